Source: an optimization exercise on an open RTL-to-GDS flow (aim: small area). Production flows keep margins and buffers that such runs may drop. Where RTL was checked, it was by simulation tests only, not by an equivalence proof against the original. The runs stand in the order in which they began. Some may have run side by side, so a run need not build on the results above it, and the first need not be the original design. Not every run is shown, and edits may drop behaviour that the tests do not exercise. Only the layout flow was run in runs 4 and 5; the RTL was not checked for function there.

==> design.v <==
`timescale 1ns / 1ps
`timescale 1ns / 1ps
`timescale 1ns / 1ps
module create_frequency(input clock, input rst, input [18:0] limit, output tick);
reg [18:0] count;
reg phase;
wire wrap = (count >= limit);
assign tick = wrap && !phase;
always @(posedge clock) begin
    if (rst) begin
        count <= 0;
        phase <= 0;
    end
    else if (wrap) begin
        count <= 0;
        phase <= ~phase;
    end
    else
        count <= count + 1'b1;
end
endmodule
`timescale 1ns / 1ps
module set_frequency(input clk, input rst, input en_4hz, input [8:0] pre,
input [3:0] placeValue,
output reg [3:0] one, output reg [3:0] ten, output reg [3:0] hundred,
output reg [3:0] thousand, output reg [18:0] limit);
localparam [18:0] N = 19'd500000;
reg [13:0] f;             
reg [18:0] cand0, cand1, cand2, cand3;
reg [13:0] r;
wire onehot = (placeValue == 4'b0001) || (placeValue == 4'b0010) ||
              (placeValue == 4'b0100) || (placeValue == 4'b1000);
wire [1:0] pv = {placeValue[3] | placeValue[2], placeValue[3] | placeValue[1]};
wire [1:0] k = en_4hz ? pv : pre[6:5];
reg [3:0] digit;
reg wrap;
reg [13:0] delta;
always @(*) begin
    case (k)
        2'd0: begin digit = one;      wrap = (one == 4'd9);      delta = wrap ? -14'd9   : 14'd1;    end
        2'd1: begin digit = ten;      wrap = (ten == 4'd9);      delta = wrap ? -14'd90  : 14'd10;   end
        2'd2: begin digit = hundred;  wrap = (hundred == 4'd9);  delta = wrap ? -14'd900 : 14'd100;  end
        default: begin digit = thousand; wrap = (thousand == 4'd8); delta = wrap ? -14'd8000 : 14'd1000; end
    endcase
end
wire [13:0] fnext = f + delta;
wire [3:0] dnext = wrap ? 4'd0 : digit + 1'b1;
wire [13:0] d = {fnext[13:1], fnext[0] | (fnext == 14'd0)};
wire [4:0] s = pre[4:0];
wire active = (pre[8:7] == 2'b01);
wire stepping = active && (s != 5'd0) && (s <= 5'd19);
wire nbit = N[5'd19 - s];
wire [14:0] a = {r, nbit};
wire [15:0] diff = {1'b0, a} - {2'b00, d};
wire ge = !diff[15];
always @(posedge clk) begin
    if (active && s == 5'd0)
        r <= 14'd0;
    else if (stepping)
        r <= ge ? diff[13:0] : a[13:0];
end
always @(posedge clk) begin
    if (stepping) begin
        case (pre[6:5])
            2'd0: cand0 <= {cand0[17:0], ge};
            2'd1: cand1 <= {cand1[17:0], ge};
            2'd2: cand2 <= {cand2[17:0], ge};
            default: cand3 <= {cand3[17:0], ge};
        endcase
    end
end
always @(posedge clk) begin
    if (rst) begin
        one <= 4'd0;
        ten <= 4'd0;
        hundred <= 4'd0;
        thousand <= 4'd1;
        f <= 14'd1000;
        limit <= 19'd500;
    end
    else if (en_4hz && onehot) begin
        f <= fnext;
        case (pv)
            2'd0: begin one <= dnext;      limit <= cand0; end
            2'd1: begin ten <= dnext;      limit <= cand1; end
            2'd2: begin hundred <= dnext;  limit <= cand2; end
            default: begin thousand <= dnext; limit <= cand3; end
        endcase
    end
end
endmodule
`timescale 1ns / 1ps
`timescale 1ns / 1ps
`timescale 1ns / 1ps
module create_pulse(input valid, input [6:0] step, input [1:0] sel,
input [5:0] maxi, input [5:0] mini, input [3:0] duty_ten, input [3:0] duty_one,
output [11:0] value);
wire [5:0] amp = maxi - mini;
wire [6:0] sine_v;
wire [5:0] saw_h;
wire [6:0] tri_h;
sine_tab t0(step, sine_v);
saw_step t1(amp, saw_h);
tri_step t2(amp, tri_h);
wire is_sine = (sel == 2'd0);
wire is_pulse = (sel == 2'd1);
wire is_tri = (sel == 2'd2);
wire down = (step >= 7'd50);
wire [6:0] step50 = down ? step - 7'd50 : step;
wire [6:0] duty = {duty_ten, 3'b000} + {duty_ten, 1'b0} + duty_one;
wire high = (step < duty);
wire [6:0] x = is_sine ? sine_v : (is_tri ? tri_h : {1'b0, saw_h});
wire [6:0] y = is_sine ? {1'b0, amp} : (is_tri ? step50 : step);
wire [11:0] p = is_pulse ? 12'd0 : x * y;
wire neg = is_pulse ? high : (is_tri & down);
wire [5:0] base = neg ? maxi : mini;
wire [11:0] b124 = {base, 7'd0} - {base, 2'd0};
wire [11:0] v = neg ? b124 - p : b124 + p;
assign value = valid ? v : 12'd0;
endmodule
`timescale 1ns / 1ps
module sine_tab(input [6:0] a, output reg [6:0] y);
always @(*) begin
    case (a)
        7'd0: y = 7'd62;
        7'd1: y = 7'd66;
        7'd2: y = 7'd70;
        7'd3: y = 7'd74;
        7'd4: y = 7'd77;
        7'd5: y = 7'd81;
        7'd6: y = 7'd85;
        7'd7: y = 7'd88;
        7'd8: y = 7'd92;
        7'd9: y = 7'd95;
        7'd10: y = 7'd98;
        7'd11: y = 7'd102;
        7'd12: y = 7'd104;
        7'd13: y = 7'd107;
        7'd14: y = 7'd110;
        7'd15: y = 7'd112;
        7'd16: y = 7'd114;
        7'd17: y = 7'd116;
        7'd18: y = 7'd118;
        7'd19: y = 7'd120;
        7'd20: y = 7'd121;
        7'd21: y = 7'd122;
        7'd22: y = 7'd123;
        7'd23: y = 7'd124;
        7'd24: y = 7'd124;
        7'd25: y = 7'd124;
        7'd26: y = 7'd124;
        7'd27: y = 7'd124;
        7'd28: y = 7'd123;
        7'd29: y = 7'd122;
        7'd30: y = 7'd121;
        7'd31: y = 7'd120;
        7'd32: y = 7'd118;
        7'd33: y = 7'd116;
        7'd34: y = 7'd114;
        7'd35: y = 7'd112;
        7'd36: y = 7'd110;
        7'd37: y = 7'd107;
        7'd38: y = 7'd104;
        7'd39: y = 7'd102;
        7'd40: y = 7'd98;
        7'd41: y = 7'd95;
        7'd42: y = 7'd92;
        7'd43: y = 7'd88;
        7'd44: y = 7'd85;
        7'd45: y = 7'd81;
        7'd46: y = 7'd77;
        7'd47: y = 7'd74;
        7'd48: y = 7'd70;
        7'd49: y = 7'd66;
        7'd50: y = 7'd62;
        7'd51: y = 7'd58;
        7'd52: y = 7'd54;
        7'd53: y = 7'd50;
        7'd54: y = 7'd47;
        7'd55: y = 7'd43;
        7'd56: y = 7'd39;
        7'd57: y = 7'd36;
        7'd58: y = 7'd32;
        7'd59: y = 7'd29;
        7'd60: y = 7'd26;
        7'd61: y = 7'd22;
        7'd62: y = 7'd20;
        7'd63: y = 7'd17;
        7'd64: y = 7'd14;
        7'd65: y = 7'd12;
        7'd66: y = 7'd10;
        7'd67: y = 7'd8;
        7'd68: y = 7'd6;
        7'd69: y = 7'd4;
        7'd70: y = 7'd3;
        7'd71: y = 7'd2;
        7'd72: y = 7'd1;
        7'd73: y = 7'd0;
        7'd74: y = 7'd0;
        7'd75: y = 7'd0;
        7'd76: y = 7'd0;
        7'd77: y = 7'd0;
        7'd78: y = 7'd1;
        7'd79: y = 7'd2;
        7'd80: y = 7'd3;
        7'd81: y = 7'd4;
        7'd82: y = 7'd6;
        7'd83: y = 7'd8;
        7'd84: y = 7'd10;
        7'd85: y = 7'd12;
        7'd86: y = 7'd14;
        7'd87: y = 7'd17;
        7'd88: y = 7'd20;
        7'd89: y = 7'd22;
        7'd90: y = 7'd26;
        7'd91: y = 7'd29;
        7'd92: y = 7'd32;
        7'd93: y = 7'd36;
        7'd94: y = 7'd39;
        7'd95: y = 7'd43;
        7'd96: y = 7'd47;
        7'd97: y = 7'd50;
        7'd98: y = 7'd54;
        7'd99: y = 7'd58;
        default: y = 7'd0;
    endcase
end
endmodule
`timescale 1ns / 1ps
module saw_step(input [5:0] a, output reg [5:0] y);
always @(*) begin
    case (a)
        6'd0: y = 6'd0;
        6'd1: y = 6'd1;
        6'd2: y = 6'd2;
        6'd3: y = 6'd3;
        6'd4: y = 6'd5;
        6'd5: y = 6'd6;
        6'd6: y = 6'd7;
        6'd7: y = 6'd8;
        6'd8: y = 6'd10;
        6'd9: y = 6'd11;
        6'd10: y = 6'd12;
        6'd11: y = 6'd13;
        6'd12: y = 6'd15;
        6'd13: y = 6'd16;
        6'd14: y = 6'd17;
        6'd15: y = 6'd18;
        6'd16: y = 6'd20;
        6'd17: y = 6'd21;
        6'd18: y = 6'd22;
        6'd19: y = 6'd23;
        6'd20: y = 6'd25;
        6'd21: y = 6'd26;
        6'd22: y = 6'd27;
        6'd23: y = 6'd28;
        6'd24: y = 6'd30;
        6'd25: y = 6'd31;
        6'd26: y = 6'd32;
        6'd27: y = 6'd33;
        6'd28: y = 6'd35;
        6'd29: y = 6'd36;
        6'd30: y = 6'd37;
        6'd31: y = 6'd38;
        6'd32: y = 6'd40;
        6'd33: y = 6'd41;
        default: y = 6'd0;
    endcase
end
endmodule
`timescale 1ns / 1ps
module tri_step(input [5:0] a, output reg [6:0] y);
always @(*) begin
    case (a)
        6'd0: y = 7'd0;
        6'd1: y = 7'd2;
        6'd2: y = 7'd5;
        6'd3: y = 7'd7;
        6'd4: y = 7'd10;
        6'd5: y = 7'd12;
        6'd6: y = 7'd15;
        6'd7: y = 7'd17;
        6'd8: y = 7'd20;
        6'd9: y = 7'd22;
        6'd10: y = 7'd25;
        6'd11: y = 7'd27;
        6'd12: y = 7'd30;
        6'd13: y = 7'd32;
        6'd14: y = 7'd35;
        6'd15: y = 7'd37;
        6'd16: y = 7'd40;
        6'd17: y = 7'd43;
        6'd18: y = 7'd45;
        6'd19: y = 7'd48;
        6'd20: y = 7'd50;
        6'd21: y = 7'd53;
        6'd22: y = 7'd55;
        6'd23: y = 7'd58;
        6'd24: y = 7'd60;
        6'd25: y = 7'd63;
        6'd26: y = 7'd65;
        6'd27: y = 7'd68;
        6'd28: y = 7'd70;
        6'd29: y = 7'd73;
        6'd30: y = 7'd75;
        6'd31: y = 7'd78;
        6'd32: y = 7'd80;
        6'd33: y = 7'd83;
        default: y = 7'd0;
    endcase
end
endmodule
`timescale 1ns / 1ps
`timescale 1ns / 1ps
module display_7segment(input [1:0] count, input [2:0] mode, input is_pulse,
input [5:0] maxi, input [5:0] mini, input [3:0] duty_ten, input [3:0] duty_one,
input [3:0] f_one, input [3:0] f_ten, input [3:0] f_hundred, input [3:0] f_thousand,
output [11:0] segSeven);
    localparam [4:0] S_U = 5'd16, S_A = 5'd17, S_H = 5'd18, S_L = 5'd19,
                     S_O = 5'd20, S_D = 5'd21, S_C = 5'd22, S_BAR = 5'd23;
    reg [5:0] v;
    reg [1:0] tens;
    reg [3:0] ones;
    always @(*) begin
        case (mode[1:0])
            2'b00: v = maxi - mini;
            2'b10: v = maxi;
            default: v = mini;
        endcase
        if (v >= 6'd30) tens = 2'd3;
        else if (v >= 6'd20) tens = 2'd2;
        else if (v >= 6'd10) tens = 2'd1;
        else tens = 2'd0;
        ones = v - tens * 4'd10;
    end
    reg [4:0] sym;
    reg dpo;
    reg [1:0] pos;
    always @(*) begin
        sym = S_BAR;
        dpo = 1'b1;
        pos = count;
        case (mode)
            3'b000, 3'b001, 3'b010, 3'b111:
                case (count)
                    2'd0: sym = S_U;
                    2'd1: sym = {1'b0, ones};
                    2'd2: begin sym = {3'b000, tens}; dpo = 1'b0; end
                    default: case (mode)
                        3'b000: sym = S_A;
                        3'b001: sym = S_L;
                        3'b010: sym = S_H;
                        default: sym = S_O;
                    endcase
                endcase
            3'b011:
                case (count)
                    2'd0: sym = {1'b0, f_one};
                    2'd1: sym = {1'b0, f_ten};
                    2'd2: sym = {1'b0, f_hundred};
                    default: sym = {1'b0, f_thousand};
                endcase
            3'b110:
                if (is_pulse)
                    case (count)
                        2'd0: sym = {1'b0, duty_one};
                        2'd1: sym = {1'b0, duty_ten};
                        2'd2: begin sym = S_D; pos = 2'd3; end
                        default: begin sym = S_C; pos = 2'd2; end
                    endcase
            default: ;
        endcase
    end
    reg [6:0] segs;
    always @(*) begin
        case (sym)
            5'd0: segs = 7'h40;
            5'd1: segs = 7'h79;
            5'd2: segs = 7'h24;
            5'd3: segs = 7'h30;
            5'd4: segs = 7'h19;
            5'd5: segs = 7'h12;
            5'd6: segs = 7'h02;
            5'd7: segs = 7'h78;
            5'd8: segs = 7'h00;
            5'd9: segs = 7'h18;
            S_U: segs = 7'h41;
            S_A: segs = 7'h08;
            S_H: segs = 7'h09;
            S_L: segs = 7'h47;
            S_O: segs = 7'h1C;
            S_D: segs = 7'h21;
            S_C: segs = 7'h27;
            default: segs = 7'h77;
        endcase
    end
    assign segSeven = {~(4'b0001 << pos), dpo, segs};
endmodule
`timescale 1ns / 1ps
`timescale 1ns / 1ps
module DA2RefComp(input clk,input rst,input en_clk,input dac_rst,
output D1,output D2,output CLK_OUT,output nSYNC,
input [11:0] DATA1,input [11:0] DATA2,input START,output DONE);
localparam [1:0] Idle = 2'd0, ShiftOut = 2'd1, SyncData = 2'd2;
reg [1:0] current_state;
reg [1:0] next_state;
reg [11:0] data1;
reg [11:0] data2;
reg clk_div;
reg [3:0] shiftCounter;
wire clk_div_rise = en_clk && !dac_rst && !clk_div;
always @(posedge clk) begin
    if (rst || dac_rst)
        clk_div <= 1'b0;
    else if (en_clk)
        clk_div <= ~clk_div;
end
assign CLK_OUT = clk_div;
always @(posedge clk) begin
    if (rst) begin
        shiftCounter <= 4'd0;
        data1 <= 12'd0;
        data2 <= 12'd0;
    end
    else if (clk_div_rise) begin
        if (current_state == Idle) begin
            shiftCounter <= 4'd0;
            data1 <= DATA1;
            data2 <= DATA2;
        end
        else if (current_state == ShiftOut)
            shiftCounter <= shiftCounter + 1'b1;
    end
end
wire [15:0] word1 = {4'b0000, data1};
wire [15:0] word2 = {4'b0000, data2};
assign D1 = word1[~shiftCounter];
assign D2 = word2[~shiftCounter];
always @(posedge clk) begin
    if (rst || dac_rst)
        current_state <= Idle;
    else if (clk_div_rise)
        current_state <= next_state;
end
assign DONE = (current_state == Idle);
assign nSYNC = (current_state != ShiftOut);
always @(*) begin
    next_state = current_state;
    case (current_state)
        Idle: if (START) next_state = ShiftOut;
        ShiftOut: if (shiftCounter == 4'hF) next_state = SyncData;
        SyncData: if (!START) next_state = Idle;
        default: next_state = Idle;
    endcase
end
endmodule
`timescale 1ns / 1ps
module myDAC(input CLOCK,input rst,input [3:0] frequencyPlaceValue,
input [3:0] dutycycle,
input minOrMax,input [2:0] mode,input [1:0] waveform,
input btnC,input btnD,input btnL,
input btnR,input btnU,
input load_B,
output [3:0] an, output dp, output [6:0] seg,
output [3:0] JA,output LED,output warning);
reg [8:0] pre;
always @(posedge CLOCK) begin
    if (rst) pre <= 9'd8;
    else pre <= pre + 1'b1;
end
wire HALF_TICK = (pre[1:0] == 2'b01);
wire TICK_4HZ = (pre == 9'd263);
wire [1:0] scan = pre[5:4];
reg [5:0] start_cnt;
reg START;
wire start_wrap = start_cnt[5] & start_cnt[4] & start_cnt[1];    
always @(posedge CLOCK) begin
    if (rst) begin
        start_cnt <= 6'd0;
        START <= 1'b0;
    end
    else if (start_wrap) begin
        start_cnt <= 6'd0;
        START <= ~START;
    end
    else
        start_cnt <= start_cnt + 1'b1;
end
reg [4:0] q1, q2;
always @(posedge CLOCK) begin
    if (rst) begin
        q1 <= 5'd0;
        q2 <= 5'd0;
    end
    else if (TICK_4HZ) begin
        q1 <= {btnC, btnD, btnL, btnR, btnU};
        q2 <= q1;
    end
end
wire [4:0] pulse = q1 & ~q2;
wire RESET = pulse[4];
wire PULSE_D = pulse[3];
wire PULSE_L = pulse[2];
wire PULSE_R = pulse[1];
wire PULSE_U = pulse[0];
wire [3:0] f_one, f_ten, f_hundred, f_thousand;
wire [18:0] limit_A;
set_frequency f1(CLOCK, rst, TICK_4HZ, pre, frequencyPlaceValue,
    f_one, f_ten, f_hundred, f_thousand, limit_A);
reg [3:0] duty_ten, duty_one;
wire [3:0] dsel = (dutycycle > 4'd9) ? 4'd0 : dutycycle;
always @(posedge CLOCK) begin
    if (rst) begin
        duty_ten <= 4'd5;
        duty_one <= 4'd0;
    end
    else if (TICK_4HZ && PULSE_R) begin
        if (duty_ten == dsel && duty_one != 4'd9)
            duty_one <= duty_one + 1'b1;
        else begin
            duty_ten <= dsel;
            duty_one <= 4'd0;
        end
    end
end
reg [5:0] maxi, mini;
wire [5:0] span = maxi - mini;
wire wide = (span >= 6'd2);
always @(posedge CLOCK) begin
    if (rst) begin
        maxi <= 6'd33;
        mini <= 6'd0;
    end
    else if (TICK_4HZ) begin
        if (!minOrMax) begin
            if (PULSE_U && !PULSE_D) begin
                if (wide) mini <= mini + 1'b1;
            end
            else if (!PULSE_U && PULSE_D) begin
                if (mini != 6'd0) mini <= mini - 1'b1;
            end
        end
        else begin
            if (PULSE_U && !PULSE_D) begin
                if (maxi != 6'd33) maxi <= maxi + 1'b1;
            end
            else if (!PULSE_U && PULSE_D) begin
                if (wide) maxi <= maxi - 1'b1;
            end
        end
    end
end
reg [5:0] maxi_B, mini_B;
reg [3:0] dutyB_ten, dutyB_one;
reg [3:0] fB_one, fB_ten, fB_hundred, fB_thousand;
reg [18:0] limit_B;
reg [1:0] wave_B;
always @(posedge CLOCK) begin
    if (rst) begin
        maxi_B <= 6'd33;
        mini_B <= 6'd0;
        dutyB_ten <= 4'd5;
        dutyB_one <= 4'd0;
        fB_one <= 4'd0;
        fB_ten <= 4'd0;
        fB_hundred <= 4'd0;
        fB_thousand <= 4'd1;
        limit_B <= 19'd500;
        wave_B <= 2'd0;
    end
    else if (TICK_4HZ && load_B && PULSE_L) begin
        maxi_B <= maxi;
        mini_B <= mini;
        dutyB_ten <= duty_ten;
        dutyB_one <= duty_one;
        fB_one <= f_one;
        fB_ten <= f_ten;
        fB_hundred <= f_hundred;
        fB_thousand <= f_thousand;
        limit_B <= limit_A;
        wave_B <= waveform;
    end
end
wire tick_A, tick_B;
create_frequency cA(CLOCK, rst, limit_A, tick_A);
create_frequency cB(CLOCK, rst, limit_B, tick_B);
reg valid_A, valid_B;
reg [6:0] step_A, step_B;
reg [5:0] smax_A, smin_A, smax_B, smin_B;
reg [3:0] sdt_A, sdo_A, sdt_B, sdo_B;
always @(posedge CLOCK) begin
    if (rst) begin
        valid_A <= 1'b0;
        step_A <= 7'd0;
        smax_A <= 6'd0;
        smin_A <= 6'd0;
        sdt_A <= 4'd0;
        sdo_A <= 4'd0;
    end
    else if (tick_A) begin
        valid_A <= 1'b1;
        step_A <= (!valid_A || step_A == 7'd99) ? 7'd0 : step_A + 1'b1;
        smax_A <= maxi;
        smin_A <= mini;
        sdt_A <= duty_ten;
        sdo_A <= duty_one;
    end
end
wire nvalid_B = valid_B | tick_B;
wire [6:0] nstep_B = !tick_B ? step_B : ((!valid_B || step_B == 7'd99) ? 7'd0 : step_B + 1'b1);
wire [5:0] nsmax_B = tick_B ? maxi_B : smax_B;
wire [5:0] nsmin_B = tick_B ? mini_B : smin_B;
wire [3:0] nsdt_B = tick_B ? dutyB_ten : sdt_B;
wire [3:0] nsdo_B = tick_B ? dutyB_one : sdo_B;
always @(posedge CLOCK) begin
    if (rst) begin
        valid_B <= 1'b0;
        step_B <= 7'd0;
        smax_B <= 6'd0;
        smin_B <= 6'd0;
        sdt_B <= 4'd0;
        sdo_B <= 4'd0;
    end
    else begin
        valid_B <= nvalid_B;
        step_B <= nstep_B;
        smax_B <= nsmax_B;
        smin_B <= nsmin_B;
        sdt_B <= nsdt_B;
        sdo_B <= nsdo_B;
    end
end
wire use_A = HALF_TICK;
wire [11:0] wave_value;
create_pulse w(use_A ? valid_A : nvalid_B, use_A ? step_A : nstep_B,
    use_A ? waveform : wave_B, use_A ? smax_A : nsmax_B, use_A ? smin_A : nsmin_B,
    use_A ? sdt_A : nsdt_B, use_A ? sdo_A : nsdo_B, wave_value);
reg [11:0] data_B;
always @(posedge CLOCK) begin
    if (pre[1:0] == 2'b00)
        data_B <= wave_value;
end
wire [11:0] DATA_A = wave_value;
wire [11:0] DATA_B = data_B;
wire [11:0] segSeven;
display_7segment s4(scan, mode, load_B ? (wave_B == 2'd1) : (waveform == 2'd1),
    load_B ? maxi_B : maxi, load_B ? mini_B : mini,
    load_B ? dutyB_ten : duty_ten, load_B ? dutyB_one : duty_one,
    load_B ? fB_one : f_one, load_B ? fB_ten : f_ten,
    load_B ? fB_hundred : f_hundred, load_B ? fB_thousand : f_thousand,
    segSeven);
assign an = segSeven[11:8];
assign dp = segSeven[7];
assign seg = segSeven[6:0];
assign warning = load_B;
DA2RefComp MY_BASIC_DAC (
 .clk(CLOCK),
 .rst(rst),
 .en_clk(HALF_TICK),
 .START(START),
 .dac_rst(RESET),
 .D1(JA[1]),
 .D2(JA[2]),
 .CLK_OUT(JA[3]),
 .nSYNC(JA[0]),
 .DATA1(DATA_A),
 .DATA2(DATA_B),
 .DONE(LED)
);
endmodule
==> run.sh <==
#!/bin/bash
# synth_recipe.tcl (not shown) runs the flow's synth.tcl, then flattens the netlist and writes it again
# the make line also repeats each setting of config.mk as NAME=value (left out here)
make -C /OpenROAD-flow-scripts/flow DESIGN_CONFIG=/design/flow/config.mk WORK_HOME=/design/flow/orfs CLKGATE_MAP_FILE= SYNTH_SCRIPT=/design/flow/synth_recipe.tcl finish
==> config.mk <==
export PLATFORM = sky130hd
export DESIGN_NAME = myDAC
export DESIGN_NICKNAME = myDAC
export VERILOG_FILES = /design/flow/design.v
export SDC_FILE = /design/flow/constraint.sdc
export NUM_CORES = 4
export LEC_CHECK = 0
export ABC_AREA = 1
export CAP_MARGIN = 20
export CORE_MARGIN = 2
export CORE_UTILIZATION = 55
export SLEW_MARGIN = 20
==> constraint.sdc <==
create_clock -name core_clock -period 110.0 [get_ports {CLOCK}]
set_input_delay 22.0000 -clock core_clock [delete_from_list [all_inputs] [get_ports {CLOCK}]]
set_output_delay 22.0000 -clock core_clock [all_outputs]
set_load 0.01 [all_outputs]
==> flow_summary.ini, run 1 <==
[worst_setup_path]
timing.critical_path.fanout_max = 45
setup.reg_to_reg.worst_slack_ns = 98.74
worstSetupStartpointType = input port
required_ns = 88.00
worst_setup_path_end_kind = primary output
path_class = input port to primary output
reg2reg_depth = 49
worst-endpoint-arrival_ns = 27.59
r2r_start = cB.count[16]
worst_r2r_endpoint = data_B[11]

[routing]
postRouteAntennaNets = 0
detail_route.wirelength_um = 60690
drt_drc_violations_left = 0
wl_per_cell_um = 15.77
viasPerCell = 5.515
detailroute.via_count = 21221
dr_iter_0_viols = 1467
drt_pre_antenna_iters = 5

[sta]
period_utilization_post_route = 0.4508
finalMaxSlewViolations = 0
rsz_0062_raised_after_global_routing = false
maxClockFrequency_ghz = 0.02017
finalClockSkew_ns = 0.02130
max_slew.worst_pin.slew_ns = 1.094
fin_crit_ns = 49.59
maxSlewHeadroom = 0.2652
final.setup.tns_ns = 0
hold_viol_final = 0
finalSetupViolations = 0

[layout]
fillerInstances = 4020
layout-area-overhead-vs-synth_pct = 9.165
layout-drive-gt1-share = 0.05242
layout.nets = 3480

[outcome]
status = timing/DRC/antenna clean

[synth]
async_flop_share = 0
syn_avg_cell_area_um2 = 7.440
synth_top_flop_cell = sky130_fd_sc_hd__dfxtp_1
synth-edff-count = 88
syn-cell-area_mm2 = 0.02407
netlist-cell-type-count = 68
number_of_cells_produced_by_synthesis = 3235
ys.warnings.count = 8
synth-seq-cells = 381
synth-seq-area-share = 0.3535

[cts]
clockRootBuffer = sky130_fd_sc_hd__clkbuf_16
clock_latency_ns = 0.57
clk_path_buf_depth = 3
cts.sink_count = 381
h-tree-depth = 2
cts_hold_repair_buffers = 0
post-cts-setup-buffer-count = 0
clock_tree_from_tritoncts = built
worst_setup_hold_path_clk_slew_ns = 0.06
cts_buffers = 41
ctsResizeCount = 0

[hold_path]
holdPathStages = 0
worst_hold_path.endpoint = f1.cand1[3]
hold_path_class = register to register
timing.hold.worst.start = f1.cand1[2]

[floorplanning]
die_height_um = 213.2
rows = 76
die-width_um = 213.2
coreArea_mm2 = 0.04317
pin_count = 40
dieArea_mm2 = 0.04545
initial_utilization = 0.5575

[global_routing]
grt_start_max_net_pins = 95
number_of_global_route_vias_before_repair = 19884
total_routing_usage_gr = 0.2679
global_route.overflow_total = 0
wire_length_of_the_first_global_routing_pass_um = 99190
antenna_found_initial = 1

[placement]
globalplace.congestion = 0.9408
buffer_ports.inserted = 39
place.detailed.hpwl_um = 44840

[flow_run]
maxCapViolations = 0
==> layout make-up <==
type / count / area (um^2) / share of cell area
clock inverters: 15 / 200.2 / 0.007619
diodes: 1 / 2.502 / 0.00009524
flip-flops and latches: 381 / 8508 / 0.3238
well taps: 585 / 732.0 / 0.02786
multi-input cells: 2301 / 13440 / 0.5116
repair buffers: 57 / 520.5 / 0.01981
inverters: 448 / 1690 / 0.06433
clock buffers: 60 / 1179 / 0.04486
==> cells in the mapped netlist, types with 6 or more instances <==
cell type | number | area, um^2
sky130_fd_sc_hd__nor3b_1 | 17 | 127.6
sky130_fd_sc_hd__a221oi_1 | 6 | 52.55
sky130_fd_sc_hd__nand2_2 | 15 | 93.84
sky130_fd_sc_hd__buf_4 | 6 | 45.04
sky130_fd_sc_hd__nor2_2 | 6 | 37.54
sky130_fd_sc_hd__nor3_1 | 47 | 235.2
sky130_fd_sc_hd__nand3_2 | 12 | 120.1
sky130_fd_sc_hd__edfxtp_1 | 88 | 2643
sky130_fd_sc_hd__nor2_1 | 293 | 1100
sky130_fd_sc_hd__nand3_1 | 124 | 620.6
sky130_fd_sc_hd__clkbuf_1 | 81 | 304.0
sky130_fd_sc_hd__inv_2 | 14 | 52.55
sky130_fd_sc_hd__a21oi_1 | 317 | 1587
sky130_fd_sc_hd__o31ai_1 | 6 | 45.04
sky130_fd_sc_hd__xor2_1 | 56 | 490.5
sky130_fd_sc_hd__nor4_1 | 8 | 50.05
sky130_fd_sc_hd__o21bai_1 | 12 | 90.09
sky130_fd_sc_hd__ha_1 | 194 | 2427
sky130_fd_sc_hd__buf_2 | 11 | 55.05
sky130_fd_sc_hd__dfxtp_1 | 293 | 5866
sky130_fd_sc_hd__inv_1 | 428 | 1607
sky130_fd_sc_hd__a211oi_1 | 9 | 67.56
sky130_fd_sc_hd__fa_1 | 34 | 680.7
sky130_fd_sc_hd__o21ai_1 | 15 | 75.07
sky130_fd_sc_hd__o211ai_1 | 27 | 202.7
sky130_fd_sc_hd__a22o_1 | 17 | 148.9
sky130_fd_sc_hd__xnor2_1 | 25 | 219.0
sky130_fd_sc_hd__o21ai_0 | 339 | 1697
sky130_fd_sc_hd__a31oi_1 | 24 | 150.1
sky130_fd_sc_hd__or2_2 | 14 | 87.58
sky130_fd_sc_hd__o22ai_1 | 8 | 50.05
sky130_fd_sc_hd__nand2_4 | 14 | 157.7
sky130_fd_sc_hd__nand4_1 | 15 | 93.84
sky130_fd_sc_hd__nand2_1 | 591 | 2218
==> layer usage <==
metal,GRT usage,share of wire,wire [um],up-vias
met3,0.03559,0.045,2720,106
met2,0.4549,0.47,28600,495
met4,0.08740,0.027,1663,0
met1,0.3530,0.46,27710,9884
li1,-,-,-,10736
met5,0,0,0,-
==> sequential cells by signal, indices dropped and copies added (netlist names), 12 cells and up <==
register	count
cB.count	19
f1.cand1	19
limit_B	19
f1.limit	19
f1.cand3	19
MY_BASIC_DAC.data1	12
MY_BASIC_DAC.data2	12
cA.count	19
data_B	12
f1.r	14
f1.cand0	19
f1.cand2	19
f1.f	14
==> layout by cell type, fill, tap and decap left out, drive strengths merged, types with 24 or more instances in the layout <==
cell type | Yosys | routed
xor2 | 56 | 56
a31oi | 24 | 24
o21ai | 356 | 356
nor3 | 47 | 47
nand2 | 620 | 620
inv | 445 | 445
nor2 | 301 | 301
nand3 | 137 | 137
a21oi | 317 | 317
edfxtp | 88 | 88
fa | 34 | 34
clkdlybuf4s50 | 0 | 38
ha | 194 | 194
o211ai | 27 | 27
clkbuf | 81 | 60
dfxtp | 293 | 293
xnor2 | 25 | 25
==> logic make-up after synthesis <==
family / after synthesis / share of synthesized area
simple gates: 1171 / 0.2108
fa+ha+maj: 228 / 0.1291
compound gates: 817 / 0.1863
xor+xnor: 81 / 0.02947
buf+inv: 553 / 0.08915
flops: 381 / 0.3535
mux: 4 / 0.001664
==> how the worst max path moves through the flow <==
stage          endpoint  depth (start not counted)    from
6_report         seg[1]                         27  load_B
5_1_grt          seg[1]                         28  load_B
4_1_cts          seg[1]                         27  load_B
3_5_place_dp     seg[1]                         27  load_B
3_3_place_gp     seg[0]                         26  load_B
2_1_floorplan    seg[0]                         26  load_B
==> critical path, stage by stage <==
cell                              delay, ns
sky130_fd_sc_hd__clkdlybuf4s50_1       0.45
sky130_fd_sc_hd__buf_4                 0.35
sky130_fd_sc_hd__o21ai_0               0.22
sky130_fd_sc_hd__ha_1                  0.25
sky130_fd_sc_hd__fa_1                  0.42
sky130_fd_sc_hd__o21ai_0               0.19
sky130_fd_sc_hd__a21oi_1               0.10
sky130_fd_sc_hd__or2_2                 0.28
sky130_fd_sc_hd__a31oi_1               0.19
sky130_fd_sc_hd__inv_1                 0.08
sky130_fd_sc_hd__a21oi_1               0.14
sky130_fd_sc_hd__nor2_1                0.11
sky130_fd_sc_hd__nand2_1               0.07
sky130_fd_sc_hd__nand2_1               0.10
sky130_fd_sc_hd__ha_1                  0.21
sky130_fd_sc_hd__inv_1                 0.06
sky130_fd_sc_hd__fa_1                  0.40
sky130_fd_sc_hd__nand2_1               0.08
sky130_fd_sc_hd__o21ai_0               0.08
sky130_fd_sc_hd__a21oi_1               0.19
sky130_fd_sc_hd__nand3_1               0.30
sky130_fd_sc_hd__inv_2                 0.24
sky130_fd_sc_hd__nand2_1               0.07
sky130_fd_sc_hd__nand2_1               0.09
sky130_fd_sc_hd__a21oi_1               0.06
sky130_fd_sc_hd__a22oi_1               0.27
sky130_fd_sc_hd__clkdlybuf4s50_1       0.59
==> per-stage QoR <==
step	std cells	worst slack [ns]	util	hold WS [ns]	instance area, um^2
2_1_floorplan	3235	61.76	-	0.4175	24070
3_3_place_gp	3772	60.64	0.5766	0.4256	24890
3_5_place_dp	3772	60.53	0.5766	0.4284	24890
4_1_cts	3847	60.50	0.6085	0.4442	26270
5_1_grt	3848	59.91	0.6086	0.4485	26280
6_report	3848	60.41	0.6086	0.4449	26280
Power of run 1 is not shown: the default activity estimate is doubtful for this run.
==> run 2: changes to the inputs <==
--- a/config.mk
+++ b/config.mk
@@ -9,4 +9,6 @@
 export CAP_MARGIN = 20
 export CORE_MARGIN = 2
 export CORE_UTILIZATION = 55
+export CTS_BUF_LIST = sky130_fd_sc_hd__clkbuf_4
+export CTS_CLUSTER_SIZE = 30
 export SLEW_MARGIN = 20
==> run 2 against run 1 <==
Net effect:
- still clean
- clock skew grew 0.077 ns
- sequential share of layout area grew 0.088 points
- non-clock buffer count is the same
- die area is the same
- first-iteration DRC count shrank 5.2%
- via count grew 2.0%
- routed wire length grew 0.84%
- hold slack lost 0.026 ns
- critical path depth is the same
- highest routed layer unchanged
==> flow_summary.ini, run 2 <==
[worst_setup_path]
reg2reg_depth = 50
worst-endpoint-arrival_ns = 27.59
path_delay_family = buffers and inverters
critical_path.max_stage_delay_ns = 0.60
worst_setup_path_end_kind = primary output
slowest_stage = sky130_fd_sc_hd__clkdlybuf4s50_1
worst_r2r_endpoint = data_B[11]
worstSetupStartpointType = input port
path_class = input port to primary output
cpMostUsedCell = sky130_fd_sc_hd__nand2_1
setup.reg_to_reg.worst_slack_ns = 98.74
r2r_start = limit_B[16]
required_ns = 88.00
timing.critical_path.buf_inv = 6
critical_path_cell_count = 27
timing.critical_path.fanout_max = 45

[sta]
final.setup.tns_ns = 0
finalSetupViolations = 0
maxClockFrequency_ghz = 0.02017
fin_crit_ns = 49.59
finalClockSkew_ns = 0.09847
period_utilization_post_route = 0.4508
finalMaxSlewViolations = 0
maxSlewHeadroom = 0.2774
max_slew.worst_pin.slew_ns = 1.076
rsz_0062_raised_after_global_routing = false
hold_viol_final = 0
setup_slack_ns = 60.41

[routing]
drt_pre_antenna_iters = 6
detail_route.wirelength_um = 61200
viasPerCell = 5.479
detailroute.via_count = 21654
drt_drc_violations_left = 0
postRouteAntennaNets = 0
dr_iter_0_viols = 1390
wl_per_cell_um = 15.48

[cts]
clock_latency_ns = 0.87
clock_tree_from_tritoncts = built
h-tree-depth = 3
cts_hold_repair_buffers = 0
cts.sink_count = 381
post-cts-setup-buffer-count = 0
cts_buffers = 102
ctsResizeCount = 0
clk_path_buf_depth = 3
worst_setup_hold_path_clk_slew_ns = 0.07
clockRootBuffer = sky130_fd_sc_hd__clkbuf_4

[floorplanning]
die_height_um = 213.2
dieArea_mm2 = 0.04545
rows = 76
pin_count = 40
die-width_um = 213.2
initial_utilization = 0.5575
coreArea_mm2 = 0.04317

[layout]
layout-area-overhead-vs-synth_pct = 8.868
layout-drive-gt1-share = 0.07969
layout.nets = 3541
most_frequent_cells_in_the_layout = sky130_fd_sc_hd__nand2_1, sky130_fd_sc_hd__inv_1, sky130_fd_sc_hd__o21ai_0
layout_commonest_cell = sky130_fd_sc_hd__nand2_1
fillerInstances = 4061

[global_routing]
gr_util_met3 = 0.04251
global_route.overflow_total = 0
grt_util_met1 = 0.3494
global_route.usage.met2 = 0.4540
grt_start_max_net_pins = 95
grt_busiest_layer = met2
wire_length_of_the_first_global_routing_pass_um = 99940
number_of_global_route_vias_before_repair = 20413
total_routing_usage_gr = 0.2704
antenna_found_initial = 2

[synth]
async_flop_share = 0
ys_top_cells_by_area = sky130_fd_sc_hd__dfxtp_1, sky130_fd_sc_hd__edfxtp_1, sky130_fd_sc_hd__ha_1
number_of_cells_produced_by_synthesis = 3235
synth_top_flop_cell = sky130_fd_sc_hd__dfxtp_1
synth-seq-area-share = 0.3535
netlist-cell-type-count = 68
ys.warnings.count = 8
synth.cells.most_frequent = sky130_fd_sc_hd__nand2_1, sky130_fd_sc_hd__inv_1, sky130_fd_sc_hd__o21ai_0, sky130_fd_sc_hd__a21oi_1
synth-seq-cells = 381
syn-cell-area_mm2 = 0.02407
yosys.cell_count.top_type = sky130_fd_sc_hd__nand2_1
synth_top_cell_area_share = 0.2437
synth-edff-count = 88
synth_top_area_cell = sky130_fd_sc_hd__dfxtp_1
syn_avg_cell_area_um2 = 7.440

[placement]
globalplace.congestion = 0.9408
pre_cts_ws_ns = 60.53
buffer_ports.inserted = 39
place.detailed.hpwl_um = 44840

[hold_path]
hold_path_class = register to register
worst_hold_path.endpoint = f1.cand3[11]
holdPathStages = 0
timing.hold.worst.start = f1.cand3[10]

[outcome]
status = timing/DRC/antenna clean

[flow_run]
maxCapViolations = 0
[run 2: cell counts after synthesis]
Identical to the previous run, type by type.
[run 2: worst max path at each step]
stage	from	end	slack, ns
2_1_floorplan	load_B	seg[0]	61.76
3_3_place_gp	load_B	seg[0]	60.64
3_5_place_dp	load_B	seg[1]	60.53
4_1_cts	load_B	seg[1]	60.51
5_1_grt	load_B	seg[1]	59.92
6_report	load_B	seg[1]	60.41
[run 2: worst reg2reg max path: cells and delay by family (launching register included)]
family | cells | cell delay, ns
DFF | 1 | 0.32
and+or+nand+nor | 21 | 3.06
buffers and inverters | 10 | 1.04
xor gates and xnor gates | 1 | 0.58
adders and majority gates | 9 | 3.68
AOI/OAI and AO/OA | 9 | 2.28
[run 2: cells by family after synthesis]
kind of cell               synth area share
DFF                                  0.3535
muxes                              0.001664
and+or+nand+nor                      0.2108
adders and majority gates            0.1291
xor gates and xnor gates            0.02947
AOI/OAI and AO/OA                    0.1863
buffers and inverters               0.08915
[run 2: metal layers]
layer  share of wire  vias up  wire length, um
met5               0        -                0
met4           0.031        0             1904
met3           0.047      127             2889
met2            0.47      555            28750
met1            0.45    10039            27650
li1                -    10933                -
[run 2: layout make-up]
type | count | area, um^2 | area share
flip-flops and latches | 381 | 8508 | 0.3247
clock inverters | 31 | 211.5 | 0.008070
clock buffers | 145 | 1089 | 0.04154
well taps | 585 | 732.0 | 0.02793
multi-input cells | 2301 | 13440 | 0.5130
diodes | 4 | 10.01 | 0.0003820
inverters | 448 | 1690 | 0.06451
repair buffers | 57 | 520.5 | 0.01986
[run 2: stage by stage]
| stage | area (um^2) | hold WS [ns] | cells | utilization |
|---|---|---|---|---|
| finish | 26200 | 0.4189 | 3952 | 0.6070 |
| global placement | 24890 | 0.4256 | 3772 | 0.5766 |
| floorplan | 24070 | 0.4175 | 3235 | - |
| detailed placement | 24890 | 0.4284 | 3772 | 0.5766 |
| CTS | 26190 | 0.4220 | 3948 | 0.6067 |
| global route | 26200 | 0.4480 | 3950 | 0.6069 |
Power of run 2 is not shown: the default activity estimate is doubtful for this run.
==> run 3: changes to the inputs <==
--- a/config.mk
+++ b/config.mk
@@ -9,6 +9,5 @@
 export CAP_MARGIN = 20
 export CORE_MARGIN = 2
 export CORE_UTILIZATION = 55
-export CTS_BUF_LIST = sky130_fd_sc_hd__clkbuf_4
-export CTS_CLUSTER_SIZE = 30
+export CTS_BUF_LIST = sky130_fd_sc_hd__clkbuf_2 sky130_fd_sc_hd__clkbuf_4 sky130_fd_sc_hd__clkbuf_8
 export SLEW_MARGIN = 20
==> run 3 against run 2 <==
Net effect:
- still clean
- first-iteration DRC count up 3.1%
- critical path depth unchanged
- utilization up 0.48 points
- die area unchanged
- non-clock buffer count unchanged
- clock skew down 0.047 ns
- global-route usage about the same
- synthesized cell count unchanged
- sequential cell count unchanged
- hold slack better by 0.023 ns
- design area up 0.79%
- highest routed layer unchanged
==> flow_summary.ini, run 3 <==
[layout]
layout-area-overhead-vs-synth_pct = 9.726
most_frequent_cells_in_the_layout = sky130_fd_sc_hd__nand2_1, sky130_fd_sc_hd__inv_1, sky130_fd_sc_hd__o21ai_0
layout_commonest_cell = sky130_fd_sc_hd__nand2_1
layout-drive-gt1-share = 0.06860
fin_area_mm2 = 0.02641
layout.nets = 3507

[sta]
fin_crit_ns = 49.63
max_slew.worst_pin.slew_ns = 1.042
finalSetupViolations = 0
finalClockSkew_ns = 0.05127
period_utilization_post_route = 0.4512
holdWs_ns = 0.4422
maxClockFrequency_ghz = 0.02015
rsz_0062_raised_after_global_routing = false
hold_viol_final = 0
maxSlewHeadroom = 0.2999
setup_slack_ns = 60.37
finalMaxSlewViolations = 0
final.setup.tns_ns = 0

[floorplanning]
rows = 76
pin_count = 40
die-width_um = 213.2
dieArea_mm2 = 0.04545
coreArea_mm2 = 0.04317
die_height_um = 213.2
initial_utilization = 0.5575

[global_routing]
number_of_global_route_vias_before_repair = 20135
wire_length_of_the_first_global_routing_pass_um = 99870
global_route.overflow_total = 0
total_routing_usage_gr = 0.2709
antenna_found_initial = 1
grt_start_max_net_pins = 95

[routing]
detailroute.via_count = 21361
drt_drc_violations_left = 0
dr_iter_0_viols = 1433
viasPerCell = 5.484
postRouteAntennaNets = 0
drt_pre_antenna_iters = 7
detail_route.wirelength_um = 61130
wl_per_cell_um = 15.69

[cts]
clock_latency_ns = 0.69
ctsResizeCount = 0
h-tree-depth = 3
clk_path_buf_depth = 3
clock_tree_from_tritoncts = built
worst_setup_hold_path_clk_slew_ns = 0.05
cts_buffers = 68
cts_hold_repair_buffers = 0
cts.sink_count = 381
post-cts-setup-buffer-count = 0
clockRootBuffer = sky130_fd_sc_hd__clkbuf_8

[synth]
syn-cell-area_mm2 = 0.02407
synth_top_area_cell = sky130_fd_sc_hd__dfxtp_1
netlist-cell-type-count = 68
ys.warnings.count = 8
synth.cells.most_frequent = sky130_fd_sc_hd__nand2_1, sky130_fd_sc_hd__inv_1, sky130_fd_sc_hd__o21ai_0, sky130_fd_sc_hd__a21oi_1
synth_top_flop_cell = sky130_fd_sc_hd__dfxtp_1
async_flop_share = 0
ys_top_cells_by_area = sky130_fd_sc_hd__dfxtp_1, sky130_fd_sc_hd__edfxtp_1, sky130_fd_sc_hd__ha_1
synth-edff-count = 88
synth-seq-area-share = 0.3535
syn_avg_cell_area_um2 = 7.440
synth_top_cell_area_share = 0.2437
yosys.cell_count.top_type = sky130_fd_sc_hd__nand2_1
number_of_cells_produced_by_synthesis = 3235
synth-seq-cells = 381

[outcome]
status = timing/DRC/antenna clean

[worst_setup_path]
worst_setup_path_startpoint = load_B
worst_setup_path_end_kind = primary output
path_class = input port to primary output
worst-endpoint-arrival_ns = 27.63
timing.critical_path.fanout_max = 45
r2r_start = cB.count[16]
worstSetupStartpointType = input port
required_ns = 88.00

[placement]
place.detailed.hpwl_um = 44840
pre_cts_ws_ns = 60.53
buffer_ports.inserted = 39
globalplace.congestion = 0.9408
placed_cell_area_mm2 = 0.02489

[hold_path]
timing.hold.worst.start = start_cnt[0]
hold_path_class = register to register

[flow_run]
maxCapViolations = 0
## run 3: path summary, 6_finish.rpt
kind	end	slack [ns]	cells past startpoint
worst min-delay path	start_cnt[0]	0.44	1
worst min register to register	start_cnt[0]	0.44	1
worst max register to register	data_B[11]	98.78	49
worst max-delay path	seg[1]	60.37	27
## run 3: stage by stage
stage,util,std cells
finish,0.6118,3895
global route,0.6118,3895
CTS,0.6116,3894
detailed placement,0.5766,3772
global placement,0.5766,3772
floorplan,-,3235
## run 3: cell type report
cell class,instances,area (um^2)
Fill cell,4010,16760
Multi-Input combinational cell,2301,13440
Sequential cell,381,8508
Inverter,448,1690
Clock buffer,97,1197
Tap cell,585,732.0
Timing Repair Buffer,57,520.5
Clock inverter,25,316.6
Antenna cell,1,2.502
## run 3: cell families after synthesis
family | share of synthesized area
compound gates | 0.1863
mux | 0.001664
fa+ha+maj | 0.1291
simple gates | 0.2108
flops | 0.3535
xor+xnor | 0.02947
buf+inv | 0.08915
## run 3: routing by layer
layer  share of wire  global-route usage  vias to the layer above
li1                -                   -                    10816
met1            0.46              0.3535                     9912
met2            0.47              0.4528                      507
met3           0.044             0.04383                      126
met4           0.030             0.09938                        0
met5               0                   0                        -
## run 3: worst max-delay path, cell delays in order
cell and delay, ns:
sky130_fd_sc_hd__clkdlybuf4s50_1 0.45, sky130_fd_sc_hd__buf_4 0.35, sky130_fd_sc_hd__o21ai_0 0.22, sky130_fd_sc_hd__ha_1 0.25, sky130_fd_sc_hd__fa_1 0.42, sky130_fd_sc_hd__o21ai_0 0.19
sky130_fd_sc_hd__a21oi_1 0.10, sky130_fd_sc_hd__or2_2 0.28, sky130_fd_sc_hd__a31oi_1 0.20, sky130_fd_sc_hd__inv_1 0.08, sky130_fd_sc_hd__a21oi_1 0.14, sky130_fd_sc_hd__nor2_1 0.11
sky130_fd_sc_hd__nand2_1 0.07, sky130_fd_sc_hd__nand2_1 0.10, sky130_fd_sc_hd__ha_1 0.21, sky130_fd_sc_hd__inv_1 0.06, sky130_fd_sc_hd__fa_1 0.40, sky130_fd_sc_hd__nand2_1 0.08
sky130_fd_sc_hd__o21ai_0 0.08, sky130_fd_sc_hd__a21oi_1 0.20, sky130_fd_sc_hd__nand3_1 0.30, sky130_fd_sc_hd__inv_2 0.23, sky130_fd_sc_hd__nand2_1 0.07, sky130_fd_sc_hd__nand2_1 0.09
sky130_fd_sc_hd__a21oi_1 0.06, sky130_fd_sc_hd__a22oi_1 0.29, sky130_fd_sc_hd__clkdlybuf4s50_1 0.60
Power of run 3 is not shown: the default activity estimate is doubtful for this run.
==> run 4: changes to the inputs <==
--- a/design.v
+++ b/design.v
@@ -47,28 +47,24 @@
 wire [3:0] dnext = wrap ? 4'd0 : digit + 1'b1;
 wire [13:0] d = {fnext[13:1], fnext[0] | (fnext == 14'd0)};
 wire [4:0] s = pre[4:0];
-wire active = (pre[8:7] == 2'b01);
-wire stepping = active && (s != 5'd0) && (s <= 5'd19);
-wire nbit = N[5'd19 - s];
-wire [14:0] a = {r, nbit};
+wire active = (pre[8:7] == 2'b01) && (s <= 5'd18);
+wire nbit = N[5'd18 - s];
+wire [14:0] a = {(s == 5'd0) ? 14'd0 : r, nbit};
 wire [15:0] diff = {1'b0, a} - {2'b00, d};
 wire ge = !diff[15];
+always @(posedge clk)
+    r <= ge ? diff[13:0] : a[13:0];
+wire [1:0] j = pre[6:5];
 always @(posedge clk) begin
-    if (active && s == 5'd0)
-        r <= 14'd0;
-    else if (stepping)
-        r <= ge ? diff[13:0] : a[13:0];
-end
-always @(posedge clk) begin
-    if (stepping) begin
-        case (pre[6:5])
-            2'd0: cand0 <= {cand0[17:0], ge};
-            2'd1: cand1 <= {cand1[17:0], ge};
-            2'd2: cand2 <= {cand2[17:0], ge};
-            default: cand3 <= {cand3[17:0], ge};
-        endcase
-    end
-end
+    cand0 <= {cand0[17:0], (active && j == 2'd0) ? ge : cand0[18]};
+    cand1 <= {cand1[17:0], (active && j == 2'd1) ? ge : cand1[18]};
+    cand2 <= {cand2[17:0], (active && j == 2'd2) ? ge : cand2[18]};
+    cand3 <= {cand3[17:0], (active && j == 2'd3) ? ge : cand3[18]};
+end
+wire [18:0] q0 = {cand0[1:0], cand0[18:2]};
+wire [18:0] q1 = {cand1[7:0], cand1[18:8]};
+wire [18:0] q2 = {cand2[13:0], cand2[18:14]};
+wire [18:0] q3 = {cand3[0], cand3[18:1]};
 always @(posedge clk) begin
     if (rst) begin
         one <= 4'd0;
@@ -81,10 +77,10 @@
     else if (en_4hz && onehot) begin
         f <= fnext;
         case (pv)
-            2'd0: begin one <= dnext;      limit <= cand0; end
-            2'd1: begin ten <= dnext;      limit <= cand1; end
-            2'd2: begin hundred <= dnext;  limit <= cand2; end
-            default: begin thousand <= dnext; limit <= cand3; end
+            2'd0: begin one <= dnext;      limit <= q0; end
+            2'd1: begin ten <= dnext;      limit <= q1; end
+            2'd2: begin hundred <= dnext;  limit <= q2; end
+            default: begin thousand <= dnext; limit <= q3; end
         endcase
     end
 end
@@ -93,7 +89,7 @@
 `timescale 1ns / 1ps
 `timescale 1ns / 1ps
 module create_pulse(input valid, input [6:0] step, input [1:0] sel,
-input [5:0] maxi, input [5:0] mini, input [3:0] duty_ten, input [3:0] duty_one,
+input [5:0] maxi, input [5:0] mini, input high,
 output [11:0] value);
 wire [5:0] amp = maxi - mini;
 wire [6:0] sine_v;
@@ -107,8 +103,6 @@
 wire is_tri = (sel == 2'd2);
 wire down = (step >= 7'd50);
 wire [6:0] step50 = down ? step - 7'd50 : step;
-wire [6:0] duty = {duty_ten, 3'b000} + {duty_ten, 1'b0} + duty_one;
-wire high = (step < duty);
 wire [6:0] x = is_sine ? sine_v : (is_tri ? tri_h : {1'b0, saw_h});
 wire [6:0] y = is_sine ? {1'b0, amp} : (is_tri ? step50 : step);
 wire [11:0] p = is_pulse ? 12'd0 : x * y;
@@ -587,54 +581,50 @@
 reg valid_A, valid_B;
 reg [6:0] step_A, step_B;
 reg [5:0] smax_A, smin_A, smax_B, smin_B;
-reg [3:0] sdt_A, sdo_A, sdt_B, sdo_B;
+reg high_A, high_B;
+wire [6:0] nstep_A = (!valid_A || step_A == 7'd99) ? 7'd0 : step_A + 1'b1;
 always @(posedge CLOCK) begin
     if (rst) begin
         valid_A <= 1'b0;
         step_A <= 7'd0;
         smax_A <= 6'd0;
         smin_A <= 6'd0;
-        sdt_A <= 4'd0;
-        sdo_A <= 4'd0;
+        high_A <= 1'b0;
     end
     else if (tick_A) begin
         valid_A <= 1'b1;
-        step_A <= (!valid_A || step_A == 7'd99) ? 7'd0 : step_A + 1'b1;
+        step_A <= nstep_A;
         smax_A <= maxi;
         smin_A <= mini;
-        sdt_A <= duty_ten;
-        sdo_A <= duty_one;
+        high_A <= (nstep_A < {duty_ten, 3'b000} + {duty_ten, 1'b0} + duty_one);
     end
 end
 wire nvalid_B = valid_B | tick_B;
 wire [6:0] nstep_B = !tick_B ? step_B : ((!valid_B || step_B == 7'd99) ? 7'd0 : step_B + 1'b1);
 wire [5:0] nsmax_B = tick_B ? maxi_B : smax_B;
 wire [5:0] nsmin_B = tick_B ? mini_B : smin_B;
-wire [3:0] nsdt_B = tick_B ? dutyB_ten : sdt_B;
-wire [3:0] nsdo_B = tick_B ? dutyB_one : sdo_B;
+wire nhigh_B = tick_B ? (nstep_B < {dutyB_ten, 3'b000} + {dutyB_ten, 1'b0} + dutyB_one) : high_B;
 always @(posedge CLOCK) begin
     if (rst) begin
         valid_B <= 1'b0;
         step_B <= 7'd0;
         smax_B <= 6'd0;
         smin_B <= 6'd0;
-        sdt_B <= 4'd0;
-        sdo_B <= 4'd0;
+        high_B <= 1'b0;
     end
     else begin
         valid_B <= nvalid_B;
         step_B <= nstep_B;
         smax_B <= nsmax_B;
         smin_B <= nsmin_B;
-        sdt_B <= nsdt_B;
-        sdo_B <= nsdo_B;
+        high_B <= nhigh_B;
     end
 end
 wire use_A = HALF_TICK;
 wire [11:0] wave_value;
 create_pulse w(use_A ? valid_A : nvalid_B, use_A ? step_A : nstep_B,
     use_A ? waveform : wave_B, use_A ? smax_A : nsmax_B, use_A ? smin_A : nsmin_B,
-    use_A ? sdt_A : nsdt_B, use_A ? sdo_A : nsdo_B, wave_value);
+    use_A ? high_A : nhigh_B, wave_value);
 reg [11:0] data_B;
 always @(posedge CLOCK) begin
     if (pre[1:0] == 2'b00)
==> flow/run.sh (new file) <==
#!/bin/bash
# Standard synthesis, then the combinational logic is re-mapped for area
# with a stronger ABC script (flip-flops untouched), then the standard
# layout from that netlist.
set -euo pipefail
W=$PWD
R=$W/orfs/results/$FLOW_PLATFORM/myDAC/base
bash standard.sh synth > $W/synth_standard.log 2>&1
cp $R/1_2_yosys.v $W/standard_1_2_yosys.v
LIB=$FLOW_HOME/platforms/sky130hd/lib/sky130_fd_sc_hd__tt_025C_1v80.lib \
DONTUSE=$W/flow/dontuse.txt IN_V=$W/standard_1_2_yosys.v TOP=$FLOW_TOP OUTDIR=$W \
OUT_V=$W/reopt_1_2_yosys.v ABC_SCRIPT=$W/flow/area.abc \
  yosys -c $W/flow/reopt.tcl > $W/reopt.log 2>&1
cp $W/reopt_1_2_yosys.v $R/1_2_yosys.v
rm -f $R/1_synth.odb
bash standard.sh > $W/layout_standard.log 2>&1
==> flow/area.abc (new file) <==
strash
&get -n
&fraig -x
&put
scorr
dc2
dretime
strash
&get -n
&dch -f
&nf -R 1000
&put
==> flow/dontuse.txt (new file) <==
-dont_use sky130_fd_sc_hd__lpflow_bleeder_1 -dont_use sky130_fd_sc_hd__lpflow_clkbufkapwr_1 -dont_use sky130_fd_sc_hd__lpflow_clkbufkapwr_16 -dont_use sky130_fd_sc_hd__lpflow_clkbufkapwr_2 -dont_use sky130_fd_sc_hd__lpflow_clkbufkapwr_4 -dont_use sky130_fd_sc_hd__lpflow_clkbufkapwr_8 -dont_use sky130_fd_sc_hd__lpflow_clkinvkapwr_1 -dont_use sky130_fd_sc_hd__lpflow_clkinvkapwr_16 -dont_use sky130_fd_sc_hd__lpflow_clkinvkapwr_2 -dont_use sky130_fd_sc_hd__lpflow_clkinvkapwr_4 -dont_use sky130_fd_sc_hd__lpflow_clkinvkapwr_8 -dont_use sky130_fd_sc_hd__lpflow_decapkapwr_12 -dont_use sky130_fd_sc_hd__lpflow_decapkapwr_3 -dont_use sky130_fd_sc_hd__lpflow_decapkapwr_4 -dont_use sky130_fd_sc_hd__lpflow_decapkapwr_6 -dont_use sky130_fd_sc_hd__lpflow_decapkapwr_8 -dont_use sky130_fd_sc_hd__lpflow_inputiso0n_1 -dont_use sky130_fd_sc_hd__lpflow_inputiso0p_1 -dont_use sky130_fd_sc_hd__lpflow_inputiso1n_1 -dont_use sky130_fd_sc_hd__lpflow_inputiso1p_1 -dont_use sky130_fd_sc_hd__lpflow_inputisolatch_1 -dont_use sky130_fd_sc_hd__lpflow_isobufsrc_1 -dont_use sky130_fd_sc_hd__lpflow_isobufsrc_16 -dont_use sky130_fd_sc_hd__lpflow_isobufsrc_2 -dont_use sky130_fd_sc_hd__lpflow_isobufsrc_4 -dont_use sky130_fd_sc_hd__lpflow_isobufsrc_8 -dont_use sky130_fd_sc_hd__lpflow_isobufsrckapwr_16 -dont_use sky130_fd_sc_hd__lpflow_lsbuf_lh_hl_isowell_tap_1 -dont_use sky130_fd_sc_hd__lpflow_lsbuf_lh_hl_isowell_tap_2 -dont_use sky130_fd_sc_hd__lpflow_lsbuf_lh_hl_isowell_tap_4 -dont_use sky130_fd_sc_hd__lpflow_lsbuf_lh_isowell_4 -dont_use sky130_fd_sc_hd__lpflow_lsbuf_lh_isowell_tap_1 -dont_use sky130_fd_sc_hd__lpflow_lsbuf_lh_isowell_tap_2 -dont_use sky130_fd_sc_hd__lpflow_lsbuf_lh_isowell_tap_4 -dont_use sky130_fd_sc_hd__probe_p_8 -dont_use sky130_fd_sc_hd__probec_p_8 
==> flow/reopt.tcl (new file) <==
# Re-map the combinational logic of the standard synthesis netlist for area.
# Flip-flops stay as they are (same instances, names and cell types).
yosys -import
set lib $::env(LIB)
set dont [exec cat $::env(DONTUSE)]
read_liberty -wb -ignore_miss_func $lib
blackbox =sky130_fd_sc_hd__df* =sky130_fd_sc_hd__edf* =sky130_fd_sc_hd__sdf* =sky130_fd_sc_hd__sedf* =sky130_fd_sc_hd__dl*
read_verilog $::env(IN_V)
hierarchy -top $::env(TOP)
flatten -wb
opt -purge
eval abc -liberty $lib $dont -script $::env(ABC_SCRIPT)
opt_clean -purge
hilomap -singleton -hicell sky130_fd_sc_hd__conb_1 HI -locell sky130_fd_sc_hd__conb_1 LO
insbuf -buf sky130_fd_sc_hd__buf_4 A X
splitnets
opt_clean -purge
tee -o $::env(OUTDIR)/reopt_stat.txt stat -liberty $lib
write_verilog -noattr -nohex -nodec $::env(OUT_V)
==> standard.sh (new file) <==
#!/bin/bash
# synth_recipe.tcl (not shown) runs the flow's synth.tcl, then flattens the netlist and writes it again
# the make line also repeats each setting of config.mk as NAME=value (left out here)
make -C /OpenROAD-flow-scripts/flow DESIGN_CONFIG=/design/flow/config.mk WORK_HOME=/design/flow/orfs CLKGATE_MAP_FILE= SYNTH_SCRIPT=/design/flow/synth_recipe.tcl "${@:-finish}"
--- a/config.mk
+++ b/config.mk
@@ -9,5 +9,4 @@
 export CAP_MARGIN = 20
 export CORE_MARGIN = 2
 export CORE_UTILIZATION = 55
-export CTS_BUF_LIST = sky130_fd_sc_hd__clkbuf_2 sky130_fd_sc_hd__clkbuf_4 sky130_fd_sc_hd__clkbuf_8
 export SLEW_MARGIN = 20
removed: run.sh
==> run 4 against run 3 <==
Net effect:
- still clean on timing, DRC and antenna
- non-clock buffer count rose by 7
- routed wire length shrank 18%
- clock skew shrank 0.031 ns
- utilization is 2.0 points higher
- sequential cell count is 14 lower
- critical path depth is 5 lower
- register-to-register slack worse by 1.3 ns
- largest cell class unchanged
==> flow_summary.ini, run 4 <==
[layout]
layout.nets = 2545
layout_commonest_cell = sky130_fd_sc_hd__dfxtp_1
layout-area-overhead-vs-synth_pct = 12.84
finish.cell_count_without_fillers = 3007
fillerInstances = 3057
layout-drive-gt1-share = 0.03723
antenna_cells_inserted = 0
most_frequent_cells_in_the_layout = sky130_fd_sc_hd__dfxtp_1, sky130_fd_sc_hd__nor2_1, sky130_fd_sc_hd__nand2_1
layout.core_utilization = 0.6313

[floorplanning]
rows = 68
initial_utilization = 0.5595
die-width_um = 191.7
pin_count = 40
coreArea_mm2 = 0.03463
die_height_um = 191.7
dieArea_mm2 = 0.03675

[global_routing]
grt_start_max_net_pins = 72
wire_length_of_the_first_global_routing_pass_um = 82330
antenna_found_initial = 0
number_of_global_route_vias_before_repair = 16713
total_routing_usage_gr = 0.2704
global_route.overflow_total = 0

[worst_setup_path]
slowest_stage = sky130_fd_sc_hd__o21ai_0
path_class = input port to primary output
worstSetupStartpointType = input port
worst_setup_path_end_kind = primary output
timing.critical_path.fanout_max = 32
required_ns = 88.00
worst-endpoint-arrival_ns = 28.27
critical_path.max_stage_delay_ns = 0.73
critical_path.cell_chain = clkdlybuf4s50_1, buf_4, mux2i_1, clkinv_1, maj3_1, maj3_1, a21oi_1, xnor2_1, o21ai_0, nor3_1, a221oi_1, o31a_1, o21ai_0, xnor2_1, xnor2_1, o21ai_0, clkinv_1, nand2_1, a21oi_1, o31a_1, nor3_1, clkdlybuf4s50_1

[synth]
syn_avg_cell_area_um2 = 8.006
syn-cell-area_mm2 = 0.01937
ys.warnings.count = 8
number_of_cells_produced_by_synthesis = 2420

[routing]
drt_drc_violations_left = 0
detailroute.via_count = 17781
detail_route.wirelength_um = 49870
drt_pre_antenna_iters = 8
wl_per_cell_um = 16.59
postRouteAntennaNets = 0
dr_iter_0_viols = 1051
viasPerCell = 5.913

[flow_run]
maxCapViolations = 0

[hold_path]
hold_path_class = register to register

[cts]
clock_latency_ns = 0.55
ctsResizeCount = 0
worst_setup_hold_path_clk_slew_ns = 0.06
cts_buffers = 39
cts_hold_repair_buffers = 0
h-tree-depth = 2
clock_tree_from_tritoncts = built
clk_path_buf_depth = 3
cts.sink_count = 367
post-cts-setup-buffer-count = 0
clockRootBuffer = sky130_fd_sc_hd__clkbuf_16

[placement]
place.detailed.hpwl_um = 35870
globalplace.congestion = 0.8914
buffer_ports.inserted = 39
place_inst = 2936

[sta]
period_utilization_post_route = 0.4570
maxSlewHeadroom = 0.2916
final.setup.tns_ns = 0
finalMaxSlewViolations = 0
rsz_0062_raised_after_global_routing = false
hold_viol_final = 0
fin_crit_ns = 50.27
max_slew.worst_pin.slew_ns = 1.060
maxClockFrequency_ghz = 0.01989
finalSetupViolations = 0
finalClockSkew_ns = 0.02067

[outcome]
status = timing/DRC/antenna clean
-- run 4: cell count changes in the layout (fill, tap and decap cells not counted), sizes merged, moves of 76 or more --
cell | previous run | this run
edfxtp | 88 | 12
inv | 447 | 1
o21ai | 356 | 142
nand2 | 620 | 302
nand3 | 137 | 40
ha | 194 | 0
xnor2 | 25 | 124
a21oi | 317 | 237
-- run 4: layer usage --
layer  track usage  wire length, um
met4       0.07426             1131
met5             0                0
met3       0.03654             2158
met1        0.3440            22420
met2        0.4783            24160
-- run 4: per-stage QoR --
stage | hold slack [ns] | worst slack, ns | instance area [um^2]
5_1_grt | 0.3520 | 59.14 | 21860
6_report | 0.3376 | 59.73 | 21860
3_5_place_dp | 0.3312 | 59.77 | 20530
3_3_place_gp | 0.3307 | 59.82 | 20530
2_1_floorplan | 0.3259 | 61.88 | 19370
4_1_cts | 0.3468 | 59.77 | 21850
-- run 4: cell type report --
type,count,area (um^2),share of cell area
multi-input cells,1971,11630,0.5318
flip-flops and latches,367,7467,0.3416
clock buffers,54,1092,0.04996
repair buffers,64,575.6,0.02633
well taps,455,569.3,0.02604
inverters,80,300.3,0.01374
clock inverters,16,231.5,0.01059
-- run 4: path summary, 6_finish.rpt --
| path | startpoint | endpoint | slack [ns] | cells past startpoint |
|---|---|---|---|---|
| worst min-delay path | f1.cand3[6] | f1.cand3[7] | 0.34 | 0 |
| worst max-delay path | load_B | seg[2] | 59.73 | 22 |
| worst max register to register | limit_B[10] | MY_BASIC_DAC.data1[11] | 97.53 | 55 |
| worst min register to register | f1.cand3[6] | f1.cand3[7] | 0.34 | 0 |
-- run 4: critical path, delay by kind of cell --
family                     cells  cell delay, ns
AOI/OAI and AO/OA              8            2.39
xor gates and xnor gates       3            0.45
adders and majority gates      2            0.79
buffers and inverters          5            1.76
muxes                          1            0.38
and+or+nand+nor                3            0.46
Power of run 4 is not shown: the default activity estimate is doubtful for this run.
==> run 5: changes to the inputs <==
==> run.sh (new file) <==
#!/bin/bash
# synth_recipe.tcl (not shown) runs the flow's synth.tcl, then flattens the netlist and writes it again
# the make line also repeats each setting of config.mk as NAME=value (left out here)
make -C /OpenROAD-flow-scripts/flow DESIGN_CONFIG=/design/flow/config.mk WORK_HOME=/design/flow/orfs CLKGATE_MAP_FILE= SYNTH_SCRIPT=/design/flow/synth_recipe.tcl finish
removed: flow/run.sh
removed: flow/area.abc
removed: flow/dontuse.txt
removed: flow/reopt.tcl
removed: standard.sh
==> run 5 against run 4 <==
Net effect:
- sequential cell count is the same
- clock skew grew 0.011 ns
- register-to-register slack gained 1.8 ns
- non-clock buffer count shrank 13
- first-iteration DRC count grew 30%
- critical path type unchanged
- die area grew 20%
- worst setup slack gained 0.53 ns
==> flow_summary.ini, run 5 <==
[synth]
synth-seq-area-share = 0.3199
synth-seq-cells = 367
number_of_cells_produced_by_synthesis = 3243
synth.cells.most_frequent = sky130_fd_sc_hd__nand2_1, sky130_fd_sc_hd__inv_1, sky130_fd_sc_hd__dfxtp_1, sky130_fd_sc_hd__o21ai_0, sky130_fd_sc_hd__nor2_1
synth_top_cell_area_share = 0.3044
netlist-cell-type-count = 69
synth-edff-count = 12
syn_avg_cell_area_um2 = 7.199
synth_top_area_cell = sky130_fd_sc_hd__dfxtp_1
yosys.cell_count.top_type = sky130_fd_sc_hd__nand2_1
synth_top_flop_cell = sky130_fd_sc_hd__dfxtp_1
ys.warnings.count = 8
syn-cell-area_mm2 = 0.02334
async_flop_share = 0
ys_top_cells_by_area = sky130_fd_sc_hd__dfxtp_1, sky130_fd_sc_hd__ha_1, sky130_fd_sc_hd__nand2_1

[worst_setup_path]
required_ns = 88.00
setup.reg_to_reg.worst_slack_ns = 99.29
timing.critical_path.fanout_max = 51
reg2reg_depth = 57
worst_r2r_endpoint = data_B[11]
path_class = input port to primary output
r2r_start = limit_B[14]
worstSetupStartpointType = input port
worst_setup_path_end_kind = primary output
worst-endpoint-arrival_ns = 27.74
timing.critical_path.buf_inv = 7
path_delay_family = buffers and inverters
cpMostUsedCell = sky130_fd_sc_hd__nand2_1
critical_path.max_stage_delay_ns = 0.60
slowest_stage = sky130_fd_sc_hd__clkdlybuf4s50_1

[routing]
wl_per_cell_um = 16.21
drt_pre_antenna_iters = 5
viasPerCell = 5.536
detailroute.via_count = 21052
dr_iter_0_viols = 1368
detail_route.wirelength_um = 61630
postRouteAntennaNets = 0
drt_drc_violations_left = 0

[layout]
layout.core_utilization = 0.6046
regArea_mm2 = 0.007467
antenna_cells_inserted = 0
fillerInstances = 4000
layout-drive-gt1-share = 0.05576
layout.nets = 3495
most_frequent_cells_in_the_layout = sky130_fd_sc_hd__nand2_1, sky130_fd_sc_hd__inv_1, sky130_fd_sc_hd__dfxtp_1
layout_commonest_cell = sky130_fd_sc_hd__nand2_1
finish.cell_count_without_fillers = 3803
layout-area-overhead-vs-synth_pct = 8.629
multi_input_comb_area_mm2 = 0.01356

[flow_run]
maxCapViolations = 0

[cts]
clockRootBuffer = sky130_fd_sc_hd__clkbuf_16
cts_buffers = 40
cts_hold_repair_buffers = 0
clock_latency_ns = 0.57
clock_tree_from_tritoncts = built
clk_path_buf_depth = 3
post-cts-setup-buffer-count = 0
cts.sink_count = 367
h-tree-depth = 2
worst_setup_hold_path_clk_slew_ns = 0.06
ctsResizeCount = 0

[sta]
rsz_0062_raised_after_global_routing = false
period_utilization_post_route = 0.4522
finalMaxSlewViolations = 0
final.setup.tns_ns = 0
fin_crit_ns = 49.74
max_slew.worst_pin.slew_ns = 1.039
hold_viol_final = 0
maxClockFrequency_ghz = 0.02010
maxSlewHeadroom = 0.3017
finalClockSkew_ns = 0.03207
finalSetupViolations = 0

[global_routing]
grt_start_max_net_pins = 101
global_route.overflow_total = 0
total_routing_usage_gr = 0.2793
antenna_found_initial = 0
number_of_global_route_vias_before_repair = 19797
wire_length_of_the_first_global_routing_pass_um = 100900

[floorplanning]
initial_utilization = 0.5565
dieArea_mm2 = 0.04411
die_height_um = 210.0
die-width_um = 210.0
rows = 75
pin_count = 40
coreArea_mm2 = 0.04195

[hold_path]
timing.hold.worst.start = f1.cand1[10]
worst_hold_path.endpoint = f1.cand1[11]
hold_path_class = register to register
holdPathStages = 0

[outcome]
status = timing/DRC/antenna clean

[placement]
place.detailed.hpwl_um = 46300
buffer_ports.inserted = 39
place_inst = 3729
globalplace.congestion = 0.9327
-- run 5: changes by cell type in the layout (fill, tap and decap cells not counted), moves of 39 or more --
cell                       before  now
sky130_fd_sc_hd__clkinv_1      80   10
sky130_fd_sc_hd__nand2_1      302  574
sky130_fd_sc_hd__ha_1           0  205
sky130_fd_sc_hd__nand3_1       40  139
sky130_fd_sc_hd__inv_1          0  475
sky130_fd_sc_hd__a22o_1        65   19
sky130_fd_sc_hd__o21ai_0      141  302
sky130_fd_sc_hd__and2_0        39    0
sky130_fd_sc_hd__nand2b_1      39    0
sky130_fd_sc_hd__mux2i_1       44    1
sky130_fd_sc_hd__nor2b_1       40    0
sky130_fd_sc_hd__xnor2_1      124   25
sky130_fd_sc_hd__a21oi_1      236  289
-- run 5: cells by family after synthesis --
group / count (synthesis) / synth area share
AOI/OAI and AO/OA: 770 / 0.1859
muxes: 1 / 0.0004288
adders and majority gates: 241 / 0.1407
buffers and inverters: 595 / 0.09974
DFF: 367 / 0.3199
xor gates and xnor gates: 84 / 0.03151
and+or+nand+nor: 1185 / 0.2218
-- run 5: worst max-delay path by stage --
stage            from      to  depth (start not counted)
2_1_floorplan  load_B  seg[1]                         25
3_3_place_gp   load_B  seg[1]                         25
3_5_place_dp   load_B  seg[1]                         25
4_1_cts        load_B  seg[1]                         25
5_1_grt        load_B  seg[4]                         26
6_report       load_B  seg[4]                         26
-- run 5: worst reg2reg max path, delay by kind of cell (launching register included) --
kind	cells	cell delay (ns)
AND/OR/NAND/NOR	29	4.02
adder cells (fa/ha/maj)	8	3.42
AO/OA/AOI/OAI	9	1.83
buffers and inverters	11	0.89
flip-flops	1	0.33
-- run 5: per-stage QoR --
step | setup WS (ns) | area [um^2] | hold slack [ns]
after floorplan | 61.61 | 23340 | 0.3259
after global placement | 60.55 | 24020 | 0.3296
after detailed placement | 60.45 | 24020 | 0.3315
after CTS | 60.43 | 25350 | 0.3478
after global routing | 59.72 | 25360 | 0.3510
final | 60.26 | 25360 | 0.3471
-- run 5: area by class of cell --
| class | instances | share of cell area |
|---|---|---|
| Multi-Input combinational cell | 2281 | 0.5347 |
| Sequential cell | 367 | 0.2945 |
| Inverter | 491 | 0.07273 |
| Clock buffer | 55 | 0.04564 |
| Tap cell | 539 | 0.02659 |
| Timing Repair Buffer | 51 | 0.01875 |
| Clock inverter | 19 | 0.007154 |
-- run 5: routing by layer --
| layer | wire (um) | GRT usage | vias up | share of wire |
|---|---|---|---|---|
| li1 | - | - | 10640 | - |
| met2 | 28110 | 0.4626 | 507 | 0.46 |
| met5 | 0 | 0 | - | 0 |
| met3 | 2918 | 0.03620 | 113 | 0.047 |
| met1 | 28770 | 0.3779 | 9792 | 0.47 |
| met4 | 1834 | 0.09293 | 0 | 0.030 |
Power of run 5 is not shown: the default activity estimate is doubtful for this run.
==> run 6: changes to the inputs <==
--- a/design.v
+++ b/design.v
@@ -88,7 +88,7 @@
 `timescale 1ns / 1ps
 `timescale 1ns / 1ps
 `timescale 1ns / 1ps
-module create_pulse(input valid, input [6:0] step, input [1:0] sel,
+module create_pulse(input [6:0] step, input [1:0] sel,
 input [5:0] maxi, input [5:0] mini, input high,
 output [11:0] value);
 wire [5:0] amp = maxi - mini;
@@ -103,14 +103,13 @@
 wire is_tri = (sel == 2'd2);
 wire down = (step >= 7'd50);
 wire [6:0] step50 = down ? step - 7'd50 : step;
-wire [6:0] x = is_sine ? sine_v : (is_tri ? tri_h : {1'b0, saw_h});
-wire [6:0] y = is_sine ? {1'b0, amp} : (is_tri ? step50 : step);
+wire [6:0] x = is_sine ? sine_v : (is_tri ? tri_h : step);
+wire [5:0] y = is_sine ? amp : (is_tri ? step50[5:0] : saw_h);
 wire [11:0] p = is_pulse ? 12'd0 : x * y;
 wire neg = is_pulse ? high : (is_tri & down);
 wire [5:0] base = neg ? maxi : mini;
 wire [11:0] b124 = {base, 7'd0} - {base, 2'd0};
-wire [11:0] v = neg ? b124 - p : b124 + p;
-assign value = valid ? v : 12'd0;
+assign value = neg ? b124 - p : b124 + p;
 endmodule
 `timescale 1ns / 1ps
 module sine_tab(input [6:0] a, output reg [6:0] y);
@@ -392,7 +391,7 @@
 endmodule
 `timescale 1ns / 1ps
 `timescale 1ns / 1ps
-module DA2RefComp(input clk,input rst,input en_clk,input dac_rst,
+module DA2RefComp(input clk,input rst,input en_clk,input en_pre,input dac_rst,
 output D1,output D2,output CLK_OUT,output nSYNC,
 input [11:0] DATA1,input [11:0] DATA2,input START,output DONE);
 localparam [1:0] Idle = 2'd0, ShiftOut = 2'd1, SyncData = 2'd2;
@@ -403,6 +402,9 @@
 reg clk_div;
 reg [3:0] shiftCounter;
 wire clk_div_rise = en_clk && !dac_rst && !clk_div;
+wire load = clk_div_rise && (current_state == Idle);
+wire preload = en_pre && !dac_rst && !clk_div && (current_state == Idle);
+reg d2_last;
 always @(posedge clk) begin
     if (rst || dac_rst)
         clk_div <= 1'b0;
@@ -416,20 +418,25 @@
         data1 <= 12'd0;
         data2 <= 12'd0;
     end
-    else if (clk_div_rise) begin
-        if (current_state == Idle) begin
-            shiftCounter <= 4'd0;
-            data1 <= DATA1;
+    else begin
+        if (preload)
             data2 <= DATA2;
+        if (clk_div_rise) begin
+            if (current_state == Idle) begin
+                shiftCounter <= 4'd0;
+                data1 <= DATA1;
+            end
+            else if (current_state == ShiftOut)
+                shiftCounter <= shiftCounter + 1'b1;
         end
-        else if (current_state == ShiftOut)
-            shiftCounter <= shiftCounter + 1'b1;
     end
 end
 wire [15:0] word1 = {4'b0000, data1};
 wire [15:0] word2 = {4'b0000, data2};
 assign D1 = word1[~shiftCounter];
-assign D2 = word2[~shiftCounter];
+assign D2 = load ? d2_last : word2[~shiftCounter];
+always @(posedge clk)
+    d2_last <= D2;
 always @(posedge clk) begin
     if (rst || dac_rst)
         current_state <= Idle;
@@ -578,42 +585,36 @@
 wire tick_A, tick_B;
 create_frequency cA(CLOCK, rst, limit_A, tick_A);
 create_frequency cB(CLOCK, rst, limit_B, tick_B);
-reg valid_A, valid_B;
 reg [6:0] step_A, step_B;
 reg [5:0] smax_A, smin_A, smax_B, smin_B;
 reg high_A, high_B;
-wire [6:0] nstep_A = (!valid_A || step_A == 7'd99) ? 7'd0 : step_A + 1'b1;
+wire [6:0] nstep_A = (step_A == 7'd99) ? 7'd0 : step_A + 1'b1;
 always @(posedge CLOCK) begin
     if (rst) begin
-        valid_A <= 1'b0;
-        step_A <= 7'd0;
+        step_A <= 7'd99;
         smax_A <= 6'd0;
         smin_A <= 6'd0;
         high_A <= 1'b0;
     end
     else if (tick_A) begin
-        valid_A <= 1'b1;
         step_A <= nstep_A;
         smax_A <= maxi;
         smin_A <= mini;
         high_A <= (nstep_A < {duty_ten, 3'b000} + {duty_ten, 1'b0} + duty_one);
     end
 end
-wire nvalid_B = valid_B | tick_B;
-wire [6:0] nstep_B = !tick_B ? step_B : ((!valid_B || step_B == 7'd99) ? 7'd0 : step_B + 1'b1);
+wire [6:0] nstep_B = !tick_B ? step_B : ((step_B == 7'd99) ? 7'd0 : step_B + 1'b1);
 wire [5:0] nsmax_B = tick_B ? maxi_B : smax_B;
 wire [5:0] nsmin_B = tick_B ? mini_B : smin_B;
 wire nhigh_B = tick_B ? (nstep_B < {dutyB_ten, 3'b000} + {dutyB_ten, 1'b0} + dutyB_one) : high_B;
 always @(posedge CLOCK) begin
     if (rst) begin
-        valid_B <= 1'b0;
-        step_B <= 7'd0;
+        step_B <= 7'd99;
         smax_B <= 6'd0;
         smin_B <= 6'd0;
         high_B <= 1'b0;
     end
     else begin
-        valid_B <= nvalid_B;
         step_B <= nstep_B;
         smax_B <= nsmax_B;
         smin_B <= nsmin_B;
@@ -622,16 +623,9 @@
 end
 wire use_A = HALF_TICK;
 wire [11:0] wave_value;
-create_pulse w(use_A ? valid_A : nvalid_B, use_A ? step_A : nstep_B,
-    use_A ? waveform : wave_B, use_A ? smax_A : nsmax_B, use_A ? smin_A : nsmin_B,
+create_pulse w(use_A ? step_A : nstep_B, use_A ? waveform : wave_B,
+    use_A ? smax_A : nsmax_B, use_A ? smin_A : nsmin_B,
     use_A ? high_A : nhigh_B, wave_value);
-reg [11:0] data_B;
-always @(posedge CLOCK) begin
-    if (pre[1:0] == 2'b00)
-        data_B <= wave_value;
-end
-wire [11:0] DATA_A = wave_value;
-wire [11:0] DATA_B = data_B;
 wire [11:0] segSeven;
 display_7segment s4(scan, mode, load_B ? (wave_B == 2'd1) : (waveform == 2'd1),
     load_B ? maxi_B : maxi, load_B ? mini_B : mini,
@@ -647,14 +641,15 @@
  .clk(CLOCK),
  .rst(rst),
  .en_clk(HALF_TICK),
+ .en_pre(pre[1:0] == 2'b00),
  .START(START),
  .dac_rst(RESET),
  .D1(JA[1]),
  .D2(JA[2]),
  .CLK_OUT(JA[3]),
  .nSYNC(JA[0]),
- .DATA1(DATA_A),
- .DATA2(DATA_B),
+ .DATA1(wave_value),
+ .DATA2(wave_value),
  .DONE(LED)
 );
 endmodule
==> flow/run.sh (new file) <==
#!/bin/bash
# Standard synthesis, then the combinational logic is re-mapped for area
# with a stronger ABC script (flip-flops untouched), then the standard
# layout from that netlist.
set -euo pipefail
W=$PWD
R=$W/orfs/results/$FLOW_PLATFORM/myDAC/base
bash standard.sh synth > $W/synth_standard.log 2>&1
cp $R/1_2_yosys.v $W/standard_1_2_yosys.v
LIB=$FLOW_HOME/platforms/sky130hd/lib/sky130_fd_sc_hd__tt_025C_1v80.lib \
DONTUSE=$W/flow/dontuse.txt IN_V=$W/standard_1_2_yosys.v TOP=$FLOW_TOP OUTDIR=$W \
OUT_V=$W/reopt_1_2_yosys.v ABC_SCRIPT=$W/flow/area.abc \
  yosys -c $W/flow/reopt.tcl > $W/reopt.log 2>&1
cp $W/reopt_1_2_yosys.v $R/1_2_yosys.v
rm -f $R/1_synth.odb
bash standard.sh > $W/layout_standard.log 2>&1
==> flow/area.abc (new file) <==
strash
&get -n
&fraig -x
&put
scorr
dc2
dretime
strash
&get -n
&dch -f
&nf -R 1000
&put
==> flow/dontuse.txt (new file) <==
-dont_use sky130_fd_sc_hd__lpflow_bleeder_1 -dont_use sky130_fd_sc_hd__lpflow_clkbufkapwr_1 -dont_use sky130_fd_sc_hd__lpflow_clkbufkapwr_16 -dont_use sky130_fd_sc_hd__lpflow_clkbufkapwr_2 -dont_use sky130_fd_sc_hd__lpflow_clkbufkapwr_4 -dont_use sky130_fd_sc_hd__lpflow_clkbufkapwr_8 -dont_use sky130_fd_sc_hd__lpflow_clkinvkapwr_1 -dont_use sky130_fd_sc_hd__lpflow_clkinvkapwr_16 -dont_use sky130_fd_sc_hd__lpflow_clkinvkapwr_2 -dont_use sky130_fd_sc_hd__lpflow_clkinvkapwr_4 -dont_use sky130_fd_sc_hd__lpflow_clkinvkapwr_8 -dont_use sky130_fd_sc_hd__lpflow_decapkapwr_12 -dont_use sky130_fd_sc_hd__lpflow_decapkapwr_3 -dont_use sky130_fd_sc_hd__lpflow_decapkapwr_4 -dont_use sky130_fd_sc_hd__lpflow_decapkapwr_6 -dont_use sky130_fd_sc_hd__lpflow_decapkapwr_8 -dont_use sky130_fd_sc_hd__lpflow_inputiso0n_1 -dont_use sky130_fd_sc_hd__lpflow_inputiso0p_1 -dont_use sky130_fd_sc_hd__lpflow_inputiso1n_1 -dont_use sky130_fd_sc_hd__lpflow_inputiso1p_1 -dont_use sky130_fd_sc_hd__lpflow_inputisolatch_1 -dont_use sky130_fd_sc_hd__lpflow_isobufsrc_1 -dont_use sky130_fd_sc_hd__lpflow_isobufsrc_16 -dont_use sky130_fd_sc_hd__lpflow_isobufsrc_2 -dont_use sky130_fd_sc_hd__lpflow_isobufsrc_4 -dont_use sky130_fd_sc_hd__lpflow_isobufsrc_8 -dont_use sky130_fd_sc_hd__lpflow_isobufsrckapwr_16 -dont_use sky130_fd_sc_hd__lpflow_lsbuf_lh_hl_isowell_tap_1 -dont_use sky130_fd_sc_hd__lpflow_lsbuf_lh_hl_isowell_tap_2 -dont_use sky130_fd_sc_hd__lpflow_lsbuf_lh_hl_isowell_tap_4 -dont_use sky130_fd_sc_hd__lpflow_lsbuf_lh_isowell_4 -dont_use sky130_fd_sc_hd__lpflow_lsbuf_lh_isowell_tap_1 -dont_use sky130_fd_sc_hd__lpflow_lsbuf_lh_isowell_tap_2 -dont_use sky130_fd_sc_hd__lpflow_lsbuf_lh_isowell_tap_4 -dont_use sky130_fd_sc_hd__probe_p_8 -dont_use sky130_fd_sc_hd__probec_p_8 
==> flow/reopt.tcl (new file) <==
# Re-map the combinational logic of the standard synthesis netlist for area.
# Flip-flops stay as they are (same instances, names and cell types).
yosys -import
set lib $::env(LIB)
set dont [exec cat $::env(DONTUSE)]
read_liberty -wb -ignore_miss_func $lib
blackbox =sky130_fd_sc_hd__df* =sky130_fd_sc_hd__edf* =sky130_fd_sc_hd__sdf* =sky130_fd_sc_hd__sedf* =sky130_fd_sc_hd__dl*
read_verilog $::env(IN_V)
hierarchy -top $::env(TOP)
flatten -wb
opt -purge
eval abc -liberty $lib $dont -script $::env(ABC_SCRIPT)
opt_clean -purge
hilomap -singleton -hicell sky130_fd_sc_hd__conb_1 HI -locell sky130_fd_sc_hd__conb_1 LO
insbuf -buf sky130_fd_sc_hd__buf_4 A X
splitnets
opt_clean -purge
tee -o $::env(OUTDIR)/reopt_stat.txt stat -liberty $lib
write_verilog -noattr -nohex -nodec $::env(OUT_V)
==> standard.sh (new file) <==
#!/bin/bash
# synth_recipe.tcl (not shown) runs the flow's synth.tcl, then flattens the netlist and writes it again
# the make line also repeats each setting of config.mk as NAME=value (left out here)
make -C /OpenROAD-flow-scripts/flow DESIGN_CONFIG=/design/flow/config.mk WORK_HOME=/design/flow/orfs CLKGATE_MAP_FILE= SYNTH_SCRIPT=/design/flow/synth_recipe.tcl "${@:-finish}"
--- a/config.mk
+++ b/config.mk
@@ -9,4 +9,6 @@
 export CAP_MARGIN = 20
 export CORE_MARGIN = 2
 export CORE_UTILIZATION = 55
+export CTS_CLUSTER_DIAMETER = 500
+export CTS_CLUSTER_SIZE = 30
 export SLEW_MARGIN = 20
removed: run.sh
==> run 6 against run 5 <==
Net effect:
- critical endpoint is now seg[6]
- synthesized area is 20% lower
- critical path type unchanged
- clock skew is 0.0043 ns lower
- still clean on timing, DRC and antenna
- highest routed layer unchanged
- non-clock buffer count is 9 higher
==> flow_summary.ini, run 6 <==
[layout]
most_frequent_cells_in_the_layout = sky130_fd_sc_hd__dfxtp_1, sky130_fd_sc_hd__nor2_1, sky130_fd_sc_hd__nand2_1
layout-drive-gt1-share = 0.02007
layout-area-overhead-vs-synth_pct = 8.198
antenna_cells_inserted = 0
layout.nets = 2463
layout_commonest_cell = sky130_fd_sc_hd__dfxtp_1

[cts]
cts_hold_repair_buffers = 0
clock_latency_ns = 0.53
cts_buffers = 15
cts.sink_count = 354
worst_setup_hold_path_clk_slew_ns = 0.12
h-tree-depth = 1
ctsResizeCount = 0
post-cts-setup-buffer-count = 0
clock_tree_from_tritoncts = built
clk_path_buf_depth = 3
clockRootBuffer = sky130_fd_sc_hd__clkbuf_16

[global_routing]
antenna_found_initial = 0
number_of_global_route_vias_before_repair = 16045
grt_start_max_net_pins = 71
wire_length_of_the_first_global_routing_pass_um = 79610
global_route.overflow_total = 0
total_routing_usage_gr = 0.2661

[floorplanning]
pin_count = 40
rows = 67
die-width_um = 188.7
die_height_um = 188.7
coreArea_mm2 = 0.03353
initial_utilization = 0.5594
dieArea_mm2 = 0.03560

[sta]
final.setup.tns_ns = 0
holdWs_ns = 0.3475
max_slew.worst_pin.slew_ns = 1.049
rsz_0062_raised_after_global_routing = false
maxSlewHeadroom = 0.3008
maxClockFrequency_ghz = 0.02010
hold_viol_final = 0
finalMaxSlewViolations = 0
finalClockSkew_ns = 0.02774
fin_crit_ns = 49.75
period_utilization_post_route = 0.4523
finalSetupViolations = 0

[routing]
drt_pre_antenna_iters = 8
detail_route.wirelength_um = 48030
wl_per_cell_um = 16.63
detailroute.via_count = 17064
drt_drc_violations_left = 0
viasPerCell = 5.907
dr_iter_0_viols = 1146
postRouteAntennaNets = 0

[worst_setup_path]
required_ns = 88.00
path_class = input port to primary output
worst-endpoint-arrival_ns = 27.75
worst_setup_path_end_kind = primary output
r2r_start = cB.count[0]
reg2reg_depth = 52
timing.critical_path.fanout_max = 39
worstSetupStartpointType = input port
worst_setup_path_startpoint = load_B

[outcome]
status = timing/DRC/antenna clean

[placement]
place.detailed.hpwl_um = 35490
buffer_ports.inserted = 39
globalplace.congestion = 0.9602

[synth]
number_of_cells_produced_by_synthesis = 2366
syn_avg_cell_area_um2 = 7.928
ys.warnings.count = 8
syn-cell-area_mm2 = 0.01876

[hold_path]
timing.hold.worst.start = f1.cand1[5]
hold_path_class = register to register
holdPathStages = 0

[flow_run]
maxCapViolations = 0
[run 6: critical path: stages]
cell and delay, ns:
sky130_fd_sc_hd__buf_2 0.63, sky130_fd_sc_hd__mux2i_1 0.45, sky130_fd_sc_hd__nand2_1 0.10, sky130_fd_sc_hd__a21oi_1 0.21
sky130_fd_sc_hd__nor2b_1 0.16, sky130_fd_sc_hd__a21oi_1 0.08, sky130_fd_sc_hd__maj3_1 0.41, sky130_fd_sc_hd__maj3_1 0.39
sky130_fd_sc_hd__xnor2_1 0.17, sky130_fd_sc_hd__nor3_1 0.06, sky130_fd_sc_hd__nor4_1 0.40, sky130_fd_sc_hd__nand2_1 0.18
sky130_fd_sc_hd__and2_0 0.24, sky130_fd_sc_hd__nor2_1 0.14, sky130_fd_sc_hd__o21ai_0 0.08, sky130_fd_sc_hd__o311ai_0 0.14
sky130_fd_sc_hd__nand2_1 0.10, sky130_fd_sc_hd__a21oi_1 0.48, sky130_fd_sc_hd__a21oi_1 0.13, sky130_fd_sc_hd__nor2_1 0.30
sky130_fd_sc_hd__o21ai_0 0.17, sky130_fd_sc_hd__a22oi_1 0.18, sky130_fd_sc_hd__a21oi_1 0.07, sky130_fd_sc_hd__clkdlybuf4s50_1 0.49
[run 6: final cells by class]
cell class              instances  area (um^2)
clock buffers                  15        375.4
clock inverters                 2        17.52
fillers                      3072        13240
inverters                      86        322.8
multi-input cells            1924        11370
flip-flops and latches        354         7087
well taps                     448        560.5
repair buffers                 60        564.3
[run 6: routing by layer]
layer	wire length, um	global-route usage	up-vias
li1	-	-	8579
met1	21150	0.3345	8019
met2	24090	0.4897	392
met3	1638	0.02235	74
met4	1151	0.06731	0
met5	0	0	-
[run 6: path summary, 6_finish.rpt]
kind	endpoint	slack, ns
max	seg[6]	60.25
max reg2reg	MY_BASIC_DAC.data1[11]	98.04
min reg2reg	f1.cand1[6]	0.35
min	f1.cand1[6]	0.35
[run 6: through the flow]
| stage | cell area (um^2) | instances | util | setup slack, ns |
|---|---|---|---|---|
| after CTS | 20260 | 2887 | 0.6041 | 60.34 |
| after global placement | 19860 | 2870 | 0.5924 | 60.67 |
| after detailed placement | 19860 | 2870 | 0.5924 | 60.37 |
| after global routing | 20290 | 2889 | 0.6052 | 59.69 |
| after floorplan | 18760 | 2366 | - | 62.27 |
| final | 20290 | 2889 | 0.6052 | 60.25 |
Power of run 6 is not shown: the default activity estimate is doubtful for this run.
==> run 7: changes to the inputs <==
--- a/config.mk
+++ b/config.mk
@@ -10,5 +10,5 @@
 export CORE_MARGIN = 2
 export CORE_UTILIZATION = 55
 export CTS_CLUSTER_DIAMETER = 500
-export CTS_CLUSTER_SIZE = 30
+export CTS_CLUSTER_SIZE = 25
 export SLEW_MARGIN = 20
==> run 7 against run 6 <==
Net effect:
- maximum frequency barely moved
- synthesized cell count did not move
- non-clock buffer count did not move
- sequential share of layout area fell by 0.20 points
- final cell count rose by 0.10%
- critical path type unchanged
- hold slack improved by 0.00078 ns
- register-to-register slack got worse by 0.05 ns
==> flow_summary.ini, run 7 <==
[outcome]
status = timing/DRC/antenna clean

[layout]
layout.nets = 2466
fillerInstances = 3054
layout-area-overhead-vs-synth_pct = 8.825
layout_commonest_cell = sky130_fd_sc_hd__dfxtp_1
fin_area_mm2 = 0.02041
antenna_cells_inserted = 0
most_frequent_cells_in_the_layout = sky130_fd_sc_hd__dfxtp_1, sky130_fd_sc_hd__nor2_1, sky130_fd_sc_hd__nand2_1
layout-drive-gt1-share = 0.02128

[sta]
final.setup.tns_ns = 0
fin_crit_ns = 49.78
hold_viol_final = 0
maxClockFrequency_ghz = 0.02009
maxSlewHeadroom = 0.2668
finalMaxSlewViolations = 0
max_slew.worst_pin.slew_ns = 1.100
finalSetupViolations = 0
finalClockSkew_ns = 0.03246
period_utilization_post_route = 0.4525
rsz_0062_raised_after_global_routing = false

[worst_setup_path]
timing.critical_path.buf_inv = 2
worstSetupStartpointType = input port
required_ns = 88.00
path_class = input port to primary output
r2r_start = cB.count[0]
worst_setup_path_end_kind = primary output
cpMostUsedCell = sky130_fd_sc_hd__a21oi_1
critical_path.max_stage_delay_ns = 0.62
critical_path.cell_chain = buf_2, mux2i_1, nand2_1, a21oi_1, nor2b_1, a21oi_1, maj3_1, maj3_1, xnor2_1, nor3_1, nor4_1, nand2_1, and2_0, nor2_1, o21ai_0, o311ai_0, nand2_1, a21oi_1, a21oi_1, nor2_1, o21ai_0, a22oi_1, a21oi_1, clkdlybuf4s50_1
slowest_stage = sky130_fd_sc_hd__buf_2
worst_r2r_endpoint = MY_BASIC_DAC.data1[11]
worst-endpoint-arrival_ns = 27.78
timing.critical_path.fanout_max = 39
path_delay_family = simple AND/OR/NAND/NOR gates
setup.reg_to_reg.worst_slack_ns = 97.99
reg2reg_depth = 52

[routing]
drt_pre_antenna_iters = 6
detail_route.wirelength_um = 48180
wl_per_cell_um = 16.66
viasPerCell = 5.902
postRouteAntennaNets = 0
drt_drc_violations_left = 0
dr_iter_0_viols = 1110
detailroute.via_count = 17070

[placement]
globalplace.congestion = 0.9602
place.detailed.hpwl_um = 35490
buffer_ports.inserted = 39
placed_cell_area_mm2 = 0.01986

[cts]
clk_path_buf_depth = 3
cts_hold_repair_buffers = 0
post-cts-setup-buffer-count = 0
clock_tree_from_tritoncts = built
cts.sink_count = 354
cts_buffers = 18
ctsResizeCount = 0
clockRootBuffer = sky130_fd_sc_hd__clkbuf_16
clock_latency_ns = 0.55
worst_setup_hold_path_clk_slew_ns = 0.10
h-tree-depth = 1

[floorplanning]
pin_count = 40
coreArea_mm2 = 0.03353
rows = 67
dieArea_mm2 = 0.03560
die_height_um = 188.7
initial_utilization = 0.5594
die-width_um = 188.7

[hold_path]
hold_path_class = register to register
holdPathStages = 0
worst_hold_path.endpoint = f1.cand1[6]
timing.hold.worst.start = f1.cand1[5]

[synth]
ys.warnings.count = 8
syn_avg_cell_area_um2 = 7.928
number_of_cells_produced_by_synthesis = 2366
syn-cell-area_mm2 = 0.01876

[global_routing]
total_routing_usage_gr = 0.2676
global_route.overflow_total = 0
wire_length_of_the_first_global_routing_pass_um = 79920
grt_start_max_net_pins = 71
number_of_global_route_vias_before_repair = 16114
antenna_found_initial = 0

[flow_run]
maxCapViolations = 0
==> run 7: area by class of cell <==
| type | count | area (um^2) | area share |
|---|---|---|---|
| clock buffers | 18 | 450.4 | 0.02207 |
| clock inverters | 2 | 60.06 | 0.002942 |
| inverters | 86 | 322.8 | 0.01581 |
| multi-input cells | 1924 | 11370 | 0.5569 |
| flip-flops and latches | 354 | 7087 | 0.3472 |
| well taps | 448 | 560.5 | 0.02746 |
| repair buffers | 60 | 564.3 | 0.02764 |
==> run 7: layer usage <==
| metal | track usage | part of all wire |
|---|---|---|
| met5 | 0 | 0 |
| met4 | 0.07181 | 0.025 |
| met3 | 0.02328 | 0.036 |
| met2 | 0.4905 | 0.50 |
| met1 | 0.3358 | 0.44 |
==> run 7: worst max-delay path by stage <==
| stage | from | end | slack (ns) | cells past startpoint |
|---|---|---|---|---|
| after floorplan | load_B | seg[6] | 62.27 | 22 |
| after global placement | load_B | seg[6] | 60.67 | 22 |
| after detailed placement | load_B | seg[6] | 60.37 | 24 |
| after CTS | load_B | seg[6] | 60.34 | 24 |
| after global routing | load_B | seg[6] | 59.69 | 24 |
| final | load_B | seg[6] | 60.22 | 24 |
==> run 7: through the flow <==
| step | hold WS, ns | instances | worst slack (ns) | util |
|---|---|---|---|---|
| finish | 0.3483 | 2892 | 60.22 | 0.6087 |
| global route | 0.3533 | 2892 | 59.69 | 0.6087 |
| CTS | 0.3430 | 2890 | 60.34 | 0.6076 |
| detailed placement | 0.3358 | 2870 | 60.37 | 0.5924 |
| global placement | 0.3292 | 2870 | 60.67 | 0.5924 |
| floorplan | 0.3262 | 2366 | 62.27 | - |
Power of run 7 is not shown: the default activity estimate is doubtful for this run.
==> run 8: changes to the inputs <==
--- a/config.mk
+++ b/config.mk
@@ -9,6 +9,6 @@
 export CAP_MARGIN = 20
 export CORE_MARGIN = 2
 export CORE_UTILIZATION = 55
-export CTS_CLUSTER_DIAMETER = 500
-export CTS_CLUSTER_SIZE = 25
+export CTS_CLUSTER_DIAMETER = 150
+export CTS_CLUSTER_SIZE = 30
 export SLEW_MARGIN = 20
==> run 8 against run 7 <==
Net effect:
- still clean
- via count about the same
- clock skew shrank 0.0031 ns
- synthesized cell count did not move
- maximum frequency hardly changed
- die area did not move
- first-iteration DRC count rose by 2.3%
- utilization shrank 0.38 points
- global-route usage decreased by 0.14 points
- design area is 0.62% lower
- count of clock-buffer cells in the layout fell by 3
- largest cell class unchanged
- highest routed layer unchanged
==> flow_summary.ini, run 8 <==
[outcome]
status = timing/DRC/antenna clean

[global_routing]
total_routing_usage_gr = 0.2663
grt_start_max_net_pins = 71
global_route.overflow_total = 0
number_of_global_route_vias_before_repair = 16044
wire_length_of_the_first_global_routing_pass_um = 79500
antenna_found_initial = 0

[layout]
regArea_mm2 = 0.007087
antenna_cells_inserted = 0
layout.nets = 2463
layout-drive-gt1-share = 0.01967
multi_input_comb_area_mm2 = 0.01137
most_frequent_cells_in_the_layout = sky130_fd_sc_hd__dfxtp_1, sky130_fd_sc_hd__nor2_1, sky130_fd_sc_hd__nand2_1
layout-area-overhead-vs-synth_pct = 8.152
finish.cell_count_without_fillers = 2888
layout_commonest_cell = sky130_fd_sc_hd__dfxtp_1
fillerInstances = 3065

[synth]
ys.warnings.count = 8
syn-cell-area_mm2 = 0.01876
number_of_cells_produced_by_synthesis = 2366
syn_avg_cell_area_um2 = 7.928

[cts]
worst_setup_hold_path_clk_slew_ns = 0.12
clk_path_buf_depth = 3
clock_tree_from_tritoncts = built
cts_buffers = 15
cts.sink_count = 354
ctsResizeCount = 0
clockRootBuffer = sky130_fd_sc_hd__clkbuf_16
clock_latency_ns = 0.52
post-cts-setup-buffer-count = 0
h-tree-depth = 1
cts_hold_repair_buffers = 0

[worst_setup_path]
worst_r2r_endpoint = MY_BASIC_DAC.data1[11]
endpoint = seg[6]
path_class = input port to primary output
worst_setup_path_startpoint = load_B
r2r_start = cB.count[0]
worstSetupStartpointType = input port
critical_path.max_stage_delay_ns = 0.61
critical_path_cell_count = 24
worst_setup_path_end_kind = primary output
reg2reg_depth = 52
required_ns = 88.00
path_delay_family = simple AND/OR/NAND/NOR gates
critical_path.cell_chain = buf_2, mux2i_1, nand2_1, a21oi_1, nor2b_1, a21oi_1, maj3_1, maj3_1, xnor2_1, nor3_1, nor4_1, nand2_1, and2_0, nor2_1, o21ai_0, o311ai_0, nand2_1, a21oi_1, a21oi_1, nor2_1, o21ai_0, a22oi_1, a21oi_1, clkdlybuf4s50_1
slowest_stage = sky130_fd_sc_hd__buf_2
worst-endpoint-arrival_ns = 27.77
timing.critical_path.fanout_max = 39
cpMostUsedCell = sky130_fd_sc_hd__a21oi_1
setup.reg_to_reg.worst_slack_ns = 98.03
timing.critical_path.buf_inv = 2

[placement]
globalplace.congestion = 0.9602
pre_cts_ws_ns = 60.37
place.detailed.hpwl_um = 35490
buffer_ports.inserted = 39
place_inst = 2870

[floorplanning]
dieArea_mm2 = 0.03560
coreArea_mm2 = 0.03353
pin_count = 40
die-width_um = 188.7
initial_utilization = 0.5594
rows = 67
die_height_um = 188.7

[hold_path]
hold_path_class = register to register
timing.hold.worst.start = f1.cand1[5]

[sta]
finalSetupViolations = 0
rsz_0062_raised_after_global_routing = false
maxClockFrequency_ghz = 0.02009
period_utilization_post_route = 0.4524
final.setup.tns_ns = 0
hold_viol_final = 0
finalClockSkew_ns = 0.02939
fin_crit_ns = 49.77
finalMaxSlewViolations = 0
max_slew.worst_pin.slew_ns = 1.064
setup_slack_ns = 60.23
maxSlewHeadroom = 0.2907

[routing]
detailroute.via_count = 17076
postRouteAntennaNets = 0
wl_per_cell_um = 16.64
dr_iter_0_viols = 1135
drt_drc_violations_left = 0
viasPerCell = 5.913
detail_route.wirelength_um = 48070
drt_pre_antenna_iters = 5

[flow_run]
maxCapViolations = 0
[run 8: worst min path at each step]
stage                               to  slack, ns  depth (start not counted)
after floorplan           f1.cand2[11]       0.33                          0
after global placement     f1.cand2[7]       0.33                          0
after detailed placement   f1.cand1[9]       0.34                          0
after CTS                 f1.cand2[15]       0.35                          0
after global routing       f1.cand3[9]       0.35                          0
final                      f1.cand1[6]       0.35                          0
[run 8: routing by layer]
layer  up-vias  global-route usage  part of all wire  routed length (um)
li1       8582                   -                 -                   -
met1      8078              0.3351              0.44               21360
met2       343              0.4885              0.50               24030
met3        73             0.01937             0.032                1535
met4         0             0.07392             0.024                1151
met5         -                   0                 0                   0
[run 8: area by class of cell]
type	count	area share
multi-input cells	1924	0.5604
flip-flops and latches	354	0.3493
repair buffers	60	0.02782
well taps	448	0.02763
clock buffers	15	0.01850
inverters	86	0.01591
clock inverters	1	0.0004318
[run 8: worst reg2reg max path, delay by kind of cell, from the launching register on]
family          cells  cell delay [ns]
simple gates       15             2.57
xor+xnor            7             1.69
compound gates     17             3.38
buf+inv             4             0.87
flops               1             0.41
mux                 1             0.17
fa+ha+maj           8             2.83
[run 8: per-stage QoR]
| step | cell area [um^2] | util | hold slack [ns] |
|---|---|---|---|
| 2_1_floorplan | 18760 | - | 0.3262 |
| 3_3_place_gp | 19860 | 0.5924 | 0.3292 |
| 3_5_place_dp | 19860 | 0.5924 | 0.3358 |
| 4_1_cts | 20250 | 0.6038 | 0.3509 |
| 5_1_grt | 20290 | 0.6050 | 0.3538 |
| 6_report | 20290 | 0.6050 | 0.3487 |
Power of run 8 is not shown: the default activity estimate is doubtful for this run.
==> run 9: changes to the inputs <==
--- a/design.v
+++ b/design.v
@@ -65,6 +65,8 @@
 wire [18:0] q1 = {cand1[7:0], cand1[18:8]};
 wire [18:0] q2 = {cand2[13:0], cand2[18:14]};
 wire [18:0] q3 = {cand3[0], cand3[18:1]};
+wire [3:0] pvh = placeValue & {4{en_4hz & onehot}};
+wire [18:0] qsel = ({19{pvh[0]}} & q0) | ({19{pvh[1]}} & q1) | ({19{pvh[2]}} & q2) | ({19{pvh[3]}} & q3);
 always @(posedge clk) begin
     if (rst) begin
         one <= 4'd0;
@@ -74,14 +76,15 @@
         f <= 14'd1000;
         limit <= 19'd500;
     end
-    else if (en_4hz && onehot) begin
-        f <= fnext;
-        case (pv)
-            2'd0: begin one <= dnext;      limit <= q0; end
-            2'd1: begin ten <= dnext;      limit <= q1; end
-            2'd2: begin hundred <= dnext;  limit <= q2; end
-            default: begin thousand <= dnext; limit <= q3; end
-        endcase
+    else begin
+        if (|pvh) begin
+            f <= fnext;
+            limit <= qsel;
+        end
+        if (pvh[0]) one <= (one == 4'd9) ? 4'd0 : one + 1'b1;
+        if (pvh[1]) ten <= (ten == 4'd9) ? 4'd0 : ten + 1'b1;
+        if (pvh[2]) hundred <= (hundred == 4'd9) ? 4'd0 : hundred + 1'b1;
+        if (pvh[3]) thousand <= (thousand == 4'd8) ? 4'd0 : thousand + 1'b1;
     end
 end
 endmodule
--- a/flow/run.sh
+++ b/flow/run.sh
@@ -13,4 +13,4 @@
   yosys -c $W/flow/reopt.tcl > $W/reopt.log 2>&1
 cp $W/reopt_1_2_yosys.v $R/1_2_yosys.v
 rm -f $R/1_synth.odb
-bash standard.sh > $W/layout_standard.log 2>&1
+bash standard.sh finish "BUFFER_PORTS_ARGS=-buffer_cell sky130_fd_sc_hd__buf_1" > $W/layout_standard.log 2>&1
--- a/config.mk
+++ b/config.mk
@@ -9,6 +9,6 @@
 export CAP_MARGIN = 20
 export CORE_MARGIN = 2
 export CORE_UTILIZATION = 55
-export CTS_CLUSTER_DIAMETER = 150
-export CTS_CLUSTER_SIZE = 30
+export CTS_CLUSTER_DIAMETER = 500
+export CTS_CLUSTER_SIZE = 25
 export SLEW_MARGIN = 20
==> run 9 against run 8 <==
Net effect:
- synthesized cell count down 2.1%
- critical path type unchanged
- routed wire length fell by 0.12%
- synthesized area shrank 0.48%
- non-clock buffer count rose by 5
- critical path depth is 3 lower
- die area decreased by 0.47%
- count of clock-buffer cells in the layout up 4
- utilization shrank 0.38 points
- maximum frequency increased by 0.51%
- highest routed layer unchanged
- still clean
- worst setup slack gained 0.25 ns
==> flow_summary.ini, run 9 <==
[routing]
drt_pre_antenna_iters = 5
postRouteAntennaNets = 0
wl_per_cell_um = 16.86
detailroute.via_count = 16793
dr_iter_0_viols = 1062
detail_route.wirelength_um = 48010
drt_drc_violations_left = 0
viasPerCell = 5.896

[cts]
clock_tree_from_tritoncts = built
cts.sink_count = 354
worst_setup_hold_path_clk_slew_ns = 0.09
clockRootBuffer = sky130_fd_sc_hd__clkbuf_16
cts_buffers = 18
h-tree-depth = 1
ctsResizeCount = 0
clk_path_buf_depth = 3
clock_latency_ns = 0.53
post-cts-setup-buffer-count = 0
cts_hold_repair_buffers = 0

[floorplanning]
initial_utilization = 0.5581
pin_count = 40
die-width_um = 188.2
die_height_um = 188.2
dieArea_mm2 = 0.03543
coreArea_mm2 = 0.03345
rows = 67

[flow_run]
maxCapViolations = 0

[sta]
maxClockFrequency_ghz = 0.02020
hold_viol_final = 0
maxSlewHeadroom = 0.3080
finalMaxSlewViolations = 0
period_utilization_post_route = 0.4501
holdWs_ns = 0.3462
rsz_0062_raised_after_global_routing = false
finalClockSkew_ns = 0.03598
final.setup.tns_ns = 0
fin_crit_ns = 49.51
finalSetupViolations = 0
max_slew.worst_pin.slew_ns = 1.027

[layout]
layout-area-overhead-vs-synth_pct = 7.722
layout.nets = 2421
layout_commonest_cell = sky130_fd_sc_hd__dfxtp_1
most_frequent_cells_in_the_layout = sky130_fd_sc_hd__dfxtp_1, sky130_fd_sc_hd__nor2_1, sky130_fd_sc_hd__nand2_1
fin_area_mm2 = 0.02011
layout-drive-gt1-share = 0.02501

[worst_setup_path]
path_class = input port to primary output
required_ns = 88.00
worst-endpoint-arrival_ns = 27.51
worst_setup_path_end_kind = primary output
timing.critical_path.fanout_max = 36
worstSetupStartpointType = input port

[synth]
ys.warnings.count = 8
number_of_cells_produced_by_synthesis = 2316
syn_avg_cell_area_um2 = 8.060
syn-cell-area_mm2 = 0.01867

[placement]
globalplace.congestion = 0.8873
buffer_ports.inserted = 39
place.detailed.hpwl_um = 34940
placed_cell_area_mm2 = 0.01958

[hold_path]
hold_path_class = register to register

[global_routing]
antenna_found_initial = 1
number_of_global_route_vias_before_repair = 15858
total_routing_usage_gr = 0.2690
grt_start_max_net_pins = 78
global_route.overflow_total = 0
wire_length_of_the_first_global_routing_pass_um = 79740

[outcome]
status = timing/DRC/antenna clean
==> run 9: final cells by class <==
class / count / area (um^2)
antenna: 1 / 2.502
clock buffer: 19 / 475.5
clock inverter: 1 / 30.03
fill: 3163 / 13340
inverter: 93 / 349.1
multi-input combinational: 1867 / 11240
sequential: 354 / 7087
tap: 448 / 560.5
timing repair buffer: 65 / 359.1
==> run 9: worst max-delay path: stages <==
cell and delay, ns:
sky130_fd_sc_hd__clkbuf_2 0.66, sky130_fd_sc_hd__mux2i_1 0.38, sky130_fd_sc_hd__clkinv_1 0.12, sky130_fd_sc_hd__nor2_1 0.19, sky130_fd_sc_hd__a21o_1 0.19, sky130_fd_sc_hd__maj3_1 0.23, sky130_fd_sc_hd__clkinv_1 0.08, sky130_fd_sc_hd__maj3_1 0.39
sky130_fd_sc_hd__nor2_1 0.12, sky130_fd_sc_hd__o221ai_1 0.18, sky130_fd_sc_hd__or4_1 0.54, sky130_fd_sc_hd__nand3_1 0.19, sky130_fd_sc_hd__nand2_1 0.12, sky130_fd_sc_hd__nand2_1 0.12, sky130_fd_sc_hd__nand2_1 0.05, sky130_fd_sc_hd__o21ai_0 0.67
sky130_fd_sc_hd__nor2_1 0.16, sky130_fd_sc_hd__o21ai_0 0.51, sky130_fd_sc_hd__a31oi_1 0.08, sky130_fd_sc_hd__a21oi_1 0.32, sky130_fd_sc_hd__buf_1 0.20
==> run 9: per-stage QoR <==
stage | util | setup slack [ns] | instances
final | 0.6012 | 60.49 | 2848
after CTS | 0.6005 | 60.57 | 2846
after global routing | 0.6012 | 59.97 | 2848
after global placement | 0.5854 | 60.85 | 2826
after detailed placement | 0.5854 | 60.57 | 2826
after floorplan | - | 62.28 | 2316
==> run 9: layer usage <==
layer	global-route usage	up-vias	wire, um
li1	-	8478	-
met1	0.3495	7874	21640
met2	0.4777	362	23250
met3	0.02086	79	1867
met4	0.07935	0	1256
met5	0	-	0
==> run 9: worst paths after layout <==
path                       to  slack (ns)  depth (start not counted)   startpoint
hold / removal    f1.cand1[3]        0.35                          0  f1.cand1[2]
setup reg to reg      f1.r[0]       97.48                         45       pre[5]
setup / recovery       seg[0]       60.49                         21       load_B
hold reg to reg   f1.cand1[3]        0.35                          0  f1.cand1[2]
Power of run 9 is not shown: the default activity estimate is doubtful for this run.
==> run 10: changes to the inputs <==
==> flow/area.abc (replaced) <==
strash
&get -n
&deepsyn -T 240
&put
strash
&get -n
&dch -f
&nf -R 1000
&put
==> run 10 against run 9 <==
Net effect:
- clock skew is 0.012 ns lower
- via count is 2.9% lower
- sequential share of layout area is 1.2 points higher
- hold slack better by 0.00059 ns
- sequential cell count stayed put
- first-iteration DRC count is 23% higher
- count of clock-buffer cells in the layout stayed put
- non-clock buffer count is 2 higher
- maximum frequency is 1.7% higher
==> flow_summary.ini, run 10 <==
[outcome]
status = timing/DRC/antenna clean

[worst_setup_path]
worst_setup_path_end_kind = primary output
path_class = input port to primary output
required_ns = 88.00
reg2reg_depth = 50
worst_r2r_endpoint = f1.r[0]
setup.reg_to_reg.worst_slack_ns = 96.98
r2r_start = pre[5]
timing.critical_path.fanout_max = 35
worst-endpoint-arrival_ns = 26.69
worstSetupStartpointType = input port

[floorplanning]
rows = 66
die_height_um = 184.7
dieArea_mm2 = 0.03410
pin_count = 40
initial_utilization = 0.5545
die-width_um = 184.7
coreArea_mm2 = 0.03237

[global_routing]
number_of_global_route_vias_before_repair = 15030
total_routing_usage_gr = 0.2796
grt_start_max_net_pins = 52
global_route.overflow_total = 0
antenna_found_initial = 0
wire_length_of_the_first_global_routing_pass_um = 77940

[placement]
place.detailed.hpwl_um = 35830
buffer_ports.inserted = 39
pre_cts_ws_ns = 61.34
globalplace.congestion = 0.9083
placed_cell_area_mm2 = 0.01888

[hold_path]
hold_path_class = register to register
holdPathStages = 0
timing.hold.worst.start = f1.cand0[16]
worst_hold_path.endpoint = f1.cand0[17]

[cts]
post-cts-setup-buffer-count = 0
clock_latency_ns = 0.53
cts_buffers = 18
cts.sink_count = 354
clock_tree_from_tritoncts = built
clockRootBuffer = sky130_fd_sc_hd__clkbuf_16
h-tree-depth = 1
worst_setup_hold_path_clk_slew_ns = 0.10
cts_hold_repair_buffers = 0
ctsResizeCount = 0
clk_path_buf_depth = 3

[layout]
layout.nets = 2277
most_frequent_cells_in_the_layout = sky130_fd_sc_hd__dfxtp_1, sky130_fd_sc_hd__nor2_1, sky130_fd_sc_hd__nand2_1
layout_commonest_cell = sky130_fd_sc_hd__dfxtp_1
layout-drive-gt1-share = 0.02882
antenna_cells_inserted = 0
layout-area-overhead-vs-synth_pct = 8.191
fin_area_mm2 = 0.01942

[routing]
detailroute.via_count = 16308
detail_route.wirelength_um = 48530
dr_iter_0_viols = 1304
drt_drc_violations_left = 0
postRouteAntennaNets = 0
viasPerCell = 6.047
wl_per_cell_um = 17.99
drt_pre_antenna_iters = 6

[sta]
finalSetupViolations = 0
fin_crit_ns = 48.69
final.setup.tns_ns = 0
rsz_0062_raised_after_global_routing = false
max_slew.worst_pin.slew_ns = 1.102
setup_slack_ns = 61.31
period_utilization_post_route = 0.4426
maxClockFrequency_ghz = 0.02054
finalClockSkew_ns = 0.02402
hold_viol_final = 0
maxSlewHeadroom = 0.2656
finalMaxSlewViolations = 0

[synth]
syn-cell-area_mm2 = 0.01795
number_of_cells_produced_by_synthesis = 2170
syn_avg_cell_area_um2 = 8.272
ys.warnings.count = 8

[flow_run]
maxCapViolations = 0
-- run 10: changes by cell type in the layout (fill, tap and decap cells not counted), sizes merged, moves of 10 or more --
cell,change
nand2,-65
a21oi,-24
a22o,+27
a211oi,-10
a22oi,+13
nor2,-32
xor2,-13
a221oi,-12
o22ai,+22
xnor2,-31
-- run 10: worst max path at each step --
stage / from / end / slack (ns)
2_1_floorplan: load_B / seg[2] / 62.84
3_3_place_gp: load_B / seg[2] / 61.44
3_5_place_dp: load_B / seg[2] / 61.34
4_1_cts: load_B / seg[2] / 61.30
5_1_grt: load_B / seg[2] / 60.75
6_report: load_B / seg[2] / 61.31
-- run 10: worst max-delay path, stage by stage --
cell	delay [ns]
sky130_fd_sc_hd__clkbuf_2	0.67
sky130_fd_sc_hd__mux2i_1	0.35
sky130_fd_sc_hd__nor2b_1	0.10
sky130_fd_sc_hd__o21ai_0	0.16
sky130_fd_sc_hd__nand2_1	0.12
sky130_fd_sc_hd__o21ai_0	0.29
sky130_fd_sc_hd__nand2_1	0.12
sky130_fd_sc_hd__nand2_1	0.13
sky130_fd_sc_hd__nand2_1	0.08
sky130_fd_sc_hd__nand3_1	0.08
sky130_fd_sc_hd__nand2_1	0.05
sky130_fd_sc_hd__a211oi_1	0.44
sky130_fd_sc_hd__clkinv_1	0.20
sky130_fd_sc_hd__a21oi_1	0.27
sky130_fd_sc_hd__xor2_1	0.10
sky130_fd_sc_hd__nor2_1	0.10
sky130_fd_sc_hd__o21ai_0	0.19
sky130_fd_sc_hd__nor2_1	0.38
sky130_fd_sc_hd__nor2_1	0.14
sky130_fd_sc_hd__o211a_1	0.26
sky130_fd_sc_hd__a211o_1	0.29
sky130_fd_sc_hd__buf_1	0.12
-- run 10: final cells by class --
type,count,area (um^2)
Clock buffer,19,475.5
Clock inverter,1,30.03
Fill cell,2992,12950
Inverter,88,330.3
Multi-Input combinational cell,1726,10570
Sequential cell,354,7087
Tap cell,442,553.0
Timing Repair Buffer,67,379.1
-- run 10: metal layers --
layer / share of wire / GRT usage / routed length [um]
met1: 0.45 / 0.3669 / 21950
met2: 0.49 / 0.4980 / 23720
met3: 0.040 / 0.02371 / 1959
met4: 0.018 / 0.06571 / 889
met5: 0 / 0 / 0
-- run 10: through the flow --
step,hold slack (ns),std cells,util
final,0.3468,2697,0.5999
after global routing,0.3516,2697,0.5999
after CTS,0.3450,2696,0.5989
after detailed placement,0.3355,2676,0.5833
after global placement,0.3326,2676,0.5831
after floorplan,0.3256,2170,-
Power of run 10 is not shown: the default activity estimate is doubtful for this run.
==> run 11: changes to the inputs <==
==> flow/area.abc (replaced) <==
strash
&get -n
&fraig -x
&put
scorr
dc2
dretime
strash
&get -n
&dch -f
&nf -R 1000
&put
--- a/config.mk
+++ b/config.mk
@@ -6,9 +6,9 @@
 export NUM_CORES = 4
 export LEC_CHECK = 0
 export ABC_AREA = 1
-export CAP_MARGIN = 20
+export CAP_MARGIN = 0
 export CORE_MARGIN = 2
 export CORE_UTILIZATION = 55
 export CTS_CLUSTER_DIAMETER = 500
 export CTS_CLUSTER_SIZE = 25
-export SLEW_MARGIN = 20
+export SLEW_MARGIN = 0
==> run 11 against run 10 <==
Net effect:
- register-to-register slack gained 0.50 ns
- count of clock-buffer cells in the layout is the same
- maximum frequency decreased by 1.7%
- critical path type unchanged
- largest cell class unchanged
==> flow_summary.ini, run 11 <==
[floorplanning]
dieArea_mm2 = 0.03543
rows = 67
die_height_um = 188.2
die-width_um = 188.2
coreArea_mm2 = 0.03345
initial_utilization = 0.5581
pin_count = 40

[layout]
layout-drive-gt1-share = 0.02460
layout.nets = 2420
fin_area_mm2 = 0.02009
fillerInstances = 3165
layout-area-overhead-vs-synth_pct = 7.614
layout_commonest_cell = sky130_fd_sc_hd__dfxtp_1
regArea_mm2 = 0.007087
multi_input_comb_area_mm2 = 0.01124
most_frequent_cells_in_the_layout = sky130_fd_sc_hd__dfxtp_1, sky130_fd_sc_hd__nor2_1, sky130_fd_sc_hd__nand2_1

[routing]
dr_iter_0_viols = 1140
detailroute.wirelength.met3_um = 1695
drt_drc_violations_left = 0
postRouteAntennaNets = 0
viasPerCell = 5.882
routed.top_layer = met4
detailroute.via_count = 16747
wl_per_cell_um = 16.84
detail_route.wirelength_um = 47930
wl_met2_um = 23130
drt_pre_antenna_iters = 8
detail_route.wirelength.met1_um = 21820

[cts]
clock_tree_from_tritoncts = built
post-cts-setup-buffer-count = 0
cts_buffers = 18
clk_path_buf_depth = 3
h-tree-depth = 1
ctsResizeCount = 0
cts_hold_repair_buffers = 0
clockRootBuffer = sky130_fd_sc_hd__clkbuf_16
clock_latency_ns = 0.53
worst_setup_hold_path_clk_slew_ns = 0.09
cts.sink_count = 354

[worst_setup_path]
worst_setup_path_startpoint = load_B
critical_path.max_stage_delay_ns = 0.66
worstSetupStartpointType = input port
timing.critical_path.buf_inv = 4
timing.critical_path.fanout_max = 36
critical_path.cell_chain = clkbuf_2, mux2i_1, clkinv_1, nor2_1, a21o_1, maj3_1, clkinv_1, maj3_1, nor2_1, o221ai_1, or4_1, nand3_1, nand2_1, nand2_1, nand2_1, o21ai_0, nor2_1, o21ai_0, a31oi_1, a21oi_1, buf_1
setup.reg_to_reg.worst_slack_ns = 97.48
worst-endpoint-arrival_ns = 27.51
path_delay_family = compound AO/OA/AOI/OAI gates
path_class = input port to primary output
required_ns = 88.00
slowest_stage = sky130_fd_sc_hd__clkbuf_2
worst_setup_path_end_kind = primary output
r2r_start = pre[5]

[sta]
finalSetupViolations = 0
holdWs_ns = 0.3476
maxSlewHeadroom = 0.2312
finalMaxSlewViolations = 0
max_slew.worst_pin.slew_ns = 1.150
finalClockSkew_ns = 0.03660
hold_viol_final = 0
maxClockFrequency_ghz = 0.02020
rsz_0062_raised_after_global_routing = false
fin_crit_ns = 49.51
final.setup.tns_ns = 0
period_utilization_post_route = 0.4501

[global_routing]
total_routing_usage_gr = 0.2690
global_route.overflow_total = 0
number_of_global_route_vias_before_repair = 15858
antenna_found_initial = 1
grt_start_max_net_pins = 78
wire_length_of_the_first_global_routing_pass_um = 79740

[outcome]
status = timing/DRC/antenna clean

[hold_path]
hold_path_class = register to register
timing.hold.worst.start = f1.cand1[2]

[flow_run]
maxCapViolations = 0

[placement]
globalplace.congestion = 0.8873
placed_cell_area_mm2 = 0.01958
buffer_ports.inserted = 39
place.detailed.hpwl_um = 34940

[synth]
ys.warnings.count = 8
syn-cell-area_mm2 = 0.01867
number_of_cells_produced_by_synthesis = 2316
syn_avg_cell_area_um2 = 8.060
==> run 11: cell types whose count changed in the layout (fill, tap and decap cells not counted), moves of 8 or more <==
cell,delta
sky130_fd_sc_hd__a21oi_1,+24
sky130_fd_sc_hd__a221oi_1,+12
sky130_fd_sc_hd__a22oi_1,-13
sky130_fd_sc_hd__xor2_1,+13
sky130_fd_sc_hd__nor2_1,+34
sky130_fd_sc_hd__a211oi_1,+11
sky130_fd_sc_hd__a22o_1,-27
sky130_fd_sc_hd__xnor2_1,+31
sky130_fd_sc_hd__nand3_1,+8
sky130_fd_sc_hd__o22ai_1,-22
sky130_fd_sc_hd__nand2_1,+65
sky130_fd_sc_hd__nand4_1,+8
==> run 11: layout make-up <==
class	instances	area share
antenna	1	0.0001246
clock buffer	19	0.02367
clock inverter	1	0.001495
inverter	93	0.01738
multi-input combinational	1867	0.5598
sequential	354	0.3528
tap	448	0.02790
timing repair buffer	64	0.01688
==> run 11: worst paths after layout <==
path | endpoint | depth (start not counted)
worst max-delay path | seg[0] | 21
worst min-delay path | f1.cand1[3] | 0
worst max register to register | f1.r[0] | 45
worst min register to register | f1.cand1[3] | 0
==> run 11: per-layer routing <==
layer  vias to the layer above  global-route usage
li1                       8482                   -
met1                      7859              0.3495
met5                         -                   0
met2                       328              0.4777
met4                         0             0.07935
met3                        78             0.02086
==> run 11: through the flow <==
step / setup WS, ns / utilization / std cells
after floorplan: 62.28 / - / 2316
after global placement: 60.85 / 0.5854 / 2826
after detailed placement: 60.57 / 0.5854 / 2826
after CTS: 60.57 / 0.6005 / 2846
after global routing: 59.97 / 0.6006 / 2847
final: 60.49 / 0.6006 / 2847
Power of run 11 is not shown: the default activity estimate is doubtful for this run.
==> run 12: changes to the inputs <==
--- a/config.mk
+++ b/config.mk
@@ -9,6 +9,8 @@
 export CAP_MARGIN = 0
 export CORE_MARGIN = 2
 export CORE_UTILIZATION = 55
+export CTS_BUF_LIST = sky130_fd_sc_hd__clkbuf_8
 export CTS_CLUSTER_DIAMETER = 500
-export CTS_CLUSTER_SIZE = 25
+export CTS_CLUSTER_SIZE = 18
+export GPL_TIMING_DRIVEN = 0
 export SLEW_MARGIN = 0
==> run 12 against run 11 <==
Net effect:
- register-to-register slack worse by 0.10 ns
- first-iteration DRC count down 1.8%
- die area unchanged
- design area shrank 0.73%
- count of clock-buffer cells in the layout is 4 higher
- critical path type unchanged
- critical endpoint is now seg[6]
==> flow_summary.ini, run 12 <==
[routing]
dr_iter_0_viols = 1119
drt_pre_antenna_iters = 6
viasPerCell = 5.908
wl_per_cell_um = 16.49
detailroute.via_count = 16785
detail_route.wirelength_um = 46850
drt_drc_violations_left = 0
postRouteAntennaNets = 0

[worst_setup_path]
critical_path.max_stage_delay_ns = 0.71
critical_path.cell_chain = buf_2, mux2i_1, clkinv_1, nor2_1, a21o_1, maj3_1, clkinv_1, maj3_1, nor2_1, o221ai_1, or4_1, nand3_1, nand2_1, nand2_1, nand2_1, o21ai_0, nor2_1, o21ai_0, nor2_1, a21oi_1, buf_1
slowest_stage = sky130_fd_sc_hd__o21ai_0
cpMostUsedCell = sky130_fd_sc_hd__nor2_1
worst_setup_path_end_kind = primary output
path_class = input port to primary output
timing.critical_path.fanout_max = 36
worst-endpoint-arrival_ns = 27.41
worstSetupStartpointType = input port
required_ns = 88.00

[cts]
clk_path_buf_depth = 3
cts_buffers = 23
cts_hold_repair_buffers = 0
clock_latency_ns = 0.62
h-tree-depth = 1
cts.sink_count = 354
ctsResizeCount = 0
clockRootBuffer = sky130_fd_sc_hd__clkbuf_8
post-cts-setup-buffer-count = 0
worst_setup_hold_path_clk_slew_ns = 0.12
clock_tree_from_tritoncts = built

[sta]
rsz_0062_raised_after_global_routing = false
period_utilization_post_route = 0.4492
fin_crit_ns = 49.41
finalSetupViolations = 0
setup_slack_ns = 60.59
final.setup.tns_ns = 0
hold_viol_final = 0
finalMaxSlewViolations = 0
maxSlewHeadroom = 0.2201
max_slew.worst_pin.slew_ns = 1.158
maxClockFrequency_ghz = 0.02024
finalClockSkew_ns = 0.04264

[placement]
place_inst = 2814
pre_cts_ws_ns = 60.60
place.detailed.hpwl_um = 34550
globalplace.congestion = 0.8794
buffer_ports.inserted = 39

[outcome]
status = timing/DRC/antenna clean

[global_routing]
grt_start_max_net_pins = 50
wire_length_of_the_first_global_routing_pass_um = 77760
total_routing_usage_gr = 0.2615
global_route.overflow_total = 0
antenna_found_initial = 1
number_of_global_route_vias_before_repair = 15742

[layout]
layout.nets = 2414
finish.cell_count_without_fillers = 2841
layout.core_utilization = 0.5962
most_frequent_cells_in_the_layout = sky130_fd_sc_hd__dfxtp_1, sky130_fd_sc_hd__nor2_1, sky130_fd_sc_hd__nand2_1
layout_commonest_cell = sky130_fd_sc_hd__dfxtp_1
layout-area-overhead-vs-synth_pct = 6.824
layout-drive-gt1-share = 0.02383

[synth]
syn-cell-area_mm2 = 0.01867
number_of_cells_produced_by_synthesis = 2316
syn_avg_cell_area_um2 = 8.060
ys.warnings.count = 8

[flow_run]
maxCapViolations = 0

[floorplanning]
die-width_um = 188.2
dieArea_mm2 = 0.03543
die_height_um = 188.2
rows = 67
coreArea_mm2 = 0.03345
pin_count = 40
initial_utilization = 0.5581

[hold_path]
hold_path_class = register to register
-- run 12: final cells by class --
class / instances / area [um^2]
antenna: 1 / 2.502
buffer: 2 / 15.01
clock buffer: 23 / 316.6
clock inverter: 2 / 20.02
fill: 3071 / 13510
inverter: 93 / 349.1
multi-input combinational: 1867 / 11260
sequential: 354 / 7087
tap: 448 / 560.5
timing repair buffer: 51 / 326.6
-- run 12: worst paths after layout --
check                           depth (start not counted)            to  slack, ns         start
worst max-delay path                                   21        seg[6]      60.59        load_B
worst min-delay path                                    0  f1.cand2[14]       0.35  f1.cand2[13]
worst min register to register                          0  f1.cand2[14]       0.35  f1.cand2[13]
worst max register to register                         45       f1.r[0]      97.38        pre[5]
-- run 12: worst max-delay path: cells and delay by family --
family | cells | cell delay [ns]
buffers and inverters | 4 | 1.01
multiplexers | 1 | 0.37
AO/OA/AOI/OAI | 5 | 1.85
adder cells (fa/ha/maj) | 2 | 0.60
AND/OR/NAND/NOR | 9 | 1.54
-- run 12: through the flow --
step	cell area, um^2	hold slack (ns)
floorplan	18670	0.3298
global placement	19370	0.3328
detailed placement	19580	0.3378
CTS	19920	0.3522
global route	19940	0.3621
finish	19940	0.3464
-- run 12: metal layers --
layer | up-vias | track usage | part of all wire
met5 | - | 0 | 0
met4 | 0 | 0.08237 | 0.029
met3 | 87 | 0.02067 | 0.037
met2 | 382 | 0.4712 | 0.49
met1 | 7850 | 0.3320 | 0.44
li1 | 8466 | - | -
Power of run 12 is not shown: the default activity estimate is doubtful for this run.
==> run 13: changes to the inputs <==
==> config.mk (replaced) <==
export PLATFORM = sky130hd
export DESIGN_NAME = myDAC
export DESIGN_NICKNAME = myDAC
export VERILOG_FILES = /design/flow/design.v
export SDC_FILE = /design/flow/constraint.sdc
export NUM_CORES = 4
export LEC_CHECK = 0
export ABC_AREA = 1
export CAP_MARGIN = 20
export CORE_MARGIN = 2
export CORE_UTILIZATION = 55
export CTS_CLUSTER_DIAMETER = 500
export CTS_CLUSTER_SIZE = 25
export GPL_TIMING_DRIVEN = 0
export SLEW_MARGIN = 20
==> run 13 against run 12 <==
Net effect:
- clock skew down 0.0036 ns
- routed wire length up 0.13%
- non-clock buffer count up 4
- critical path depth up 1
- hold slack better by 0.0058 ns
- synthesized cell count unchanged
- sequential share of layout area down 0.44 points
- highest routed layer unchanged
==> flow_summary.ini, run 13 <==
[synth]
syn_avg_cell_area_um2 = 8.060
number_of_cells_produced_by_synthesis = 2316
syn-cell-area_mm2 = 0.01867
ys.warnings.count = 8

[cts]
clock_tree_from_tritoncts = built
cts.sink_count = 354
worst_setup_hold_path_clk_slew_ns = 0.09
clock_latency_ns = 0.56
clockRootBuffer = sky130_fd_sc_hd__clkbuf_16
post-cts-setup-buffer-count = 0
cts_buffers = 18
cts_hold_repair_buffers = 0
h-tree-depth = 1
ctsResizeCount = 0
clk_path_buf_depth = 3

[layout]
layout.nets = 2413
layout_commonest_cell = sky130_fd_sc_hd__dfxtp_1
layout-area-overhead-vs-synth_pct = 8.164
most_frequent_cells_in_the_layout = sky130_fd_sc_hd__dfxtp_1, sky130_fd_sc_hd__nor2_1, sky130_fd_sc_hd__nand2_1
layout-drive-gt1-share = 0.02426
antenna_cells_inserted = 0

[global_routing]
wire_length_of_the_first_global_routing_pass_um = 78600
grt_start_max_net_pins = 41
number_of_global_route_vias_before_repair = 15835
total_routing_usage_gr = 0.2646
antenna_found_initial = 0
global_route.overflow_total = 0

[placement]
buffer_ports.inserted = 39
place.detailed.hpwl_um = 34910
globalplace.congestion = 0.8794

[sta]
hold_viol_final = 0
finalMaxSlewViolations = 0
finalSetupViolations = 0
final.setup.tns_ns = 0
maxClockFrequency_ghz = 0.02024
period_utilization_post_route = 0.4491
rsz_0062_raised_after_global_routing = false
fin_crit_ns = 49.40
max_slew.worst_pin.slew_ns = 1.147
finalClockSkew_ns = 0.03902
maxSlewHeadroom = 0.2273

[worst_setup_path]
worst-endpoint-arrival_ns = 27.40
r2r_start = pre[5]
required_ns = 88.00
timing.critical_path.fanout_max = 23
setup.reg_to_reg.worst_slack_ns = 97.37
reg2reg_depth = 45
worst_r2r_endpoint = f1.r[0]
path_class = input port to primary output
worstSetupStartpointType = input port
worst_setup_path_end_kind = primary output

[routing]
wl_per_cell_um = 16.53
viasPerCell = 5.863
drt_drc_violations_left = 0
drt_pre_antenna_iters = 5
detailroute.via_count = 16645
dr_iter_0_viols = 936
postRouteAntennaNets = 0
detail_route.wirelength_um = 46920

[floorplanning]
die_height_um = 188.2
pin_count = 40
dieArea_mm2 = 0.03543
coreArea_mm2 = 0.03345
initial_utilization = 0.5581
die-width_um = 188.2
rows = 67

[outcome]
status = timing/DRC/antenna clean

[hold_path]
worst_hold_path.endpoint = f1.cand3[18]
timing.hold.worst.start = f1.cand3[17]
hold_path_class = register to register
holdPathStages = 0

[flow_run]
maxCapViolations = 0
## run 13: critical path: stages
cell and delay (ns):
sky130_fd_sc_hd__buf_2 0.34, sky130_fd_sc_hd__buf_16 0.22, sky130_fd_sc_hd__mux2i_1 0.31, sky130_fd_sc_hd__clkinv_1 0.10, sky130_fd_sc_hd__nor2_1 0.26, sky130_fd_sc_hd__a21o_1 0.21
sky130_fd_sc_hd__maj3_1 0.23, sky130_fd_sc_hd__clkinv_1 0.08, sky130_fd_sc_hd__maj3_1 0.39, sky130_fd_sc_hd__nor2_1 0.12, sky130_fd_sc_hd__o221ai_1 0.18, sky130_fd_sc_hd__or4_1 0.53
sky130_fd_sc_hd__nand3_1 0.17, sky130_fd_sc_hd__nand2_1 0.12, sky130_fd_sc_hd__nand2_1 0.12, sky130_fd_sc_hd__nand2_1 0.05, sky130_fd_sc_hd__o21ai_0 0.73, sky130_fd_sc_hd__nor2_1 0.16
sky130_fd_sc_hd__o21ai_0 0.49, sky130_fd_sc_hd__nor2_1 0.09, sky130_fd_sc_hd__a21oi_1 0.28, sky130_fd_sc_hd__buf_1 0.21
## run 13: area by class of cell
cell class / instances / area, um^2
Clock buffer: 18 / 450.4
Inverter: 93 / 349.1
Tap cell: 448 / 560.5
Fill cell: 3074 / 13260
Buffer: 2 / 15.01
Clock inverter: 2 / 60.06
Multi-Input combinational cell: 1867 / 11280
Sequential cell: 354 / 7087
Timing Repair Buffer: 55 / 389.1
## run 13: worst max-delay path by stage
| stage | from | end | slack [ns] | depth (start not counted) |
|---|---|---|---|---|
| after detailed placement | load_B | seg[6] | 60.70 | 22 |
| after global placement | load_B | seg[6] | 59.88 | 21 |
| after CTS | load_B | seg[6] | 60.70 | 22 |
| final | load_B | seg[6] | 60.60 | 22 |
| after floorplan | load_B | seg[6] | 62.28 | 21 |
| after global routing | load_B | seg[6] | 60.27 | 22 |
## run 13: metal layers
metal	GRT usage	wire length, um	up-vias
met4	0.08025	1245	0
met2	0.4763	23240	348
li1	-	-	8453
met3	0.01639	1528	65
met1	0.3402	20900	7779
met5	0	0	-
## run 13: metrics by stage
stage	utilization	hold slack [ns]	setup WS, ns	cells	instance area (um^2)
6_report	0.6036	0.3523	60.60	2839	20190
5_1_grt	0.6036	0.3598	60.27	2839	20190
4_1_cts	0.6034	0.3495	60.70	2838	20180
3_5_place_dp	0.5881	0.3378	60.70	2818	19670
3_3_place_gp	0.5792	0.3328	59.88	2803	19370
2_1_floorplan	-	0.3298	62.28	2316	18670
Power of run 13 is not shown: the default activity estimate is doubtful for this run.
==> run 14: changes to the inputs <==
--- a/design.v
+++ b/design.v
@@ -37,10 +37,10 @@
 reg [13:0] delta;
 always @(*) begin
     case (k)
-        2'd0: begin digit = one;      wrap = (one == 4'd9);      delta = wrap ? -14'd9   : 14'd1;    end
-        2'd1: begin digit = ten;      wrap = (ten == 4'd9);      delta = wrap ? -14'd90  : 14'd10;   end
-        2'd2: begin digit = hundred;  wrap = (hundred == 4'd9);  delta = wrap ? -14'd900 : 14'd100;  end
-        default: begin digit = thousand; wrap = (thousand == 4'd8); delta = wrap ? -14'd8000 : 14'd1000; end
+        2'd0: begin digit = one;      wrap = (one[3] & one[0]);      delta = wrap ? -14'd9   : 14'd1;    end
+        2'd1: begin digit = ten;      wrap = (ten[3] & ten[0]);      delta = wrap ? -14'd90  : 14'd10;   end
+        2'd2: begin digit = hundred;  wrap = (hundred[3] & hundred[0]);  delta = wrap ? -14'd900 : 14'd100;  end
+        default: begin digit = thousand; wrap = thousand[3]; delta = wrap ? -14'd8000 : 14'd1000; end
     endcase
 end
 wire [13:0] fnext = f + delta;
@@ -81,10 +81,10 @@
             f <= fnext;
             limit <= qsel;
         end
-        if (pvh[0]) one <= (one == 4'd9) ? 4'd0 : one + 1'b1;
-        if (pvh[1]) ten <= (ten == 4'd9) ? 4'd0 : ten + 1'b1;
-        if (pvh[2]) hundred <= (hundred == 4'd9) ? 4'd0 : hundred + 1'b1;
-        if (pvh[3]) thousand <= (thousand == 4'd8) ? 4'd0 : thousand + 1'b1;
+        if (pvh[0]) one <= (one[3] & one[0]) ? 4'd0 : one + 1'b1;
+        if (pvh[1]) ten <= (ten[3] & ten[0]) ? 4'd0 : ten + 1'b1;
+        if (pvh[2]) hundred <= (hundred[3] & hundred[0]) ? 4'd0 : hundred + 1'b1;
+        if (pvh[3]) thousand <= thousand[3] ? 4'd0 : thousand + 1'b1;
     end
 end
 endmodule
@@ -95,10 +95,9 @@
 input [5:0] maxi, input [5:0] mini, input high,
 output [11:0] value);
 wire [5:0] amp = maxi - mini;
-wire [6:0] sine_v;
+wire [5:0] sine_q;
 wire [5:0] saw_h;
 wire [6:0] tri_h;
-sine_tab t0(step, sine_v);
 saw_step t1(amp, saw_h);
 tri_step t2(amp, tri_h);
 wire is_sine = (sel == 2'd0);
@@ -106,6 +105,8 @@
 wire is_tri = (sel == 2'd2);
 wire down = (step >= 7'd50);
 wire [6:0] step50 = down ? step - 7'd50 : step;
+sine_tab t0(step50[5:0], sine_q);
+wire [6:0] sine_v = down ? 7'd62 - sine_q : 7'd62 + sine_q;
 wire [6:0] x = is_sine ? sine_v : (is_tri ? tri_h : step);
 wire [5:0] y = is_sine ? amp : (is_tri ? step50[5:0] : saw_h);
 wire [11:0] p = is_pulse ? 12'd0 : x * y;
@@ -115,110 +116,60 @@
 assign value = neg ? b124 - p : b124 + p;
 endmodule
 `timescale 1ns / 1ps
-module sine_tab(input [6:0] a, output reg [6:0] y);
+module sine_tab(input [5:0] a, output reg [5:0] y);
 always @(*) begin
     case (a)
-        7'd0: y = 7'd62;
-        7'd1: y = 7'd66;
-        7'd2: y = 7'd70;
-        7'd3: y = 7'd74;
-        7'd4: y = 7'd77;
-        7'd5: y = 7'd81;
-        7'd6: y = 7'd85;
-        7'd7: y = 7'd88;
-        7'd8: y = 7'd92;
-        7'd9: y = 7'd95;
-        7'd10: y = 7'd98;
-        7'd11: y = 7'd102;
-        7'd12: y = 7'd104;
-        7'd13: y = 7'd107;
-        7'd14: y = 7'd110;
-        7'd15: y = 7'd112;
-        7'd16: y = 7'd114;
-        7'd17: y = 7'd116;
-        7'd18: y = 7'd118;
-        7'd19: y = 7'd120;
-        7'd20: y = 7'd121;
-        7'd21: y = 7'd122;
-        7'd22: y = 7'd123;
-        7'd23: y = 7'd124;
-        7'd24: y = 7'd124;
-        7'd25: y = 7'd124;
-        7'd26: y = 7'd124;
-        7'd27: y = 7'd124;
-        7'd28: y = 7'd123;
-        7'd29: y = 7'd122;
-        7'd30: y = 7'd121;
-        7'd31: y = 7'd120;
-        7'd32: y = 7'd118;
-        7'd33: y = 7'd116;
-        7'd34: y = 7'd114;
-        7'd35: y = 7'd112;
-        7'd36: y = 7'd110;
-        7'd37: y = 7'd107;
-        7'd38: y = 7'd104;
-        7'd39: y = 7'd102;
-        7'd40: y = 7'd98;
-        7'd41: y = 7'd95;
-        7'd42: y = 7'd92;
-        7'd43: y = 7'd88;
-        7'd44: y = 7'd85;
-        7'd45: y = 7'd81;
-        7'd46: y = 7'd77;
-        7'd47: y = 7'd74;
-        7'd48: y = 7'd70;
-        7'd49: y = 7'd66;
-        7'd50: y = 7'd62;
-        7'd51: y = 7'd58;
-        7'd52: y = 7'd54;
-        7'd53: y = 7'd50;
-        7'd54: y = 7'd47;
-        7'd55: y = 7'd43;
-        7'd56: y = 7'd39;
-        7'd57: y = 7'd36;
-        7'd58: y = 7'd32;
-        7'd59: y = 7'd29;
-        7'd60: y = 7'd26;
-        7'd61: y = 7'd22;
-        7'd62: y = 7'd20;
-        7'd63: y = 7'd17;
-        7'd64: y = 7'd14;
-        7'd65: y = 7'd12;
-        7'd66: y = 7'd10;
-        7'd67: y = 7'd8;
-        7'd68: y = 7'd6;
-        7'd69: y = 7'd4;
-        7'd70: y = 7'd3;
-        7'd71: y = 7'd2;
-        7'd72: y = 7'd1;
-        7'd73: y = 7'd0;
-        7'd74: y = 7'd0;
-        7'd75: y = 7'd0;
-        7'd76: y = 7'd0;
-        7'd77: y = 7'd0;
-        7'd78: y = 7'd1;
-        7'd79: y = 7'd2;
-        7'd80: y = 7'd3;
-        7'd81: y = 7'd4;
-        7'd82: y = 7'd6;
-        7'd83: y = 7'd8;
-        7'd84: y = 7'd10;
-        7'd85: y = 7'd12;
-        7'd86: y = 7'd14;
-        7'd87: y = 7'd17;
-        7'd88: y = 7'd20;
-        7'd89: y = 7'd22;
-        7'd90: y = 7'd26;
-        7'd91: y = 7'd29;
-        7'd92: y = 7'd32;
-        7'd93: y = 7'd36;
-        7'd94: y = 7'd39;
-        7'd95: y = 7'd43;
-        7'd96: y = 7'd47;
-        7'd97: y = 7'd50;
-        7'd98: y = 7'd54;
-        7'd99: y = 7'd58;
-        default: y = 7'd0;
+        6'd0: y = 6'd0;
+        6'd1: y = 6'd4;
+        6'd2: y = 6'd8;
+        6'd3: y = 6'd12;
+        6'd4: y = 6'd15;
+        6'd5: y = 6'd19;
+        6'd6: y = 6'd23;
+        6'd7: y = 6'd26;
+        6'd8: y = 6'd30;
+        6'd9: y = 6'd33;
+        6'd10: y = 6'd36;
+        6'd11: y = 6'd40;
+        6'd12: y = 6'd42;
+        6'd13: y = 6'd45;
+        6'd14: y = 6'd48;
+        6'd15: y = 6'd50;
+        6'd16: y = 6'd52;
+        6'd17: y = 6'd54;
+        6'd18: y = 6'd56;
+        6'd19: y = 6'd58;
+        6'd20: y = 6'd59;
+        6'd21: y = 6'd60;
+        6'd22: y = 6'd61;
+        6'd23: y = 6'd62;
+        6'd24: y = 6'd62;
+        6'd25: y = 6'd62;
+        6'd26: y = 6'd62;
+        6'd27: y = 6'd62;
+        6'd28: y = 6'd61;
+        6'd29: y = 6'd60;
+        6'd30: y = 6'd59;
+        6'd31: y = 6'd58;
+        6'd32: y = 6'd56;
+        6'd33: y = 6'd54;
+        6'd34: y = 6'd52;
+        6'd35: y = 6'd50;
+        6'd36: y = 6'd48;
+        6'd37: y = 6'd45;
+        6'd38: y = 6'd42;
+        6'd39: y = 6'd40;
+        6'd40: y = 6'd36;
+        6'd41: y = 6'd33;
+        6'd42: y = 6'd30;
+        6'd43: y = 6'd26;
+        6'd44: y = 6'd23;
+        6'd45: y = 6'd19;
+        6'd46: y = 6'd15;
+        6'd47: y = 6'd12;
+        6'd48: y = 6'd8;
+        6'd49: y = 6'd4;
+        default: y = 6'd0;
     endcase
 end
 endmodule
@@ -519,7 +470,7 @@
         duty_one <= 4'd0;
     end
     else if (TICK_4HZ && PULSE_R) begin
-        if (duty_ten == dsel && duty_one != 4'd9)
+        if (duty_ten == dsel && !(duty_one[3] & duty_one[0]))
             duty_one <= duty_one + 1'b1;
         else begin
             duty_ten <= dsel;
@@ -529,7 +480,7 @@
 end
 reg [5:0] maxi, mini;
 wire [5:0] span = maxi - mini;
-wire wide = (span >= 6'd2);
+wire wide = (span[5:1] != 5'd0);
 always @(posedge CLOCK) begin
     if (rst) begin
         maxi <= 6'd33;
@@ -546,7 +497,7 @@
         end
         else begin
             if (PULSE_U && !PULSE_D) begin
-                if (maxi != 6'd33) maxi <= maxi + 1'b1;
+                if (!(maxi[5] & maxi[0])) maxi <= maxi + 1'b1;
             end
             else if (!PULSE_U && PULSE_D) begin
                 if (wide) maxi <= maxi - 1'b1;
@@ -591,7 +542,7 @@
 reg [6:0] step_A, step_B;
 reg [5:0] smax_A, smin_A, smax_B, smin_B;
 reg high_A, high_B;
-wire [6:0] nstep_A = (step_A == 7'd99) ? 7'd0 : step_A + 1'b1;
+wire [6:0] nstep_A = (step_A[6] & step_A[5] & step_A[1] & step_A[0]) ? 7'd0 : step_A + 1'b1;
 always @(posedge CLOCK) begin
     if (rst) begin
         step_A <= 7'd99;
@@ -606,7 +557,7 @@
         high_A <= (nstep_A < {duty_ten, 3'b000} + {duty_ten, 1'b0} + duty_one);
     end
 end
-wire [6:0] nstep_B = !tick_B ? step_B : ((step_B == 7'd99) ? 7'd0 : step_B + 1'b1);
+wire [6:0] nstep_B = !tick_B ? step_B : ((step_B[6] & step_B[5] & step_B[1] & step_B[0]) ? 7'd0 : step_B + 1'b1);
 wire [5:0] nsmax_B = tick_B ? maxi_B : smax_B;
 wire [5:0] nsmin_B = tick_B ? mini_B : smin_B;
 wire nhigh_B = tick_B ? (nstep_B < {dutyB_ten, 3'b000} + {dutyB_ten, 1'b0} + dutyB_one) : high_B;
--- a/config.mk
+++ b/config.mk
@@ -9,7 +9,7 @@
 export CAP_MARGIN = 20
 export CORE_MARGIN = 2
 export CORE_UTILIZATION = 55
-export CTS_CLUSTER_DIAMETER = 500
-export CTS_CLUSTER_SIZE = 25
-export GPL_TIMING_DRIVEN = 0
+export CTS_BUF_LIST = sky130_fd_sc_hd__clkbuf_8
+export CTS_CLUSTER_DIAMETER = 100
+export CTS_CLUSTER_SIZE = 18
 export SLEW_MARGIN = 20
==> run 14 against run 13 <==
Net effect:
- critical path depth up 4
- utilization down 0.84 points
- largest cell class unchanged
- routed wire length down 1.0%
- still clean
- first-iteration DRC count up 12%
- sequential share of layout area up 0.67 points
- non-clock buffer count up 4
- die area down 0.95%
- final cell count down 1.4%
- count of clock-buffer cells in the layout up 6
- synthesized cell count down 2.2%
- maximum frequency down 0.25%
==> flow_summary.ini, run 14 <==
[outcome]
status = timing/DRC/antenna clean

[placement]
buffer_ports.inserted = 39
place_inst = 2769
place.detailed.hpwl_um = 33730
globalplace.congestion = 0.8828
pre_cts_ws_ns = 60.59

[floorplanning]
pin_count = 40
die-width_um = 187.3
die_height_um = 187.3
rows = 67
dieArea_mm2 = 0.03509
coreArea_mm2 = 0.03328
initial_utilization = 0.5554

[sta]
rsz_0062_raised_after_global_routing = false
finalSetupViolations = 0
finalMaxSlewViolations = 0
maxClockFrequency_ghz = 0.02019
maxSlewHeadroom = 0.2984
period_utilization_post_route = 0.4503
fin_crit_ns = 49.53
setup_slack_ns = 60.47
finalClockSkew_ns = 0.06144
final.setup.tns_ns = 0
hold_viol_final = 0
max_slew.worst_pin.slew_ns = 1.045

[layout]
multi_input_comb_area_mm2 = 0.01113
regArea_mm2 = 0.007087
layout-area-overhead-vs-synth_pct = 7.168
layout_commonest_cell = sky130_fd_sc_hd__dfxtp_1
finish.cell_count_without_fillers = 2798
layout-drive-gt1-share = 0.02894
most_frequent_cells_in_the_layout = sky130_fd_sc_hd__dfxtp_1, sky130_fd_sc_hd__nor2_1, sky130_fd_sc_hd__nand2_1
antenna_cells_inserted = 0
fillerInstances = 3188
layout.nets = 2371

[synth]
ys.warnings.count = 8
number_of_cells_produced_by_synthesis = 2264
syn_avg_cell_area_um2 = 8.165
syn-cell-area_mm2 = 0.01849

[routing]
viasPerCell = 5.822
dr_iter_0_viols = 1049
wl_per_cell_um = 16.59
detailroute.via_count = 16289
drt_pre_antenna_iters = 7
postRouteAntennaNets = 0
detail_route.wirelength_um = 46430
drt_drc_violations_left = 0

[hold_path]
hold_path_class = register to register
timing.hold.worst.start = f1.cand3[6]

[global_routing]
wire_length_of_the_first_global_routing_pass_um = 75950
grt_start_max_net_pins = 96
grt_util_met1 = 0.3302
total_routing_usage_gr = 0.2604
global_route.overflow_total = 0
grt_busiest_layer = met2
global_route.usage.met2 = 0.4684
number_of_global_route_vias_before_repair = 15231
gr_util_met3 = 0.02439
antenna_found_initial = 0

[worst_setup_path]
worst_r2r_endpoint = f1.r[12]
timing.critical_path.fanout_max = 37
r2r_start = pre[5]
worst-endpoint-arrival_ns = 27.53
worst_setup_path_end_kind = primary output
setup.reg_to_reg.worst_slack_ns = 97.38
path_class = input port to primary output
endpoint = seg[5]
required_ns = 88.00
worst_setup_path_startpoint = load_B
reg2reg_depth = 42
worstSetupStartpointType = input port

[cts]
clk_path_buf_depth = 3
cts_buffers = 24
cts.sink_count = 354
clock_tree_from_tritoncts = built
ctsResizeCount = 0
worst_setup_hold_path_clk_slew_ns = 0.12
post-cts-setup-buffer-count = 0
clock_latency_ns = 0.63
clockRootBuffer = sky130_fd_sc_hd__clkbuf_8
h-tree-depth = 1
cts_hold_repair_buffers = 0

[flow_run]
maxCapViolations = 0
[run 14: how the worst min path moves through the flow]
| stage | cells past startpoint | to | slack [ns] |
|---|---|---|---|
| finish | 0 | f1.cand3[7] | 0.35 |
| global route | 0 | f1.cand0[2] | 0.36 |
| CTS | 0 | f1.cand1[8] | 0.35 |
| detailed placement | 0 | f1.cand1[5] | 0.34 |
| global placement | 0 | f1.cand0[5] | 0.33 |
| floorplan | 0 | f1.cand0[1] | 0.33 |
[run 14: metal layers]
metal  routed length (um)  share of wire  vias up
li1                     -              -     8246
met1                20930           0.45     7714
met2                22780           0.49      264
met3                 1518          0.033       65
met4                 1197          0.026        0
met5                    0              0        -
[run 14: stage by stage]
stage,util,hold WS [ns],cell area [um^2]
3_5_place_dp,0.5826,0.3379,19390
2_1_floorplan,-,0.3298,18490
5_1_grt,0.5952,0.3556,19810
6_report,0.5952,0.3464,19810
4_1_cts,0.5938,0.3513,19760
3_3_place_gp,0.5826,0.3316,19390
[run 14: worst max-delay path, stage by stage]
cell	delay [ns]
sky130_fd_sc_hd__clkbuf_2	0.69
sky130_fd_sc_hd__mux2i_1	0.31
sky130_fd_sc_hd__clkinv_1	0.09
sky130_fd_sc_hd__nor2_1	0.19
sky130_fd_sc_hd__clkinv_1	0.10
sky130_fd_sc_hd__maj3_1	0.39
sky130_fd_sc_hd__a21oi_1	0.25
sky130_fd_sc_hd__maj3_1	0.27
sky130_fd_sc_hd__xnor2_1	0.13
sky130_fd_sc_hd__nand2b_1	0.08
sky130_fd_sc_hd__o211ai_1	0.15
sky130_fd_sc_hd__nor4_1	0.10
sky130_fd_sc_hd__a211oi_1	0.29
sky130_fd_sc_hd__a21boi_0	0.54
sky130_fd_sc_hd__xor2_1	0.19
sky130_fd_sc_hd__nand2_1	0.07
sky130_fd_sc_hd__nand2_1	0.09
sky130_fd_sc_hd__nand2_1	0.05
sky130_fd_sc_hd__o32ai_1	0.41
sky130_fd_sc_hd__clkinv_1	0.28
sky130_fd_sc_hd__nand2_1	0.18
sky130_fd_sc_hd__nor2_1	0.05
sky130_fd_sc_hd__nor2_1	0.20
sky130_fd_sc_hd__a31oi_1	0.07
sky130_fd_sc_hd__a31oi_1	0.17
sky130_fd_sc_hd__buf_1	0.18
[run 14: cell type report]
cell class / instances / share of cell area
multi-input cells: 1826 / 0.5621
inverters: 82 / 0.01554
clock buffers: 24 / 0.01667
clock inverters: 3 / 0.002211
well taps: 448 / 0.02830
repair buffers: 61 / 0.01750
flip-flops and latches: 354 / 0.3577
Power of run 14 is not shown: the default activity estimate is doubtful for this run.
==> run 15: changes to the inputs <==
--- a/config.mk
+++ b/config.mk
@@ -10,6 +10,6 @@
 export CORE_MARGIN = 2
 export CORE_UTILIZATION = 55
 export CTS_BUF_LIST = sky130_fd_sc_hd__clkbuf_8
-export CTS_CLUSTER_DIAMETER = 100
-export CTS_CLUSTER_SIZE = 18
+export CTS_CLUSTER_DIAMETER = 500
+export CTS_CLUSTER_SIZE = 14
 export SLEW_MARGIN = 20
==> run 15 against run 14 <==
Net effect:
- global-route usage is 0.072 points lower
- routed wire length is 0.23% higher
- critical path depth stayed put
- sequential share of layout area is 0.086 points lower
- count of clock-buffer cells in the layout is 5 higher
- design area is 0.24% higher
- hold slack better by 0.00066 ns
- non-clock buffer count stayed put
- die area stayed put
- synthesized area stayed put
- final cell count is 0.14% higher
- largest cell class unchanged
==> flow_summary.ini, run 15 <==
[sta]
maxSlewHeadroom = 0.2959
maxClockFrequency_ghz = 0.02020
finalClockSkew_ns = 0.02866
hold_viol_final = 0
max_slew.worst_pin.slew_ns = 1.056
rsz_0062_raised_after_global_routing = false
final.setup.tns_ns = 0
period_utilization_post_route = 0.4501
fin_crit_ns = 49.51
finalMaxSlewViolations = 0
finalSetupViolations = 0

[cts]
ctsResizeCount = 0
cts.sink_count = 354
post-cts-setup-buffer-count = 0
cts_hold_repair_buffers = 0
clockRootBuffer = sky130_fd_sc_hd__clkbuf_8
clock_tree_from_tritoncts = built
h-tree-depth = 1
clk_path_buf_depth = 3
clock_latency_ns = 0.63
cts_buffers = 29
worst_setup_hold_path_clk_slew_ns = 0.09

[placement]
place_inst = 2769
globalplace.congestion = 0.8828
place.detailed.hpwl_um = 33730
placed_cell_area_mm2 = 0.01939
buffer_ports.inserted = 39

[worst_setup_path]
worst_setup_path_end_kind = primary output
path_class = input port to primary output
worst-endpoint-arrival_ns = 27.51
setup.reg_to_reg.worst_slack_ns = 97.36
timing.critical_path.fanout_max = 37
worstSetupStartpointType = input port
required_ns = 88.00

[global_routing]
antenna_found_initial = 0
wire_length_of_the_first_global_routing_pass_um = 75960
grt_start_max_net_pins = 96
total_routing_usage_gr = 0.2596
global_route.overflow_total = 0
number_of_global_route_vias_before_repair = 15285

[routing]
detail_route.wirelength_um = 46540
wl_per_cell_um = 16.61
viasPerCell = 5.839
drt_pre_antenna_iters = 8
dr_iter_0_viols = 906
detailroute.via_count = 16360
drt_drc_violations_left = 0
postRouteAntennaNets = 0

[hold_path]
hold_path_class = register to register

[synth]
syn_avg_cell_area_um2 = 8.165
number_of_cells_produced_by_synthesis = 2264
syn-cell-area_mm2 = 0.01849
ys.warnings.count = 8

[floorplanning]
coreArea_mm2 = 0.03328
pin_count = 40
rows = 67
die-width_um = 187.3
initial_utilization = 0.5554
die_height_um = 187.3
dieArea_mm2 = 0.03509

[layout]
antenna_cells_inserted = 0
multi_input_comb_area_mm2 = 0.01113
fillerInstances = 3177
finish.cell_count_without_fillers = 2802
layout_commonest_cell = sky130_fd_sc_hd__dfxtp_1
layout-drive-gt1-share = 0.03059
fin_area_mm2 = 0.01986
most_frequent_cells_in_the_layout = sky130_fd_sc_hd__dfxtp_1, sky130_fd_sc_hd__nor2_1, sky130_fd_sc_hd__nand2_1
layout-area-overhead-vs-synth_pct = 7.425
layout.nets = 2376
regArea_mm2 = 0.007087

[outcome]
status = timing/DRC/antenna clean

[flow_run]
maxCapViolations = 0
run 15: changes by cell type in the layout (fill, tap and decap cells not counted):
cell	before	now
sky130_fd_sc_hd__inv_12	1	0
sky130_fd_sc_hd__clkinv_8	1	0
sky130_fd_sc_hd__clkbuf_8	24	29
sky130_fd_sc_hd__inv_8	1	2
run 15: layer usage:
metal,part of all wire,wire length [um],vias up,global-route usage
met4,0.029,1361,0,0.08059
met3,0.030,1419,77,0.02533
met2,0.49,22820,279,0.4650
li1,-,-,8265,-
met5,0,0,-,0
met1,0.45,20940,7739,0.3293
run 15: cell type report:
class / count / share of cell area
timing repair buffer: 61 / 0.01745
clock inverter: 2 / 0.001134
multi-input combinational: 1826 / 0.5607
tap: 448 / 0.02823
sequential: 354 / 0.3569
inverter: 82 / 0.01550
clock buffer: 29 / 0.02010
run 15: critical path, stage by stage:
cell                       delay, ns
sky130_fd_sc_hd__clkbuf_2       0.68
sky130_fd_sc_hd__mux2i_1        0.31
sky130_fd_sc_hd__clkinv_1       0.09
sky130_fd_sc_hd__nor2_1         0.19
sky130_fd_sc_hd__clkinv_1       0.10
sky130_fd_sc_hd__maj3_1         0.39
sky130_fd_sc_hd__a21oi_1        0.25
sky130_fd_sc_hd__maj3_1         0.27
sky130_fd_sc_hd__xnor2_1        0.13
sky130_fd_sc_hd__nand2b_1       0.08
sky130_fd_sc_hd__o211ai_1       0.14
sky130_fd_sc_hd__nor4_1         0.09
sky130_fd_sc_hd__a211oi_1       0.28
sky130_fd_sc_hd__a21boi_0       0.54
sky130_fd_sc_hd__xor2_1         0.19
sky130_fd_sc_hd__nand2_1        0.07
sky130_fd_sc_hd__nand2_1        0.09
sky130_fd_sc_hd__nand2_1        0.05
sky130_fd_sc_hd__o32ai_1        0.40
sky130_fd_sc_hd__clkinv_1       0.28
sky130_fd_sc_hd__nand2_1        0.18
sky130_fd_sc_hd__nor2_1         0.05
sky130_fd_sc_hd__nor2_1         0.20
sky130_fd_sc_hd__a31oi_1        0.07
sky130_fd_sc_hd__a31oi_1        0.17
sky130_fd_sc_hd__buf_1          0.18
run 15: worst paths after layout:
kind                    start      endpoint  cells after the start
setup / recovery       load_B        seg[5]                     26
hold / removal    f1.cand1[9]  f1.cand1[10]                      0
setup reg to reg       pre[5]       f1.r[0]                     43
hold reg to reg   f1.cand1[9]  f1.cand1[10]                      0
run 15: per-stage QoR:
stage	hold WS [ns]	utilization	setup slack, ns
2_1_floorplan	0.3298	-	62.01
3_3_place_gp	0.3316	0.5826	60.68
3_5_place_dp	0.3379	0.5826	60.59
4_1_cts	0.3500	0.5952	60.54
5_1_grt	0.3514	0.5967	59.85
6_report	0.3470	0.5967	60.49
Power of run 15 is not shown: the default activity estimate is doubtful for this run.
==> run 16: changes to the inputs <==
==> flow/area.abc (replaced) <==
strash
&get -n
&deepsyn -T 240
&put
strash
&get -n
&dch -f
&nf -R 1000
&put
--- a/config.mk
+++ b/config.mk
@@ -9,7 +9,6 @@
 export CAP_MARGIN = 20
 export CORE_MARGIN = 2
 export CORE_UTILIZATION = 55
-export CTS_BUF_LIST = sky130_fd_sc_hd__clkbuf_8
 export CTS_CLUSTER_DIAMETER = 500
-export CTS_CLUSTER_SIZE = 14
+export CTS_CLUSTER_SIZE = 25
 export SLEW_MARGIN = 20
==> run 16 against run 15 <==
Net effect:
- still clean
- worst setup slack improved by 0.28 ns
- routed wire length fell by 1.2%
- clock skew rose by 0.011 ns
- design area fell by 4.2%
- final cell count fell by 7.0%
- count of clock-buffer cells in the layout fell by 11
- maximum frequency rose by 0.57%
- synthesized cell count fell by 6.3%
- utilization rose by 0.47 points
- hold slack got worse by 0.0013 ns
- critical endpoint is now seg[3]
- highest routed layer unchanged
==> flow_summary.ini, run 16 <==
[sta]
rsz_0062_raised_after_global_routing = false
hold_viol_final = 0
fin_crit_ns = 49.23
finalClockSkew_ns = 0.03938
final.setup.tns_ns = 0
period_utilization_post_route = 0.4475
maxClockFrequency_ghz = 0.02031
max_slew.worst_pin.slew_ns = 0.9083
maxSlewHeadroom = 0.3945
finalMaxSlewViolations = 0
finalSetupViolations = 0

[routing]
viasPerCell = 6.081
wl_per_cell_um = 17.64
dr_iter_0_viols = 1031
detailroute.via_count = 15852
drt_drc_violations_left = 0
detail_route.wirelength_um = 45990
drt_pre_antenna_iters = 6
postRouteAntennaNets = 0

[worst_setup_path]
cpMostUsedCell = sky130_fd_sc_hd__nand2_1
path_class = input port to primary output
slowest_stage = sky130_fd_sc_hd__o32ai_1
critical_path.max_stage_delay_ns = 0.73
worst-endpoint-arrival_ns = 27.23
timing.critical_path.fanout_max = 39
worstSetupStartpointType = input port
worst_setup_path_end_kind = primary output
required_ns = 88.00
critical_path.cell_chain = clkbuf_2, mux2i_1, nor2b_1, nor2_1, nor2b_1, a21o_1, nand2_1, nand2_1, nand2_1, nand2_1, nand2_1, o21ai_0, nand2_1, or2_0, a31oi_1, nor3_1, o32ai_1, clkinv_1, nor2_1, nor3_1, o32ai_1, nor3_1, buf_1

[cts]
clock_latency_ns = 0.56
post-cts-setup-buffer-count = 0
ctsResizeCount = 0
clockRootBuffer = sky130_fd_sc_hd__clkbuf_16
cts_buffers = 18
clock_tree_from_tritoncts = built
cts.sink_count = 354
worst_setup_hold_path_clk_slew_ns = 0.10
h-tree-depth = 1
cts_hold_repair_buffers = 0
clk_path_buf_depth = 3

[placement]
buffer_ports.inserted = 39
place.detailed.hpwl_um = 34200
globalplace.congestion = 0.9134

[floorplanning]
pin_count = 40
die-width_um = 183.2
initial_utilization = 0.5586
rows = 65
dieArea_mm2 = 0.03358
coreArea_mm2 = 0.03164
die_height_um = 183.2

[flow_run]
maxCapViolations = 0

[layout]
layout-area-overhead-vs-synth_pct = 7.668
layout.nets = 2225
fillerInstances = 2914
layout-drive-gt1-share = 0.02360
most_frequent_cells_in_the_layout = sky130_fd_sc_hd__dfxtp_1, sky130_fd_sc_hd__nand2_1, sky130_fd_sc_hd__nor2_1
layout_commonest_cell = sky130_fd_sc_hd__dfxtp_1

[global_routing]
antenna_found_initial = 1
number_of_global_route_vias_before_repair = 14822
grt_start_max_net_pins = 55
wire_length_of_the_first_global_routing_pass_um = 75070
total_routing_usage_gr = 0.2710
global_route.overflow_total = 0

[synth]
number_of_cells_produced_by_synthesis = 2122
syn-cell-area_mm2 = 0.01767
syn_avg_cell_area_um2 = 8.327
ys.warnings.count = 8

[outcome]
status = timing/DRC/antenna clean

[hold_path]
hold_path_class = register to register
==> run 16: worst paths after layout <==
path,from,end,slack [ns],cells after the start
setup reg to reg,cB.count[0],MY_BASIC_DAC.data1[11],95.92,59
hold / removal,f1.cand1[3],f1.cand1[4],0.35,0
hold reg to reg,f1.cand1[3],f1.cand1[4],0.35,0
setup / recovery,load_B,seg[3],60.77,23
==> run 16: layout make-up <==
class,instances,area [um^2],area share
multi-input combinational,1678,10260,0.5393
sequential,354,7087,0.3725
tap,402,503.0,0.02644
clock buffer,18,450.4,0.02367
inverter,88,330.3,0.01736
timing repair buffer,63,329.1,0.01730
clock inverter,2,60.06,0.003157
antenna,2,5.005,0.0002631
==> run 16: critical path, delay by kind of cell <==
kind / cells / cell delay (ns)
AO/OA/AOI/OAI: 5 / 1.90
AND/OR/NAND/NOR: 14 / 1.98
buffers and inverters: 3 / 1.01
multiplexers: 1 / 0.30
==> run 16: layer usage <==
layer  share of wire  GRT usage  vias to the layer above  wire length (um)
met5               0          0                        -                 0
met2            0.48     0.4705                      370             21930
met3           0.039    0.02740                       96              1792
li1                -          -                     7850                 -
met1            0.44     0.3450                     7536             20300
met4           0.043     0.1120                        0              1969
==> run 16: stage by stage <==
step           cell area (um^2)  instances  utilization  hold WS (ns)  worst slack, ns
3_5_place_dp              18490       2584       0.5845        0.3337            60.90
4_1_cts                   19000       2604       0.6006        0.3508            60.90
2_1_floorplan             17670       2122            -        0.3256            62.45
3_3_place_gp              18490       2584       0.5845        0.3347            61.06
5_1_grt                   19020       2606       0.6013        0.3565            60.29
6_report                  19030       2607       0.6014        0.3457            60.77
Power of run 16 is not shown: the default activity estimate is doubtful for this run.
==> run 17: changes to the inputs <==
--- a/design.v
+++ b/design.v
@@ -367,24 +367,21 @@
 end
 assign CLK_OUT = clk_div;
 always @(posedge clk) begin
-    if (rst) begin
+    if (rst)
         shiftCounter <= 4'd0;
-        data1 <= 12'd0;
-        data2 <= 12'd0;
-    end
-    else begin
-        if (preload)
-            data2 <= DATA2;
-        if (clk_div_rise) begin
-            if (current_state == Idle) begin
-                shiftCounter <= 4'd0;
-                data1 <= DATA1;
-            end
-            else if (current_state == ShiftOut)
-                shiftCounter <= shiftCounter + 1'b1;
-        end
+    else if (clk_div_rise) begin
+        if (current_state == Idle)
+            shiftCounter <= 4'd0;
+        else if (current_state == ShiftOut)
+            shiftCounter <= shiftCounter + 1'b1;
     end
 end
+always @(posedge clk) begin
+    if (preload)
+        data2 <= DATA2;
+    if (load)
+        data1 <= DATA1;
+end
 wire [15:0] word1 = {4'b0000, data1};
 wire [15:0] word2 = {4'b0000, data2};
 assign D1 = word1[~shiftCounter];
==> flow/area.abc (replaced) <==
strash
&get -n
&deepsyn -T 900
&put
strash
&get -n
&dch -f
&nf -R 1000
&put
==> run 17 against run 16 <==
Net effect:
- die area increased by 0.13%
- critical endpoint is now seg[1]
- first-iteration DRC count increased by 9.0%
- sequential share of layout area increased by 1.1 points
- worst setup slack improved by 0.55 ns
- via count decreased by 2.2%
==> flow_summary.ini, run 17 <==
[outcome]
status = timing/DRC/antenna clean

[floorplanning]
dieArea_mm2 = 0.03362
rows = 65
initial_utilization = 0.5593
die-width_um = 183.4
pin_count = 40
coreArea_mm2 = 0.03164
die_height_um = 183.4

[layout]
most_frequent_cells_in_the_layout = sky130_fd_sc_hd__dfxtp_1, sky130_fd_sc_hd__nor2_1, sky130_fd_sc_hd__nand2_1
layout_commonest_cell = sky130_fd_sc_hd__dfxtp_1
regArea_mm2 = 0.007327
layout-drive-gt1-share = 0.02575
fillerInstances = 2785
layout.nets = 2195
multi_input_comb_area_mm2 = 0.01007
layout-area-overhead-vs-synth_pct = 7.856
antenna_cells_inserted = 0

[sta]
fin_crit_ns = 48.68
rsz_0062_raised_after_global_routing = false
finalSetupViolations = 0
maxClockFrequency_ghz = 0.02054
finalMaxSlewViolations = 0
finalClockSkew_ns = 0.02189
final.setup.tns_ns = 0
hold_viol_final = 0
max_slew.worst_pin.slew_ns = 1.053
maxSlewHeadroom = 0.2981
period_utilization_post_route = 0.4425

[hold_path]
holdPathStages = 0
hold_path_class = register to register
worst_hold_path.endpoint = f1.cand3[15]
timing.hold.worst.start = f1.cand3[14]

[cts]
post-cts-setup-buffer-count = 0
cts_buffers = 18
clock_latency_ns = 0.52
cts.sink_count = 354
cts_hold_repair_buffers = 0
worst_setup_hold_path_clk_slew_ns = 0.09
ctsResizeCount = 0
clock_tree_from_tritoncts = built
clockRootBuffer = sky130_fd_sc_hd__clkbuf_16
clk_path_buf_depth = 3
h-tree-depth = 1

[worst_setup_path]
timing.critical_path.fanout_max = 37
required_ns = 88.00
setup.reg_to_reg.worst_slack_ns = 95.20
worstSetupStartpointType = input port
path_class = input port to primary output
worst-endpoint-arrival_ns = 26.68
r2r_start = cB.count[1]
reg2reg_depth = 68
worst_setup_path_startpoint = load_B
worst_r2r_endpoint = MY_BASIC_DAC.data1[11]
worst_setup_path_end_kind = primary output

[routing]
wl_per_cell_um = 17.07
postRouteAntennaNets = 0
dr_iter_0_viols = 1124
drt_pre_antenna_iters = 6
detailroute.via_count = 15511
detail_route.wirelength_um = 44000
drt_drc_violations_left = 0
viasPerCell = 6.019

[global_routing]
total_routing_usage_gr = 0.2627
antenna_found_initial = 0
grt_start_max_net_pins = 49
global_route.overflow_total = 0
wire_length_of_the_first_global_routing_pass_um = 73130
number_of_global_route_vias_before_repair = 14474

[placement]
place.detailed.hpwl_um = 32070
buffer_ports.inserted = 39
globalplace.congestion = 0.8799

[synth]
ys.warnings.count = 8
syn-cell-area_mm2 = 0.01769
syn_avg_cell_area_um2 = 8.450
number_of_cells_produced_by_synthesis = 2094

[flow_run]
maxCapViolations = 0
-- run 17: cell count changes in the layout (fill, tap and decap cells not counted), moves of 18 or more --
cell	change
sky130_fd_sc_hd__nor2_1	+42
sky130_fd_sc_hd__dfxtp_1	-24
sky130_fd_sc_hd__nand2_1	-37
sky130_fd_sc_hd__edfxtp_1	+24
sky130_fd_sc_hd__a21oi_1	+28
sky130_fd_sc_hd__a22o_1	-18
sky130_fd_sc_hd__nand2b_1	-20
sky130_fd_sc_hd__a22oi_1	-33
sky130_fd_sc_hd__maj3_1	-20
-- run 17: worst max path at each step --
stage | to | slack [ns] | depth (start not counted)
floorplan | seg[1] | 62.89 | 15
global placement | seg[1] | 61.66 | 17
detailed placement | seg[1] | 61.43 | 17
CTS | seg[1] | 61.39 | 17
global route | seg[0] | 60.92 | 18
finish | seg[1] | 61.32 | 17
-- run 17: layout make-up --
| cell class | instances | area share |
|---|---|---|
| multi-input combinational | 1653 | 0.5278 |
| sequential | 354 | 0.3839 |
| tap | 402 | 0.02636 |
| clock buffer | 21 | 0.02531 |
| timing repair buffer | 61 | 0.01836 |
| inverter | 85 | 0.01672 |
| clock inverter | 1 | 0.001573 |
-- run 17: per-layer routing --
metal	vias to the layer above	global-route usage	part of all wire
li1	7758	-	-
met1	7303	0.3801	0.49
met2	398	0.4242	0.44
met3	52	0.03157	0.054
met4	0	0.05184	0.017
met5	-	0	0
-- run 17: critical path, stage by stage --
cell and delay (ns):
sky130_fd_sc_hd__clkbuf_2 0.65, sky130_fd_sc_hd__mux2i_1 0.31, sky130_fd_sc_hd__nand2b_1 0.24, sky130_fd_sc_hd__a21boi_0 0.38, sky130_fd_sc_hd__maj3_1 0.32, sky130_fd_sc_hd__nor4_1 0.07, sky130_fd_sc_hd__a221oi_1 0.24, sky130_fd_sc_hd__o21ai_0 0.31
sky130_fd_sc_hd__a21oi_1 0.30, sky130_fd_sc_hd__nor2b_1 0.08, sky130_fd_sc_hd__o21a_1 0.19, sky130_fd_sc_hd__o311ai_0 0.69, sky130_fd_sc_hd__a21o_1 0.18, sky130_fd_sc_hd__or2_0 0.26, sky130_fd_sc_hd__a21oi_1 0.14, sky130_fd_sc_hd__mux2i_1 0.15
sky130_fd_sc_hd__buf_1 0.16
-- run 17: per-stage QoR --
step           utilization  hold WS (ns)  setup slack (ns)  area, um^2  instances
3_3_place_gp        0.5845        0.3338             61.66       18490       2551
5_1_grt             0.6032        0.3570             60.92       19080       2577
6_report            0.6032        0.3507             61.32       19080       2577
4_1_cts             0.6024        0.3534             61.39       19060       2575
2_1_floorplan            -        0.3256             62.89       17690       2094
3_5_place_dp        0.5862        0.3350             61.43       18550       2553
Power of run 17 is not shown: the default activity estimate is doubtful for this run.
==> run 18: changes to the inputs <==
==> flow/area.abc (replaced) <==
strash
&get -n
&fraig -x
&put
scorr
dc2
dretime
strash
&get -n
&dch -f
&nf -R 1000
&put
==> run 18 against run 17 <==
Net effect:
- still clean on timing, DRC and antenna
- register-to-register slack better by 2.4 ns
- die area increased by 3.5%
- sequential cell count did not move
- final cell count grew 5.4%
- via count up 2.7%
- routed wire length grew 2.4%
- synthesized cell count up 5.0%
- critical endpoint is now seg[6]
==> flow_summary.ini, run 18 <==
[synth]
number_of_cells_produced_by_synthesis = 2198
ys.warnings.count = 8
syn-cell-area_mm2 = 0.01834
syn_avg_cell_area_um2 = 8.342

[cts]
clock_tree_from_tritoncts = built
cts_buffers = 18
cts_hold_repair_buffers = 0
cts.sink_count = 354
worst_setup_hold_path_clk_slew_ns = 0.09
clockRootBuffer = sky130_fd_sc_hd__clkbuf_16
clk_path_buf_depth = 3
ctsResizeCount = 0
h-tree-depth = 1
clock_latency_ns = 0.54
post-cts-setup-buffer-count = 0

[routing]
drt_drc_violations_left = 0
drt_pre_antenna_iters = 7
dr_iter_0_viols = 902
postRouteAntennaNets = 0
detail_route.wirelength_um = 45070
detailroute.via_count = 15928
viasPerCell = 5.862
wl_per_cell_um = 16.59

[floorplanning]
die-width_um = 186.6
coreArea_mm2 = 0.03270
pin_count = 40
dieArea_mm2 = 0.03481
initial_utilization = 0.5607
rows = 66
die_height_um = 186.6

[sta]
hold_viol_final = 0
maxClockFrequency_ghz = 0.01988
maxSlewHeadroom = 0.2662
finalMaxSlewViolations = 0
finalClockSkew_ns = 0.03198
finalSetupViolations = 0
period_utilization_post_route = 0.4573
rsz_0062_raised_after_global_routing = false
max_slew.worst_pin.slew_ns = 1.095
final.setup.tns_ns = 0
fin_crit_ns = 50.30

[placement]
place.detailed.hpwl_um = 33260
placed_cell_area_mm2 = 0.01919
globalplace.congestion = 0.8716
buffer_ports.inserted = 39

[global_routing]
grt_start_max_net_pins = 60
antenna_found_initial = 0
wire_length_of_the_first_global_routing_pass_um = 74430
number_of_global_route_vias_before_repair = 14930
global_route.overflow_total = 0
total_routing_usage_gr = 0.2534

[worst_setup_path]
reg2reg_depth = 51
worstSetupStartpointType = input port
timing.critical_path.fanout_max = 38
path_class = input port to primary output
worst-endpoint-arrival_ns = 28.30
required_ns = 88.00
worst_setup_path_end_kind = primary output

[layout]
layout-area-overhead-vs-synth_pct = 7.411
fin_area_mm2 = 0.01969
layout_commonest_cell = sky130_fd_sc_hd__dfxtp_1
most_frequent_cells_in_the_layout = sky130_fd_sc_hd__dfxtp_1, sky130_fd_sc_hd__nor2_1, sky130_fd_sc_hd__nand2_1
layout.core_utilization = 0.6022
layout.nets = 2295
layout-drive-gt1-share = 0.02330
antenna_cells_inserted = 0

[hold_path]
holdPathStages = 0
hold_path_class = register to register

[outcome]
status = timing/DRC/antenna clean

[flow_run]
maxCapViolations = 0
## run 18: critical path, cell delays in order
cell                        delay, ns
sky130_fd_sc_hd__clkbuf_2        0.69
sky130_fd_sc_hd__mux2i_1         0.42
sky130_fd_sc_hd__clkinv_1        0.12
sky130_fd_sc_hd__maj3_1          0.42
sky130_fd_sc_hd__a21boi_0        0.32
sky130_fd_sc_hd__maj3_1          0.27
sky130_fd_sc_hd__o21ai_0         0.10
sky130_fd_sc_hd__o21ai_0         0.32
sky130_fd_sc_hd__nor4_1          0.10
sky130_fd_sc_hd__a2111oi_0       0.52
sky130_fd_sc_hd__a21boi_0        0.48
sky130_fd_sc_hd__clkinv_1        0.18
sky130_fd_sc_hd__nand2_1         0.10
sky130_fd_sc_hd__a221oi_1        0.09
sky130_fd_sc_hd__nor4_1          0.82
sky130_fd_sc_hd__nor2_1          0.13
sky130_fd_sc_hd__or2_0           0.29
sky130_fd_sc_hd__nand2b_1        0.20
sky130_fd_sc_hd__a22oi_1         0.15
sky130_fd_sc_hd__a21oi_1         0.06
sky130_fd_sc_hd__a21oi_1         0.31
sky130_fd_sc_hd__buf_1           0.20
## run 18: final timing paths
path	startpoint	to	slack [ns]
hold / removal	f1.cand3[14]	f1.cand3[15]	0.34
hold reg to reg	f1.cand3[14]	f1.cand3[15]	0.34
setup / recovery	load_B	seg[6]	59.70
setup reg to reg	cB.count[1]	MY_BASIC_DAC.data2[11]	97.57
## run 18: area by class of cell
type	count	area, um^2
timing repair buffer	57	286.5
multi-input combinational	1753	10690
clock inverter	2	46.29
sequential	354	7327
clock buffer	20	457.9
inverter	89	334.1
tap	442	553.0
fill	3045	13010
## run 18: layer usage
metal / track usage / part of all wire
met5: 0 / 0
met4: 0.07723 / 0.027
met3: 0.01994 / 0.026
met2: 0.4633 / 0.49
met1: 0.3176 / 0.45
## run 18: through the flow
step           std cells  hold WS (ns)  setup WS (ns)
2_1_floorplan       2198        0.3256          61.71
3_5_place_dp        2695        0.3365          59.81
6_report            2717        0.3392          59.70
4_1_cts             2717        0.3395          59.79
5_1_grt             2717        0.3515          59.12
3_3_place_gp        2695        0.3324          60.08
Power of run 18 is not shown: the default activity estimate is doubtful for this run.
==> run 19: changes to the inputs <==
--- a/config.mk
+++ b/config.mk
@@ -8,7 +8,7 @@
 export ABC_AREA = 1
 export CAP_MARGIN = 20
 export CORE_MARGIN = 2
-export CORE_UTILIZATION = 55
+export CORE_UTILIZATION = 70
 export CTS_CLUSTER_DIAMETER = 500
 export CTS_CLUSTER_SIZE = 25
 export SLEW_MARGIN = 20
==> run 19 against run 18 <==
Net effect:
- still clean
- register-to-register slack improved by 0.03 ns
- synthesized area unchanged
- sequential share of layout area increased by 0.25 points
- highest routed layer unchanged
==> flow_summary.ini, run 19 <==
[worst_setup_path]
worst-endpoint-arrival_ns = 28.28
path_delay_family = compound AO/OA/AOI/OAI gates
slowest_stage = sky130_fd_sc_hd__nor4_1
path_class = input port to primary output
r2r_start = cB.count[0]
worst_setup_path_startpoint = load_B
timing.critical_path.fanout_max = 38
setup.reg_to_reg.worst_slack_ns = 97.60
critical_path.max_stage_delay_ns = 0.82
worst_r2r_endpoint = MY_BASIC_DAC.data1[11]
critical_path_cell_count = 22
worst_setup_path_end_kind = primary output
timing.critical_path.buf_inv = 4
worstSetupStartpointType = input port
reg2reg_depth = 51
endpoint = seg[6]
critical_path.cell_chain = clkbuf_2, mux2i_1, clkinv_1, maj3_1, a21boi_0, maj3_1, o21ai_0, o21ai_0, nor4_1, a2111oi_0, a21boi_0, clkinv_1, nand2_1, a221oi_1, nor4_1, nor2_1, or2_0, nand2b_1, a22oi_1, a21oi_1, a21oi_1, buf_1
required_ns = 88.00

[layout]
layout-area-overhead-vs-synth_pct = 6.701
antenna_cells_inserted = 0
layout.nets = 2293
layout-drive-gt1-share = 0.02243
fillerInstances = 1916
layout_commonest_cell = sky130_fd_sc_hd__dfxtp_1
most_frequent_cells_in_the_layout = sky130_fd_sc_hd__dfxtp_1, sky130_fd_sc_hd__nor2_1, sky130_fd_sc_hd__nand2_1

[cts]
cts_buffers = 18
post-cts-setup-buffer-count = 0
clk_path_buf_depth = 3
clock_latency_ns = 0.53
cts_hold_repair_buffers = 0
clockRootBuffer = sky130_fd_sc_hd__clkbuf_16
cts.sink_count = 354
worst_setup_hold_path_clk_slew_ns = 0.09
ctsResizeCount = 0
clock_tree_from_tritoncts = built
h-tree-depth = 1

[sta]
holdWs_ns = 0.3414
maxClockFrequency_ghz = 0.01989
period_utilization_post_route = 0.4571
maxSlewHeadroom = 0.3050
rsz_0062_raised_after_global_routing = false
hold_viol_final = 0
final.setup.tns_ns = 0
max_slew.worst_pin.slew_ns = 1.039
finalMaxSlewViolations = 0
finalClockSkew_ns = 0.04409
finalSetupViolations = 0
fin_crit_ns = 50.28

[floorplanning]
initial_utilization = 0.7076
dieArea_mm2 = 0.02750
die_height_um = 165.8
coreArea_mm2 = 0.02591
pin_count = 40
rows = 59
die-width_um = 165.8

[outcome]
status = timing/DRC/antenna clean

[synth]
syn_avg_cell_area_um2 = 8.342
ys.warnings.count = 8
syn-cell-area_mm2 = 0.01834
number_of_cells_produced_by_synthesis = 2198

[global_routing]
total_routing_usage_gr = 0.3182
number_of_global_route_vias_before_repair = 15600
grt_start_max_net_pins = 72
antenna_found_initial = 0
wire_length_of_the_first_global_routing_pass_um = 74780
global_route.overflow_total = 0

[routing]
detailroute.via_count = 16284
detail_route.wirelength_um = 45010
dr_iter_0_viols = 1250
wl_per_cell_um = 17.25
postRouteAntennaNets = 0
drt_pre_antenna_iters = 7
viasPerCell = 6.241
drt_drc_violations_left = 0

[placement]
buffer_ports.inserted = 39
place.detailed.hpwl_um = 32400
globalplace.congestion = 0.9236

[hold_path]
hold_path_class = register to register

[flow_run]
maxCapViolations = 0
==> run 19: stage by stage <==
step | instances | instance area, um^2 | util | worst slack [ns]
2_1_floorplan | 2198 | 18340 | - | 61.71
3_3_place_gp | 2586 | 19040 | 0.7349 | 60.14
3_5_place_dp | 2586 | 19040 | 0.7349 | 59.90
4_1_cts | 2609 | 19560 | 0.7548 | 59.88
5_1_grt | 2609 | 19560 | 0.7550 | 59.23
6_report | 2609 | 19560 | 0.7550 | 59.72
==> run 19: worst reg2reg max path: cells and delay by family (launching register included) <==
kind                       cells  cell delay (ns)
buffers and inverters          2             0.35
muxes                          1             0.18
AOI/OAI and AO/OA             17             3.07
xor gates and xnor gates       9             2.16
adders and majority gates      4             1.49
and+or+nand+nor               18             4.48
DFF                            1             0.42
==> run 19: cell type report <==
class                   count  area [um^2]  area share
multi-input cells        1753        10700      0.5467
flip-flops and latches    354         7327      0.3745
well taps                 335        419.2     0.02142
clock inverters             1        30.03    0.001535
inverters                  89        334.1     0.01708
clock buffers              22        486.7     0.02488
repair buffers             55        271.5     0.01388
==> run 19: how the worst min path moves through the flow <==
stage | from | end | cells after the start
after floorplan | f1.cand3[8] | f1.cand3[9] | 0
after global placement | f1.cand3[15] | f1.cand3[16] | 0
after detailed placement | f1.cand0[7] | f1.cand0[8] | 0
after CTS | f1.cand2[17] | f1.cand2[18] | 0
after global routing | f1.cand0[3] | f1.cand0[4] | 0
final | f1.cand2[14] | f1.cand2[15] | 0
==> run 19: per-layer routing <==
metal  track usage  part of all wire
met1        0.3897              0.41
met2        0.5851              0.51
met3       0.02741             0.045
met4        0.1138             0.035
met5             0                 0
Power of run 19 is not shown: the default activity estimate is doubtful for this run.
==> run 20: changes to the inputs <==
==> flow/run.sh (replaced) <==
#!/bin/bash
# Standard synthesis, then the combinational logic is re-mapped for area
# with stronger ABC scripts (flip-flops untouched: same instances, names and
# cell types); the smallest of the re-mapped netlists is laid out with the
# standard flow.
set -euo pipefail
W=$PWD
R=$W/orfs/results/$FLOW_PLATFORM/myDAC/base
bash standard.sh synth > $W/synth_standard.log 2>&1
cp $R/1_2_yosys.v $W/standard_1_2_yosys.v
LIB=$FLOW_HOME/platforms/sky130hd/lib/sky130_fd_sc_hd__tt_025C_1v80.lib
best=""
bestarea=""
for s in 0 1 2 3; do
  mkdir -p $W/reopt_$s
  sed "s/SEED/$s/" $W/flow/area.abc.in > $W/reopt_$s/area.abc
  LIB=$LIB DONTUSE=$W/flow/dontuse.txt IN_V=$W/standard_1_2_yosys.v TOP=$FLOW_TOP \
  OUTDIR=$W/reopt_$s OUT_V=$W/reopt_$s/netlist.v ABC_SCRIPT=$W/reopt_$s/area.abc \
    yosys -c $W/flow/reopt.tcl > $W/reopt_$s/reopt.log 2>&1 &
done
wait
for s in 0 1 2 3; do
  a=$(awk '/Chip area/ {print $NF}' $W/reopt_$s/reopt_stat.txt 2>/dev/null || true)
  echo "seed $s: area $a" >> $W/reopt_choice.log
  if [[ -n "$a" && -s $W/reopt_$s/netlist.v ]]; then
    if [[ -z "$best" ]] || awk -v a="$a" -v b="$bestarea" 'BEGIN {exit !(a < b)}'; then
      best=$s; bestarea=$a
    fi
  fi
done
echo "chosen: seed $best, area $bestarea" >> $W/reopt_choice.log
if [[ -n "$best" ]]; then
  cp $W/reopt_$best/netlist.v $R/1_2_yosys.v
  rm -f $R/1_synth.odb
fi
bash standard.sh finish "BUFFER_PORTS_ARGS=-buffer_cell sky130_fd_sc_hd__buf_1" > $W/layout_standard.log 2>&1
==> flow/area.abc.in (new file) <==
strash
&get -n
&deepsyn -T 420 -S SEED
&put
strash
&get -n
&dch -f
&nf -R 1000
&put
--- a/config.mk
+++ b/config.mk
@@ -8,7 +8,7 @@
 export ABC_AREA = 1
 export CAP_MARGIN = 20
 export CORE_MARGIN = 2
-export CORE_UTILIZATION = 70
+export CORE_UTILIZATION = 55
 export CTS_CLUSTER_DIAMETER = 500
 export CTS_CLUSTER_SIZE = 25
 export SLEW_MARGIN = 20
removed: flow/area.abc
==> run 20 against run 19 <==
Net effect:
- still clean
- die area rose by 22%
- sequential share of layout area rose by 1.2 points
- sequential cell count did not move
- synthesized area fell by 3.8%
- count of clock-buffer cells in the layout fell by 2
- hold slack improved by 0.0037 ns
- maximum frequency rose by 3.3%
- clock skew fell by 0.0091 ns
- non-clock buffer count rose by 3
- routed wire length fell by 3.0%
- final cell count fell by 0.92%
- synthesized cell count fell by 4.2%
==> flow_summary.ini, run 20 <==
[sta]
hold_viol_final = 0
max_slew.worst_pin.slew_ns = 1.065
rsz_0062_raised_after_global_routing = false
finalClockSkew_ns = 0.03498
holdWs_ns = 0.3451
setup_slack_ns = 61.32
final.setup.tns_ns = 0
finalMaxSlewViolations = 0
fin_crit_ns = 48.68
maxClockFrequency_ghz = 0.02054
finalSetupViolations = 0
maxSlewHeadroom = 0.2901
period_utilization_post_route = 0.4425

[routing]
dr_iter_0_viols = 989
postRouteAntennaNets = 0
detail_route.wirelength_um = 43650
detailroute.via_count = 15201
drt_pre_antenna_iters = 6
drt_drc_violations_left = 0
viasPerCell = 5.880
wl_per_cell_um = 16.89

[synth]
syn_avg_cell_area_um2 = 8.377
ys.warnings.count = 8
syn-cell-area_mm2 = 0.01763
number_of_cells_produced_by_synthesis = 2105

[outcome]
status = timing/DRC/antenna clean

[cts]
cts_hold_repair_buffers = 0
clock_tree_from_tritoncts = built
clk_path_buf_depth = 3
ctsResizeCount = 0
cts.sink_count = 354
cts_buffers = 18
post-cts-setup-buffer-count = 0
clockRootBuffer = sky130_fd_sc_hd__clkbuf_16
clock_latency_ns = 0.54
worst_setup_hold_path_clk_slew_ns = 0.10
h-tree-depth = 1

[global_routing]
grt_start_max_net_pins = 49
wire_length_of_the_first_global_routing_pass_um = 72210
antenna_found_initial = 1
number_of_global_route_vias_before_repair = 14326
gr_util_met3 = 0.02323
total_routing_usage_gr = 0.2608
grt_util_met1 = 0.3343
global_route.usage.met2 = 0.4735
grt_busiest_layer = met2
global_route.overflow_total = 0

[worst_setup_path]
setup.reg_to_reg.worst_slack_ns = 95.76
path_class = input port to primary output
required_ns = 88.00
worst-endpoint-arrival_ns = 26.68
timing.critical_path.fanout_max = 42
worst_r2r_endpoint = MY_BASIC_DAC.data2[11]
worstSetupStartpointType = input port
worst_setup_path_end_kind = primary output
reg2reg_depth = 65
r2r_start = limit_B[1]

[layout]
fillerInstances = 2906
layout_commonest_cell = sky130_fd_sc_hd__dfxtp_1
most_frequent_cells_in_the_layout = sky130_fd_sc_hd__dfxtp_1, sky130_fd_sc_hd__nor2_1, sky130_fd_sc_hd__nand2_1
antenna_cells_inserted = 0
finish.cell_count_without_fillers = 2585
layout.nets = 2203
layout-drive-gt1-share = 0.02153
layout-area-overhead-vs-synth_pct = 7.457

[hold_path]
worst_hold_path.endpoint = f1.cand0[17]
timing.hold.worst.start = f1.cand0[16]
hold_path_class = register to register
holdPathStages = 0

[floorplanning]
dieArea_mm2 = 0.03351
pin_count = 40
rows = 65
initial_utilization = 0.5588
coreArea_mm2 = 0.03156
die-width_um = 183.1
die_height_um = 183.1

[placement]
globalplace.congestion = 0.8873
place_inst = 2563
pre_cts_ws_ns = 61.37
buffer_ports.inserted = 39
place.detailed.hpwl_um = 31880

[flow_run]
maxCapViolations = 0
-- run 20: how the worst max path moves through the flow --
stage	from	to	slack, ns
after global placement	load_B	seg[3]	61.58
after CTS	load_B	seg[3]	61.36
after detailed placement	load_B	seg[3]	61.37
final	load_B	seg[3]	61.32
after floorplan	load_B	seg[4]	62.73
after global routing	load_B	seg[4]	60.82
-- run 20: per-stage QoR --
stage                     area [um^2]    util
after floorplan                 17630       -
after global placement          18430  0.5840
after detailed placement        18430  0.5840
after CTS                       18950  0.6004
after global routing            18950  0.6005
final                           18950  0.6005
-- run 20: critical path: stages --
cell and delay, ns:
sky130_fd_sc_hd__clkbuf_2 0.74, sky130_fd_sc_hd__mux2_1 0.40, sky130_fd_sc_hd__a21oi_1 0.21, sky130_fd_sc_hd__nor2_1 0.08
sky130_fd_sc_hd__nor2b_1 0.21, sky130_fd_sc_hd__o21ai_0 0.14, sky130_fd_sc_hd__nand2_1 0.11, sky130_fd_sc_hd__clkinv_1 0.06
sky130_fd_sc_hd__a222oi_1 0.28, sky130_fd_sc_hd__o21ai_0 0.31, sky130_fd_sc_hd__nor2_1 0.20, sky130_fd_sc_hd__nor3_1 0.06
sky130_fd_sc_hd__or3_1 0.41, sky130_fd_sc_hd__xnor2_1 0.14, sky130_fd_sc_hd__a21oi_1 0.45, sky130_fd_sc_hd__nand3_1 0.22
sky130_fd_sc_hd__a21oi_1 0.23, sky130_fd_sc_hd__o31ai_1 0.09, sky130_fd_sc_hd__a21oi_1 0.13, sky130_fd_sc_hd__buf_1 0.16
-- run 20: cell type report --
type                       instances  area (um^2)  share of cell area
multi-input combinational       1652         9946              0.5249
sequential                       354         7327              0.3867
tap                              402        503.0             0.02654
clock buffer                      20        457.9             0.02417
inverter                          97        364.1             0.01921
timing repair buffer              58        291.5             0.01538
clock inverter                     2        60.06            0.003169
-- run 20: per-layer routing --
layer | wire length (um) | part of all wire | up-vias
met3 | 1476 | 0.034 | 65
li1 | - | - | 7689
met2 | 21650 | 0.50 | 293
met5 | 18 | 0.00041 | -
met4 | 999 | 0.023 | 2
met1 | 19510 | 0.45 | 7152
Power of run 20 is not shown: the default activity estimate is doubtful for this run.
==> run 21: changes to the inputs <==
==> flow/run.sh (replaced) <==
#!/bin/bash
# Standard synthesis, then the combinational logic is re-mapped for area
# with a stronger ABC script (flip-flops untouched), then the standard
# layout from that netlist.
set -euo pipefail
W=$PWD
R=$W/orfs/results/$FLOW_PLATFORM/myDAC/base
bash standard.sh synth > $W/synth_standard.log 2>&1
cp $R/1_2_yosys.v $W/standard_1_2_yosys.v
LIB=$FLOW_HOME/platforms/sky130hd/lib/sky130_fd_sc_hd__tt_025C_1v80.lib \
DONTUSE=$W/flow/dontuse.txt IN_V=$W/standard_1_2_yosys.v TOP=$FLOW_TOP OUTDIR=$W \
OUT_V=$W/reopt_1_2_yosys.v ABC_SCRIPT=$W/flow/area.abc \
  yosys -c $W/flow/reopt.tcl > $W/reopt.log 2>&1
cp $W/reopt_1_2_yosys.v $R/1_2_yosys.v
rm -f $R/1_synth.odb
bash standard.sh finish "BUFFER_PORTS_ARGS=-buffer_cell sky130_fd_sc_hd__buf_1" > $W/layout_standard.log 2>&1
==> flow/area.abc (new file) <==
strash
&get -n
&fraig -x
&put
scorr
dc2
dretime
strash
&get -n
&dch -f
&nf -R 1000
&put
--- a/config.mk
+++ b/config.mk
@@ -9,6 +9,7 @@
 export CAP_MARGIN = 20
 export CORE_MARGIN = 2
 export CORE_UTILIZATION = 55
+export CTS_BUF_LIST = sky130_fd_sc_hd__clkbuf_8 sky130_fd_sc_hd__clkbuf_16
 export CTS_CLUSTER_DIAMETER = 500
 export CTS_CLUSTER_SIZE = 25
 export SLEW_MARGIN = 20
removed: flow/area.abc.in
==> run 21 against run 20 <==
Net effect:
- still clean on timing, DRC and antenna
- routed wire length is 3.2% higher
- maximum frequency is 3.2% lower
- global-route usage decreased by 0.74 points
- worst setup slack got worse by 1.6 ns
- sequential share of layout area shrank 1.5 points
- final cell count is 5.1% higher
- sequential cell count unchanged
- non-clock buffer count fell by 1
- register-to-register slack improved by 1.8 ns
- first-iteration DRC count is 8.8% lower
- highest routed layer is now met4
==> flow_summary.ini, run 21 <==
[outcome]
status = timing/DRC/antenna clean

[synth]
ys.warnings.count = 8
syn_avg_cell_area_um2 = 8.342
number_of_cells_produced_by_synthesis = 2198
syn-cell-area_mm2 = 0.01834

[flow_run]
maxCapViolations = 0

[layout]
layout-drive-gt1-share = 0.02330
layout-area-overhead-vs-synth_pct = 7.411
antenna_cells_inserted = 0
finish.cell_count_without_fillers = 2717
layout_commonest_cell = sky130_fd_sc_hd__dfxtp_1
layout.nets = 2295
most_frequent_cells_in_the_layout = sky130_fd_sc_hd__dfxtp_1, sky130_fd_sc_hd__nor2_1, sky130_fd_sc_hd__nand2_1

[placement]
place.detailed.hpwl_um = 33260
globalplace.congestion = 0.8716
place_inst = 2695
buffer_ports.inserted = 39

[sta]
hold_viol_final = 0
finalClockSkew_ns = 0.03194
maxClockFrequency_ghz = 0.01988
fin_crit_ns = 50.30
final.setup.tns_ns = 0
period_utilization_post_route = 0.4573
max_slew.worst_pin.slew_ns = 1.095
rsz_0062_raised_after_global_routing = false
finalSetupViolations = 0
finalMaxSlewViolations = 0
maxSlewHeadroom = 0.2660

[global_routing]
wire_length_of_the_first_global_routing_pass_um = 74430
antenna_found_initial = 0
global_route.overflow_total = 0
number_of_global_route_vias_before_repair = 14930
grt_start_max_net_pins = 60
total_routing_usage_gr = 0.2534

[cts]
post-cts-setup-buffer-count = 0
clk_path_buf_depth = 3
worst_setup_hold_path_clk_slew_ns = 0.09
cts.sink_count = 354
cts_hold_repair_buffers = 0
h-tree-depth = 1
cts_buffers = 18
clock_latency_ns = 0.54
clockRootBuffer = sky130_fd_sc_hd__clkbuf_16
clock_tree_from_tritoncts = built
ctsResizeCount = 0

[routing]
drt_pre_antenna_iters = 7
dr_iter_0_viols = 902
detailroute.via_count = 15927
wl_per_cell_um = 16.59
postRouteAntennaNets = 0
drt_drc_violations_left = 0
detail_route.wirelength_um = 45070
viasPerCell = 5.862

[floorplanning]
coreArea_mm2 = 0.03270
rows = 66
die_height_um = 186.6
initial_utilization = 0.5607
pin_count = 40
die-width_um = 186.6
dieArea_mm2 = 0.03481

[worst_setup_path]
timing.critical_path.fanout_max = 38
worst_setup_path_end_kind = primary output
path_class = input port to primary output
worstSetupStartpointType = input port
worst-endpoint-arrival_ns = 28.30
required_ns = 88.00

[hold_path]
hold_path_class = register to register
[run 21: cell type report]
type / count / area [um^2]
fillers: 3045 / 13010
multi-input cells: 1753 / 10690
flip-flops and latches: 354 / 7327
well taps: 442 / 553.0
clock buffers: 18 / 450.4
inverters: 89 / 334.1
repair buffers: 57 / 286.5
clock inverters: 4 / 53.80
[run 21: critical path, stage by stage]
cell and delay, ns:
sky130_fd_sc_hd__clkbuf_2 0.69, sky130_fd_sc_hd__mux2i_1 0.42, sky130_fd_sc_hd__clkinv_1 0.12, sky130_fd_sc_hd__maj3_1 0.42, sky130_fd_sc_hd__a21boi_0 0.32, sky130_fd_sc_hd__maj3_1 0.27
sky130_fd_sc_hd__o21ai_0 0.10, sky130_fd_sc_hd__o21ai_0 0.32, sky130_fd_sc_hd__nor4_1 0.10, sky130_fd_sc_hd__a2111oi_0 0.52, sky130_fd_sc_hd__a21boi_0 0.48, sky130_fd_sc_hd__clkinv_1 0.18
sky130_fd_sc_hd__nand2_1 0.10, sky130_fd_sc_hd__a221oi_1 0.09, sky130_fd_sc_hd__nor4_1 0.82, sky130_fd_sc_hd__nor2_1 0.13, sky130_fd_sc_hd__or2_0 0.29, sky130_fd_sc_hd__nand2b_1 0.20
sky130_fd_sc_hd__a22oi_1 0.15, sky130_fd_sc_hd__a21oi_1 0.06, sky130_fd_sc_hd__a21oi_1 0.31, sky130_fd_sc_hd__buf_1 0.20
[run 21: final timing paths]
kind / from / endpoint / slack, ns / depth (start not counted)
max: load_B / seg[6] / 59.70 / 22
min: f1.cand3[14] / f1.cand3[15] / 0.34 / 0
min reg2reg: f1.cand3[14] / f1.cand3[15] / 0.34 / 0
max reg2reg: cB.count[1] / MY_BASIC_DAC.data2[11] / 97.57 / 51
[run 21: stage by stage]
step / instance area (um^2) / setup slack [ns] / util / hold slack (ns)
after floorplan: 18340 / 61.71 / - / 0.3256
after global placement: 19190 / 60.08 / 0.5868 / 0.3324
after detailed placement: 19190 / 59.81 / 0.5868 / 0.3365
after CTS: 19690 / 59.79 / 0.6022 / 0.3395
after global routing: 19690 / 59.12 / 0.6022 / 0.3515
final: 19690 / 59.70 / 0.6022 / 0.3392
[run 21: metal layers]
layer	global-route usage	share of wire	vias to the layer above
met5	0	0	-
met4	0.07723	0.027	0
met3	0.01994	0.026	66
met2	0.4633	0.49	254
met1	0.3176	0.45	7571
li1	-	-	8036
Power of run 21 is not shown: the default activity estimate is doubtful for this run.
==> run 22: changes to the inputs <==
==> flow/run.sh (replaced) <==
#!/bin/bash
# Standard synthesis, then the combinational logic is re-mapped for area
# with stronger ABC scripts (flip-flops untouched: same instances, names and
# cell types); the smallest of the re-mapped netlists is laid out with the
# standard flow.
set -euo pipefail
W=$PWD
R=$W/orfs/results/$FLOW_PLATFORM/myDAC/base
bash standard.sh synth > $W/synth_standard.log 2>&1
cp $R/1_2_yosys.v $W/standard_1_2_yosys.v
LIB=$FLOW_HOME/platforms/sky130hd/lib/sky130_fd_sc_hd__tt_025C_1v80.lib
best=""
bestarea=""
for round in 0 1; do
  for k in 0 1 2 3; do
    s=$((round * 4 + k))
    mkdir -p $W/reopt_$s
    sed "s/SEED/$s/" $W/flow/area.abc.in > $W/reopt_$s/area.abc
    LIB=$LIB DONTUSE=$W/flow/dontuse.txt IN_V=$W/standard_1_2_yosys.v TOP=$FLOW_TOP \
    OUTDIR=$W/reopt_$s OUT_V=$W/reopt_$s/netlist.v ABC_SCRIPT=$W/reopt_$s/area.abc \
      yosys -c $W/flow/reopt.tcl > $W/reopt_$s/reopt.log 2>&1 &
  done
  wait
done
for s in 0 1 2 3 4 5 6 7; do
  a=$(awk '/Chip area/ {print $NF}' $W/reopt_$s/reopt_stat.txt 2>/dev/null || true)
  echo "seed $s: area $a" >> $W/reopt_choice.log
  if [[ -n "$a" && -s $W/reopt_$s/netlist.v ]]; then
    if [[ -z "$best" ]] || awk -v a="$a" -v b="$bestarea" 'BEGIN {exit !(a < b)}'; then
      best=$s; bestarea=$a
    fi
  fi
done
echo "chosen: seed $best, area $bestarea" >> $W/reopt_choice.log
if [[ -n "$best" ]]; then
  cp $W/reopt_$best/netlist.v $R/1_2_yosys.v
  rm -f $R/1_synth.odb
fi
bash standard.sh finish "BUFFER_PORTS_ARGS=-buffer_cell sky130_fd_sc_hd__buf_1" > $W/layout_standard.log 2>&1
==> flow/area.abc.in (new file) <==
strash
&get -n
&deepsyn -T 300 -S SEED
&put
strash
&get -n
&dch -f
&nf -R 1000
&put
--- a/config.mk
+++ b/config.mk
@@ -9,7 +9,6 @@
 export CAP_MARGIN = 20
 export CORE_MARGIN = 2
 export CORE_UTILIZATION = 55
-export CTS_BUF_LIST = sky130_fd_sc_hd__clkbuf_8 sky130_fd_sc_hd__clkbuf_16
 export CTS_CLUSTER_DIAMETER = 500
 export CTS_CLUSTER_SIZE = 25
 export SLEW_MARGIN = 20
removed: flow/area.abc
==> run 22 against run 21 <==
Net effect:
- sequential share of layout area rose by 1.4 points
- largest cell class unchanged
- critical endpoint is now seg[3]
- maximum frequency up 3.1%
- utilization about the same
- count of clock-buffer cells in the layout increased by 2
- clock skew increased by 0.0069 ns
- non-clock buffer count is 6 higher
==> flow_summary.ini, run 22 <==
[worst_setup_path]
reg2reg_depth = 64
worst-endpoint-arrival_ns = 26.77
path_class = input port to primary output
timing.critical_path.buf_inv = 2
slowest_stage = sky130_fd_sc_hd__clkbuf_2
cpMostUsedCell = sky130_fd_sc_hd__nand2_1
worst_setup_path_end_kind = primary output
worstSetupStartpointType = input port
setup.reg_to_reg.worst_slack_ns = 95.87
critical_path_cell_count = 21
critical_path.max_stage_delay_ns = 0.68
required_ns = 88.00
path_delay_family = compound AO/OA/AOI/OAI gates
worst_r2r_endpoint = MY_BASIC_DAC.data1[11]
timing.critical_path.fanout_max = 39
critical_path.cell_chain = clkbuf_2, mux2i_1, nor2b_1, maj3_1, nand2_1, nand2_1, nand2_1, nand2_1, maj3_1, o211ai_1, o211ai_1, a21oi_1, o21ai_0, a41oi_1, nand2_1, nor2_1, a21o_1, o22a_1, nand2_1, o31ai_1, buf_1
endpoint = seg[3]
worst_setup_path_startpoint = load_B
r2r_start = cB.count[1]

[synth]
syn_avg_cell_area_um2 = 8.514
number_of_cells_produced_by_synthesis = 2067
syn-cell-area_mm2 = 0.01760
ys.warnings.count = 8

[layout]
regArea_mm2 = 0.007327
fillerInstances = 2857
antenna_cells_inserted = 0
multi_input_comb_area_mm2 = 0.009966
layout-drive-gt1-share = 0.02558
most_frequent_cells_in_the_layout = sky130_fd_sc_hd__dfxtp_1, sky130_fd_sc_hd__nor2_1, sky130_fd_sc_hd__nand2_1
finish.cell_count_without_fillers = 2552
layout.nets = 2170
layout_commonest_cell = sky130_fd_sc_hd__dfxtp_1
layout-area-overhead-vs-synth_pct = 7.899

[cts]
cts_hold_repair_buffers = 0
cts_buffers = 18
cts.sink_count = 354
clk_path_buf_depth = 3
clockRootBuffer = sky130_fd_sc_hd__clkbuf_16
clock_tree_from_tritoncts = built
clock_latency_ns = 0.56
ctsResizeCount = 0
h-tree-depth = 1
post-cts-setup-buffer-count = 0
worst_setup_hold_path_clk_slew_ns = 0.10

[floorplanning]
dieArea_mm2 = 0.03345
die_height_um = 182.9
initial_utilization = 0.5577
pin_count = 40
coreArea_mm2 = 0.03156
rows = 65
die-width_um = 182.9

[placement]
buffer_ports.inserted = 39
place_inst = 2529
place.detailed.hpwl_um = 32720
globalplace.congestion = 0.9295

[sta]
final.setup.tns_ns = 0
maxClockFrequency_ghz = 0.02050
finalClockSkew_ns = 0.03887
holdWs_ns = 0.3430
max_slew.worst_pin.slew_ns = 1.063
hold_viol_final = 0
rsz_0062_raised_after_global_routing = false
finalMaxSlewViolations = 0
fin_crit_ns = 48.77
period_utilization_post_route = 0.4434
finalSetupViolations = 0
maxSlewHeadroom = 0.2914

[routing]
detailroute.via_count = 15313
wl_per_cell_um = 17.50
drt_drc_violations_left = 0
dr_iter_0_viols = 1020
drt_pre_antenna_iters = 8
detail_route.wirelength_um = 44660
viasPerCell = 6.000
postRouteAntennaNets = 0

[global_routing]
total_routing_usage_gr = 0.2652
wire_length_of_the_first_global_routing_pass_um = 73100
global_route.usage.met2 = 0.4587
grt_busiest_layer = met2
antenna_found_initial = 1
global_route.overflow_total = 0
gr_util_met3 = 0.02502
number_of_global_route_vias_before_repair = 14277
grt_util_met1 = 0.3571
grt_start_max_net_pins = 44

[outcome]
status = timing/DRC/antenna clean

[flow_run]
maxCapViolations = 0

[hold_path]
holdPathStages = 0
hold_path_class = register to register
==> run 22: stage by stage <==
stage	cell area, um^2	worst slack [ns]	util
3_3_place_gp	18450	61.37	0.5847
5_1_grt	18990	60.61	0.6018
6_report	18990	61.23	0.6018
4_1_cts	18970	61.27	0.6012
2_1_floorplan	17600	62.49	-
3_5_place_dp	18450	61.30	0.5847
==> run 22: cell type report <==
cell class | count | area share
multi-input cells | 1622 | 0.5248
flip-flops and latches | 354 | 0.3858
well taps | 402 | 0.02649
clock buffers | 20 | 0.02412
repair buffers | 63 | 0.01799
inverters | 89 | 0.01759
clock inverters | 2 | 0.003163
==> run 22: worst min path at each step <==
stage                 start            to
3_3_place_gp   f1.cand3[10]  f1.cand3[11]
5_1_grt        f1.cand0[14]  f1.cand0[15]
4_1_cts         f1.cand2[9]  f1.cand2[10]
3_5_place_dp   f1.cand0[12]  f1.cand0[13]
6_report        f1.cand2[9]  f1.cand2[10]
2_1_floorplan  f1.cand0[12]  f1.cand0[13]
==> run 22: layer usage <==
layer  routed length [um]  vias to the layer above
li1                     -                     7656
met1                20660                     7278
met2                21160                      311
met3                 1679                       66
met4                 1145                        2
met5                   13                        -
Power of run 22 is not shown: the default activity estimate is doubtful for this run.
==> run 23: changes to the inputs <==
==> flow/run.sh (replaced) <==
#!/bin/bash
# Standard synthesis, then the combinational logic is re-mapped for area
# with a stronger ABC script (flip-flops untouched), then the standard
# layout from that netlist.
set -euo pipefail
W=$PWD
R=$W/orfs/results/$FLOW_PLATFORM/myDAC/base
bash standard.sh synth > $W/synth_standard.log 2>&1
cp $R/1_2_yosys.v $W/standard_1_2_yosys.v
LIB=$FLOW_HOME/platforms/sky130hd/lib/sky130_fd_sc_hd__tt_025C_1v80.lib \
DONTUSE=$W/flow/dontuse.txt IN_V=$W/standard_1_2_yosys.v TOP=$FLOW_TOP OUTDIR=$W \
OUT_V=$W/reopt_1_2_yosys.v ABC_SCRIPT=$W/flow/area.abc \
  yosys -c $W/flow/reopt.tcl > $W/reopt.log 2>&1
cp $W/reopt_1_2_yosys.v $R/1_2_yosys.v
rm -f $R/1_synth.odb
bash standard.sh finish "BUFFER_PORTS_ARGS=-buffer_cell sky130_fd_sc_hd__buf_1" > $W/layout_standard.log 2>&1
==> flow/area.abc (new file) <==
strash
&get -n
&fraig -x
&put
scorr
dc2
dretime
strash
&get -n
&dch -f
&nf -R 1000
&put
--- a/config.mk
+++ b/config.mk
@@ -9,6 +9,7 @@
 export CAP_MARGIN = 20
 export CORE_MARGIN = 2
 export CORE_UTILIZATION = 55
+export CTS_BUF_LIST = sky130_fd_sc_hd__clkbuf_8
 export CTS_CLUSTER_DIAMETER = 500
-export CTS_CLUSTER_SIZE = 25
+export CTS_CLUSTER_SIZE = 14
 export SLEW_MARGIN = 20
removed: flow/area.abc.in
==> run 23 against run 22 <==
Net effect:
- global-route usage is 1.2 points lower
- routed wire length is 1.1% higher
- die area is 4.1% higher
- critical endpoint is now seg[6]
- still clean on timing, DRC and antenna
- synthesized cell count rose by 6.3%
- largest cell class unchanged
- worst setup slack lost 1.5 ns
==> flow_summary.ini, run 23 <==
[outcome]
status = timing/DRC/antenna clean

[global_routing]
grt_start_max_net_pins = 60
number_of_global_route_vias_before_repair = 14977
total_routing_usage_gr = 0.2528
wire_length_of_the_first_global_routing_pass_um = 74220
global_route.overflow_total = 0
antenna_found_initial = 0

[sta]
holdWs_ns = 0.3509
final.setup.tns_ns = 0
max_slew.worst_pin.slew_ns = 1.111
rsz_0062_raised_after_global_routing = false
finalClockSkew_ns = 0.02964
period_utilization_post_route = 0.4569
finalMaxSlewViolations = 0
finalSetupViolations = 0
hold_viol_final = 0
fin_crit_ns = 50.26
maxClockFrequency_ghz = 0.01990
maxSlewHeadroom = 0.2556

[floorplanning]
coreArea_mm2 = 0.03270
pin_count = 40
rows = 66
die-width_um = 186.6
die_height_um = 186.6
dieArea_mm2 = 0.03481
initial_utilization = 0.5607

[worst_setup_path]
critical_path.cell_chain = clkbuf_2, mux2i_1, clkinv_1, maj3_1, a21boi_0, maj3_1, o21ai_0, o21ai_0, nor4_1, a2111oi_0, a21boi_0, clkinv_1, nand2_1, a221oi_1, nor4_1, nor2_1, or2_0, nand2b_1, a22oi_1, a21oi_1, a21oi_1, buf_1
timing.critical_path.buf_inv = 4
path_class = input port to primary output
worstSetupStartpointType = input port
path_delay_family = compound AO/OA/AOI/OAI gates
required_ns = 88.00
critical_path_cell_count = 22
worst-endpoint-arrival_ns = 28.26
reg2reg_depth = 51
timing.critical_path.fanout_max = 38
critical_path.max_stage_delay_ns = 0.83
worst_setup_path_end_kind = primary output
slowest_stage = sky130_fd_sc_hd__nor4_1

[placement]
buffer_ports.inserted = 39
globalplace.congestion = 0.8716
place.detailed.hpwl_um = 33260

[flow_run]
maxCapViolations = 0

[layout]
most_frequent_cells_in_the_layout = sky130_fd_sc_hd__dfxtp_1, sky130_fd_sc_hd__nor2_1, sky130_fd_sc_hd__nand2_1
layout.nets = 2306
layout-area-overhead-vs-synth_pct = 7.042
layout_commonest_cell = sky130_fd_sc_hd__dfxtp_1
layout-drive-gt1-share = 0.02797
fillerInstances = 3056
antenna_cells_inserted = 0

[cts]
clockRootBuffer = sky130_fd_sc_hd__clkbuf_8
clk_path_buf_depth = 3
clock_latency_ns = 0.61
h-tree-depth = 1
clock_tree_from_tritoncts = built
post-cts-setup-buffer-count = 0
cts.sink_count = 354
cts_buffers = 29
ctsResizeCount = 0
cts_hold_repair_buffers = 0
worst_setup_hold_path_clk_slew_ns = 0.09

[hold_path]
holdPathStages = 0
hold_path_class = register to register

[synth]
syn_avg_cell_area_um2 = 8.342
ys.warnings.count = 8
number_of_cells_produced_by_synthesis = 2198
syn-cell-area_mm2 = 0.01834

[routing]
detailroute.via_count = 15943
drt_drc_violations_left = 0
postRouteAntennaNets = 0
viasPerCell = 5.840
drt_pre_antenna_iters = 5
wl_per_cell_um = 16.53
detail_route.wirelength_um = 45140
dr_iter_0_viols = 867
run 23: cell types whose count changed in the layout (fill, tap and decap cells not counted), sizes merged, moves of 10 or more:
cell / change
a21oi: +29
a211oi: +18
nor2: +26
xnor2: +30
a221oi: +15
o211ai: -10
o22a: -12
nand2: +53
o22ai: -20
a22o: -30
nand3: +10
mux2i: +15
o21ai: +36
run 23: cell type report:
type	instances	area, um^2	share of cell area
Clock buffer	29	399.1	0.02034
Sequential cell	354	7327	0.3733
Clock inverter	6	37.54	0.001913
Tap cell	442	553.0	0.02818
Timing Repair Buffer	57	286.5	0.01460
Inverter	89	334.1	0.01702
Multi-Input combinational cell	1753	10690	0.5446
run 23: worst reg2reg max path, delay by kind of cell (launching register included):
kind | cells | cell delay [ns]
DFF | 1 | 0.42
xor gates and xnor gates | 9 | 2.16
adders and majority gates | 4 | 1.53
buffers and inverters | 2 | 0.36
and+or+nand+nor | 18 | 4.43
AOI/OAI and AO/OA | 17 | 3.09
muxes | 1 | 0.18
run 23: routing by layer:
metal | global-route usage | vias to the layer above | wire, um
met1 | 0.3143 | 7547 | 20230
met3 | 0.02219 | 65 | 1327
met2 | 0.4635 | 271 | 22390
li1 | - | 8060 | -
met4 | 0.07692 | 0 | 1184
met5 | 0 | - | 0
run 23: metrics by stage:
| step | instances | instance area, um^2 | setup WS, ns | utilization |
|---|---|---|---|---|
| after global placement | 2695 | 19190 | 60.08 | 0.5868 |
| after detailed placement | 2695 | 19190 | 59.81 | 0.5868 |
| final | 2730 | 19630 | 59.74 | 0.6002 |
| after CTS | 2730 | 19630 | 59.79 | 0.6002 |
| after floorplan | 2198 | 18340 | 61.71 | - |
| after global routing | 2730 | 19630 | 59.12 | 0.6002 |
run 23: path summary, 6_finish.rpt:
kind | start | endpoint | slack [ns]
max | load_B | seg[6] | 59.74
min | f1.cand3[16] | f1.cand3[17] | 0.35
max reg2reg | cB.count[1] | MY_BASIC_DAC.data1[11] | 97.59
min reg2reg | f1.cand3[16] | f1.cand3[17] | 0.35
Power of run 23 is not shown: the default activity estimate is doubtful for this run.
==> run 24: changes to the inputs <==
==> flow/run.sh (replaced) <==
#!/bin/bash
# Standard synthesis, then the combinational logic is re-mapped for area
# with stronger ABC scripts (flip-flops untouched: same instances, names and
# cell types); the smallest of the re-mapped netlists is laid out with the
# standard flow.
set -euo pipefail
W=$PWD
R=$W/orfs/results/$FLOW_PLATFORM/myDAC/base
bash standard.sh synth > $W/synth_standard.log 2>&1
cp $R/1_2_yosys.v $W/standard_1_2_yosys.v
LIB=$FLOW_HOME/platforms/sky130hd/lib/sky130_fd_sc_hd__tt_025C_1v80.lib
best=""
bestarea=""
for s in 0 1 2 3; do
  mkdir -p $W/reopt_$s
  sed "s/SEED/$s/" $W/flow/area.abc.in > $W/reopt_$s/area.abc
  LIB=$LIB DONTUSE=$W/flow/dontuse.txt IN_V=$W/standard_1_2_yosys.v TOP=$FLOW_TOP \
  OUTDIR=$W/reopt_$s OUT_V=$W/reopt_$s/netlist.v ABC_SCRIPT=$W/reopt_$s/area.abc \
    yosys -c $W/flow/reopt.tcl > $W/reopt_$s/reopt.log 2>&1 &
done
wait
for s in 0 1 2 3; do
  a=$(awk '/Chip area/ {print $NF}' $W/reopt_$s/reopt_stat.txt 2>/dev/null || true)
  echo "seed $s: area $a" >> $W/reopt_choice.log
  if [[ -n "$a" && -s $W/reopt_$s/netlist.v ]]; then
    if [[ -z "$best" ]] || awk -v a="$a" -v b="$bestarea" 'BEGIN {exit !(a < b)}'; then
      best=$s; bestarea=$a
    fi
  fi
done
echo "chosen: seed $best, area $bestarea" >> $W/reopt_choice.log
if [[ -n "$best" ]]; then
  cp $W/reopt_$best/netlist.v $R/1_2_yosys.v
  rm -f $R/1_synth.odb
fi
bash standard.sh finish "BUFFER_PORTS_ARGS=-buffer_cell sky130_fd_sc_hd__buf_1" > $W/layout_standard.log 2>&1
==> flow/area.abc.in (new file) <==
strash
&get -n
&deepsyn -T 420 -S SEED
&put
strash
&get -n
&dch -f
&nf -R 1000
&put
removed: flow/area.abc
==> run 24 against run 23 <==
Net effect:
- worst setup slack better by 1.6 ns
- global-route usage is 0.88 points higher
- first-iteration DRC count is 24% higher
- count of clock-buffer cells in the layout stayed put
- non-clock buffer count is 4 higher
- hold slack better by 0.0011 ns
- sequential share of layout area is 1.2 points higher
- synthesized area is 3.5% lower
- final cell count is 5.2% lower
- critical path depth is 5 lower
- design area is 3.2% lower
- die area is 3.4% lower
- critical path type unchanged
- largest cell class unchanged
==> flow_summary.ini, run 24 <==
[sta]
maxClockFrequency_ghz = 0.02055
period_utilization_post_route = 0.4425
max_slew.worst_pin.slew_ns = 1.058
rsz_0062_raised_after_global_routing = false
maxSlewHeadroom = 0.2945
finalClockSkew_ns = 0.02309
finalSetupViolations = 0
finalMaxSlewViolations = 0
setup_slack_ns = 61.33
hold_viol_final = 0
final.setup.tns_ns = 0
fin_crit_ns = 48.67

[cts]
clockRootBuffer = sky130_fd_sc_hd__clkbuf_8
worst_setup_hold_path_clk_slew_ns = 0.09
h-tree-depth = 1
post-cts-setup-buffer-count = 0
clock_latency_ns = 0.59
cts_buffers = 29
cts_hold_repair_buffers = 0
ctsResizeCount = 0
clk_path_buf_depth = 3
cts.sink_count = 354
clock_tree_from_tritoncts = built

[floorplanning]
die_height_um = 183.4
rows = 65
pin_count = 40
dieArea_mm2 = 0.03362
initial_utilization = 0.5593
coreArea_mm2 = 0.03164
die-width_um = 183.4

[synth]
number_of_cells_produced_by_synthesis = 2094
syn_avg_cell_area_um2 = 8.450
ys.warnings.count = 8
syn-cell-area_mm2 = 0.01769

[layout]
layout_commonest_cell = sky130_fd_sc_hd__dfxtp_1
layout-area-overhead-vs-synth_pct = 7.382
fin_area_mm2 = 0.01900
most_frequent_cells_in_the_layout = sky130_fd_sc_hd__dfxtp_1, sky130_fd_sc_hd__nor2_1, sky130_fd_sc_hd__nand2_1
antenna_cells_inserted = 0
layout.nets = 2206
layout-drive-gt1-share = 0.03065
layout.core_utilization = 0.6006

[global_routing]
antenna_found_initial = 0
grt_util_met1 = 0.3781
gr_util_met3 = 0.03316
total_routing_usage_gr = 0.2616
global_route.overflow_total = 0
grt_busiest_layer = met2
number_of_global_route_vias_before_repair = 14592
global_route.usage.met2 = 0.4161
grt_start_max_net_pins = 49
wire_length_of_the_first_global_routing_pass_um = 73040

[flow_run]
maxCapViolations = 0

[routing]
wl_per_cell_um = 16.94
drt_pre_antenna_iters = 6
detailroute.via_count = 15509
detail_route.wirelength_um = 43850
dr_iter_0_viols = 1073
viasPerCell = 5.993
postRouteAntennaNets = 0
drt_drc_violations_left = 0

[placement]
placed_cell_area_mm2 = 0.01855
buffer_ports.inserted = 39
globalplace.congestion = 0.8799
pre_cts_ws_ns = 61.43
place.detailed.hpwl_um = 32070

[worst_setup_path]
critical_path.cell_chain = clkbuf_2, mux2i_1, nand2b_1, a21boi_0, maj3_1, nor4_1, a221oi_1, o21ai_0, a21oi_1, nor2b_1, o21a_1, o311ai_0, a21o_1, or2_0, a21oi_1, mux2i_1, buf_1
timing.critical_path.fanout_max = 37
required_ns = 88.00
worst_setup_path_startpoint = load_B
path_delay_family = compound AO/OA/AOI/OAI gates
critical_path.max_stage_delay_ns = 0.68
r2r_start = cB.count[1]
path_class = input port to primary output
worst-endpoint-arrival_ns = 26.67
worst_setup_path_end_kind = primary output
slowest_stage = sky130_fd_sc_hd__o311ai_0
worstSetupStartpointType = input port
timing.critical_path.buf_inv = 2

[outcome]
status = timing/DRC/antenna clean

[hold_path]
timing.hold.worst.start = f1.cand3[14]
hold_path_class = register to register
-- run 24: cell count changes in the layout (fill, tap and decap cells not counted), sizes merged, moves of 17 or more --
cell    before  now
xnor2      166  111
maj3        45   24
a22o        35   66
nand2      252  213
a31oi       14   31
a211oi      25    6
o22ai       20   42
o21ai      139  112
nand3       52   33
a21oi      190  155
nor2b       20   41
-- run 24: final timing paths --
check / end / slack, ns / depth (start not counted)
hold reg to reg: f1.cand3[15] / 0.35 / 0
setup reg to reg: MY_BASIC_DAC.data1[11] / 95.23 / 68
setup / recovery: seg[1] / 61.33 / 17
hold / removal: f1.cand3[15] / 0.35 / 0
-- run 24: cell type report --
cell class / instances / area, um^2
clock buffer: 29 / 399.1
sequential: 354 / 7327
fill: 2807 / 12640
tap: 402 / 503.0
multi-input combinational: 1653 / 10070
inverter: 85 / 319.1
timing repair buffer: 61 / 350.3
clock inverter: 4 / 30.03
-- run 24: worst register-to-register path: cells and delay by family (launching register included) --
family                   cells  cell delay [ns]
buffers and inverters        4             0.52
adder cells (fa/ha/maj)      6             1.70
AO/OA/AOI/OAI               26             5.55
AND/OR/NAND/NOR             23             4.06
XOR/XNOR                     9             2.29
flip-flops                   1             0.40
-- run 24: through the flow --
step,hold WS (ns),cells
floorplan,0.3256,2094
global placement,0.3338,2551
detailed placement,0.3350,2553
CTS,0.3510,2586
global route,0.3569,2588
finish,0.3521,2588
-- run 24: metal layers --
layer / up-vias / routed length (um)
met5: - / 0
met4: 0 / 1002
met3: 70 / 2678
met2: 428 / 18880
met1: 7244 / 21280
li1: 7767 / -
Power of run 24 is not shown: the default activity estimate is doubtful for this run.

==> afterwards: timing with drivers on the ports <==
In the flow no input, the clock included, has a driving cell. The finished layouts below were timed again as built, in two steps.
Step 1 sets driving cells, clkbuf_16 on the clock port and buf_2 on the other inputs (assumed; they add their load-dependent delay and slew).
Step 2 times the ports against the registers' clock, not the clock port: input delays grow and output delays shrink by t, the midpoint of the rising clock arrivals with the driver on.
Slacks: no drivers / after step 1 / after step 2; pairs: no drivers / after step 1.
| run | t, ns | slack for setup (ns) | hold WS [ns] |
|---|---|---|---|
| run 1 | 0.619 | 60.413 / 60.389 / 60.389 | 0.445 / 0.445 / 0.445 |
| run 2 | 0.881 | 60.413 / 60.389 / 60.389 | 0.419 / 0.419 / 0.419 |
| run 3 | 0.709 | 60.371 / 60.347 / 60.347 | 0.442 / 0.442 / 0.442 |
| run 4 | 0.597 | 59.726 / 59.699 / 59.699 | 0.338 / 0.338 / 0.338 |
| run 5 | 0.614 | 60.260 / 60.226 / 60.226 | 0.347 / 0.347 / 0.347 |
| run 6 | 0.568 | 60.249 / 60.208 / 60.208 | 0.347 / 0.347 / 0.347 |
| run 7 | 0.589 | 60.222 / 60.181 / 60.181 | 0.348 / 0.348 / 0.348 |
| run 8 | 0.558 | 60.231 / 60.193 / 60.193 | 0.349 / 0.349 / 0.349 |
| run 9 | 0.571 | 60.485 / 60.433 / 60.433 | 0.346 / 0.346 / 0.346 |
| run 10 | 0.572 | 61.312 / 61.285 / 61.285 | 0.347 / 0.347 / 0.347 |
| run 11 | 0.571 | 60.494 / 60.442 / 60.442 | 0.348 / 0.348 / 0.348 |
| run 12 | 0.652 | 60.590 / 60.541 / 60.541 | 0.346 / 0.346 / 0.346 |
| run 13 | 0.600 | 60.596 / 60.544 / 60.544 | 0.352 / 0.352 / 0.352 |
| run 14 | 0.656 | 60.470 / 60.449 / 60.449 | 0.346 / 0.346 / 0.346 |
| run 15 | 0.666 | 60.494 / 60.473 / 60.473 | 0.347 / 0.347 / 0.347 |
| run 16 | 0.590 | 60.774 / 60.754 / 60.754 | 0.346 / 0.346 / 0.346 |
| run 17 | 0.571 | 61.322 / 61.299 / 61.299 | 0.351 / 0.351 / 0.351 |
| run 18 | 0.581 | 59.698 / 59.651 / 59.651 | 0.339 / 0.339 / 0.339 |
| run 19 | 0.557 | 59.723 / 59.669 / 59.669 | 0.341 / 0.341 / 0.341 |
| run 20 | 0.575 | 61.324 / 61.298 / 61.298 | 0.345 / 0.345 / 0.345 |
| run 21 | 0.581 | 59.698 / 59.651 / 59.651 | 0.339 / 0.339 / 0.339 |
| run 22 | 0.587 | 61.230 / 61.208 / 61.208 | 0.343 / 0.343 / 0.343 |
| run 23 | 0.648 | 59.743 / 59.691 / 59.691 | 0.351 / 0.351 / 0.351 |
| run 24 | 0.635 | 61.326 / 61.304 / 61.304 | 0.352 / 0.352 / 0.352 |
After both steps every run listed still meets setup and hold. For run 19, which loses most, drivers alone change the setup slack by -0.054 ns; drivers and shift together by -0.054 ns.
